This design comes from an exercise in tuning for small area and a short achievable clock period on the open sky130 flow, not from production work.
The RTL was checked by simulation tests, not by an equivalence proof against the original design.
The runs stand in the order in which they began. Some may have run side by side, so a run need not build on the results above it, and the first need not be the original design.
Some runs may be left out. An edit can pass the tests and still lose a function that they never use.

--- flow/design.v ---
`timescale 1ns / 1ps
module cordic_single_stage #(parameter m = 6, parameter n = 10, parameter iter_length = 4)(clk, x_in, y_in, z_in, i, atan, x_out, y_out, z_out);
	input clk;
	input signed [m + n - 1:0] x_in, y_in, z_in;
	input signed [m + n - 1:0] atan;
	input [iter_length - 1:0] i;
	output reg [m + n - 1:0] x_out, y_out, z_out;
	reg signed [1:0] d;	
	always @(posedge clk) begin
		d = z_in[m + n - 1] == 1'b0 ? 1 : -1;
		x_out <= x_in - d * (y_in >>> i);
		y_out <= y_in + d * (x_in >>> i);
		z_out <= z_in - d * atan;
	end
endmodule
`timescale 1ns / 1ps
module cordic_pipeline(clk, x0, y0, z0, out_x, out_y, out_z);
	parameter M = 6;
	parameter N = 10;
	parameter ITER_BIT = 4;
	parameter ITER_COUNT = 11;
	input clk;
	input signed [M + N - 1:0] x0;
	input signed [M + N - 1:0] y0;
	input signed [M + N - 1:0] z0;
	output signed [M + N - 1:0] out_x;
	output signed [M + N - 1:0] out_y;
	output signed [M + N - 1:0] out_z;
	reg signed [M + N - 1:0] atan_lut [ITER_COUNT:0];
	initial begin
		atan_lut[0] = 16'b0000001100100100;
		atan_lut[1] = 16'b0000000111011010;
		atan_lut[2] = 16'b0000000011111010;
		atan_lut[3] = 16'b0000000001111111;
		atan_lut[4] = 16'b0000000000111111;
		atan_lut[5] = 16'b0000000000011111;
		atan_lut[6] = 16'b0000000000001111;
		atan_lut[7] = 16'b0000000000000111;
		atan_lut[8] = 16'b0000000000000011;
		atan_lut[9] = 16'b0000000000000001;
		atan_lut[10] = 16'b0000000000000000;
		atan_lut[11] = 16'b0000000000000000;
	end
	wire signed [M + N - 1:0] x_values [ITER_COUNT:0];
	wire signed [M + N - 1:0] y_values [ITER_COUNT:0];
	wire signed [M + N - 1:0] z_values [ITER_COUNT:0];
	assign x_values[0] = x0;
	assign y_values[0] = y0;
	assign z_values[0] = z0;
	genvar i;
	generate
		for (i = 0; i < ITER_COUNT; i = i + 1)
			begin
				cordic_single_stage #(.m(M), .n(N), .iter_length(ITER_BIT)) stage (
					 .clk(clk), 
					 .x_in(x_values[i]), 
					 .y_in(y_values[i]), 
					 .z_in(z_values[i]), 
					 .i(i), 
					 .atan(atan_lut[i]), 
					 .x_out(x_values[i + 1]), 
					 .y_out(y_values[i + 1]), 
					 .z_out(z_values[i + 1])
				);
			end
	endgenerate
	assign out_x = x_values[ITER_COUNT];
	assign out_y = y_values[ITER_COUNT];
	assign out_z = z_values[ITER_COUNT];
endmodule
module cordic_stream (
  input  wire        clk,
  input  wire        rst,
  input  wire        in_valid,
  input  wire [15:0] x0,
  input  wire [15:0] y0,
  input  wire [15:0] z0,
  output wire        out_valid,
  output wire [15:0] out_x,
  output wire [15:0] out_y,
  output wire [15:0] out_z
);
  reg [10:0] valid_sr;
  always @(posedge clk) begin
    if (rst)
      valid_sr <= 11'd0;
    else
      valid_sr <= {valid_sr[9:0], in_valid};
  end
  assign out_valid = valid_sr[10];
  cordic_pipeline core (
    .clk(clk), .x0(x0), .y0(y0), .z0(z0),
    .out_x(out_x), .out_y(out_y), .out_z(out_z)
  );
endmodule
--- flow/run.sh ---
#!/bin/bash
# synth_recipe.tcl (not shown) runs the flow's synth.tcl, then flattens the netlist and writes it again
# the make line also repeats each setting of config.mk as NAME=value (left out here)
make -C /OpenROAD-flow-scripts/flow DESIGN_CONFIG=/design/flow/config.mk WORK_HOME=/design/flow/orfs CLKGATE_MAP_FILE= SYNTH_SCRIPT=/design/flow/synth_recipe.tcl finish
--- flow/config.mk ---
export PLATFORM = sky130hd
export DESIGN_NAME = cordic_stream
export DESIGN_NICKNAME = cordic_stream
export VERILOG_FILES = /design/flow/design.v
export SDC_FILE = /design/flow/constraint.sdc
export NUM_CORES = 4
export LEC_CHECK = 0
export CAP_MARGIN = 20
export CORE_MARGIN = 2
export CORE_UTILIZATION = 40
export SLEW_MARGIN = 20
--- flow/constraint.sdc ---
create_clock -name core_clock -period 5.0 [get_ports {clk}]
set_input_delay 1.0000 -clock core_clock [delete_from_list [all_inputs] [get_ports {clk}]]
set_output_delay 1.0000 -clock core_clock [all_outputs]
set_load 0.01 [all_outputs]
==> impl_metrics.toml, run 1 <==
[critical_path]
rr_startpoint = "core.genblk1[7].stage.z_out[15]"
rrSetupSlack_ps = 1230
cp.arrival_ps = 4290
startpoint_type = "input pin"
end_kind = "flop"
startpoint = "z0[15]"
crit_required_ps = 5510
reg2reg_to = "core.genblk1[8].stage.x_out[14]"
r2r_cells = 13
crit_fanout = 29
crit_path_end = "core.genblk1[0].stage.x_out[15]"
crit_type = "in2reg"

[route]
vias = 34060
drc = 0
via_per_inst = 4.926
first_pass_iters = 5
ant_nets = 0
drt_wl_total_um = 91420
wl_per_cell_um = 13.22
dr.first_iter.drc_count = 1296

[cts]
clk_pin_slew_ps = 50
numCtsBuffers = 71
clk_latency_ps = 640
root_buffer = "clkbuf_16"
cts_tree = "built"
postCtsHoldBufs = 0
clock_path_buffers = 3
cts-htree-levels = 3
postCtsSetupRepairBufs = 0
cts_resized = 0
cts.sinks = 539

[floorplan]
initial_utilization_pct = 40.27
die_h_um = 343.1
die_w_um = 343.1
die_area_mm2 = 0.1177
fp.coreArea_mm2 = 0.1142
io_pins = 100
rows = 124

[global_route]
grt_pass1_vias = 33620
grt-ovfl-total = 0
grt_max_degree = 30
grt_pass1_wl_um = 158500
antenna_found_initial = 0
track_usage_pct = 15.93

[placement]
gp_congestion = 0.8676
place_area_mm2 = 0.04869
hpwl_um = 75450
place_inst = 6788
port_buffers = 99

[sta]
period_needed_ps = 3783
relSlewSlack_pct = 34.97
rsz0062_at_grt = "false"
setup_viol = 0
post-route-period-util_pct = 75.67
timing.setup.tns_ps = 0
worstMarginPinSlew_ps = 968.9
clock_skew_ps = 32.95
fmax_mhz = 264.3
slew_violations = 0
report.final.hold_viol_count = 0

[synthesis]
synth_top_area_cell = "dfxtp_1"
ys_seq_elements = 539
synth_nets = 6324
synth_ff_type = "dfxtp_1"
netlist.area_leader.share_pct = 23.47
synthCells = 5244
synth_area_leaders = "dfxtp_1 (23%), ha_1 (22%), fa_1 (10%)"
avgSynthCellArea_um2 = 8.768
async_reset_ff_share_pct = 0
seq_area_frac_synth_pct = 23.47
netlist_area_mm2 = 0.04598
yosys_warnings = 14
synth_edf_count = 0
synth_cell_types = 84

[final_layout]
nFillCells = 11280
area_delta_synth_final_pct = 11.09
final_cells = 6915
drive_gt1_share_pct = 3.905
n_antenna_cell = 0
final_cell_area_mm2 = 0.05108
post-route-util_pct = 44.73
multi_input_area_mm2 = 0.03173
seq_area_mm2 = 0.01079
fin_nets = 6429

[job]
cap_violations = 0

[hold_path]
hp-class = "reg2reg"

[outcome]
status = "finished clean"
[critical path, stage by stage]
cell             delay (ps)
clkdlybuf4s50_1         460
inv_1                   140
buf_4                   320
nor2_1                  100
ha_1                    280
inv_1                    80
fa_1                    420
ha_1                    340
o21ai_0                 100
a31oi_1                 220
o21ai_1                 170
o311ai_1                380
a21oi_1                 140
xnor2_1                 140
[how the worst min path moves through the flow]
stage,to,depth (start not counted),startpoint
global placement,core.genblk1[1].stage.z_out[0],0,core.genblk1[0].stage.z_out[0]
CTS,core.genblk1[1].stage.z_out[0],0,core.genblk1[0].stage.z_out[0]
detailed placement,core.genblk1[1].stage.z_out[0],0,core.genblk1[0].stage.z_out[0]
finish,core.genblk1[10].stage.z_out[1],0,core.genblk1[9].stage.z_out[1]
global route,core.genblk1[10].stage.z_out[1],0,core.genblk1[9].stage.z_out[1]
floorplan,core.genblk1[10].stage.z_out[0],0,core.genblk1[9].stage.z_out[0]
[kinds of logic (layout without fill, tap and decap cells)]
family	Yosys count	after routing	share of synthesized area, %
fa+ha+maj	1029	1029	31.85
xor+xnor	446	446	8.495
mux	33	33	0.7483
simple gates	1182	1182	12.46
compound gates	1092	1092	15.44
flops	539	539	23.47
buf+inv	923	1082	7.537
[sequential cells by signal, summed over array words and instances, names as in the netlist]
register and cells:
core.genblk1.stage.y_out 176, valid_sr 11, core.genblk1.stage.z_out 176, core.genblk1.stage.x_out 176
[synth_stat cells (63+ instances only)]
master,n
nand2b_1,82
nor3_1,79
xor2_1,110
clkbuf_1,82
ha_1,793
o21a_1,79
nor2b_1,96
inv_1,829
a21o_1,120
a21oi_1,330
o21ai_1,88
nor2_1,464
dfxtp_1,539
o21ai_0,118
fa_1,236
nand3_1,63
nand2_1,167
xnor2_1,336
[per-layer routing]
layer  track usage [%]  vias to the layer above  part of all wire (%)
li1                  -                    17900                     -
met1             19.80                    15660                    47
met2             28.75                      369                    48
met3             2.078                      135                   2.8
met4             4.276                        0                   2.3
met5                 0                        -                     0
[area by class of cell]
type                       instances  area share (%)
clock buffer                     102           4.086
multi-input combinational       3782           62.11
sequential                       539           21.12
clock inverter                    25          0.6001
tap                             1512           3.704
inverter                         836           6.143
timing repair buffer             119           2.234
[metrics by stage]
step / hold WS, ps / setup slack, ps
after floorplan: 309.6 / 948.1
after global placement: 313.7 / 671.1
after detailed placement: 319.3 / 621.3
after CTS: 332.4 / 1184
after global routing: 337.2 / 952.1
final: 328.1 / 1217
[cell usage in the layout, fill, tap and decap left out, types with 79 or more instances in the layout]
cell type / synthesis / layout
nand2_1: 167 / 167
nor2_1: 464 / 464
o21ai_0: 118 / 118
clkdlybuf4s50_1: 0 / 99
xor2_1: 110 / 110
nand2b_1: 82 / 82
nor2b_1: 96 / 96
o21a_1: 79 / 79
nor3_1: 79 / 79
dfxtp_1: 539 / 539
a21oi_1: 330 / 330
inv_1: 829 / 829
xnor2_1: 336 / 336
o21ai_1: 88 / 88
fa_1: 236 / 236
a21o_1: 120 / 120
ha_1: 793 / 793
Power of run 1 is not shown: default switching activity piles up to over one toggle a cycle in this logic, so the estimate is an artifact.
==> run 2: changes to the inputs <==
==> flow/design.v (replaced) <==
module cordic_single_stage #(parameter K = 0, parameter [15:0] ATAN = 16'd0) (
  input  wire [15:0] x_in,
  input  wire [15:0] y_in,
  input  wire [15:0] z_in,
  output wire [15:0] x_out,
  output wire [15:0] y_out,
  output wire [15:0] z_out
);
  wire [31:0] xe = {{16{x_in[15]}}, x_in};
  wire [31:0] ye = {{16{y_in[15]}}, y_in};
  wire [15:0] sx = xe[K +: 16];
  wire [15:0] sy = ye[K +: 16];
  wire n = ~z_in[15];
  wire m = z_in[15];
  cordic_add_xy ax (.a(x_in), .b(sy ^ {16{n}}), .cin(n), .s(x_out));
  cordic_add_xy ay (.a(y_in), .b(sx ^ {16{m}}), .cin(m), .s(y_out));
  cordic_add_z  az (.a(z_in), .b(ATAN ^ {16{n}}), .cin(n), .s(z_out));
endmodule
module cordic_add_xy (input wire [15:0] a, input wire [15:0] b, input wire cin, output wire [15:0] s);
  wire [15:0] p = a ^ b;
  wire [15:0] g0 = a & b;
  wire [15:0] gg0 = {g0[15:1], g0[0] | (p[0] & cin)};
  wire [15:0] pp0 = p;
  wire g1_1 = gg0[1] | (pp0[1] & gg0[0]);
  wire p1_1 = pp0[1] & pp0[0];
  wire g1_3 = gg0[3] | (pp0[3] & gg0[2]);
  wire p1_3 = pp0[3] & pp0[2];
  wire g1_5 = gg0[5] | (pp0[5] & gg0[4]);
  wire p1_5 = pp0[5] & pp0[4];
  wire g1_7 = gg0[7] | (pp0[7] & gg0[6]);
  wire p1_7 = pp0[7] & pp0[6];
  wire g1_9 = gg0[9] | (pp0[9] & gg0[8]);
  wire p1_9 = pp0[9] & pp0[8];
  wire g1_11 = gg0[11] | (pp0[11] & gg0[10]);
  wire p1_11 = pp0[11] & pp0[10];
  wire g1_13 = gg0[13] | (pp0[13] & gg0[12]);
  wire p1_13 = pp0[13] & pp0[12];
  wire g1_15 = gg0[15] | (pp0[15] & gg0[14]);
  wire p1_15 = pp0[15] & pp0[14];
  wire g2_2 = gg0[2] | (pp0[2] & g1_1);
  wire p2_2 = pp0[2] & p1_1;
  wire g2_3 = g1_3 | (p1_3 & g1_1);
  wire p2_3 = p1_3 & p1_1;
  wire g2_6 = gg0[6] | (pp0[6] & g1_5);
  wire p2_6 = pp0[6] & p1_5;
  wire g2_7 = g1_7 | (p1_7 & g1_5);
  wire p2_7 = p1_7 & p1_5;
  wire g2_10 = gg0[10] | (pp0[10] & g1_9);
  wire p2_10 = pp0[10] & p1_9;
  wire g2_11 = g1_11 | (p1_11 & g1_9);
  wire p2_11 = p1_11 & p1_9;
  wire g2_14 = gg0[14] | (pp0[14] & g1_13);
  wire p2_14 = pp0[14] & p1_13;
  wire g2_15 = g1_15 | (p1_15 & g1_13);
  wire p2_15 = p1_15 & p1_13;
  wire g3_4 = gg0[4] | (pp0[4] & g2_3);
  wire p3_4 = pp0[4] & p2_3;
  wire g3_5 = g1_5 | (p1_5 & g2_3);
  wire p3_5 = p1_5 & p2_3;
  wire g3_6 = g2_6 | (p2_6 & g2_3);
  wire p3_6 = p2_6 & p2_3;
  wire g3_7 = g2_7 | (p2_7 & g2_3);
  wire p3_7 = p2_7 & p2_3;
  wire g3_12 = gg0[12] | (pp0[12] & g2_11);
  wire p3_12 = pp0[12] & p2_11;
  wire g3_13 = g1_13 | (p1_13 & g2_11);
  wire p3_13 = p1_13 & p2_11;
  wire g3_14 = g2_14 | (p2_14 & g2_11);
  wire p3_14 = p2_14 & p2_11;
  wire g3_15 = g2_15 | (p2_15 & g2_11);
  wire p3_15 = p2_15 & p2_11;
  wire g4_8 = gg0[8] | (pp0[8] & g3_7);
  wire p4_8 = pp0[8] & p3_7;
  wire g4_9 = g1_9 | (p1_9 & g3_7);
  wire p4_9 = p1_9 & p3_7;
  wire g4_10 = g2_10 | (p2_10 & g3_7);
  wire p4_10 = p2_10 & p3_7;
  wire g4_11 = g2_11 | (p2_11 & g3_7);
  wire p4_11 = p2_11 & p3_7;
  wire g4_12 = g3_12 | (p3_12 & g3_7);
  wire p4_12 = p3_12 & p3_7;
  wire g4_13 = g3_13 | (p3_13 & g3_7);
  wire p4_13 = p3_13 & p3_7;
  wire g4_14 = g3_14 | (p3_14 & g3_7);
  wire p4_14 = p3_14 & p3_7;
  wire g4_15 = g3_15 | (p3_15 & g3_7);
  wire p4_15 = p3_15 & p3_7;
  wire [15:0] c = {g4_14, g4_13, g4_12, g4_11, g4_10, g4_9, g4_8, g3_7, g3_6, g3_5, g3_4, g2_3, g2_2, g1_1, gg0[0], cin};
  assign s = p ^ c;
endmodule
module cordic_add_z (input wire [15:0] a, input wire [15:0] b, input wire cin, output wire [15:0] s);
  wire [15:0] p = a ^ b;
  wire [15:0] g0 = a & b;
  wire [15:0] gg0 = {g0[15:1], g0[0] | (p[0] & cin)};
  wire [15:0] pp0 = p;
  wire g1_1 = gg0[1] | (pp0[1] & gg0[0]);
  wire p1_1 = pp0[1] & pp0[0];
  wire g2_2 = gg0[2] | (pp0[2] & g1_1);
  wire p2_2 = pp0[2] & p1_1;
  wire g3_3 = gg0[3] | (pp0[3] & g2_2);
  wire p3_3 = pp0[3] & p2_2;
  wire g4_4 = gg0[4] | (pp0[4] & g3_3);
  wire p4_4 = pp0[4] & p3_3;
  wire g5_5 = gg0[5] | (pp0[5] & g4_4);
  wire p5_5 = pp0[5] & p4_4;
  wire g6_6 = gg0[6] | (pp0[6] & g5_5);
  wire p6_6 = pp0[6] & p5_5;
  wire g7_7 = gg0[7] | (pp0[7] & g6_6);
  wire p7_7 = pp0[7] & p6_6;
  wire g8_8 = gg0[8] | (pp0[8] & g7_7);
  wire p8_8 = pp0[8] & p7_7;
  wire g9_9 = gg0[9] | (pp0[9] & g8_8);
  wire p9_9 = pp0[9] & p8_8;
  wire g10_10 = gg0[10] | (pp0[10] & g9_9);
  wire p10_10 = pp0[10] & p9_9;
  wire g11_11 = gg0[11] | (pp0[11] & g10_10);
  wire p11_11 = pp0[11] & p10_10;
  wire g12_12 = gg0[12] | (pp0[12] & g11_11);
  wire p12_12 = pp0[12] & p11_11;
  wire g13_13 = gg0[13] | (pp0[13] & g12_12);
  wire p13_13 = pp0[13] & p12_12;
  wire g14_14 = gg0[14] | (pp0[14] & g13_13);
  wire p14_14 = pp0[14] & p13_13;
  wire g15_15 = gg0[15] | (pp0[15] & g14_14);
  wire p15_15 = pp0[15] & p14_14;
  wire [15:0] c = {g14_14, g13_13, g12_12, g11_11, g10_10, g9_9, g8_8, g7_7, g6_6, g5_5, g4_4, g3_3, g2_2, g1_1, gg0[0], cin};
  assign s = p ^ c;
endmodule
module cordic_pipeline (
  input  wire        clk,
  input  wire [15:0] x0,
  input  wire [15:0] y0,
  input  wire [15:0] z0,
  output wire [15:0] out_x,
  output wire [15:0] out_y,
  output wire [15:0] out_z
);
  wire [15:0] xc0 = x0, yc0 = y0, zc0 = z0;
  wire [15:0] xn0, yn0, zn0;
  cordic_single_stage #(.K(0), .ATAN(16'd804)) it0 (
    .x_in(xc0), .y_in(yc0), .z_in(zc0), .x_out(xn0), .y_out(yn0), .z_out(zn0));
  reg [15:0] xr0, yr0, zr0;
  always @(posedge clk) begin
    xr0 <= xn0; yr0 <= yn0; zr0 <= zn0;
  end
  wire [15:0] xc1 = xr0, yc1 = yr0, zc1 = zr0;
  wire [15:0] xn1, yn1, zn1;
  cordic_single_stage #(.K(1), .ATAN(16'd474)) it1 (
    .x_in(xc1), .y_in(yc1), .z_in(zc1), .x_out(xn1), .y_out(yn1), .z_out(zn1));
  reg [15:0] xr1, yr1, zr1;
  always @(posedge clk) begin
    xr1 <= xn1; yr1 <= yn1; zr1 <= zn1;
  end
  wire [15:0] xc2 = xr1, yc2 = yr1, zc2 = zr1;
  wire [15:0] xn2, yn2, zn2;
  cordic_single_stage #(.K(2), .ATAN(16'd250)) it2 (
    .x_in(xc2), .y_in(yc2), .z_in(zc2), .x_out(xn2), .y_out(yn2), .z_out(zn2));
  reg [15:0] xr2, yr2, zr2;
  always @(posedge clk) begin
    xr2 <= xn2; yr2 <= yn2; zr2 <= zn2;
  end
  wire [15:0] xc3 = xr2, yc3 = yr2, zc3 = zr2;
  wire [15:0] xn3, yn3, zn3;
  cordic_single_stage #(.K(3), .ATAN(16'd127)) it3 (
    .x_in(xc3), .y_in(yc3), .z_in(zc3), .x_out(xn3), .y_out(yn3), .z_out(zn3));
  reg [15:0] xr3, yr3, zr3;
  always @(posedge clk) begin
    xr3 <= xn3; yr3 <= yn3; zr3 <= zn3;
  end
  wire [15:0] xc4 = xr3, yc4 = yr3, zc4 = zr3;
  wire [15:0] xn4, yn4, zn4;
  cordic_single_stage #(.K(4), .ATAN(16'd63)) it4 (
    .x_in(xc4), .y_in(yc4), .z_in(zc4), .x_out(xn4), .y_out(yn4), .z_out(zn4));
  reg [15:0] xr4, yr4, zr4;
  always @(posedge clk) begin
    xr4 <= xn4; yr4 <= yn4; zr4 <= zn4;
  end
  wire [15:0] xc5 = xr4, yc5 = yr4, zc5 = zr4;
  wire [15:0] xn5, yn5, zn5;
  cordic_single_stage #(.K(5), .ATAN(16'd31)) it5 (
    .x_in(xc5), .y_in(yc5), .z_in(zc5), .x_out(xn5), .y_out(yn5), .z_out(zn5));
  reg [15:0] xr5, yr5, zr5;
  always @(posedge clk) begin
    xr5 <= xn5; yr5 <= yn5; zr5 <= zn5;
  end
  wire [15:0] xc6 = xr5, yc6 = yr5, zc6 = zr5;
  wire [15:0] xn6, yn6, zn6;
  cordic_single_stage #(.K(6), .ATAN(16'd15)) it6 (
    .x_in(xc6), .y_in(yc6), .z_in(zc6), .x_out(xn6), .y_out(yn6), .z_out(zn6));
  reg [15:0] xr6, yr6, zr6;
  always @(posedge clk) begin
    xr6 <= xn6; yr6 <= yn6; zr6 <= zn6;
  end
  wire [15:0] xc7 = xr6, yc7 = yr6, zc7 = zr6;
  wire [15:0] xn7, yn7, zn7;
  cordic_single_stage #(.K(7), .ATAN(16'd7)) it7 (
    .x_in(xc7), .y_in(yc7), .z_in(zc7), .x_out(xn7), .y_out(yn7), .z_out(zn7));
  reg [15:0] xr7, yr7, zr7;
  always @(posedge clk) begin
    xr7 <= xn7; yr7 <= yn7; zr7 <= zn7;
  end
  wire [15:0] xc8 = xr7, yc8 = yr7, zc8 = zr7;
  wire [15:0] xn8, yn8, zn8;
  cordic_single_stage #(.K(8), .ATAN(16'd3)) it8 (
    .x_in(xc8), .y_in(yc8), .z_in(zc8), .x_out(xn8), .y_out(yn8), .z_out(zn8));
  reg [15:0] xr8, yr8, zr8;
  always @(posedge clk) begin
    xr8 <= xn8; yr8 <= yn8; zr8 <= zn8;
  end
  wire [15:0] xc9 = xr8, yc9 = yr8, zc9 = zr8;
  wire [15:0] xn9, yn9, zn9;
  cordic_single_stage #(.K(9), .ATAN(16'd1)) it9 (
    .x_in(xc9), .y_in(yc9), .z_in(zc9), .x_out(xn9), .y_out(yn9), .z_out(zn9));
  reg [15:0] xr9, yr9, zr9;
  always @(posedge clk) begin
    xr9 <= xn9; yr9 <= yn9; zr9 <= zn9;
  end
  wire [15:0] xc10 = xr9, yc10 = yr9, zc10 = zr9;
  wire [15:0] xn10, yn10, zn10;
  cordic_single_stage #(.K(10), .ATAN(16'd0)) it10 (
    .x_in(xc10), .y_in(yc10), .z_in(zc10), .x_out(xn10), .y_out(yn10), .z_out(zn10));
  reg [15:0] xr10, yr10, zr10;
  always @(posedge clk) begin
    xr10 <= xn10; yr10 <= yn10; zr10 <= zn10;
  end
  wire [15:0] xc11 = xr10, yc11 = yr10, zc11 = zr10;
  assign out_x = xc11;
  assign out_y = yc11;
  assign out_z = zc11;
endmodule
module cordic_stream (
  input  wire        clk,
  input  wire        rst,
  input  wire        in_valid,
  input  wire [15:0] x0,
  input  wire [15:0] y0,
  input  wire [15:0] z0,
  output wire        out_valid,
  output wire [15:0] out_x,
  output wire [15:0] out_y,
  output wire [15:0] out_z
);
  reg [10:0] valid_sr;
  always @(posedge clk) begin
    if (rst)
      valid_sr <= 11'd0;
    else
      valid_sr <= {valid_sr[9:0], in_valid};
  end
  assign out_valid = valid_sr[10];
  cordic_pipeline core (
    .clk(clk), .x0(x0), .y0(y0), .z0(z0),
    .out_x(out_x), .out_y(out_y), .out_z(out_z)
  );
endmodule
--- a/flow/config.mk
+++ b/flow/config.mk
@@ -9,3 +9,4 @@
 export CORE_MARGIN = 2
-export CORE_UTILIZATION = 40
+export CORE_UTILIZATION = 55
+export SETUP_SLACK_MARGIN = 2.5
 export SLEW_MARGIN = 20
==> run 2 against run 1 <==
The layout now fails its checks (negative setup slack). Count of clock-buffer cells in the layout decreased by 23. Wire length is 36% lower. Synthesized cell count down 45%. First-iteration DRC count shrank 62%. Register-to-register slack lost 1900 ps. Cell area down 26%. Maximum frequency is 33% lower. Global-route usage rose by 4.9 points. Utilization rose by 26 points. Non-clock buffer count is 139 higher. Critical endpoint is now core.zr10[14]. Largest cell class unchanged.
==> impl_metrics.toml, run 2 <==
[sta]
worstMarginPinSlew_ps = 647.2
fmax_mhz = 176.1
relSlewSlack_pct = 56.40
report.final.hold_viol_count = 0
rsz0062_at_grt = "true"
setup_viol = 17
setup_slack_ps = -677.7
period_needed_ps = 5678
slew_violations = 0
clock_skew_ps = 21.92
post-route-period-util_pct = 113.6

[synthesis]
synth_nets = 3461
yosysMostFrequentCell = "inv_1"
synth_cell_types = 45
synth_top_area_cell = "dfxtp_1"
synth_common_cells = "inv_1 (550), dfxtp_1 (539), ha_1 (295)"
async_reset_ff_share_pct = 0
seq_area_frac_synth_pct = 36.07
synth_adder_area_share_pct = 28.26
synth_mux_area_share_pct = 0.3680
synthCells = 2877
synth_xor_area_share_pct = 13.29
synth_top_family_by_area = "adder cells"
ys_seq_elements = 539
netlist_area_mm2 = 0.02992
synth_ff_type = "dfxtp_1"
synth_area_leaders = "dfxtp_1 (36%), fa_1 (16%), ha_1 (12%)"
synth_compound_area_share_pct = 8.478
yosys_warnings = 2
netlist.area_leader.share_pct = 36.07
yosys.area_share.simple_pct = 6.140
avgSynthCellArea_um2 = 10.40
synth_edf_count = 0

[cts]
clock_path_buffers = 3
clk_pin_slew_ps = 60
numCtsBuffers = 59
root_buffer = "clkbuf_16"
cts_tree = "built"
cts-htree-levels = 2
clk_latency_ps = 630
cts.sinks = 539

[final_layout]
n_antenna_cell = 0
area_delta_synth_final_pct = 26.80
drive_gt1_share_pct = 26.49
nFillCells = 3957
final_cell_mix = "dfxtp_1 (516), inv_1 (460), ha_1 (277)"
seq_area_mm2 = 0.01084
fin_nets = 3744
final_common_cell = "dfxtp_1"
multi_input_area_mm2 = 0.01942
post-route-util_pct = 70.49

[floorplan]
rows = 85
die_area_mm2 = 0.05628
fp.coreArea_mm2 = 0.05381
initial_utilization_pct = 55.59
die_w_um = 237.2
io_pins = 100
die_h_um = 237.2

[global_route]
grt_pass1_vias = 20140
grt_max_degree = 31
antenna_found_initial = 0
grt-ovfl-total = 0
grt_pass1_wl_um = 95300
track_usage_pct = 20.83

[hold_path]
hp-class = "reg2reg"
min_from = "core.zr1[0]"

[route]
ant_nets = 0
via_per_inst = 4.924
wl_per_cell_um = 15.01
first_pass_iters = 5
drc = 0
drt_wl_total_um = 58560
vias = 19210
dr.first_iter.drc_count = 493

[critical_path]
crit_fanout = 2
startpoint = "core.zr9[15]"
crit_type = "reg2reg"
crit_required_ps = 5530
end_kind = "flop"
startpoint_type = "flop"
cp.arrival_ps = 6210
rr_startpoint = "core.zr9[15]"

[placement]
port_buffers = 99
gp_congestion = 0.8123
hpwl_um = 42880

[job]
cap_violations = 0

[outcome]
status = "finished with violations"
violations = "negative setup slack"
run 2: cell types whose count changed after synthesis, moves of 81 or more:
cell,previous run,this run
ha_1,793,295
nand2_1,167,62
nor2_1,464,183
a21oi_1,330,130
a21o_1,120,39
inv_1,829,550
o21ai_0,118,32
run 2: kinds of logic (layout without fill, tap and decap cells):
| kind of cell | Yosys count | after routing |
|---|---|---|
| xor gates and xnor gates | 453 | 453 |
| DFF | 539 | 539 |
| buffers and inverters | 586 | 914 |
| muxes | 11 | 11 |
| AOI/OAI and AO/OA | 356 | 356 |
| and+or+nand+nor | 399 | 399 |
| adders and majority gates | 533 | 533 |
run 2: worst max-delay path, cell delays in order, from the launching register on:
cell	delay, ps
dfxtp_4	360
inv_8	60
ha_4	110
nor2_2	40
fa_2	340
fa_2	350
fa_2	350
fa_2	350
fa_2	350
fa_2	340
fa_2	350
fa_2	350
fa_2	350
fa_2	350
fa_2	340
fa_2	340
fa_2	350
fa_1	480
inv_1	40
run 2: area by class of cell:
class,count,share of cell area (%)
clock inverters,27,0.8708
multi-input cells,1752,51.21
well taps,696,2.296
repair buffers,258,7.214
inverters,550,5.522
flip-flops and latches,539,28.59
clock buffers,79,4.301
run 2: path summary, 6_finish.rpt:
check,to,slack (ps),cells past startpoint
max,core.zr10[14],-680,18
min,core.zr2[0],330,0
max reg2reg,core.zr10[14],-680,18
min reg2reg,core.zr2[0],330,0
run 2: metrics by stage:
step / worst slack, ps / area, µm² / cells / hold slack, ps / setup TNS (ps)
floorplan: -970.5 / 31330 / 2877 / 379.4 / -12980
global placement: -645.8 / 32850 / 3667 / 317.5 / -5106
detailed placement: -734.0 / 32850 / 3667 / 313.5 / -6510
CTS: -724.2 / 35990 / 3816 / 326.9 / -5160
global route: -823.4 / 37930 / 3901 / 329.2 / -7229
finish: -677.7 / 37930 / 3901 / 327.6 / -5104
run 2: repair_timing:
action                                  in CTS  in global routing
setup buffers                               36                 85
hold buffers                                 0                  0
pin swaps                                   92                117
cloned                                       7                  0
endpoints found under the setup margin     399                340
resized for setup                          187                261
run 2: layer usage:
layer	up-vias	global-route usage (%)	part of all wire [%]
met5	-	0	0
li1	9620	-	-
met3	93	3.077	2.7
met4	0	5.336	2.0
met2	187	39.35	54
met1	9307	24.59	41
Power of run 2 is left out for the same reason.
==> run 3: changes to the inputs <==
--- a/flow/config.mk
+++ b/flow/config.mk
@@ -9,4 +9,3 @@
 export CORE_MARGIN = 2
-export CORE_UTILIZATION = 55
-export SETUP_SLACK_MARGIN = 2.5
+export CORE_UTILIZATION = 40
 export SLEW_MARGIN = 20
==> run 3 against run 2 <==
The layout still fails its checks (negative setup slack). Utilization decreased by 24 points. Cell area shrank 8.2%. Via count down 4.1%. Sequential cell count stayed put. Critical path type unchanged. Critical endpoint unchanged. Highest routed layer unchanged.
==> impl_metrics.toml, run 3 <==
[critical_path]
path_common_cell = "fa_2"
startpoint_type = "flop"
crit_required_ps = 5500
r2r_cells = 18
crit_type = "reg2reg"
rrSetupSlack_ps = -730
cp_slowest_cell = "fa_1"
crit_cells = 18
end_kind = "flop"
path_cells = "inv_8, ha_4, nor2_2, fa_2, fa_2, fa_2, fa_2, fa_2, fa_2, fa_2, fa_2, fa_2, fa_2, fa_2, fa_2, fa_2, fa_1, inv_1"
crit_fanout = 2
cp.arrival_ps = 6230
critPathBufInv = 2
reg2reg_to = "core.zr10[14]"
crit_family = "adder cells"
rr_startpoint = "core.zr9[15]"
critPathMaxStageDelay_ps = 480

[placement]
dp_slack_ps = -737.3
port_buffers = 99
hpwl_um = 43240
place_area_mm2 = 0.03268
gp_congestion = 0.8776

[synthesis]
synth_common_cells = "inv_1 (550), dfxtp_1 (539), ha_1 (295)"
ys_seq_elements = 539
netlist.area_leader.share_pct = 36.07
synth_edf_count = 0
synth_nets = 3461
synth_area_leaders = "dfxtp_1 (36%), fa_1 (16%), ha_1 (12%)"
async_reset_ff_share_pct = 0
yosysMostFrequentCell = "inv_1"
avgSynthCellArea_um2 = 10.40
yosys_warnings = 2
netlist_area_mm2 = 0.02992
synthCells = 2877
seq_area_frac_synth_pct = 36.07
synth_top_area_cell = "dfxtp_1"
synth_cell_types = 45
synth_ff_type = "dfxtp_1"

[cts]
clock_path_buffers = 3
cts_tree = "built"
root_buffer = "clkbuf_16"
cts-htree-levels = 2
numCtsBuffers = 59
clk_latency_ps = 650
clk_pin_slew_ps = 60
postCtsHoldBufs = 0
cts.sinks = 539

[sta]
relSlewSlack_pct = 43.70
period_needed_ps = 5732
post-route-period-util_pct = 114.6
rsz0062_at_grt = "true"
fmax_mhz = 174.5
clock_skew_ps = 55.75
report.final.hold_viol_count = 0
setup_viol = 19
worstMarginPinSlew_ps = 838.5
slew_violations = 0
setup_slack_ps = -732.1

[floorplan]
io_pins = 100
die_h_um = 277.5
rows = 100
die_w_um = 277.5
die_area_mm2 = 0.07700
initial_utilization_pct = 40.32
fp.coreArea_mm2 = 0.07420

[final_layout]
nFillCells = 6830
drive_gt1_share_pct = 11.79
final_cell_area_mm2 = 0.03481
n_antenna_cell = 0
final_cell_mix = "dfxtp_1 (518), inv_1 (516), ha_1 (293)"
area_delta_synth_final_pct = 16.37
fin_nets = 3622
final_common_cell = "dfxtp_1"

[route]
via_per_inst = 4.539
drt_wl_total_um = 52420
dr.first_iter.drc_count = 592
drc = 0
vias = 18410
wl_per_cell_um = 12.92
first_pass_iters = 5
ant_nets = 0

[outcome]
violations = "negative setup slack"
status = "finished with violations"

[global_route]
grt_pass1_wl_um = 88310
grt_pass1_vias = 19160
grt-ovfl-total = 0
track_usage_pct = 13.71
grt_max_degree = 31
antenna_found_initial = 1

[hold_path]
hp-class = "reg2reg"
whs_endpoint = "core.zr2[0]"
hold_path_depth = 0
min_from = "core.zr1[0]"

[job]
cap_violations = 0
run 3: cell counts after synthesis:
Identical to the previous run, type by type.
run 3: per-stage QoR:
| stage | hold WS [ps] | std cells | TNS (ps) | utilization [%] |
|---|---|---|---|---|
| global placement | 326.8 | 3945 | -5736 | 44.05 |
| CTS | 333.9 | 4056 | -5846 | 46.91 |
| floorplan | 379.4 | 2877 | -12620 | - |
| finish | 329.7 | 4056 | -5726 | 46.92 |
| detailed placement | 319.7 | 3945 | -6887 | 44.05 |
| global route | 339.9 | 4056 | -8128 | 46.92 |
run 3: worst max-delay path by stage:
stage / end / slack (ps) / from
5_1_grt: core.zr10[14] / -870 / core.zr9[0]
4_1_cts: core.zr10[14] / -750 / core.zr9[0]
3_3_place_gp: core.zr10[14] / -710 / core.zr9[0]
6_report: core.zr10[14] / -730 / core.zr9[15]
2_1_floorplan: core.zr10[14] / -970 / core.zr9[15]
3_5_place_dp: core.zr10[14] / -740 / core.zr9[0]
run 3: cell families (layout without fill, tap and decap cells):
kind of cell	Yosys count	count (layout)	share of synthesized area (%)
AND/OR/NAND/NOR	399	399	6.140
multiplexers	11	11	0.3681
flip-flops	539	539	36.07
AO/OA/AOI/OAI	356	356	8.478
buffers and inverters	586	796	7.394
XOR/XNOR	453	453	13.29
adder cells (fa/ha/maj)	533	533	28.26
run 3: worst register-to-register path, cell delays in order, from the launching register on:
cell and delay [ps]:
dfxtp_4 360, inv_8 60, ha_4 110, nor2_2 40, fa_2 330, fa_2 350, fa_2 350, fa_2 350
fa_2 350, fa_2 340, fa_2 340, fa_2 350, fa_2 350, fa_2 340, fa_2 340, fa_2 350
fa_2 350, fa_1 480, inv_1 40
run 3: final cells by class:
cell class                      count  area (µm²)  area share [%]
Timing Repair Buffer              136        1266           3.637
Clock inverter                     28       424.2           1.218
Clock buffer                       82        1683           4.834
Sequential cell                   539       10840           31.14
Inverter                          550        2092           6.009
Tap cell                          969        1212           3.483
Multi-Input combinational cell   1752       17290           49.68
run 3: routing by layer:
metal / track usage [%] / routed length [µm] / part of all wire (%)
met1: 16.13 / 22590 / 43
met4: 4.181 / 1351 / 2.6
met3: 2.064 / 1687 / 3.2
met5: 0 / 0 / 0
met2: 25.51 / 26790 / 51
run 3: timing repair:
| item | in CTS | in global routing |
|---|---|---|
| setup buffers | 1 | 0 |
| gates resized for setup | 20 | 6 |
| endpoints found under the setup margin | 19 | 22 |
Power of run 3 is left out for the same reason.
==> run 4: changes to the inputs <==
==> flow/design.v (replaced) <==
module cordic_single_stage #(parameter K = 0) (
  input  wire [15:0] x_in,
  input  wire [15:0] y_in,
  input  wire        zneg,
  output wire [15:0] x_out,
  output wire [15:0] y_out
);
  wire [31:0] xe = {{16{x_in[15]}}, x_in};
  wire [31:0] ye = {{16{y_in[15]}}, y_in};
  wire [15:0] sx = xe[K +: 16];
  wire [15:0] sy = ye[K +: 16];
  wire n = ~zneg;
  cordic_add_xy ax (.a(x_in), .b(sy ^ {16{n}}), .cin(n), .s(x_out));
  cordic_add_xy ay (.a(y_in), .b(sx ^ {16{zneg}}), .cin(zneg), .s(y_out));
endmodule
module cordic_add_xy (input wire [15:0] a, input wire [15:0] b, input wire cin, output wire [15:0] s);
  wire t1 = (a[0] ^ b[0]);
  wire t2 = (a[1] ^ b[1]);
  wire t3 = (a[2] ^ b[2]);
  wire t4 = (a[3] ^ b[3]);
  wire t5 = (a[4] ^ b[4]);
  wire t6 = (a[5] ^ b[5]);
  wire t7 = (a[6] ^ b[6]);
  wire t8 = (a[7] ^ b[7]);
  wire t9 = (a[8] ^ b[8]);
  wire t10 = (a[9] ^ b[9]);
  wire t11 = (a[10] ^ b[10]);
  wire t12 = (a[11] ^ b[11]);
  wire t13 = (a[12] ^ b[12]);
  wire t14 = (a[13] ^ b[13]);
  wire t15 = (a[14] ^ b[14]);
  wire t16 = (a[15] ^ b[15]);
  wire t17 = (a[0] & b[0]);
  wire t18 = (a[1] & b[1]);
  wire t19 = (a[2] & b[2]);
  wire t20 = (a[3] & b[3]);
  wire t21 = (a[4] & b[4]);
  wire t22 = (a[5] & b[5]);
  wire t23 = (a[6] & b[6]);
  wire t24 = (a[7] & b[7]);
  wire t25 = (a[8] & b[8]);
  wire t26 = (a[9] & b[9]);
  wire t27 = (a[10] & b[10]);
  wire t28 = (a[11] & b[11]);
  wire t29 = (a[12] & b[12]);
  wire t30 = (a[13] & b[13]);
  wire t31 = (a[14] & b[14]);
  wire t32 = (a[15] & b[15]);
  wire t33 = (t17 | (t1 & cin));
  wire t34 = (t18 | (t2 & t33));
  wire t35 = (t2 & t1);
  wire t36 = (t20 | (t4 & t19));
  wire t37 = (t4 & t3);
  wire t38 = (t22 | (t6 & t21));
  wire t39 = (t6 & t5);
  wire t40 = (t24 | (t8 & t23));
  wire t41 = (t8 & t7);
  wire t42 = (t26 | (t10 & t25));
  wire t43 = (t10 & t9);
  wire t44 = (t28 | (t12 & t27));
  wire t45 = (t12 & t11);
  wire t46 = (t30 | (t14 & t29));
  wire t47 = (t14 & t13);
  wire t48 = (t32 | (t16 & t31));
  wire t49 = (t16 & t15);
  wire t50 = (t19 | (t3 & t34));
  wire t51 = (t3 & t35);
  wire t52 = (t36 | (t37 & t34));
  wire t53 = (t37 & t35);
  wire t54 = (t23 | (t7 & t38));
  wire t55 = (t7 & t39);
  wire t56 = (t40 | (t41 & t38));
  wire t57 = (t41 & t39);
  wire t58 = (t27 | (t11 & t42));
  wire t59 = (t11 & t43);
  wire t60 = (t44 | (t45 & t42));
  wire t61 = (t45 & t43);
  wire t62 = (t31 | (t15 & t46));
  wire t63 = (t15 & t47);
  wire t64 = (t48 | (t49 & t46));
  wire t65 = (t49 & t47);
  wire t66 = (t21 | (t5 & t52));
  wire t67 = (t5 & t53);
  wire t68 = (t38 | (t39 & t52));
  wire t69 = (t39 & t53);
  wire t70 = (t54 | (t55 & t52));
  wire t71 = (t55 & t53);
  wire t72 = (t56 | (t57 & t52));
  wire t73 = (t57 & t53);
  wire t74 = (t29 | (t13 & t60));
  wire t75 = (t13 & t61);
  wire t76 = (t46 | (t47 & t60));
  wire t77 = (t47 & t61);
  wire t78 = (t62 | (t63 & t60));
  wire t79 = (t63 & t61);
  wire t80 = (t64 | (t65 & t60));
  wire t81 = (t65 & t61);
  wire t82 = (t25 | (t9 & t72));
  wire t83 = (t9 & t73);
  wire t84 = (t42 | (t43 & t72));
  wire t85 = (t43 & t73);
  wire t86 = (t58 | (t59 & t72));
  wire t87 = (t59 & t73);
  wire t88 = (t60 | (t61 & t72));
  wire t89 = (t61 & t73);
  wire t90 = (t74 | (t75 & t72));
  wire t91 = (t75 & t73);
  wire t92 = (t76 | (t77 & t72));
  wire t93 = (t77 & t73);
  wire t94 = (t78 | (t79 & t72));
  wire t95 = (t79 & t73);
  wire t96 = (t80 | (t81 & t72));
  wire t97 = (t81 & t73);
  assign s = {(t16 ^ t94), (t15 ^ t92), (t14 ^ t90), (t13 ^ t88), (t12 ^ t86), (t11 ^ t84), (t10 ^ t82), (t9 ^ t72), (t8 ^ t70), (t7 ^ t68), (t6 ^ t66), (t5 ^ t52), (t4 ^ t50), (t3 ^ t34), (t2 ^ t33), (t1 ^ cin)};
endmodule
module cordic_pipeline (
  input  wire        clk,
  input  wire [15:0] x0,
  input  wire [15:0] y0,
  input  wire [15:0] z0,
  output wire [15:0] out_x,
  output wire [15:0] out_y,
  output wire [15:0] out_z
);
  wire [15:0] xc0 = x0, yc0 = y0, zc0 = z0;
  wire [15:0] xn0, yn0, zn0;
  cordic_single_stage #(.K(0)) it0 (
    .x_in(xc0), .y_in(yc0), .zneg(zc0[15]), .x_out(xn0), .y_out(yn0));
  cordic_z0 zs0 (.z(zc0), .zo(zn0));
  reg [15:0] xr0, yr0, zr0;
  always @(posedge clk) begin
    xr0 <= xn0; yr0 <= yn0; zr0 <= zn0;
  end
  wire [15:0] xc1 = xr0, yc1 = yr0, zc1 = zr0;
  wire [15:0] xn1, yn1, zn1;
  cordic_single_stage #(.K(1)) it1 (
    .x_in(xc1), .y_in(yc1), .zneg(zc1[15]), .x_out(xn1), .y_out(yn1));
  cordic_z1 zs1 (.z(zc1), .zo(zn1));
  reg [15:0] xr1, yr1, zr1;
  always @(posedge clk) begin
    xr1 <= xn1; yr1 <= yn1; zr1 <= zn1;
  end
  wire [15:0] xc2 = xr1, yc2 = yr1, zc2 = zr1;
  wire [15:0] xn2, yn2, zn2;
  cordic_single_stage #(.K(2)) it2 (
    .x_in(xc2), .y_in(yc2), .zneg(zc2[15]), .x_out(xn2), .y_out(yn2));
  cordic_z2 zs2 (.z(zc2), .zo(zn2));
  reg [15:0] xr2, yr2, zr2;
  always @(posedge clk) begin
    xr2 <= xn2; yr2 <= yn2; zr2 <= zn2;
  end
  wire [15:0] xc3 = xr2, yc3 = yr2, zc3 = zr2;
  wire [15:0] xn3, yn3, zn3;
  cordic_single_stage #(.K(3)) it3 (
    .x_in(xc3), .y_in(yc3), .zneg(zc3[15]), .x_out(xn3), .y_out(yn3));
  cordic_z3 zs3 (.z(zc3), .zo(zn3));
  reg [15:0] xr3, yr3, zr3;
  always @(posedge clk) begin
    xr3 <= xn3; yr3 <= yn3; zr3 <= zn3;
  end
  wire [15:0] xc4 = xr3, yc4 = yr3, zc4 = zr3;
  wire [15:0] xn4, yn4, zn4;
  cordic_single_stage #(.K(4)) it4 (
    .x_in(xc4), .y_in(yc4), .zneg(zc4[15]), .x_out(xn4), .y_out(yn4));
  cordic_z4 zs4 (.z(zc4), .zo(zn4));
  reg [15:0] xr4, yr4, zr4;
  always @(posedge clk) begin
    xr4 <= xn4; yr4 <= yn4; zr4 <= zn4;
  end
  wire [15:0] xc5 = xr4, yc5 = yr4, zc5 = zr4;
  wire [15:0] xn5, yn5, zn5;
  cordic_single_stage #(.K(5)) it5 (
    .x_in(xc5), .y_in(yc5), .zneg(zc5[15]), .x_out(xn5), .y_out(yn5));
  cordic_z5 zs5 (.z(zc5), .zo(zn5));
  reg [15:0] xr5, yr5, zr5;
  always @(posedge clk) begin
    xr5 <= xn5; yr5 <= yn5; zr5 <= zn5;
  end
  wire [15:0] xc6 = xr5, yc6 = yr5, zc6 = zr5;
  wire [15:0] xn6, yn6, zn6;
  cordic_single_stage #(.K(6)) it6 (
    .x_in(xc6), .y_in(yc6), .zneg(zc6[15]), .x_out(xn6), .y_out(yn6));
  cordic_z6 zs6 (.z(zc6), .zo(zn6));
  reg [15:0] xr6, yr6, zr6;
  always @(posedge clk) begin
    xr6 <= xn6; yr6 <= yn6; zr6 <= zn6;
  end
  wire [15:0] xc7 = xr6, yc7 = yr6, zc7 = zr6;
  wire [15:0] xn7, yn7, zn7;
  cordic_single_stage #(.K(7)) it7 (
    .x_in(xc7), .y_in(yc7), .zneg(zc7[15]), .x_out(xn7), .y_out(yn7));
  cordic_z7 zs7 (.z(zc7), .zo(zn7));
  reg [15:0] xr7, yr7, zr7;
  always @(posedge clk) begin
    xr7 <= xn7; yr7 <= yn7; zr7 <= zn7;
  end
  wire [15:0] xc8 = xr7, yc8 = yr7, zc8 = zr7;
  wire [15:0] xn8, yn8, zn8;
  cordic_single_stage #(.K(8)) it8 (
    .x_in(xc8), .y_in(yc8), .zneg(zc8[15]), .x_out(xn8), .y_out(yn8));
  cordic_z8 zs8 (.z(zc8), .zo(zn8));
  reg [15:0] xr8, yr8, zr8;
  always @(posedge clk) begin
    xr8 <= xn8; yr8 <= yn8; zr8 <= zn8;
  end
  wire [15:0] xc9 = xr8, yc9 = yr8, zc9 = zr8;
  wire [15:0] xn9, yn9, zn9;
  cordic_single_stage #(.K(9)) it9 (
    .x_in(xc9), .y_in(yc9), .zneg(zc9[15]), .x_out(xn9), .y_out(yn9));
  cordic_z9 zs9 (.z(zc9), .zo(zn9));
  reg [15:0] xr9, yr9, zr9;
  always @(posedge clk) begin
    xr9 <= xn9; yr9 <= yn9; zr9 <= zn9;
  end
  wire [15:0] xc10 = xr9, yc10 = yr9, zc10 = zr9;
  wire [15:0] xn10, yn10, zn10;
  cordic_single_stage #(.K(10)) it10 (
    .x_in(xc10), .y_in(yc10), .zneg(zc10[15]), .x_out(xn10), .y_out(yn10));
  cordic_z10 zs10 (.z(zc10), .zo(zn10));
  reg [15:0] xr10, yr10, zr10;
  always @(posedge clk) begin
    xr10 <= xn10; yr10 <= yn10; zr10 <= zn10;
  end
  wire [15:0] xc11 = xr10, yc11 = yr10, zc11 = zr10;
  assign out_x = xc11;
  assign out_y = yc11;
  assign out_z = zc11;
endmodule
module cordic_z0 (input wire [15:0] z, output wire [15:0] zo);
  wire t1 = ~z[2];
  wire t2 = ~z[5];
  wire t3 = ~z[8];
  wire t4 = ~z[9];
  wire t5 = (z[1] & z[0]);
  wire t6 = (z[3] & z[2]);
  wire t7 = (z[3] & t1);
  wire t8 = (t2 & z[4]);
  wire t9 = (z[7] & z[6]);
  wire t10 = (z[9] | (t4 & z[8]));
  wire t11 = (t4 & t3);
  wire t12 = (z[11] & z[10]);
  wire t13 = (z[13] & z[12]);
  wire t14 = (z[15] & z[14]);
  wire t15 = (t1 & t5);
  wire t16 = (t7 & t5);
  wire t17 = (z[6] & z[5]);
  wire t18 = (z[6] & t8);
  wire t19 = (t9 & z[5]);
  wire t20 = (t9 & t8);
  wire t21 = (z[10] & t10);
  wire t22 = (z[10] & t11);
  wire t23 = (t12 & t10);
  wire t24 = (t12 & t11);
  wire t25 = (z[14] & t13);
  wire t26 = (t14 & t13);
  wire t27 = (z[4] & t6);
  wire t28 = (z[4] & t16);
  wire t29 = (z[5] | (t8 & t6));
  wire t30 = (t8 & t16);
  wire t31 = (t17 | (t18 & t6));
  wire t32 = (t18 & t16);
  wire t33 = (t19 | (t20 & t6));
  wire t34 = (t20 & t16);
  wire t35 = (z[12] & t23);
  wire t36 = (z[12] & t24);
  wire t37 = (t13 & t23);
  wire t38 = (t13 & t24);
  wire t39 = (t25 & t23);
  wire t40 = (t25 & t24);
  wire t41 = (t26 & t23);
  wire t42 = (t26 & t24);
  wire t43 = (z[8] | (t3 & t33));
  wire t44 = (t3 & t34);
  wire t45 = (t10 | (t11 & t33));
  wire t46 = (t11 & t34);
  wire t47 = (t21 | (t22 & t33));
  wire t48 = (t22 & t34);
  wire t49 = (t23 | (t24 & t33));
  wire t50 = (t24 & t34);
  wire t51 = (t35 | (t36 & t33));
  wire t52 = (t36 & t34);
  wire t53 = (t37 | (t38 & t33));
  wire t54 = (t38 & t34);
  wire t55 = (t39 | (t40 & t33));
  wire t56 = (t40 & t34);
  wire t57 = (t41 | (t42 & t33));
  wire t58 = (t42 & t34);
  wire t59 = ~z[0];
  wire t60 = ~z[1];
  wire t61 = ~z[3];
  wire t62 = ~z[4];
  wire t63 = ~z[6];
  wire t64 = ~z[7];
  wire t65 = ~z[10];
  wire t66 = ~z[11];
  wire t67 = ~z[12];
  wire t68 = ~z[13];
  wire t69 = ~z[14];
  wire t70 = ~z[15];
  wire t71 = (z[0] | t59);
  wire t72 = (z[1] | (t60 & t71));
  wire t73 = (t60 & t59);
  wire t74 = (t61 & z[2]);
  wire t75 = (z[5] & z[4]);
  wire t76 = (z[5] & t62);
  wire t77 = (z[7] | (t64 & z[6]));
  wire t78 = (t64 & t63);
  wire t79 = (z[9] & z[8]);
  wire t80 = (z[11] | (t66 & z[10]));
  wire t81 = (t66 & t65);
  wire t82 = (z[13] | (t68 & z[12]));
  wire t83 = (t68 & t67);
  wire t84 = (z[15] | (t70 & z[14]));
  wire t85 = (t70 & t69);
  wire t86 = (z[2] & t72);
  wire t87 = (z[2] & t73);
  wire t88 = (z[3] | (t74 & t72));
  wire t89 = (t74 & t73);
  wire t90 = (z[6] | (t63 & t75));
  wire t91 = (t63 & t76);
  wire t92 = (t77 | (t78 & t75));
  wire t93 = (t78 & t76);
  wire t94 = (t65 & t79);
  wire t95 = (t81 & t79);
  wire t96 = (z[14] | (t69 & t82));
  wire t97 = (t69 & t83);
  wire t98 = (t84 | (t85 & t82));
  wire t99 = (t85 & t83);
  wire t100 = (z[4] | (t62 & t88));
  wire t101 = (t62 & t89);
  wire t102 = (t75 | (t76 & t88));
  wire t103 = (t76 & t89);
  wire t104 = (t90 | (t91 & t88));
  wire t105 = (t91 & t89);
  wire t106 = (t92 | (t93 & t88));
  wire t107 = (t93 & t89);
  wire t108 = (z[12] | (t67 & t80));
  wire t109 = (t67 & t95);
  wire t110 = (t82 | (t83 & t80));
  wire t111 = (t83 & t95);
  wire t112 = (t96 | (t97 & t80));
  wire t113 = (t97 & t95);
  wire t114 = (t98 | (t99 & t80));
  wire t115 = (t99 & t95);
  wire t116 = (z[8] & t106);
  wire t117 = (z[8] & t107);
  wire t118 = (t79 & t106);
  wire t119 = (t79 & t107);
  wire t120 = (z[10] | (t94 & t106));
  wire t121 = (t94 & t107);
  wire t122 = (t80 | (t95 & t106));
  wire t123 = (t95 & t107);
  wire t124 = (t108 | (t109 & t106));
  wire t125 = (t109 & t107);
  wire t126 = (t110 | (t111 & t106));
  wire t127 = (t111 & t107);
  wire t128 = (t112 | (t113 & t106));
  wire t129 = (t113 & t107);
  wire t130 = (t114 | (t115 & t106));
  wire t131 = (t115 & t107);
  wire [15:0] zp = {(z[15] ^ t55), (z[14] ^ t53), (z[13] ^ t51), (z[12] ^ t49), (z[11] ^ t47), (z[10] ^ t45), (t4 ^ t43), (t3 ^ t33), (z[7] ^ t31), (z[6] ^ t29), (t2 ^ t27), (z[4] ^ t6), (z[3] ^ z[2]), t1, z[1], z[0]};
  wire [15:0] zm = {(t70 ^ t128), (t69 ^ t126), (t68 ^ t124), (t67 ^ t122), (t66 ^ t120), (t65 ^ t118), (z[9] ^ t116), (z[8] ^ t106), (t64 ^ t104), (t63 ^ t102), (z[5] ^ t100), (t62 ^ t88), (t61 ^ t86), (z[2] ^ t72), (t60 ^ t71), ~t59};
  assign zo = z[15] ? zp : zm;
endmodule
module cordic_z1 (input wire [15:0] z, output wire [15:0] zo);
  wire t1 = ~z[1];
  wire t2 = ~z[3];
  wire t3 = ~z[4];
  wire t4 = ~z[6];
  wire t5 = ~z[7];
  wire t6 = ~z[8];
  wire t7 = (t1 & z[0]);
  wire t8 = (t2 & z[2]);
  wire t9 = (z[5] & z[4]);
  wire t10 = (z[5] & t3);
  wire t11 = (z[7] | (t5 & z[6]));
  wire t12 = (t5 & t4);
  wire t13 = (z[9] & z[8]);
  wire t14 = (z[9] & t6);
  wire t15 = (z[11] & z[10]);
  wire t16 = (z[13] & z[12]);
  wire t17 = (z[15] & z[14]);
  wire t18 = (z[2] & z[1]);
  wire t19 = (z[2] & t7);
  wire t20 = (z[3] | (t8 & z[1]));
  wire t21 = (t8 & t7);
  wire t22 = (z[6] | (t4 & t9));
  wire t23 = (t4 & t10);
  wire t24 = (t11 | (t12 & t9));
  wire t25 = (t12 & t10);
  wire t26 = (z[10] & t13);
  wire t27 = (z[10] & t14);
  wire t28 = (t15 & t13);
  wire t29 = (t15 & t14);
  wire t30 = (z[14] & t16);
  wire t31 = (t17 & t16);
  wire t32 = (z[4] | (t3 & t20));
  wire t33 = (t3 & t21);
  wire t34 = (t9 | (t10 & t20));
  wire t35 = (t10 & t21);
  wire t36 = (t22 | (t23 & t20));
  wire t37 = (t23 & t21);
  wire t38 = (t24 | (t25 & t20));
  wire t39 = (t25 & t21);
  wire t40 = (z[12] & t28);
  wire t41 = (z[12] & t29);
  wire t42 = (t16 & t28);
  wire t43 = (t16 & t29);
  wire t44 = (t30 & t28);
  wire t45 = (t30 & t29);
  wire t46 = (t31 & t28);
  wire t47 = (t31 & t29);
  wire t48 = (z[8] | (t6 & t38));
  wire t49 = (t6 & t39);
  wire t50 = (t13 | (t14 & t38));
  wire t51 = (t14 & t39);
  wire t52 = (t26 | (t27 & t38));
  wire t53 = (t27 & t39);
  wire t54 = (t28 | (t29 & t38));
  wire t55 = (t29 & t39);
  wire t56 = (t40 | (t41 & t38));
  wire t57 = (t41 & t39);
  wire t58 = (t42 | (t43 & t38));
  wire t59 = (t43 & t39);
  wire t60 = (t44 | (t45 & t38));
  wire t61 = (t45 & t39);
  wire t62 = (t46 | (t47 & t38));
  wire t63 = (t47 & t39);
  wire t64 = ~z[0];
  wire t65 = ~z[2];
  wire t66 = ~z[5];
  wire t67 = ~z[9];
  wire t68 = ~z[10];
  wire t69 = ~z[11];
  wire t70 = ~z[12];
  wire t71 = ~z[13];
  wire t72 = ~z[14];
  wire t73 = ~z[15];
  wire t74 = (z[0] | t64);
  wire t75 = (z[1] & t74);
  wire t76 = (z[1] & t64);
  wire t77 = (z[3] & z[2]);
  wire t78 = (z[3] & t65);
  wire t79 = (t66 & z[4]);
  wire t80 = (z[7] & z[6]);
  wire t81 = (t67 & z[8]);
  wire t82 = (z[11] | (t69 & z[10]));
  wire t83 = (t69 & t68);
  wire t84 = (z[13] | (t71 & z[12]));
  wire t85 = (t71 & t70);
  wire t86 = (z[15] | (t73 & z[14]));
  wire t87 = (t73 & t72);
  wire t88 = (z[2] | (t65 & t75));
  wire t89 = (t65 & t76);
  wire t90 = (t77 | (t78 & t75));
  wire t91 = (t78 & t76);
  wire t92 = (z[6] & z[5]);
  wire t93 = (z[6] & t79);
  wire t94 = (t80 & z[5]);
  wire t95 = (t80 & t79);
  wire t96 = (z[10] | (t68 & z[9]));
  wire t97 = (t68 & t81);
  wire t98 = (t82 | (t83 & z[9]));
  wire t99 = (t83 & t81);
  wire t100 = (z[14] | (t72 & t84));
  wire t101 = (t72 & t85);
  wire t102 = (t86 | (t87 & t84));
  wire t103 = (t87 & t85);
  wire t104 = (z[4] & t90);
  wire t105 = (z[4] & t91);
  wire t106 = (z[5] | (t79 & t90));
  wire t107 = (t79 & t91);
  wire t108 = (t92 | (t93 & t90));
  wire t109 = (t93 & t91);
  wire t110 = (t94 | (t95 & t90));
  wire t111 = (t95 & t91);
  wire t112 = (z[12] | (t70 & t98));
  wire t113 = (t70 & t99);
  wire t114 = (t84 | (t85 & t98));
  wire t115 = (t85 & t99);
  wire t116 = (t100 | (t101 & t98));
  wire t117 = (t101 & t99);
  wire t118 = (t102 | (t103 & t98));
  wire t119 = (t103 & t99);
  wire t120 = (z[8] & t110);
  wire t121 = (z[8] & t111);
  wire t122 = (z[9] | (t81 & t110));
  wire t123 = (t81 & t111);
  wire t124 = (t96 | (t97 & t110));
  wire t125 = (t97 & t111);
  wire t126 = (t98 | (t99 & t110));
  wire t127 = (t99 & t111);
  wire t128 = (t112 | (t113 & t110));
  wire t129 = (t113 & t111);
  wire t130 = (t114 | (t115 & t110));
  wire t131 = (t115 & t111);
  wire t132 = (t116 | (t117 & t110));
  wire t133 = (t117 & t111);
  wire t134 = (t118 | (t119 & t110));
  wire t135 = (t119 & t111);
  wire [15:0] zp = {(z[15] ^ t60), (z[14] ^ t58), (z[13] ^ t56), (z[12] ^ t54), (z[11] ^ t52), (z[10] ^ t50), (z[9] ^ t48), (t6 ^ t38), (t5 ^ t36), (t4 ^ t34), (z[5] ^ t32), (t3 ^ t20), (t2 ^ t18), (z[2] ^ z[1]), t1, z[0]};
  wire [15:0] zm = {(t73 ^ t132), (t72 ^ t130), (t71 ^ t128), (t70 ^ t126), (t69 ^ t124), (t68 ^ t122), (t67 ^ t120), (z[8] ^ t110), (z[7] ^ t108), (z[6] ^ t106), (t66 ^ t104), (z[4] ^ t90), (z[3] ^ t88), (t65 ^ t75), (z[1] ^ t74), ~t64};
  assign zo = z[15] ? zp : zm;
endmodule
module cordic_z2 (input wire [15:0] z, output wire [15:0] zo);
  wire t1 = ~z[1];
  wire t2 = ~z[3];
  wire t3 = ~z[4];
  wire t4 = ~z[5];
  wire t5 = ~z[6];
  wire t6 = ~z[7];
  wire t7 = (t1 & z[0]);
  wire t8 = (t2 & z[2]);
  wire t9 = (z[5] | (t4 & z[4]));
  wire t10 = (t4 & t3);
  wire t11 = (z[7] | (t6 & z[6]));
  wire t12 = (t6 & t5);
  wire t13 = (z[9] & z[8]);
  wire t14 = (z[11] & z[10]);
  wire t15 = (z[13] & z[12]);
  wire t16 = (z[15] & z[14]);
  wire t17 = (z[2] & z[1]);
  wire t18 = (z[2] & t7);
  wire t19 = (z[3] | (t8 & z[1]));
  wire t20 = (t8 & t7);
  wire t21 = (z[6] | (t5 & t9));
  wire t22 = (t5 & t10);
  wire t23 = (t11 | (t12 & t9));
  wire t24 = (t12 & t10);
  wire t25 = (z[10] & t13);
  wire t26 = (t14 & t13);
  wire t27 = (z[14] & t15);
  wire t28 = (t16 & t15);
  wire t29 = (z[4] | (t3 & t19));
  wire t30 = (t3 & t20);
  wire t31 = (t9 | (t10 & t19));
  wire t32 = (t10 & t20);
  wire t33 = (t21 | (t22 & t19));
  wire t34 = (t22 & t20);
  wire t35 = (t23 | (t24 & t19));
  wire t36 = (t24 & t20);
  wire t37 = (z[12] & t26);
  wire t38 = (t15 & t26);
  wire t39 = (t27 & t26);
  wire t40 = (t28 & t26);
  wire t41 = (z[8] & t35);
  wire t42 = (z[8] & t36);
  wire t43 = (t13 & t35);
  wire t44 = (t13 & t36);
  wire t45 = (t25 & t35);
  wire t46 = (t25 & t36);
  wire t47 = (t26 & t35);
  wire t48 = (t26 & t36);
  wire t49 = (t37 & t35);
  wire t50 = (t37 & t36);
  wire t51 = (t38 & t35);
  wire t52 = (t38 & t36);
  wire t53 = (t39 & t35);
  wire t54 = (t39 & t36);
  wire t55 = (t40 & t35);
  wire t56 = (t40 & t36);
  wire t57 = ~z[0];
  wire t58 = ~z[2];
  wire t59 = ~z[8];
  wire t60 = ~z[9];
  wire t61 = ~z[10];
  wire t62 = ~z[11];
  wire t63 = ~z[12];
  wire t64 = ~z[13];
  wire t65 = ~z[14];
  wire t66 = ~z[15];
  wire t67 = (z[0] | t57);
  wire t68 = (z[1] & t67);
  wire t69 = (z[1] & t57);
  wire t70 = (z[3] & z[2]);
  wire t71 = (z[3] & t58);
  wire t72 = (z[5] & z[4]);
  wire t73 = (z[7] & z[6]);
  wire t74 = (z[9] | (t60 & z[8]));
  wire t75 = (t60 & t59);
  wire t76 = (z[11] | (t62 & z[10]));
  wire t77 = (t62 & t61);
  wire t78 = (z[13] | (t64 & z[12]));
  wire t79 = (t64 & t63);
  wire t80 = (z[15] | (t66 & z[14]));
  wire t81 = (t66 & t65);
  wire t82 = (z[2] | (t58 & t68));
  wire t83 = (t58 & t69);
  wire t84 = (t70 | (t71 & t68));
  wire t85 = (t71 & t69);
  wire t86 = (z[6] & t72);
  wire t87 = (t73 & t72);
  wire t88 = (z[10] | (t61 & t74));
  wire t89 = (t61 & t75);
  wire t90 = (t76 | (t77 & t74));
  wire t91 = (t77 & t75);
  wire t92 = (z[14] | (t65 & t78));
  wire t93 = (t65 & t79);
  wire t94 = (t80 | (t81 & t78));
  wire t95 = (t81 & t79);
  wire t96 = (z[4] & t84);
  wire t97 = (z[4] & t85);
  wire t98 = (t72 & t84);
  wire t99 = (t72 & t85);
  wire t100 = (t86 & t84);
  wire t101 = (t86 & t85);
  wire t102 = (t87 & t84);
  wire t103 = (t87 & t85);
  wire t104 = (z[12] | (t63 & t90));
  wire t105 = (t63 & t91);
  wire t106 = (t78 | (t79 & t90));
  wire t107 = (t79 & t91);
  wire t108 = (t92 | (t93 & t90));
  wire t109 = (t93 & t91);
  wire t110 = (t94 | (t95 & t90));
  wire t111 = (t95 & t91);
  wire t112 = (z[8] | (t59 & t102));
  wire t113 = (t59 & t103);
  wire t114 = (t74 | (t75 & t102));
  wire t115 = (t75 & t103);
  wire t116 = (t88 | (t89 & t102));
  wire t117 = (t89 & t103);
  wire t118 = (t90 | (t91 & t102));
  wire t119 = (t91 & t103);
  wire t120 = (t104 | (t105 & t102));
  wire t121 = (t105 & t103);
  wire t122 = (t106 | (t107 & t102));
  wire t123 = (t107 & t103);
  wire t124 = (t108 | (t109 & t102));
  wire t125 = (t109 & t103);
  wire t126 = (t110 | (t111 & t102));
  wire t127 = (t111 & t103);
  wire [15:0] zp = {(z[15] ^ t53), (z[14] ^ t51), (z[13] ^ t49), (z[12] ^ t47), (z[11] ^ t45), (z[10] ^ t43), (z[9] ^ t41), (z[8] ^ t35), (t6 ^ t33), (t5 ^ t31), (t4 ^ t29), (t3 ^ t19), (t2 ^ t17), (z[2] ^ z[1]), t1, z[0]};
  wire [15:0] zm = {(t66 ^ t124), (t65 ^ t122), (t64 ^ t120), (t63 ^ t118), (t62 ^ t116), (t61 ^ t114), (t60 ^ t112), (t59 ^ t102), (z[7] ^ t100), (z[6] ^ t98), (z[5] ^ t96), (z[4] ^ t84), (z[3] ^ t82), (t58 ^ t68), (z[1] ^ t67), ~t57};
  assign zo = z[15] ? zp : zm;
endmodule
module cordic_z3 (input wire [15:0] z, output wire [15:0] zo);
  wire t1 = ~z[0];
  wire t2 = ~z[1];
  wire t3 = ~z[2];
  wire t4 = ~z[3];
  wire t5 = ~z[4];
  wire t6 = ~z[5];
  wire t7 = ~z[6];
  wire t8 = (z[1] | (t2 & z[0]));
  wire t9 = (t2 & t1);
  wire t10 = (z[3] | (t4 & z[2]));
  wire t11 = (t4 & t3);
  wire t12 = (z[5] | (t6 & z[4]));
  wire t13 = (t6 & t5);
  wire t14 = (z[7] & z[6]);
  wire t15 = (z[7] & t7);
  wire t16 = (z[9] & z[8]);
  wire t17 = (z[11] & z[10]);
  wire t18 = (z[13] & z[12]);
  wire t19 = (z[15] & z[14]);
  wire t20 = (z[2] | (t3 & t8));
  wire t21 = (t3 & t9);
  wire t22 = (t10 | (t11 & t8));
  wire t23 = (t11 & t9);
  wire t24 = (z[6] | (t7 & t12));
  wire t25 = (t7 & t13);
  wire t26 = (t14 | (t15 & t12));
  wire t27 = (t15 & t13);
  wire t28 = (z[10] & t16);
  wire t29 = (t17 & t16);
  wire t30 = (z[14] & t18);
  wire t31 = (t19 & t18);
  wire t32 = (z[4] | (t5 & t22));
  wire t33 = (t5 & t23);
  wire t34 = (t12 | (t13 & t22));
  wire t35 = (t13 & t23);
  wire t36 = (t24 | (t25 & t22));
  wire t37 = (t25 & t23);
  wire t38 = (t26 | (t27 & t22));
  wire t39 = (t27 & t23);
  wire t40 = (z[12] & t29);
  wire t41 = (t18 & t29);
  wire t42 = (t30 & t29);
  wire t43 = (t31 & t29);
  wire t44 = (z[8] & t38);
  wire t45 = (z[8] & t39);
  wire t46 = (t16 & t38);
  wire t47 = (t16 & t39);
  wire t48 = (t28 & t38);
  wire t49 = (t28 & t39);
  wire t50 = (t29 & t38);
  wire t51 = (t29 & t39);
  wire t52 = (t40 & t38);
  wire t53 = (t40 & t39);
  wire t54 = (t41 & t38);
  wire t55 = (t41 & t39);
  wire t56 = (t42 & t38);
  wire t57 = (t42 & t39);
  wire t58 = (t43 & t38);
  wire t59 = (t43 & t39);
  wire t60 = ~z[7];
  wire t61 = ~z[8];
  wire t62 = ~z[9];
  wire t63 = ~z[10];
  wire t64 = ~z[11];
  wire t65 = ~z[12];
  wire t66 = ~z[13];
  wire t67 = ~z[14];
  wire t68 = ~z[15];
  wire t69 = (z[1] & z[0]);
  wire t70 = (z[1] & z[0]);
  wire t71 = (z[3] & z[2]);
  wire t72 = (z[5] & z[4]);
  wire t73 = (t60 & z[6]);
  wire t74 = (z[9] | (t62 & z[8]));
  wire t75 = (t62 & t61);
  wire t76 = (z[11] | (t64 & z[10]));
  wire t77 = (t64 & t63);
  wire t78 = (z[13] | (t66 & z[12]));
  wire t79 = (t66 & t65);
  wire t80 = (z[15] | (t68 & z[14]));
  wire t81 = (t68 & t67);
  wire t82 = (z[2] & t69);
  wire t83 = (z[2] & t70);
  wire t84 = (t71 & t69);
  wire t85 = (t71 & t70);
  wire t86 = (z[6] & t72);
  wire t87 = (t73 & t72);
  wire t88 = (z[10] | (t63 & t74));
  wire t89 = (t63 & t75);
  wire t90 = (t76 | (t77 & t74));
  wire t91 = (t77 & t75);
  wire t92 = (z[14] | (t67 & t78));
  wire t93 = (t67 & t79);
  wire t94 = (t80 | (t81 & t78));
  wire t95 = (t81 & t79);
  wire t96 = (z[4] & t84);
  wire t97 = (z[4] & t85);
  wire t98 = (t72 & t84);
  wire t99 = (t72 & t85);
  wire t100 = (t86 & t84);
  wire t101 = (t86 & t85);
  wire t102 = (z[7] | (t87 & t84));
  wire t103 = (t87 & t85);
  wire t104 = (z[12] | (t65 & t90));
  wire t105 = (t65 & t91);
  wire t106 = (t78 | (t79 & t90));
  wire t107 = (t79 & t91);
  wire t108 = (t92 | (t93 & t90));
  wire t109 = (t93 & t91);
  wire t110 = (t94 | (t95 & t90));
  wire t111 = (t95 & t91);
  wire t112 = (z[8] | (t61 & t102));
  wire t113 = (t61 & t103);
  wire t114 = (t74 | (t75 & t102));
  wire t115 = (t75 & t103);
  wire t116 = (t88 | (t89 & t102));
  wire t117 = (t89 & t103);
  wire t118 = (t90 | (t91 & t102));
  wire t119 = (t91 & t103);
  wire t120 = (t104 | (t105 & t102));
  wire t121 = (t105 & t103);
  wire t122 = (t106 | (t107 & t102));
  wire t123 = (t107 & t103);
  wire t124 = (t108 | (t109 & t102));
  wire t125 = (t109 & t103);
  wire t126 = (t110 | (t111 & t102));
  wire t127 = (t111 & t103);
  wire [15:0] zp = {(z[15] ^ t56), (z[14] ^ t54), (z[13] ^ t52), (z[12] ^ t50), (z[11] ^ t48), (z[10] ^ t46), (z[9] ^ t44), (z[8] ^ t38), (z[7] ^ t36), (t7 ^ t34), (t6 ^ t32), (t5 ^ t22), (t4 ^ t20), (t3 ^ t8), (t2 ^ z[0]), t1};
  wire [15:0] zm = {(t68 ^ t124), (t67 ^ t122), (t66 ^ t120), (t65 ^ t118), (t64 ^ t116), (t63 ^ t114), (t62 ^ t112), (t61 ^ t102), (t60 ^ t100), (z[6] ^ t98), (z[5] ^ t96), (z[4] ^ t84), (z[3] ^ t82), (z[2] ^ t69), (z[1] ^ z[0]), ~z[0]};
  assign zo = z[15] ? zp : zm;
endmodule
module cordic_z4 (input wire [15:0] z, output wire [15:0] zo);
  wire t1 = ~z[0];
  wire t2 = ~z[1];
  wire t3 = ~z[2];
  wire t4 = ~z[3];
  wire t5 = ~z[4];
  wire t6 = ~z[5];
  wire t7 = (z[1] | (t2 & z[0]));
  wire t8 = (t2 & t1);
  wire t9 = (z[3] | (t4 & z[2]));
  wire t10 = (t4 & t3);
  wire t11 = (z[5] | (t6 & z[4]));
  wire t12 = (t6 & t5);
  wire t13 = (z[7] & z[6]);
  wire t14 = (z[9] & z[8]);
  wire t15 = (z[11] & z[10]);
  wire t16 = (z[13] & z[12]);
  wire t17 = (z[15] & z[14]);
  wire t18 = (z[2] | (t3 & t7));
  wire t19 = (t3 & t8);
  wire t20 = (t9 | (t10 & t7));
  wire t21 = (t10 & t8);
  wire t22 = (z[6] & t11);
  wire t23 = (z[6] & t12);
  wire t24 = (t13 & t11);
  wire t25 = (t13 & t12);
  wire t26 = (z[10] & t14);
  wire t27 = (t15 & t14);
  wire t28 = (z[14] & t16);
  wire t29 = (t17 & t16);
  wire t30 = (z[4] | (t5 & t20));
  wire t31 = (t5 & t21);
  wire t32 = (t11 | (t12 & t20));
  wire t33 = (t12 & t21);
  wire t34 = (t22 | (t23 & t20));
  wire t35 = (t23 & t21);
  wire t36 = (t24 | (t25 & t20));
  wire t37 = (t25 & t21);
  wire t38 = (z[12] & t27);
  wire t39 = (t16 & t27);
  wire t40 = (t28 & t27);
  wire t41 = (t29 & t27);
  wire t42 = (z[8] & t36);
  wire t43 = (z[8] & t37);
  wire t44 = (t14 & t36);
  wire t45 = (t14 & t37);
  wire t46 = (t26 & t36);
  wire t47 = (t26 & t37);
  wire t48 = (t27 & t36);
  wire t49 = (t27 & t37);
  wire t50 = (t38 & t36);
  wire t51 = (t38 & t37);
  wire t52 = (t39 & t36);
  wire t53 = (t39 & t37);
  wire t54 = (t40 & t36);
  wire t55 = (t40 & t37);
  wire t56 = (t41 & t36);
  wire t57 = (t41 & t37);
  wire t58 = ~z[6];
  wire t59 = ~z[7];
  wire t60 = ~z[8];
  wire t61 = ~z[9];
  wire t62 = ~z[10];
  wire t63 = ~z[11];
  wire t64 = ~z[12];
  wire t65 = ~z[13];
  wire t66 = ~z[14];
  wire t67 = ~z[15];
  wire t68 = (z[1] & z[0]);
  wire t69 = (z[1] & z[0]);
  wire t70 = (z[3] & z[2]);
  wire t71 = (z[5] & z[4]);
  wire t72 = (z[7] | (t59 & z[6]));
  wire t73 = (t59 & t58);
  wire t74 = (z[9] | (t61 & z[8]));
  wire t75 = (t61 & t60);
  wire t76 = (z[11] | (t63 & z[10]));
  wire t77 = (t63 & t62);
  wire t78 = (z[13] | (t65 & z[12]));
  wire t79 = (t65 & t64);
  wire t80 = (z[15] | (t67 & z[14]));
  wire t81 = (t67 & t66);
  wire t82 = (z[2] & t68);
  wire t83 = (z[2] & t69);
  wire t84 = (t70 & t68);
  wire t85 = (t70 & t69);
  wire t86 = (t58 & t71);
  wire t87 = (t73 & t71);
  wire t88 = (z[10] | (t62 & t74));
  wire t89 = (t62 & t75);
  wire t90 = (t76 | (t77 & t74));
  wire t91 = (t77 & t75);
  wire t92 = (z[14] | (t66 & t78));
  wire t93 = (t66 & t79);
  wire t94 = (t80 | (t81 & t78));
  wire t95 = (t81 & t79);
  wire t96 = (z[4] & t84);
  wire t97 = (z[4] & t85);
  wire t98 = (t71 & t84);
  wire t99 = (t71 & t85);
  wire t100 = (z[6] | (t86 & t84));
  wire t101 = (t86 & t85);
  wire t102 = (t72 | (t87 & t84));
  wire t103 = (t87 & t85);
  wire t104 = (z[12] | (t64 & t90));
  wire t105 = (t64 & t91);
  wire t106 = (t78 | (t79 & t90));
  wire t107 = (t79 & t91);
  wire t108 = (t92 | (t93 & t90));
  wire t109 = (t93 & t91);
  wire t110 = (t94 | (t95 & t90));
  wire t111 = (t95 & t91);
  wire t112 = (z[8] | (t60 & t102));
  wire t113 = (t60 & t103);
  wire t114 = (t74 | (t75 & t102));
  wire t115 = (t75 & t103);
  wire t116 = (t88 | (t89 & t102));
  wire t117 = (t89 & t103);
  wire t118 = (t90 | (t91 & t102));
  wire t119 = (t91 & t103);
  wire t120 = (t104 | (t105 & t102));
  wire t121 = (t105 & t103);
  wire t122 = (t106 | (t107 & t102));
  wire t123 = (t107 & t103);
  wire t124 = (t108 | (t109 & t102));
  wire t125 = (t109 & t103);
  wire t126 = (t110 | (t111 & t102));
  wire t127 = (t111 & t103);
  wire [15:0] zp = {(z[15] ^ t54), (z[14] ^ t52), (z[13] ^ t50), (z[12] ^ t48), (z[11] ^ t46), (z[10] ^ t44), (z[9] ^ t42), (z[8] ^ t36), (z[7] ^ t34), (z[6] ^ t32), (t6 ^ t30), (t5 ^ t20), (t4 ^ t18), (t3 ^ t7), (t2 ^ z[0]), t1};
  wire [15:0] zm = {(t67 ^ t124), (t66 ^ t122), (t65 ^ t120), (t64 ^ t118), (t63 ^ t116), (t62 ^ t114), (t61 ^ t112), (t60 ^ t102), (t59 ^ t100), (t58 ^ t98), (z[5] ^ t96), (z[4] ^ t84), (z[3] ^ t82), (z[2] ^ t68), (z[1] ^ z[0]), ~z[0]};
  assign zo = z[15] ? zp : zm;
endmodule
module cordic_z5 (input wire [15:0] z, output wire [15:0] zo);
  wire t1 = ~z[0];
  wire t2 = ~z[1];
  wire t3 = ~z[2];
  wire t4 = ~z[3];
  wire t5 = ~z[4];
  wire t6 = (z[1] | (t2 & z[0]));
  wire t7 = (t2 & t1);
  wire t8 = (z[3] | (t4 & z[2]));
  wire t9 = (t4 & t3);
  wire t10 = (z[5] & z[4]);
  wire t11 = (z[5] & t5);
  wire t12 = (z[7] & z[6]);
  wire t13 = (z[9] & z[8]);
  wire t14 = (z[11] & z[10]);
  wire t15 = (z[13] & z[12]);
  wire t16 = (z[15] & z[14]);
  wire t17 = (z[2] | (t3 & t6));
  wire t18 = (t3 & t7);
  wire t19 = (t8 | (t9 & t6));
  wire t20 = (t9 & t7);
  wire t21 = (z[6] & t10);
  wire t22 = (z[6] & t11);
  wire t23 = (t12 & t10);
  wire t24 = (t12 & t11);
  wire t25 = (z[10] & t13);
  wire t26 = (t14 & t13);
  wire t27 = (z[14] & t15);
  wire t28 = (t16 & t15);
  wire t29 = (z[4] | (t5 & t19));
  wire t30 = (t5 & t20);
  wire t31 = (t10 | (t11 & t19));
  wire t32 = (t11 & t20);
  wire t33 = (t21 | (t22 & t19));
  wire t34 = (t22 & t20);
  wire t35 = (t23 | (t24 & t19));
  wire t36 = (t24 & t20);
  wire t37 = (z[12] & t26);
  wire t38 = (t15 & t26);
  wire t39 = (t27 & t26);
  wire t40 = (t28 & t26);
  wire t41 = (z[8] & t35);
  wire t42 = (z[8] & t36);
  wire t43 = (t13 & t35);
  wire t44 = (t13 & t36);
  wire t45 = (t25 & t35);
  wire t46 = (t25 & t36);
  wire t47 = (t26 & t35);
  wire t48 = (t26 & t36);
  wire t49 = (t37 & t35);
  wire t50 = (t37 & t36);
  wire t51 = (t38 & t35);
  wire t52 = (t38 & t36);
  wire t53 = (t39 & t35);
  wire t54 = (t39 & t36);
  wire t55 = (t40 & t35);
  wire t56 = (t40 & t36);
  wire t57 = ~z[5];
  wire t58 = ~z[6];
  wire t59 = ~z[7];
  wire t60 = ~z[8];
  wire t61 = ~z[9];
  wire t62 = ~z[10];
  wire t63 = ~z[11];
  wire t64 = ~z[12];
  wire t65 = ~z[13];
  wire t66 = ~z[14];
  wire t67 = ~z[15];
  wire t68 = (z[1] & z[0]);
  wire t69 = (z[1] & z[0]);
  wire t70 = (z[3] & z[2]);
  wire t71 = (t57 & z[4]);
  wire t72 = (z[7] | (t59 & z[6]));
  wire t73 = (t59 & t58);
  wire t74 = (z[9] | (t61 & z[8]));
  wire t75 = (t61 & t60);
  wire t76 = (z[11] | (t63 & z[10]));
  wire t77 = (t63 & t62);
  wire t78 = (z[13] | (t65 & z[12]));
  wire t79 = (t65 & t64);
  wire t80 = (z[15] | (t67 & z[14]));
  wire t81 = (t67 & t66);
  wire t82 = (z[2] & t68);
  wire t83 = (z[2] & t69);
  wire t84 = (t70 & t68);
  wire t85 = (t70 & t69);
  wire t86 = (z[6] | (t58 & z[5]));
  wire t87 = (t58 & t71);
  wire t88 = (t72 | (t73 & z[5]));
  wire t89 = (t73 & t71);
  wire t90 = (z[10] | (t62 & t74));
  wire t91 = (t62 & t75);
  wire t92 = (t76 | (t77 & t74));
  wire t93 = (t77 & t75);
  wire t94 = (z[14] | (t66 & t78));
  wire t95 = (t66 & t79);
  wire t96 = (t80 | (t81 & t78));
  wire t97 = (t81 & t79);
  wire t98 = (z[4] & t84);
  wire t99 = (z[4] & t85);
  wire t100 = (z[5] | (t71 & t84));
  wire t101 = (t71 & t85);
  wire t102 = (t86 | (t87 & t84));
  wire t103 = (t87 & t85);
  wire t104 = (t88 | (t89 & t84));
  wire t105 = (t89 & t85);
  wire t106 = (z[12] | (t64 & t92));
  wire t107 = (t64 & t93);
  wire t108 = (t78 | (t79 & t92));
  wire t109 = (t79 & t93);
  wire t110 = (t94 | (t95 & t92));
  wire t111 = (t95 & t93);
  wire t112 = (t96 | (t97 & t92));
  wire t113 = (t97 & t93);
  wire t114 = (z[8] | (t60 & t104));
  wire t115 = (t60 & t105);
  wire t116 = (t74 | (t75 & t104));
  wire t117 = (t75 & t105);
  wire t118 = (t90 | (t91 & t104));
  wire t119 = (t91 & t105);
  wire t120 = (t92 | (t93 & t104));
  wire t121 = (t93 & t105);
  wire t122 = (t106 | (t107 & t104));
  wire t123 = (t107 & t105);
  wire t124 = (t108 | (t109 & t104));
  wire t125 = (t109 & t105);
  wire t126 = (t110 | (t111 & t104));
  wire t127 = (t111 & t105);
  wire t128 = (t112 | (t113 & t104));
  wire t129 = (t113 & t105);
  wire [15:0] zp = {(z[15] ^ t53), (z[14] ^ t51), (z[13] ^ t49), (z[12] ^ t47), (z[11] ^ t45), (z[10] ^ t43), (z[9] ^ t41), (z[8] ^ t35), (z[7] ^ t33), (z[6] ^ t31), (z[5] ^ t29), (t5 ^ t19), (t4 ^ t17), (t3 ^ t6), (t2 ^ z[0]), t1};
  wire [15:0] zm = {(t67 ^ t126), (t66 ^ t124), (t65 ^ t122), (t64 ^ t120), (t63 ^ t118), (t62 ^ t116), (t61 ^ t114), (t60 ^ t104), (t59 ^ t102), (t58 ^ t100), (t57 ^ t98), (z[4] ^ t84), (z[3] ^ t82), (z[2] ^ t68), (z[1] ^ z[0]), ~z[0]};
  assign zo = z[15] ? zp : zm;
endmodule
module cordic_z6 (input wire [15:0] z, output wire [15:0] zo);
  wire t1 = ~z[0];
  wire t2 = ~z[1];
  wire t3 = ~z[2];
  wire t4 = ~z[3];
  wire t5 = (z[1] | (t2 & z[0]));
  wire t6 = (t2 & t1);
  wire t7 = (z[3] | (t4 & z[2]));
  wire t8 = (t4 & t3);
  wire t9 = (z[5] & z[4]);
  wire t10 = (z[7] & z[6]);
  wire t11 = (z[9] & z[8]);
  wire t12 = (z[11] & z[10]);
  wire t13 = (z[13] & z[12]);
  wire t14 = (z[15] & z[14]);
  wire t15 = (z[2] | (t3 & t5));
  wire t16 = (t3 & t6);
  wire t17 = (t7 | (t8 & t5));
  wire t18 = (t8 & t6);
  wire t19 = (z[6] & t9);
  wire t20 = (t10 & t9);
  wire t21 = (z[10] & t11);
  wire t22 = (t12 & t11);
  wire t23 = (z[14] & t13);
  wire t24 = (t14 & t13);
  wire t25 = (z[4] & t17);
  wire t26 = (z[4] & t18);
  wire t27 = (t9 & t17);
  wire t28 = (t9 & t18);
  wire t29 = (t19 & t17);
  wire t30 = (t19 & t18);
  wire t31 = (t20 & t17);
  wire t32 = (t20 & t18);
  wire t33 = (z[12] & t22);
  wire t34 = (t13 & t22);
  wire t35 = (t23 & t22);
  wire t36 = (t24 & t22);
  wire t37 = (z[8] & t31);
  wire t38 = (z[8] & t32);
  wire t39 = (t11 & t31);
  wire t40 = (t11 & t32);
  wire t41 = (t21 & t31);
  wire t42 = (t21 & t32);
  wire t43 = (t22 & t31);
  wire t44 = (t22 & t32);
  wire t45 = (t33 & t31);
  wire t46 = (t33 & t32);
  wire t47 = (t34 & t31);
  wire t48 = (t34 & t32);
  wire t49 = (t35 & t31);
  wire t50 = (t35 & t32);
  wire t51 = (t36 & t31);
  wire t52 = (t36 & t32);
  wire t53 = ~z[4];
  wire t54 = ~z[5];
  wire t55 = ~z[6];
  wire t56 = ~z[7];
  wire t57 = ~z[8];
  wire t58 = ~z[9];
  wire t59 = ~z[10];
  wire t60 = ~z[11];
  wire t61 = ~z[12];
  wire t62 = ~z[13];
  wire t63 = ~z[14];
  wire t64 = ~z[15];
  wire t65 = (z[1] & z[0]);
  wire t66 = (z[1] & z[0]);
  wire t67 = (z[3] & z[2]);
  wire t68 = (z[5] | (t54 & z[4]));
  wire t69 = (t54 & t53);
  wire t70 = (z[7] | (t56 & z[6]));
  wire t71 = (t56 & t55);
  wire t72 = (z[9] | (t58 & z[8]));
  wire t73 = (t58 & t57);
  wire t74 = (z[11] | (t60 & z[10]));
  wire t75 = (t60 & t59);
  wire t76 = (z[13] | (t62 & z[12]));
  wire t77 = (t62 & t61);
  wire t78 = (z[15] | (t64 & z[14]));
  wire t79 = (t64 & t63);
  wire t80 = (z[2] & t65);
  wire t81 = (z[2] & t66);
  wire t82 = (t67 & t65);
  wire t83 = (t67 & t66);
  wire t84 = (z[6] | (t55 & t68));
  wire t85 = (t55 & t69);
  wire t86 = (t70 | (t71 & t68));
  wire t87 = (t71 & t69);
  wire t88 = (z[10] | (t59 & t72));
  wire t89 = (t59 & t73);
  wire t90 = (t74 | (t75 & t72));
  wire t91 = (t75 & t73);
  wire t92 = (z[14] | (t63 & t76));
  wire t93 = (t63 & t77);
  wire t94 = (t78 | (t79 & t76));
  wire t95 = (t79 & t77);
  wire t96 = (z[4] | (t53 & t82));
  wire t97 = (t53 & t83);
  wire t98 = (t68 | (t69 & t82));
  wire t99 = (t69 & t83);
  wire t100 = (t84 | (t85 & t82));
  wire t101 = (t85 & t83);
  wire t102 = (t86 | (t87 & t82));
  wire t103 = (t87 & t83);
  wire t104 = (z[12] | (t61 & t90));
  wire t105 = (t61 & t91);
  wire t106 = (t76 | (t77 & t90));
  wire t107 = (t77 & t91);
  wire t108 = (t92 | (t93 & t90));
  wire t109 = (t93 & t91);
  wire t110 = (t94 | (t95 & t90));
  wire t111 = (t95 & t91);
  wire t112 = (z[8] | (t57 & t102));
  wire t113 = (t57 & t103);
  wire t114 = (t72 | (t73 & t102));
  wire t115 = (t73 & t103);
  wire t116 = (t88 | (t89 & t102));
  wire t117 = (t89 & t103);
  wire t118 = (t90 | (t91 & t102));
  wire t119 = (t91 & t103);
  wire t120 = (t104 | (t105 & t102));
  wire t121 = (t105 & t103);
  wire t122 = (t106 | (t107 & t102));
  wire t123 = (t107 & t103);
  wire t124 = (t108 | (t109 & t102));
  wire t125 = (t109 & t103);
  wire t126 = (t110 | (t111 & t102));
  wire t127 = (t111 & t103);
  wire [15:0] zp = {(z[15] ^ t49), (z[14] ^ t47), (z[13] ^ t45), (z[12] ^ t43), (z[11] ^ t41), (z[10] ^ t39), (z[9] ^ t37), (z[8] ^ t31), (z[7] ^ t29), (z[6] ^ t27), (z[5] ^ t25), (z[4] ^ t17), (t4 ^ t15), (t3 ^ t5), (t2 ^ z[0]), t1};
  wire [15:0] zm = {(t64 ^ t124), (t63 ^ t122), (t62 ^ t120), (t61 ^ t118), (t60 ^ t116), (t59 ^ t114), (t58 ^ t112), (t57 ^ t102), (t56 ^ t100), (t55 ^ t98), (t54 ^ t96), (t53 ^ t82), (z[3] ^ t80), (z[2] ^ t65), (z[1] ^ z[0]), ~z[0]};
  assign zo = z[15] ? zp : zm;
endmodule
module cordic_z7 (input wire [15:0] z, output wire [15:0] zo);
  wire t1 = ~z[0];
  wire t2 = ~z[1];
  wire t3 = ~z[2];
  wire t4 = (z[1] | (t2 & z[0]));
  wire t5 = (t2 & t1);
  wire t6 = (z[3] & z[2]);
  wire t7 = (z[3] & t3);
  wire t8 = (z[5] & z[4]);
  wire t9 = (z[7] & z[6]);
  wire t10 = (z[9] & z[8]);
  wire t11 = (z[11] & z[10]);
  wire t12 = (z[13] & z[12]);
  wire t13 = (z[15] & z[14]);
  wire t14 = (z[2] | (t3 & t4));
  wire t15 = (t3 & t5);
  wire t16 = (t6 | (t7 & t4));
  wire t17 = (t7 & t5);
  wire t18 = (z[6] & t8);
  wire t19 = (t9 & t8);
  wire t20 = (z[10] & t10);
  wire t21 = (t11 & t10);
  wire t22 = (z[14] & t12);
  wire t23 = (t13 & t12);
  wire t24 = (z[4] & t16);
  wire t25 = (z[4] & t17);
  wire t26 = (t8 & t16);
  wire t27 = (t8 & t17);
  wire t28 = (t18 & t16);
  wire t29 = (t18 & t17);
  wire t30 = (t19 & t16);
  wire t31 = (t19 & t17);
  wire t32 = (z[12] & t21);
  wire t33 = (t12 & t21);
  wire t34 = (t22 & t21);
  wire t35 = (t23 & t21);
  wire t36 = (z[8] & t30);
  wire t37 = (z[8] & t31);
  wire t38 = (t10 & t30);
  wire t39 = (t10 & t31);
  wire t40 = (t20 & t30);
  wire t41 = (t20 & t31);
  wire t42 = (t21 & t30);
  wire t43 = (t21 & t31);
  wire t44 = (t32 & t30);
  wire t45 = (t32 & t31);
  wire t46 = (t33 & t30);
  wire t47 = (t33 & t31);
  wire t48 = (t34 & t30);
  wire t49 = (t34 & t31);
  wire t50 = (t35 & t30);
  wire t51 = (t35 & t31);
  wire t52 = ~z[3];
  wire t53 = ~z[4];
  wire t54 = ~z[5];
  wire t55 = ~z[6];
  wire t56 = ~z[7];
  wire t57 = ~z[8];
  wire t58 = ~z[9];
  wire t59 = ~z[10];
  wire t60 = ~z[11];
  wire t61 = ~z[12];
  wire t62 = ~z[13];
  wire t63 = ~z[14];
  wire t64 = ~z[15];
  wire t65 = (z[1] & z[0]);
  wire t66 = (z[1] & z[0]);
  wire t67 = (t52 & z[2]);
  wire t68 = (z[5] | (t54 & z[4]));
  wire t69 = (t54 & t53);
  wire t70 = (z[7] | (t56 & z[6]));
  wire t71 = (t56 & t55);
  wire t72 = (z[9] | (t58 & z[8]));
  wire t73 = (t58 & t57);
  wire t74 = (z[11] | (t60 & z[10]));
  wire t75 = (t60 & t59);
  wire t76 = (z[13] | (t62 & z[12]));
  wire t77 = (t62 & t61);
  wire t78 = (z[15] | (t64 & z[14]));
  wire t79 = (t64 & t63);
  wire t80 = (z[2] & t65);
  wire t81 = (z[2] & t66);
  wire t82 = (z[3] | (t67 & t65));
  wire t83 = (t67 & t66);
  wire t84 = (z[6] | (t55 & t68));
  wire t85 = (t55 & t69);
  wire t86 = (t70 | (t71 & t68));
  wire t87 = (t71 & t69);
  wire t88 = (z[10] | (t59 & t72));
  wire t89 = (t59 & t73);
  wire t90 = (t74 | (t75 & t72));
  wire t91 = (t75 & t73);
  wire t92 = (z[14] | (t63 & t76));
  wire t93 = (t63 & t77);
  wire t94 = (t78 | (t79 & t76));
  wire t95 = (t79 & t77);
  wire t96 = (z[4] | (t53 & t82));
  wire t97 = (t53 & t83);
  wire t98 = (t68 | (t69 & t82));
  wire t99 = (t69 & t83);
  wire t100 = (t84 | (t85 & t82));
  wire t101 = (t85 & t83);
  wire t102 = (t86 | (t87 & t82));
  wire t103 = (t87 & t83);
  wire t104 = (z[12] | (t61 & t90));
  wire t105 = (t61 & t91);
  wire t106 = (t76 | (t77 & t90));
  wire t107 = (t77 & t91);
  wire t108 = (t92 | (t93 & t90));
  wire t109 = (t93 & t91);
  wire t110 = (t94 | (t95 & t90));
  wire t111 = (t95 & t91);
  wire t112 = (z[8] | (t57 & t102));
  wire t113 = (t57 & t103);
  wire t114 = (t72 | (t73 & t102));
  wire t115 = (t73 & t103);
  wire t116 = (t88 | (t89 & t102));
  wire t117 = (t89 & t103);
  wire t118 = (t90 | (t91 & t102));
  wire t119 = (t91 & t103);
  wire t120 = (t104 | (t105 & t102));
  wire t121 = (t105 & t103);
  wire t122 = (t106 | (t107 & t102));
  wire t123 = (t107 & t103);
  wire t124 = (t108 | (t109 & t102));
  wire t125 = (t109 & t103);
  wire t126 = (t110 | (t111 & t102));
  wire t127 = (t111 & t103);
  wire [15:0] zp = {(z[15] ^ t48), (z[14] ^ t46), (z[13] ^ t44), (z[12] ^ t42), (z[11] ^ t40), (z[10] ^ t38), (z[9] ^ t36), (z[8] ^ t30), (z[7] ^ t28), (z[6] ^ t26), (z[5] ^ t24), (z[4] ^ t16), (z[3] ^ t14), (t3 ^ t4), (t2 ^ z[0]), t1};
  wire [15:0] zm = {(t64 ^ t124), (t63 ^ t122), (t62 ^ t120), (t61 ^ t118), (t60 ^ t116), (t59 ^ t114), (t58 ^ t112), (t57 ^ t102), (t56 ^ t100), (t55 ^ t98), (t54 ^ t96), (t53 ^ t82), (t52 ^ t80), (z[2] ^ t65), (z[1] ^ z[0]), ~z[0]};
  assign zo = z[15] ? zp : zm;
endmodule
module cordic_z8 (input wire [15:0] z, output wire [15:0] zo);
  wire t1 = ~z[0];
  wire t2 = ~z[1];
  wire t3 = (z[1] | (t2 & z[0]));
  wire t4 = (t2 & t1);
  wire t5 = (z[3] & z[2]);
  wire t6 = (z[5] & z[4]);
  wire t7 = (z[7] & z[6]);
  wire t8 = (z[9] & z[8]);
  wire t9 = (z[11] & z[10]);
  wire t10 = (z[13] & z[12]);
  wire t11 = (z[15] & z[14]);
  wire t12 = (z[2] & t3);
  wire t13 = (z[2] & t4);
  wire t14 = (t5 & t3);
  wire t15 = (t5 & t4);
  wire t16 = (z[6] & t6);
  wire t17 = (t7 & t6);
  wire t18 = (z[10] & t8);
  wire t19 = (t9 & t8);
  wire t20 = (z[14] & t10);
  wire t21 = (t11 & t10);
  wire t22 = (z[4] & t14);
  wire t23 = (z[4] & t15);
  wire t24 = (t6 & t14);
  wire t25 = (t6 & t15);
  wire t26 = (t16 & t14);
  wire t27 = (t16 & t15);
  wire t28 = (t17 & t14);
  wire t29 = (t17 & t15);
  wire t30 = (z[12] & t19);
  wire t31 = (t10 & t19);
  wire t32 = (t20 & t19);
  wire t33 = (t21 & t19);
  wire t34 = (z[8] & t28);
  wire t35 = (z[8] & t29);
  wire t36 = (t8 & t28);
  wire t37 = (t8 & t29);
  wire t38 = (t18 & t28);
  wire t39 = (t18 & t29);
  wire t40 = (t19 & t28);
  wire t41 = (t19 & t29);
  wire t42 = (t30 & t28);
  wire t43 = (t30 & t29);
  wire t44 = (t31 & t28);
  wire t45 = (t31 & t29);
  wire t46 = (t32 & t28);
  wire t47 = (t32 & t29);
  wire t48 = (t33 & t28);
  wire t49 = (t33 & t29);
  wire t50 = ~z[2];
  wire t51 = ~z[3];
  wire t52 = ~z[4];
  wire t53 = ~z[5];
  wire t54 = ~z[6];
  wire t55 = ~z[7];
  wire t56 = ~z[8];
  wire t57 = ~z[9];
  wire t58 = ~z[10];
  wire t59 = ~z[11];
  wire t60 = ~z[12];
  wire t61 = ~z[13];
  wire t62 = ~z[14];
  wire t63 = ~z[15];
  wire t64 = (z[1] & z[0]);
  wire t65 = (z[1] & z[0]);
  wire t66 = (z[3] | (t51 & z[2]));
  wire t67 = (t51 & t50);
  wire t68 = (z[5] | (t53 & z[4]));
  wire t69 = (t53 & t52);
  wire t70 = (z[7] | (t55 & z[6]));
  wire t71 = (t55 & t54);
  wire t72 = (z[9] | (t57 & z[8]));
  wire t73 = (t57 & t56);
  wire t74 = (z[11] | (t59 & z[10]));
  wire t75 = (t59 & t58);
  wire t76 = (z[13] | (t61 & z[12]));
  wire t77 = (t61 & t60);
  wire t78 = (z[15] | (t63 & z[14]));
  wire t79 = (t63 & t62);
  wire t80 = (z[2] | (t50 & t64));
  wire t81 = (t50 & t65);
  wire t82 = (t66 | (t67 & t64));
  wire t83 = (t67 & t65);
  wire t84 = (z[6] | (t54 & t68));
  wire t85 = (t54 & t69);
  wire t86 = (t70 | (t71 & t68));
  wire t87 = (t71 & t69);
  wire t88 = (z[10] | (t58 & t72));
  wire t89 = (t58 & t73);
  wire t90 = (t74 | (t75 & t72));
  wire t91 = (t75 & t73);
  wire t92 = (z[14] | (t62 & t76));
  wire t93 = (t62 & t77);
  wire t94 = (t78 | (t79 & t76));
  wire t95 = (t79 & t77);
  wire t96 = (z[4] | (t52 & t82));
  wire t97 = (t52 & t83);
  wire t98 = (t68 | (t69 & t82));
  wire t99 = (t69 & t83);
  wire t100 = (t84 | (t85 & t82));
  wire t101 = (t85 & t83);
  wire t102 = (t86 | (t87 & t82));
  wire t103 = (t87 & t83);
  wire t104 = (z[12] | (t60 & t90));
  wire t105 = (t60 & t91);
  wire t106 = (t76 | (t77 & t90));
  wire t107 = (t77 & t91);
  wire t108 = (t92 | (t93 & t90));
  wire t109 = (t93 & t91);
  wire t110 = (t94 | (t95 & t90));
  wire t111 = (t95 & t91);
  wire t112 = (z[8] | (t56 & t102));
  wire t113 = (t56 & t103);
  wire t114 = (t72 | (t73 & t102));
  wire t115 = (t73 & t103);
  wire t116 = (t88 | (t89 & t102));
  wire t117 = (t89 & t103);
  wire t118 = (t90 | (t91 & t102));
  wire t119 = (t91 & t103);
  wire t120 = (t104 | (t105 & t102));
  wire t121 = (t105 & t103);
  wire t122 = (t106 | (t107 & t102));
  wire t123 = (t107 & t103);
  wire t124 = (t108 | (t109 & t102));
  wire t125 = (t109 & t103);
  wire t126 = (t110 | (t111 & t102));
  wire t127 = (t111 & t103);
  wire [15:0] zp = {(z[15] ^ t46), (z[14] ^ t44), (z[13] ^ t42), (z[12] ^ t40), (z[11] ^ t38), (z[10] ^ t36), (z[9] ^ t34), (z[8] ^ t28), (z[7] ^ t26), (z[6] ^ t24), (z[5] ^ t22), (z[4] ^ t14), (z[3] ^ t12), (z[2] ^ t3), (t2 ^ z[0]), t1};
  wire [15:0] zm = {(t63 ^ t124), (t62 ^ t122), (t61 ^ t120), (t60 ^ t118), (t59 ^ t116), (t58 ^ t114), (t57 ^ t112), (t56 ^ t102), (t55 ^ t100), (t54 ^ t98), (t53 ^ t96), (t52 ^ t82), (t51 ^ t80), (t50 ^ t64), (z[1] ^ z[0]), ~z[0]};
  assign zo = z[15] ? zp : zm;
endmodule
module cordic_z9 (input wire [15:0] z, output wire [15:0] zo);
  wire t1 = ~z[0];
  wire t2 = (z[1] & z[0]);
  wire t3 = (z[1] & t1);
  wire t4 = (z[3] & z[2]);
  wire t5 = (z[5] & z[4]);
  wire t6 = (z[7] & z[6]);
  wire t7 = (z[9] & z[8]);
  wire t8 = (z[11] & z[10]);
  wire t9 = (z[13] & z[12]);
  wire t10 = (z[15] & z[14]);
  wire t11 = (z[2] & t2);
  wire t12 = (z[2] & t3);
  wire t13 = (t4 & t2);
  wire t14 = (t4 & t3);
  wire t15 = (z[6] & t5);
  wire t16 = (t6 & t5);
  wire t17 = (z[10] & t7);
  wire t18 = (t8 & t7);
  wire t19 = (z[14] & t9);
  wire t20 = (t10 & t9);
  wire t21 = (z[4] & t13);
  wire t22 = (z[4] & t14);
  wire t23 = (t5 & t13);
  wire t24 = (t5 & t14);
  wire t25 = (t15 & t13);
  wire t26 = (t15 & t14);
  wire t27 = (t16 & t13);
  wire t28 = (t16 & t14);
  wire t29 = (z[12] & t18);
  wire t30 = (t9 & t18);
  wire t31 = (t19 & t18);
  wire t32 = (t20 & t18);
  wire t33 = (z[8] & t27);
  wire t34 = (z[8] & t28);
  wire t35 = (t7 & t27);
  wire t36 = (t7 & t28);
  wire t37 = (t17 & t27);
  wire t38 = (t17 & t28);
  wire t39 = (t18 & t27);
  wire t40 = (t18 & t28);
  wire t41 = (t29 & t27);
  wire t42 = (t29 & t28);
  wire t43 = (t30 & t27);
  wire t44 = (t30 & t28);
  wire t45 = (t31 & t27);
  wire t46 = (t31 & t28);
  wire t47 = (t32 & t27);
  wire t48 = (t32 & t28);
  wire t49 = ~z[1];
  wire t50 = ~z[2];
  wire t51 = ~z[3];
  wire t52 = ~z[4];
  wire t53 = ~z[5];
  wire t54 = ~z[6];
  wire t55 = ~z[7];
  wire t56 = ~z[8];
  wire t57 = ~z[9];
  wire t58 = ~z[10];
  wire t59 = ~z[11];
  wire t60 = ~z[12];
  wire t61 = ~z[13];
  wire t62 = ~z[14];
  wire t63 = ~z[15];
  wire t64 = (z[1] | (t49 & z[0]));
  wire t65 = (t49 & z[0]);
  wire t66 = (z[3] | (t51 & z[2]));
  wire t67 = (t51 & t50);
  wire t68 = (z[5] | (t53 & z[4]));
  wire t69 = (t53 & t52);
  wire t70 = (z[7] | (t55 & z[6]));
  wire t71 = (t55 & t54);
  wire t72 = (z[9] | (t57 & z[8]));
  wire t73 = (t57 & t56);
  wire t74 = (z[11] | (t59 & z[10]));
  wire t75 = (t59 & t58);
  wire t76 = (z[13] | (t61 & z[12]));
  wire t77 = (t61 & t60);
  wire t78 = (z[15] | (t63 & z[14]));
  wire t79 = (t63 & t62);
  wire t80 = (z[2] | (t50 & t64));
  wire t81 = (t50 & t65);
  wire t82 = (t66 | (t67 & t64));
  wire t83 = (t67 & t65);
  wire t84 = (z[6] | (t54 & t68));
  wire t85 = (t54 & t69);
  wire t86 = (t70 | (t71 & t68));
  wire t87 = (t71 & t69);
  wire t88 = (z[10] | (t58 & t72));
  wire t89 = (t58 & t73);
  wire t90 = (t74 | (t75 & t72));
  wire t91 = (t75 & t73);
  wire t92 = (z[14] | (t62 & t76));
  wire t93 = (t62 & t77);
  wire t94 = (t78 | (t79 & t76));
  wire t95 = (t79 & t77);
  wire t96 = (z[4] | (t52 & t82));
  wire t97 = (t52 & t83);
  wire t98 = (t68 | (t69 & t82));
  wire t99 = (t69 & t83);
  wire t100 = (t84 | (t85 & t82));
  wire t101 = (t85 & t83);
  wire t102 = (t86 | (t87 & t82));
  wire t103 = (t87 & t83);
  wire t104 = (z[12] | (t60 & t90));
  wire t105 = (t60 & t91);
  wire t106 = (t76 | (t77 & t90));
  wire t107 = (t77 & t91);
  wire t108 = (t92 | (t93 & t90));
  wire t109 = (t93 & t91);
  wire t110 = (t94 | (t95 & t90));
  wire t111 = (t95 & t91);
  wire t112 = (z[8] | (t56 & t102));
  wire t113 = (t56 & t103);
  wire t114 = (t72 | (t73 & t102));
  wire t115 = (t73 & t103);
  wire t116 = (t88 | (t89 & t102));
  wire t117 = (t89 & t103);
  wire t118 = (t90 | (t91 & t102));
  wire t119 = (t91 & t103);
  wire t120 = (t104 | (t105 & t102));
  wire t121 = (t105 & t103);
  wire t122 = (t106 | (t107 & t102));
  wire t123 = (t107 & t103);
  wire t124 = (t108 | (t109 & t102));
  wire t125 = (t109 & t103);
  wire t126 = (t110 | (t111 & t102));
  wire t127 = (t111 & t103);
  wire [15:0] zp = {(z[15] ^ t45), (z[14] ^ t43), (z[13] ^ t41), (z[12] ^ t39), (z[11] ^ t37), (z[10] ^ t35), (z[9] ^ t33), (z[8] ^ t27), (z[7] ^ t25), (z[6] ^ t23), (z[5] ^ t21), (z[4] ^ t13), (z[3] ^ t11), (z[2] ^ t2), (z[1] ^ z[0]), t1};
  wire [15:0] zm = {(t63 ^ t124), (t62 ^ t122), (t61 ^ t120), (t60 ^ t118), (t59 ^ t116), (t58 ^ t114), (t57 ^ t112), (t56 ^ t102), (t55 ^ t100), (t54 ^ t98), (t53 ^ t96), (t52 ^ t82), (t51 ^ t80), (t50 ^ t64), (t49 ^ z[0]), ~z[0]};
  assign zo = z[15] ? zp : zm;
endmodule
module cordic_z10 (input wire [15:0] z, output wire [15:0] zo);
  wire t1 = (z[1] & z[0]);
  wire t2 = (z[3] & z[2]);
  wire t3 = (z[5] & z[4]);
  wire t4 = (z[7] & z[6]);
  wire t5 = (z[9] & z[8]);
  wire t6 = (z[11] & z[10]);
  wire t7 = (z[13] & z[12]);
  wire t8 = (z[15] & z[14]);
  wire t9 = (z[2] & t1);
  wire t10 = (t2 & t1);
  wire t11 = (z[6] & t3);
  wire t12 = (t4 & t3);
  wire t13 = (z[10] & t5);
  wire t14 = (t6 & t5);
  wire t15 = (z[14] & t7);
  wire t16 = (t8 & t7);
  wire t17 = (z[4] & t10);
  wire t18 = (t3 & t10);
  wire t19 = (t11 & t10);
  wire t20 = (t12 & t10);
  wire t21 = (z[12] & t14);
  wire t22 = (t7 & t14);
  wire t23 = (t15 & t14);
  wire t24 = (t16 & t14);
  wire t25 = (z[8] & t20);
  wire t26 = (t5 & t20);
  wire t27 = (t13 & t20);
  wire t28 = (t14 & t20);
  wire t29 = (t21 & t20);
  wire t30 = (t22 & t20);
  wire t31 = (t23 & t20);
  wire t32 = (t24 & t20);
  wire t33 = ~z[0];
  wire t34 = ~z[1];
  wire t35 = ~z[2];
  wire t36 = ~z[3];
  wire t37 = ~z[4];
  wire t38 = ~z[5];
  wire t39 = ~z[6];
  wire t40 = ~z[7];
  wire t41 = ~z[8];
  wire t42 = ~z[9];
  wire t43 = ~z[10];
  wire t44 = ~z[11];
  wire t45 = ~z[12];
  wire t46 = ~z[13];
  wire t47 = ~z[14];
  wire t48 = ~z[15];
  wire t49 = (z[0] | t33);
  wire t50 = (z[1] | (t34 & t49));
  wire t51 = (t34 & t33);
  wire t52 = (z[3] | (t36 & z[2]));
  wire t53 = (t36 & t35);
  wire t54 = (z[5] | (t38 & z[4]));
  wire t55 = (t38 & t37);
  wire t56 = (z[7] | (t40 & z[6]));
  wire t57 = (t40 & t39);
  wire t58 = (z[9] | (t42 & z[8]));
  wire t59 = (t42 & t41);
  wire t60 = (z[11] | (t44 & z[10]));
  wire t61 = (t44 & t43);
  wire t62 = (z[13] | (t46 & z[12]));
  wire t63 = (t46 & t45);
  wire t64 = (z[15] | (t48 & z[14]));
  wire t65 = (t48 & t47);
  wire t66 = (z[2] | (t35 & t50));
  wire t67 = (t35 & t51);
  wire t68 = (t52 | (t53 & t50));
  wire t69 = (t53 & t51);
  wire t70 = (z[6] | (t39 & t54));
  wire t71 = (t39 & t55);
  wire t72 = (t56 | (t57 & t54));
  wire t73 = (t57 & t55);
  wire t74 = (z[10] | (t43 & t58));
  wire t75 = (t43 & t59);
  wire t76 = (t60 | (t61 & t58));
  wire t77 = (t61 & t59);
  wire t78 = (z[14] | (t47 & t62));
  wire t79 = (t47 & t63);
  wire t80 = (t64 | (t65 & t62));
  wire t81 = (t65 & t63);
  wire t82 = (z[4] | (t37 & t68));
  wire t83 = (t37 & t69);
  wire t84 = (t54 | (t55 & t68));
  wire t85 = (t55 & t69);
  wire t86 = (t70 | (t71 & t68));
  wire t87 = (t71 & t69);
  wire t88 = (t72 | (t73 & t68));
  wire t89 = (t73 & t69);
  wire t90 = (z[12] | (t45 & t76));
  wire t91 = (t45 & t77);
  wire t92 = (t62 | (t63 & t76));
  wire t93 = (t63 & t77);
  wire t94 = (t78 | (t79 & t76));
  wire t95 = (t79 & t77);
  wire t96 = (t80 | (t81 & t76));
  wire t97 = (t81 & t77);
  wire t98 = (z[8] | (t41 & t88));
  wire t99 = (t41 & t89);
  wire t100 = (t58 | (t59 & t88));
  wire t101 = (t59 & t89);
  wire t102 = (t74 | (t75 & t88));
  wire t103 = (t75 & t89);
  wire t104 = (t76 | (t77 & t88));
  wire t105 = (t77 & t89);
  wire t106 = (t90 | (t91 & t88));
  wire t107 = (t91 & t89);
  wire t108 = (t92 | (t93 & t88));
  wire t109 = (t93 & t89);
  wire t110 = (t94 | (t95 & t88));
  wire t111 = (t95 & t89);
  wire t112 = (t96 | (t97 & t88));
  wire t113 = (t97 & t89);
  wire [15:0] zp = {z[15], z[14], z[13], z[12], z[11], z[10], z[9], z[8], z[7], z[6], z[5], z[4], z[3], z[2], z[1], z[0]};
  wire [15:0] zm = {(t48 ^ t110), (t47 ^ t108), (t46 ^ t106), (t45 ^ t104), (t44 ^ t102), (t43 ^ t100), (t42 ^ t98), (t41 ^ t88), (t40 ^ t86), (t39 ^ t84), (t38 ^ t82), (t37 ^ t68), (t36 ^ t66), (t35 ^ t50), (t34 ^ t49), ~t33};
  assign zo = z[15] ? zp : zm;
endmodule
module cordic_stream (
  input  wire        clk,
  input  wire        rst,
  input  wire        in_valid,
  input  wire [15:0] x0,
  input  wire [15:0] y0,
  input  wire [15:0] z0,
  output wire        out_valid,
  output wire [15:0] out_x,
  output wire [15:0] out_y,
  output wire [15:0] out_z
);
  reg [10:0] valid_sr;
  always @(posedge clk) begin
    if (rst)
      valid_sr <= 11'd0;
    else
      valid_sr <= {valid_sr[9:0], in_valid};
  end
  assign out_valid = valid_sr[10];
  cordic_pipeline core (
    .clk(clk), .x0(x0), .y0(y0), .z0(z0),
    .out_x(out_x), .out_y(out_y), .out_z(out_z)
  );
endmodule
--- a/flow/config.mk
+++ b/flow/config.mk
@@ -9,3 +9,4 @@
 export CORE_MARGIN = 2
-export CORE_UTILIZATION = 40
+export CORE_UTILIZATION = 55
+export SETUP_SLACK_MARGIN = 2.4
 export SLEW_MARGIN = 20
==> run 4 against run 3 <==
Now clean on timing, DRC and antenna. Cell area is 7.5% higher. Cell count decreased by 4.6%. Global-route usage grew 9.1 points. Worst hold slack lost 5.5 ps. Setup slack gained 2900 ps. Synthesized cell count decreased by 1.4%.
==> impl_metrics.toml, run 4 <==
[route]
via_per_inst = 5.358
drt_wl_total_um = 65900
vias = 20730
first_pass_iters = 5
drc = 0
wl_per_cell_um = 17.03
dr.first_iter.drc_count = 744
ant_nets = 0

[sta]
post-route-period-util_pct = 55.66
fmax_mhz = 359.3
period_needed_ps = 2783
timing.setup.tns_ps = 0
report.final.hold_viol_count = 0
setup_viol = 0
rsz0062_at_grt = "true"
relSlewSlack_pct = 50.48
clock_skew_ps = 22.82
worstMarginPinSlew_ps = 732.8
slew_violations = 0

[cts]
clk_latency_ps = 620
cts_tree = "built"
cts.sinks = 539
numCtsBuffers = 59
clk_pin_slew_ps = 60
clock_path_buffers = 3
postCtsHoldBufs = 0
root_buffer = "clkbuf_16"
cts-htree-levels = 2

[critical_path]
startpoint_type = "flop"
path_cells = "buf_6, mux2_4, fa_2, a211oi_2, o21bai_2, a21oi_2, nor2b_1, o21ai_1, nand2_1, fa_2, xor2_2"
path_common_cell = "fa_2"
crit_family = "adder cells"
critPathMaxStageDelay_ps = 400
cp.arrival_ps = 3270
crit_required_ps = 5490
critPathBufInv = 1
end_kind = "flop"
cp_slowest_cell = "fa_2"
crit_fanout = 6
crit_type = "reg2reg"

[synthesis]
synth_ff_type = "dfxtp_1"
yosysMostFrequentCell = "dfxtp_1"
yosys_warnings = 2
synth_adder_area_share_pct = 20.57
netlist.area_leader.share_pct = 36.82
synth_common_cells = "dfxtp_1 (539), ha_1 (341), xnor2_1 (309)"
synthCells = 2838
synth_cell_types = 67
seq_area_frac_synth_pct = 36.82
synth_area_leaders = "dfxtp_1 (37%), ha_1 (15%), xnor2_1 (9.2%)"
synth_top_family_by_area = "adder cells"
avgSynthCellArea_um2 = 10.33
synth_top_area_cell = "dfxtp_1"
synth_compound_area_share_pct = 11.48
synth_mux_area_share_pct = 2.130
synth_nets = 3318
synth_edf_count = 0
ys_seq_elements = 539
async_reset_ff_share_pct = 0
yosys.area_share.simple_pct = 8.598
netlist_area_mm2 = 0.02931
synth_xor_area_share_pct = 18.16

[outcome]
status = "finished clean"

[placement]
port_buffers = 99
gp_congestion = 0.8635
hpwl_um = 47060
place_inst = 3569

[floorplan]
initial_utilization_pct = 55.66
die_h_um = 234.8
io_pins = 100
die_w_um = 234.8
die_area_mm2 = 0.05515
rows = 84
fp.coreArea_mm2 = 0.05266

[job]
cap_violations = 0

[final_layout]
drive_gt1_share_pct = 21.18
final_cell_mix = "dfxtp_1 (521), ha_1 (317), xnor2_1 (276)"
fin_nets = 3617
final_common_cell = "dfxtp_1"
n_antenna_cell = 0
final_cells = 3870
area_delta_synth_final_pct = 27.72

[global_route]
grt_pass1_vias = 20600
antenna_found_initial = 0
grt_pass1_wl_um = 103200
track_usage_pct = 22.78
grt-ovfl-total = 0
grt_max_degree = 25

[hold_path]
hp-class = "reg2reg"
-- run 4: cell types whose count changed in the layout (fill, tap and decap cells not counted), moves of 39 or more --
cell,previous run,this run
o21a_1,58,6
mux2i_1,11,50
a21oi_2,2,48
fa_1,97,42
fa_2,141,46
nand2_1,62,134
nor2_1,182,88
xor2_1,177,268
buf_4,37,158
inv_1,516,106
-- run 4: kinds of logic after synthesis --
kind of cell,after synthesis
XOR/XNOR,607
flip-flops,539
AO/OA/AOI/OAI,527
AND/OR/NAND/NOR,500
adder cells (fa/ha/maj),429
buffers and inverters,174
multiplexers,61
other,1
-- run 4: final cells by class --
class,instances,area (µm²)
clock buffer,76,1650
clock inverter,30,420.4
fill,3853,15220
inverter,107,402.9
multi-input combinational,2125,20200
sequential,539,10850
tap,688,860.8
timing repair buffer,305,3052
-- run 4: timing repair --
item / 4_1_cts / 5_1_grt
endpoints found under the setup margin: 207 / 118
gates cloned: 3 / 2
pin swaps: 100 / 194
setup buffers: 126 / 64
resized for setup: 210 / 212
-- run 4: worst paths after layout --
| kind | cells after the start | endpoint | slack [ps] | start |
|---|---|---|---|---|
| setup reg to reg | 11 | core.yr1[9] | 2220 | core.zr0[15] |
| hold / removal | 0 | core.zr10[13] | 320 | core.zr9[13] |
| setup / recovery | 11 | core.yr1[9] | 2220 | core.zr0[15] |
| hold reg to reg | 0 | core.zr10[13] | 320 | core.zr9[13] |
-- run 4: stage by stage --
step	hold WS, ps	instance area (µm²)	setup slack [ps]	utilization [%]
floorplan	309.6	30400	1731	-
detailed placement	312.1	31510	1183	59.85
global placement	310.7	31510	1240	59.85
CTS	325.9	35690	2281	67.78
global route	331.7	37430	2162	71.09
finish	324.2	37430	2217	71.09
-- run 4: worst reg2reg max path, stage by stage, from the launching register on --
cell      delay (ps)
dfxtp_4          390
buf_6            150
mux2_4           280
fa_2             400
a211oi_2         250
o21bai_2         130
a21oi_2          200
nor2b_1          100
o21ai_1          160
nand2_1           80
fa_2             360
xor2_2           170
-- run 4: per-layer routing --
layer	up-vias	global-route usage (%)	share of wire (%)
met5	-	0	0
met4	0	7.979	3.7
met3	129	2.655	2.5
met2	255	42.85	53
met1	9821	26.49	41
li1	10530	-	-
Power of run 4 is left out for the same reason.
==> run 5: changes to the inputs <==
--- a/flow/config.mk
+++ b/flow/config.mk
@@ -9,3 +9,3 @@
 export CORE_MARGIN = 2
-export CORE_UTILIZATION = 55
+export CORE_UTILIZATION = 40
 export SETUP_SLACK_MARGIN = 2.4
==> run 5 against run 4 <==
Sequential share of layout area grew 0.54 points. Via count decreased by 1.7%. Worst hold slack lost 6.3 ps. Non-clock buffer count down 54. Count of clock-buffer cells in the layout grew 10. Die area increased by 37%. Sequential cell count stayed put. Wire length decreased by 6.7%. Synthesized cell count stayed put. Setup slack improved by 100 ps. Critical endpoint is now core.yr5[15]. Highest routed layer unchanged.
==> impl_metrics.toml, run 5 <==
[outcome]
status = "finished clean"

[route]
first_pass_iters = 7
via_per_inst = 4.983
ant_nets = 0
dr_wl_met2_um = 33570
dr.first_iter.drc_count = 699
wl_per_cell_um = 15.02
top_layer_used = "met4"
drt-met1-wl_um = 23720
wl_met3_um = 1758
drc = 0
vias = 20380
drt_wl_total_um = 61460

[global_route]
track_usage_pct = 15.83
grt_pass1_wl_um = 98710
grt_pass1_vias = 21070
grt-ovfl-total = 0
grt_max_degree = 23
antenna_found_initial = 0

[floorplan]
fp.coreArea_mm2 = 0.07271
die_w_um = 274.7
die_area_mm2 = 0.07545
io_pins = 100
rows = 99
die_h_um = 274.7
initial_utilization_pct = 40.31

[cts]
cts-htree-levels = 2
clock_path_buffers = 3
postCtsHoldBufs = 0
root_buffer = "clkbuf_16"
numCtsBuffers = 59
clk_pin_slew_ps = 60
cts_tree = "built"
cts.sinks = 539
clk_latency_ps = 650

[final_layout]
post-route-util_pct = 50.56
n_antenna_cell = 0
final_common_cell = "dfxtp_1"
final_cell_mix = "dfxtp_1 (518), ha_1 (322), xnor2_1 (276)"
area_delta_synth_final_pct = 25.42
drive_gt1_share_pct = 18.45
fin_nets = 3563

[sta]
rsz0062_at_grt = "true"
post-route-period-util_pct = 53.67
report.final.hold_viol_count = 0
setup_viol = 0
clock_skew_ps = 29.39
fmax_mhz = 372.6
timing.setup.tns_ps = 0
slew_violations = 0
period_needed_ps = 2684
relSlewSlack_pct = 57.53
worstMarginPinSlew_ps = 632.5

[synthesis]
seq_area_frac_synth_pct = 36.82
synth_common_cells = "dfxtp_1 (539), ha_1 (341), xnor2_1 (309)"
async_reset_ff_share_pct = 0
yosysMostFrequentCell = "dfxtp_1"
netlist_area_mm2 = 0.02931
avgSynthCellArea_um2 = 10.33
synth_top_area_cell = "dfxtp_1"
synthCells = 2838
synth_ff_type = "dfxtp_1"
ys_seq_elements = 539
yosys_warnings = 2
synth_area_leaders = "dfxtp_1 (37%), ha_1 (15%), xnor2_1 (9.2%)"
synth_edf_count = 0
synth_cell_types = 67
netlist.area_leader.share_pct = 36.82
synth_nets = 3318

[hold_path]
hold_path_depth = 0
min_from = "core.zr9[5]"
hp-class = "reg2reg"
whs_endpoint = "core.zr10[5]"

[critical_path]
startpoint_type = "flop"
crit_fanout = 8
crit_type = "reg2reg"
cp.arrival_ps = 3240
reg2reg_to = "core.yr5[15]"
r2r_cells = 10
rrSetupSlack_ps = 2320
crit_required_ps = 5560
end_kind = "flop"
rr_startpoint = "core.zr4[15]"

[placement]
hpwl_um = 44990
gp_congestion = 0.8506
port_buffers = 99

[job]
cap_violations = 0
==> run 5: cell counts after synthesis <==
No cell type changed its count.
==> run 5: cell families after synthesis <==
group,Yosys count,share of synthesized area (%)
multiplexers,61,2.130
AO/OA/AOI/OAI,527,11.48
adder cells (fa/ha/maj),429,20.57
AND/OR/NAND/NOR,500,8.598
other,1,0.01279
XOR/XNOR,607,18.16
buffers and inverters,174,2.228
flip-flops,539,36.82
==> run 5: repair_timing <==
| action | CTS | global route |
|---|---|---|
| cloned | 4 | 3 |
| buffers inserted | 70 | 62 |
| resized for setup | 179 | 153 |
| setup endpoints to repair | 202 | 98 |
| pin swaps | 57 | 111 |
==> run 5: cell type report <==
type | instances | area [µm²]
clock buffer | 86 | 1698
inverter | 107 | 406.6
tap | 959 | 1200
fill | 6343 | 35950
multi-input combinational | 2125 | 19830
sequential | 539 | 10850
timing repair buffer | 251 | 2434
clock inverter | 24 | 347.8
==> run 5: critical path, stage by stage (launching register included) <==
cell and delay, ps:
dfxtp_4 380, buf_12 150, mux2_2 270, fa_2 350, a211oi_2 250, o21bai_2 100, buf_4 150, o41ai_4 430
o2111ai_2 220, a21oi_2 170, xor2_1 150
==> run 5: worst max-delay path by stage <==
stage               slack (ps)          from           end  cells after the start
floorplan                 1730        z0[15]   core.xr0[9]                     13
global placement          1220         x0[1]   core.yr0[9]                     11
detailed placement        1210         x0[1]   core.yr0[9]                     11
CTS                       2260  core.zr9[15]  core.xr10[9]                     11
global route              2210  core.zr4[15]  core.yr5[15]                     10
finish                    2320  core.zr4[15]  core.yr5[15]                     10
==> run 5: layer usage <==
layer  vias up  global-route usage (%)
met3       139                   2.426
met1      9528                   16.31
met4         0                   6.679
met2       302                   31.35
li1      10420                       -
met5         -                       0
==> run 5: metrics by stage <==
stage | instance area (µm²) | hold slack, ps | setup slack [ps] | std cells
2_1_floorplan | 30400 | 309.6 | 1731 | 2838
3_3_place_gp | 31870 | 309.7 | 1219 | 3842
3_5_place_dp | 31870 | 312.1 | 1207 | 3842
4_1_cts | 35370 | 324.4 | 2265 | 4026
5_1_grt | 36760 | 329.8 | 2215 | 4091
6_report | 36760 | 317.9 | 2316 | 4091
Power of run 5 is left out for the same reason.
==> run 6: changes to the inputs <==
--- a/flow/config.mk
+++ b/flow/config.mk
@@ -10,2 +10,4 @@
 export CORE_UTILIZATION = 40
+export CTS_CLUSTER_DIAMETER = 60
+export CTS_CLUSTER_SIZE = 20
 export SETUP_SLACK_MARGIN = 2.4
==> run 6 against run 5 <==
Global-route usage shrank 0.28 points. Wire length is 0.81% lower. Setup slack worse by 14 ps. Critical path type unchanged. Highest routed layer unchanged.
==> impl_metrics.toml, run 6 <==
[sta]
fmax_mhz = 370.6
period_needed_ps = 2698
rsz0062_at_grt = "true"
worstMarginPinSlew_ps = 669.1
report.final.hold_viol_count = 0
clock_skew_ps = 38.25
post-route-period-util_pct = 53.96
relSlewSlack_pct = 55.07
slew_violations = 0
timing.setup.tns_ps = 0
setup_viol = 0

[route]
vias = 20290
ant_nets = 0
dr.first_iter.drc_count = 612
drc = 0
drt_wl_total_um = 60970
wl_per_cell_um = 14.94
first_pass_iters = 4
via_per_inst = 4.973

[global_route]
antenna_found_initial = 0
grt_pass1_wl_um = 97260
track_usage_pct = 15.55
grt-ovfl-total = 0
grt_max_degree = 23
grt_pass1_vias = 20750

[floorplan]
rows = 99
die_h_um = 274.7
fp.coreArea_mm2 = 0.07271
die_w_um = 274.7
initial_utilization_pct = 40.31
io_pins = 100
die_area_mm2 = 0.07545

[hold_path]
hp-class = "reg2reg"

[synthesis]
synth_top_area_cell = "dfxtp_1"
synth_common_cells = "dfxtp_1 (539), ha_1 (341), xnor2_1 (309)"
netlist_area_mm2 = 0.02931
seq_area_frac_synth_pct = 36.82
synth_cell_types = 67
synth_nets = 3318
yosys_warnings = 2
synth_edf_count = 0
synth_ff_type = "dfxtp_1"
synth_area_leaders = "dfxtp_1 (37%), ha_1 (15%), xnor2_1 (9.2%)"
yosysMostFrequentCell = "dfxtp_1"
avgSynthCellArea_um2 = 10.33
netlist.area_leader.share_pct = 36.82
synthCells = 2838
async_reset_ff_share_pct = 0
ys_seq_elements = 539

[critical_path]
cp.arrival_ps = 3220
rrSetupSlack_ps = 2300
crit_family = "compound AO/OA/AOI/OAI gates"
cp_slowest_cell = "o41ai_4"
rr_startpoint = "core.zr4[15]"
crit_path_end = "core.yr5[15]"
crit_fanout = 6
end_kind = "flop"
r2r_cells = 10
startpoint = "core.zr4[15]"
path_cells = "buf_12, mux2_2, fa_2, a211oi_2, o21bai_2, buf_4, o41ai_4, o2111ai_2, a21oi_2, xor2_1"
reg2reg_to = "core.yr5[15]"
crit_required_ps = 5520
startpoint_type = "flop"
critPathMaxStageDelay_ps = 430
critPathBufInv = 2
crit_type = "reg2reg"
crit_cells = 10

[cts]
root_buffer = "clkbuf_16"
cts-htree-levels = 2
cts_tree = "built"
cts.sinks = 539
clk_pin_slew_ps = 80
clock_path_buffers = 3
clk_latency_ps = 620
numCtsBuffers = 47

[outcome]
status = "finished clean"

[final_layout]
drive_gt1_share_pct = 19.48
fin_nets = 3564
final_cell_mix = "dfxtp_1 (518), ha_1 (316), xnor2_1 (271)"
n_antenna_cell = 0
area_delta_synth_final_pct = 25.35
final_common_cell = "dfxtp_1"

[placement]
port_buffers = 99
hpwl_um = 44990
gp_congestion = 0.8506

[job]
cap_violations = 0
-- run 6: kinds of logic (layout without fill, tap and decap cells) --
logic type,count (synthesis),in the layout,synth area share (%)
buffers and inverters,174,457,2.228
other,1,1,0.01279
DFF,539,539,36.82
AOI/OAI and AO/OA,527,527,11.48
and+or+nand+nor,500,500,8.598
adders and majority gates,429,429,20.57
muxes,61,61,2.130
xor gates and xnor gates,607,607,18.16
-- run 6: worst reg2reg max path: stages (launching register included) --
cell       delay (ps)
dfxtp_4           390
buf_12            140
mux2_2            270
fa_2              360
a211oi_2          250
o21bai_2          100
buf_4             150
o41ai_4           430
o2111ai_2         220
a21oi_2           170
xor2_1            150
-- run 6: worst min-delay path by stage --
stage | startpoint | to | slack, ps | depth (start not counted)
final | core.zr9[11] | core.zr10[11] | 330 | 0
after global routing | core.zr1[0] | core.zr2[0] | 330 | 0
after CTS | core.zr9[11] | core.zr10[11] | 330 | 0
after detailed placement | core.zr9[10] | core.zr10[10] | 310 | 0
after global placement | core.zr9[10] | core.zr10[10] | 310 | 0
after floorplan | core.zr9[0] | core.zr10[0] | 310 | 0
-- run 6: final cells by class --
type	instances	area, µm²
repair buffers	264	2582
clock buffers	50	1209
fillers	6352	35970
well taps	959	1200
multi-input cells	2125	20060
inverters	107	406.6
clock inverters	36	424.2
flip-flops and latches	539	10850
-- run 6: stage by stage --
stage,setup WS (ps),utilization (%),hold slack (ps),cells,area [µm²]
6_report,2302,50.53,330.3,4080,36740
5_1_grt,2200,50.53,333.1,4080,36740
2_1_floorplan,1731,-,309.6,2838,30400
3_5_place_dp,1207,43.83,312.1,3842,31870
4_1_cts,2298,48.09,331.1,3996,34970
3_3_place_gp,1219,43.83,309.7,3842,31870
-- run 6: repair_timing --
| item | in CTS | in global routing |
|---|---|---|
| hold buffers | 0 | 0 |
| setup buffers | 64 | 81 |
| setup endpoints to repair | 204 | 100 |
| resized for setup | 182 | 190 |
| gates cloned | 4 | 3 |
| pin swaps | 60 | 115 |
-- run 6: metal layers --
layer,vias to the layer above,global-route usage (%),part of all wire [%]
met5,-,0,0
met4,0,6.093,4.2
met3,137,2.313,2.5
met2,246,31.08,54
met1,9497,16.02,39
li1,10410,-,-
Power of run 6 is left out for the same reason.
==> run 7: changes to the inputs <==
--- a/flow/config.mk
+++ b/flow/config.mk
@@ -10,4 +10,4 @@
 export CORE_UTILIZATION = 40
-export CTS_CLUSTER_DIAMETER = 60
-export CTS_CLUSTER_SIZE = 20
+export CTS_CLUSTER_DIAMETER = 80
+export CTS_CLUSTER_SIZE = 30
 export SETUP_SLACK_MARGIN = 2.4
==> run 7 against run 6 <==
Sequential share of layout area grew 0.41 points. Still clean. Sequential cell count unchanged. Synthesized area did not move. First-iteration DRC count shrank 0.65%.
==> impl_metrics.toml, run 7 <==
[final_layout]
n_antenna_cell = 0
drive_gt1_share_pct = 18.66
final_common_cell = "dfxtp_1"
fin_nets = 3553
area_delta_synth_final_pct = 23.63
post-route-util_pct = 49.83
final_cell_mix = "dfxtp_1 (519), ha_1 (319), xnor2_1 (273)"

[sta]
clock_skew_ps = 28.42
relSlewSlack_pct = 57.09
timing.setup.tns_ps = 0
report.final.hold_viol_count = 0
period_needed_ps = 2736
setup_viol = 0
post-route-period-util_pct = 54.73
worstMarginPinSlew_ps = 639.1
slew_violations = 0
fmax_mhz = 365.5
rsz0062_at_grt = "true"

[global_route]
track_usage_pct = 15.16
grt_max_degree = 29
antenna_found_initial = 0
grt-ovfl-total = 0
grt_pass1_wl_um = 95680
grt_pass1_vias = 20350

[critical_path]
startpoint_type = "flop"
critPathMaxStageDelay_ps = 430
critPathBufInv = 2
crit_type = "reg2reg"
crit_fanout = 4
crit_family = "compound AO/OA/AOI/OAI gates"
cp.arrival_ps = 3300
cp_slowest_cell = "o41ai_4"
rrSetupSlack_ps = 2260
path_cells = "buf_8, mux2_4, fa_2, a211oi_2, o21bai_2, buf_4, o41ai_4, o2111ai_2, a21oi_2, xor2_1"
end_kind = "flop"
crit_required_ps = 5570

[cts]
root_buffer = "clkbuf_16"
postCtsHoldBufs = 0
cts_tree = "built"
cts-htree-levels = 1
clock_path_buffers = 3
numCtsBuffers = 31
clk_pin_slew_ps = 100
clk_latency_ps = 630
cts.sinks = 539

[synthesis]
yosysMostFrequentCell = "dfxtp_1"
netlist_area_mm2 = 0.02931
avgSynthCellArea_um2 = 10.33
synth_area_leaders = "dfxtp_1 (37%), ha_1 (15%), xnor2_1 (9.2%)"
yosys_warnings = 2
async_reset_ff_share_pct = 0
netlist.area_leader.share_pct = 36.82
synth_ff_type = "dfxtp_1"
synth_cell_types = 67
synth_edf_count = 0
synth_top_area_cell = "dfxtp_1"
ys_seq_elements = 539
synth_nets = 3318
synthCells = 2838
seq_area_frac_synth_pct = 36.82
synth_common_cells = "dfxtp_1 (539), ha_1 (341), xnor2_1 (309)"

[placement]
gp_congestion = 0.8506
hpwl_um = 44990
port_buffers = 99

[floorplan]
die_h_um = 274.7
die_area_mm2 = 0.07545
die_w_um = 274.7
io_pins = 100
fp.coreArea_mm2 = 0.07271
initial_utilization_pct = 40.31
rows = 99

[route]
first_pass_iters = 6
dr.first_iter.drc_count = 608
drt_wl_total_um = 60610
wl_per_cell_um = 14.94
via_per_inst = 4.979
drc = 0
vias = 20190
ant_nets = 0

[hold_path]
hp-class = "reg2reg"

[outcome]
status = "finished clean"

[job]
cap_violations = 0
-- run 7: cell counts after synthesis --
Identical to the previous run, type by type.
-- run 7: what timing repair did --
| item | in CTS | in global routing |
|---|---|---|
| cloned | 2 | 5 |
| gates resized for setup | 178 | 190 |
| setup buffers | 62 | 88 |
| endpoints found under the hold margin | 0 | 0 |
| setup endpoints to repair | 206 | 98 |
| pin swaps | 45 | 135 |
-- run 7: cell type report --
cell class | instances | area (µm²)
inverter | 107 | 406.6
clock buffer | 34 | 817.0
multi-input combinational | 2125 | 20010
fill | 6392 | 36480
sequential | 539 | 10850
tap | 959 | 1200
timing repair buffer | 269 | 2614
clock inverter | 23 | 335.3
-- run 7: path summary, 6_finish.rpt --
kind	startpoint	end	cells after the start
max	core.zr9[15]	core.yr10[15]	10
min	core.zr9[4]	core.zr10[4]	0
max reg2reg	core.zr9[15]	core.yr10[15]	10
min reg2reg	core.zr9[4]	core.zr10[4]	0
-- run 7: kinds of logic (layout without fill, tap and decap cells) --
group | Yosys count | count (layout) | synth area share, %
AOI/OAI and AO/OA | 527 | 527 | 11.48
other | 1 | 1 | 0.01279
adders and majority gates | 429 | 429 | 20.57
buffers and inverters | 174 | 433 | 2.228
muxes | 61 | 61 | 2.130
xor gates and xnor gates | 607 | 607 | 18.16
DFF | 539 | 539 | 36.82
and+or+nand+nor | 500 | 500 | 8.598
-- run 7: worst reg2reg max path: cells and delay by family, from the launching register on --
| kind | cells | cell delay [ps] |
|---|---|---|
| muxes | 1 | 280 |
| adders and majority gates | 1 | 390 |
| buffers and inverters | 2 | 290 |
| AOI/OAI and AO/OA | 5 | 1210 |
| DFF | 1 | 370 |
| xor gates and xnor gates | 1 | 140 |
-- run 7: through the flow --
stage | cell area (µm²) | hold WS (ps) | worst slack [ps] | std cells
floorplan | 30400 | 309.6 | 1731 | 2838
global placement | 31870 | 309.7 | 1219 | 3842
detailed placement | 31870 | 312.1 | 1207 | 3842
CTS | 34410 | 335.9 | 2303 | 3963
global route | 36230 | 340.7 | 2185 | 4056
finish | 36230 | 332.9 | 2264 | 4056
-- run 7: metal layers --
layer | vias to the layer above | routed length (µm) | part of all wire [%] | global-route usage, %
met4 | 0 | 2125 | 3.5 | 4.863
met5 | - | 0 | 0 | 0
met2 | 237 | 33440 | 55 | 30.88
li1 | 10350 | - | - | -
met3 | 106 | 1391 | 2.3 | 1.545
met1 | 9497 | 23650 | 39 | 15.97
Power of run 7 is left out for the same reason.
==> run 8: changes to the inputs <==
--- a/flow/config.mk
+++ b/flow/config.mk
@@ -7,2 +7,3 @@
 export LEC_CHECK = 0
+export ABC_AREA = 1
 export CAP_MARGIN = 20
@@ -10,5 +11,3 @@
 export CORE_UTILIZATION = 40
-export CTS_CLUSTER_DIAMETER = 80
-export CTS_CLUSTER_SIZE = 30
-export SETUP_SLACK_MARGIN = 2.4
+export SETUP_SLACK_MARGIN = 2.7
 export SLEW_MARGIN = 20
==> run 8 against run 7 <==
Setup slack gained 460 ps. Still clean on timing, DRC and antenna. Clock skew fell by 3.2 ps. Wire length grew 16%. Cell area increased by 11%. Via count grew 28%.
==> impl_metrics.toml, run 8 <==
[critical_path]
crit_fanout = 9
crit_type = "reg2reg"
end_kind = "flop"
cp.arrival_ps = 2730
startpoint_type = "flop"
crit_required_ps = 5460

[route]
dr.first_iter.drc_count = 777
drt_wl_total_um = 70450
wl_per_cell_um = 12.55
ant_nets = 0
drc = 0
vias = 25830
first_pass_iters = 5
via_per_inst = 4.600

[floorplan]
fp.coreArea_mm2 = 0.08198
rows = 105
die_w_um = 291.6
initial_utilization_pct = 40.34
io_pins = 100
die_h_um = 291.6
die_area_mm2 = 0.08500

[sta]
clock_skew_ps = 25.25
timing.setup.tns_ps = 0
fmax_mhz = 439.1
period_needed_ps = 2278
worstMarginPinSlew_ps = 510.4
post-route-period-util_pct = 45.55
setup_slack_ps = 2722
relSlewSlack_pct = 65.85
report.final.hold_viol_count = 0
rsz0062_at_grt = "true"
slew_violations = 0
setup_viol = 0

[cts]
root_buffer = "clkbuf_16"
clk_latency_ps = 600
clk_pin_slew_ps = 50
cts-htree-levels = 3
cts.sinks = 539
numCtsBuffers = 66
cts_tree = "built"
clock_path_buffers = 3
postCtsHoldBufs = 0

[synthesis]
ys_seq_elements = 539
synthCells = 4243
synth_nets = 4723
synth_edf_count = 0
synth_common_cells = "nand2_1 (1278), dfxtp_1 (539), inv_1 (406)"
synth_area_leaders = "dfxtp_1 (33%), nand2_1 (15%), ha_1 (13%)"
async_reset_ff_share_pct = 0
synth_cell_types = 46
avgSynthCellArea_um2 = 7.795
netlist_area_mm2 = 0.03307
synth_top_area_cell = "dfxtp_1"
netlist.area_leader.share_pct = 32.62
seq_area_frac_synth_pct = 32.62
yosys_warnings = 2
yosysMostFrequentCell = "nand2_1"
synth_ff_type = "dfxtp_1"

[placement]
hpwl_um = 53480
gp_congestion = 0.8392
port_buffers = 99
dp_slack_ps = 1572

[final_layout]
nFillCells = 7868
drive_gt1_share_pct = 13.78
final_cell_mix = "nand2_1 (1228), dfxtp_1 (524), inv_1 (394)"
n_antenna_cell = 0
area_delta_synth_final_pct = 21.18
final_common_cell = "nand2_1"
fin_nets = 4974
post-route-util_pct = 48.89

[global_route]
grt-ovfl-total = 0
grt_use_met1_pct = 17.95
grt_max_degree = 36
track_usage_pct = 16.30
grt_pass1_wl_um = 115900
antenna_found_initial = 0
met2_usage_pct = 30.89
grt_use_met3_pct = 2.405
top_usage_layer = "met2"
grt_pass1_vias = 24810

[hold_path]
hp-class = "reg2reg"

[outcome]
status = "finished clean"

[job]
cap_violations = 0
[run 8: cell types whose count changed after synthesis, moves of 38 or more]
| cell | before | now |
|---|---|---|
| nand2_1 | 142 | 1278 |
| inv_1 | 106 | 406 |
| xnor2_1 | 309 | 117 |
| nor2_1 | 90 | 279 |
| nand3_1 | 41 | 184 |
| a21oi_1 | 165 | 254 |
| a21o_1 | 54 | 0 |
| o21ai_0 | 112 | 67 |
| buf_2 | 0 | 42 |
| mux2i_1 | 50 | 10 |
| o21ai_1 | 0 | 38 |
[run 8: cell families (layout without fill, tap and decap cells)]
kind of cell | count (synthesis) | count (layout) | synth area share [%]
AOI/OAI and AO/OA | 413 | 413 | 6.700
xor gates and xnor gates | 418 | 418 | 11.23
adders and majority gates | 429 | 429 | 18.23
buffers and inverters | 493 | 794 | 5.871
DFF | 539 | 539 | 32.62
muxes | 20 | 20 | 0.6431
other | 1 | 1 | 0.01134
and+or+nand+nor | 1930 | 1930 | 24.70
[run 8: worst paths after layout]
kind | from | to | slack (ps) | cells after the start
setup / recovery | core.zr3[15] | core.yr4[9] | 2720 | 9
hold / removal | core.zr9[4] | core.zr10[4] | 320 | 0
setup reg to reg | core.zr3[15] | core.yr4[9] | 2720 | 9
hold reg to reg | core.zr9[4] | core.zr10[4] | 320 | 0
[run 8: layout make-up]
| class | instances | area, µm² | share of cell area, % |
|---|---|---|---|
| Clock buffer | 88 | 1907 | 4.757 |
| Clock inverter | 30 | 354.1 | 0.8834 |
| Inverter | 426 | 1660 | 4.142 |
| Sequential cell | 539 | 10830 | 27.02 |
| Tap cell | 1070 | 1339 | 3.340 |
| Timing Repair Buffer | 249 | 2509 | 6.259 |
| Multi-Input combinational cell | 3211 | 21480 | 53.58 |
| Timing Repair inverter | 1 | 5.005 | 0.01249 |
[run 8: timing repair]
item,4_1_cts,5_1_grt
resized for setup,213,136
setup endpoints to repair,278,89
pin swaps,27,85
endpoints found under the hold margin,0,0
setup buffers,57,71
cloned,5,5
[run 8: routing by layer]
metal	wire length, µm	vias to the layer above
met3	2021	141
li1	-	13980
met2	36080	319
met4	2885	0
met1	29460	11380
met5	0	-
[run 8: per-stage QoR]
stage | cells | hold slack [ps] | cell area [µm²]
floorplan | 4243 | 309.6 | 33430
detailed placement | 5358 | 312.1 | 35380
global route | 5614 | 329.4 | 40080
global placement | 5358 | 312.3 | 35380
finish | 5614 | 324.7 | 40080
CTS | 5538 | 325.6 | 38860
[run 8: critical path, cell delays in order (launching register included)]
cell and delay [ps]:
dfxtp_4 390, buf_12 150, mux2_4 280, fa_2 390, nand3_2 100, nand2_4 60
nand2_2 90, nand3_4 90, fa_2 420, xor2_2 180
Power of run 8 is left out for the same reason.
==> run 9: changes to the inputs <==
--- a/flow/config.mk
+++ b/flow/config.mk
@@ -7,7 +7,9 @@
 export LEC_CHECK = 0
-export ABC_AREA = 1
 export CAP_MARGIN = 20
 export CORE_MARGIN = 2
-export CORE_UTILIZATION = 40
-export SETUP_SLACK_MARGIN = 2.7
+export CORE_UTILIZATION = 60
+export CTS_CLUSTER_DIAMETER = 60
+export CTS_CLUSTER_SIZE = 20
+export PLACE_DENSITY = 0.75
+export SETUP_SLACK_MARGIN = 2.4
 export SLEW_MARGIN = 20
==> run 9 against run 8 <==
Register-to-register slack got worse by 410 ps. Sequential cell count unchanged. Non-clock buffer count increased by 32. First-iteration DRC count increased by 12%. Utilization increased by 27 points. Global-route usage increased by 7.7 points. Setup slack got worse by 440 ps. Maximum frequency decreased by 16%. Wire length decreased by 8.5%. Count of clock-buffer cells in the layout decreased by 35. Sequential share of layout area increased by 2.8 points. Critical path depth increased by 3. Critical endpoint is now core.xr0[9].
==> impl_metrics.toml, run 9 <==
[floorplan]
die_h_um = 225.0
fp.coreArea_mm2 = 0.04795
io_pins = 100
rows = 80
die_area_mm2 = 0.05063
initial_utilization_pct = 61.13
die_w_um = 225.0

[critical_path]
reg2reg_to = "core.xr9[9]"
crit_type = "in2reg"
startpoint = "z0[15]"
rr_startpoint = "core.zr8[15]"
crit_fanout = 8
cp.arrival_ps = 3190
critPathMaxStageDelay_ps = 390
startpoint_type = "input pin"
path_cells = "buf_16, buf_8, o21ai_4, fa_2, a211oi_4, o21bai_4, a21oi_2, nor2b_1, o21ai_1, nand2_1, fa_2, xor2_1"
path_common_cell = "fa_2"
cp_slowest_cell = "fa_2"
rrSetupSlack_ps = 2310
r2r_cells = 9
crit_required_ps = 5470
end_kind = "flop"

[synthesis]
avgSynthCellArea_um2 = 10.33
ys_seq_elements = 539
netlist_area_mm2 = 0.02931
synth_ff_type = "dfxtp_1"
synth_area_leaders = "dfxtp_1 (37%), ha_1 (15%), xnor2_1 (9.2%)"
synth_cell_types = 67
netlist.area_leader.share_pct = 36.82
synth_common_cells = "dfxtp_1 (539), ha_1 (341), xnor2_1 (309)"
synth_top_area_cell = "dfxtp_1"
seq_area_frac_synth_pct = 36.82
synth_nets = 3318
yosys_warnings = 2
synthCells = 2838
synth_edf_count = 0
yosysMostFrequentCell = "dfxtp_1"
async_reset_ff_share_pct = 0

[cts]
root_buffer = "clkbuf_16"
cts_tree = "built"
clock_path_buffers = 3
cts.sinks = 539
numCtsBuffers = 43
clk_latency_ps = 590
clk_pin_slew_ps = 80
cts-htree-levels = 2

[route]
drt_wl_total_um = 64430
dr.first_iter.drc_count = 869
ant_nets = 0
drc = 0
first_pass_iters = 5
vias = 21060
via_per_inst = 5.626
wl_per_cell_um = 17.21

[sta]
setup_viol = 0
relSlewSlack_pct = 47.51
post-route-period-util_pct = 54.33
timing.setup.tns_ps = 0
report.final.hold_viol_count = 0
worstMarginPinSlew_ps = 776.7
clock_skew_ps = 24.92
slew_violations = 0
rsz0062_at_grt = "true"
fmax_mhz = 368.1
whs_ps = 322.8
period_needed_ps = 2716

[outcome]
status = "finished clean"

[final_layout]
n_antenna_cell = 0
nFillCells = 3033
final_cell_mix = "dfxtp_1 (519), ha_1 (314), xnor2_1 (277)"
drive_gt1_share_pct = 19.94
fin_nets = 3577
area_delta_synth_final_pct = 24.19
final_common_cell = "dfxtp_1"

[global_route]
grt_pass1_wl_um = 98590
grt-ovfl-total = 0
track_usage_pct = 23.97
grt_max_degree = 25
antenna_found_initial = 0
grt_pass1_vias = 20940

[hold_path]
whs_endpoint = "core.zr1[0]"
min_from = "core.zr0[0]"
hold_path_depth = 0
hp-class = "reg2reg"

[placement]
port_buffers = 99
hpwl_um = 45130
gp_congestion = 0.8640

[job]
cap_violations = 0
==> run 9: what timing repair did <==
item / CTS / global route
buffers inserted: 95 / 73
resized for setup: 215 / 195
endpoints found under the setup margin: 208 / 109
gates cloned: 2 / 1
pin swaps: 83 / 142
hold buffers: 0 / 0
==> run 9: cells by family after synthesis <==
| family | count (synthesis) | share of synthesized area [%] |
|---|---|---|
| buffers and inverters | 174 | 2.228 |
| AO/OA/AOI/OAI | 527 | 11.48 |
| flip-flops | 539 | 36.82 |
| XOR/XNOR | 607 | 18.16 |
| other | 1 | 0.01279 |
| multiplexers | 61 | 2.130 |
| AND/OR/NAND/NOR | 500 | 8.598 |
| adder cells (fa/ha/maj) | 429 | 20.57 |
==> run 9: worst max-delay path, delay by kind of cell <==
kind / cells / cell delay (ps)
AO/OA/AOI/OAI: 5 / 810
XOR/XNOR: 1 / 160
adder cells (fa/ha/maj): 2 / 740
buffers and inverters: 2 / 290
AND/OR/NAND/NOR: 2 / 170
==> run 9: metal layers <==
layer	global-route usage [%]	vias to the layer above	wire (µm)
met2	47.37	390	35260
met1	24.58	10060	23810
met3	2.868	161	1911
met4	12.03	0	3453
li1	-	10450	-
met5	0	-	0
==> run 9: final cells by class <==
| class | instances | area [µm²] | share of cell area [%] |
|---|---|---|---|
| Clock buffer | 53 | 1176 | 3.231 |
| Clock inverter | 24 | 330.3 | 0.9075 |
| Inverter | 107 | 414.1 | 1.138 |
| Multi-Input combinational cell | 2125 | 20130 | 55.30 |
| Sequential cell | 539 | 10850 | 29.80 |
| Tap cell | 615 | 769.5 | 2.114 |
| Timing Repair Buffer | 281 | 2733 | 7.507 |
==> run 9: through the flow <==
step	instances	utilization (%)	setup WS [ps]	instance area, µm²
3_5_place_dp	3496	65.54	991.6	31420
3_3_place_gp	3496	65.54	1100	31420
4_1_cts	3670	72.45	2348	34740
5_1_grt	3744	75.92	2222	36400
2_1_floorplan	2838	-	1731	30400
6_report	3744	75.92	2284	36400
==> run 9: worst max-delay path by stage <==
stage | end | slack, ps | cells past startpoint
after floorplan | core.xr0[9] | 1730 | 13
after global placement | core.yr0[8] | 1100 | 11
after detailed placement | core.yr0[8] | 990 | 11
after CTS | core.xr4[9] | 2350 | 11
after global routing | core.yr5[13] | 2220 | 12
final | core.xr0[9] | 2280 | 12
Power of run 9 is left out for the same reason.
==> run 10: changes to the inputs <==
==> flow/config.mk (replaced) <==
export PLATFORM = sky130hd
export DESIGN_NAME = cordic_stream
export DESIGN_NICKNAME = cordic_stream
export VERILOG_FILES = /design/flow/design.v
export SDC_FILE = /design/flow/constraint.sdc
export NUM_CORES = 4
export LEC_CHECK = 0
export ABC_AREA = 1
export CAP_MARGIN = 20
export CORE_MARGIN = 2
export CORE_UTILIZATION = 40
export SETUP_SLACK_MARGIN = 2.9
export SLEW_MARGIN = 20
==> run 10 against run 9 <==
Still clean on timing, DRC and antenna. First-iteration DRC count down 6.1%. Cell count up 53%. Synthesized cell count up 50%. Maximum frequency up 17%. Die area up 68%. Critical path type is now reg2reg.
==> impl_metrics.toml, run 10 <==
[outcome]
status = "finished clean"

[synthesis]
synth_top_area_cell = "dfxtp_1"
ys_seq_elements = 539
netlist.area_leader.share_pct = 32.62
synth_xor_area_share_pct = 11.23
avgSynthCellArea_um2 = 7.795
yosys.area_share.simple_pct = 24.70
synthCells = 4243
async_reset_ff_share_pct = 0
synth_cell_types = 46
seq_area_frac_synth_pct = 32.62
synth_nets = 4723
synth_mux_area_share_pct = 0.6431
synth_compound_area_share_pct = 6.700
synth_top_family_by_area = "simple AND/OR/NAND/NOR gates"
yosys_warnings = 2
yosysMostFrequentCell = "nand2_1"
synth_ff_type = "dfxtp_1"
synth_edf_count = 0
netlist_area_mm2 = 0.03307
synth_common_cells = "nand2_1 (1278), dfxtp_1 (539), inv_1 (406)"
synth_area_leaders = "dfxtp_1 (33%), nand2_1 (15%), ha_1 (13%)"
synth_adder_area_share_pct = 18.23

[route]
first_pass_iters = 6
via_per_inst = 4.672
ant_nets = 0
vias = 26750
drc = 0
wl_per_cell_um = 13.14
dr.first_iter.drc_count = 816
drt_wl_total_um = 75210

[final_layout]
final_cell_mix = "nand2_1 (1116), dfxtp_1 (521), inv_1 (382)"
n_antenna_cell = 0
drive_gt1_share_pct = 27.68
area_delta_synth_final_pct = 34.85
final_common_cell = "nand2_1"
fin_nets = 5086
final_cells = 5726

[placement]
hpwl_um = 51180
gp_congestion = 0.8671
port_buffers = 99
place_inst = 5353

[sta]
slew_violations = 0
worstMarginPinSlew_ps = 869.4
relSlewSlack_pct = 41.43
post-route-period-util_pct = 46.47
rsz0062_at_grt = "true"
whs_ps = 324.8
report.final.hold_viol_count = 0
clock_skew_ps = 22.79
timing.setup.tns_ps = 0
setup_viol = 0
period_needed_ps = 2324
fmax_mhz = 430.4

[critical_path]
startpoint_type = "flop"
rr_startpoint = "core.zr4[15]"
crit_type = "reg2reg"
cp_slowest_cell = "dfxtp_4"
end_kind = "flop"
crit_required_ps = 5490
startpoint = "core.zr4[15]"
path_cells = "clkbuf_16, buf_12, xor2_4, ha_4, a21oi_1, nand3_4, fa_2, xor2_2"
cp.arrival_ps = 2810
critPathMaxStageDelay_ps = 420
rrSetupSlack_ps = 2680
crit_fanout = 5

[cts]
clk_pin_slew_ps = 60
clock_path_buffers = 3
clk_latency_ps = 600
cts.sinks = 539
cts_tree = "built"
numCtsBuffers = 66
root_buffer = "clkbuf_16"
cts-htree-levels = 3

[job]
cap_violations = 0

[global_route]
grt-ovfl-total = 0
antenna_found_initial = 1
grt_max_degree = 23
track_usage_pct = 16.35
grt_pass1_vias = 25290
grt_pass1_wl_um = 116700

[hold_path]
hp-class = "reg2reg"
min_from = "core.zr9[14]"

[floorplan]
rows = 105
die_area_mm2 = 0.08500
initial_utilization_pct = 40.34
io_pins = 100
die_w_um = 291.6
die_h_um = 291.6
fp.coreArea_mm2 = 0.08198
[run 10: cell count changes in the layout (fill, tap and decap cells not counted), sizes merged, moves of 124 or more]
cell | previous run | this run
buf | 185 | 309
inv | 119 | 423
nand2 | 142 | 1295
nand3 | 41 | 213
nor2 | 90 | 302
xnor2 | 310 | 124
[run 10: cells by family (layout without fill, tap and decap cells)]
family,Yosys count,in the layout
simple gates,1930,1930
flops,539,539
buf+inv,493,906
fa+ha+maj,429,429
xor+xnor,418,418
compound gates,413,413
mux,20,20
other cells,1,1
[run 10: routing by layer]
| metal | wire, µm | track usage [%] | part of all wire, % | vias to the layer above |
|---|---|---|---|---|
| met5 | 11 | 0 | 0.015 | - |
| met4 | 3589 | 7.040 | 4.8 | 2 |
| met2 | 41230 | 33.00 | 55 | 356 |
| met1 | 28520 | 16.52 | 38 | 12010 |
| li1 | - | - | - | 14210 |
| met3 | 1861 | 2.108 | 2.5 | 172 |
[run 10: area by class of cell]
cell class / instances / area, µm²
clock buffer: 91 / 1948
clock inverter: 27 / 390.4
fill: 7219 / 37380
inverter: 426 / 1669
multi-input combinational: 3211 / 24740
sequential: 539 / 10840
tap: 1070 / 1339
timing repair buffer: 361 / 3659
timing repair inverter: 1 / 8.758
[run 10: worst max-delay path: cells and delay by family (launching register included)]
kind | cells | cell delay [ps]
fa+ha+maj | 2 | 630
buf+inv | 2 | 330
flops | 1 | 420
simple gates | 1 | 120
xor+xnor | 2 | 490
compound gates | 1 | 230
[run 10: worst paths after layout]
path | endpoint | cells past startpoint
max | core.yr5[9] | 8
min | core.zr10[14] | 0
max reg2reg | core.yr5[9] | 8
min reg2reg | core.zr10[14] | 0
[run 10: what timing repair did]
action                     4_1_cts  5_1_grt
cloned                          10        6
setup buffers                  126      113
resized for setup              516      667
hold buffers                     0        0
pin swaps                      118      268
setup endpoints to repair      343      203
[run 10: through the flow]
step	utilization, %	setup WS [ps]	area (µm²)
after floorplan	-	2066	33850
after global placement	43.47	1503	35630
after detailed placement	43.47	1427	35630
after CTS	49.23	2717	40360
after global routing	54.40	2649	44600
final	54.40	2676	44600
Power of run 10 is left out for the same reason.
==> run 11: changes to the inputs <==
==> flow/design.v (replaced) <==
module cordic_single_stage #(parameter K = 0, parameter [15:0] ATAN = 16'd0) (
  input  wire [15:0] x_in,
  input  wire [15:0] yi_in,
  input  wire [14:0] w_in,
  input  wire        d_in,
  output wire [15:0] x_out,
  output wire [15:0] yi_out,
  output wire [14:0] w_out,
  output wire        d_out
);
  wire [31:0] xe = {{16{x_in[15]}}, x_in};
  wire [31:0] ye = {{16{yi_in[15]}}, yi_in};
  wire [15:0] sx = xe[K +: 16];
  wire [15:0] sy = ye[K +: 16];
  wire [15:0] y_t;
  cordic_add_xy ax (.a(x_in), .b(sy), .cin(d_in), .s(x_out));
  cordic_add_xy ay (.a(yi_in), .b(~sx), .cin(1'b1), .s(y_t));
  wire [15:0] u = {1'b1, w_in} + ATAN;
  wire flip = ~u[15];
  assign d_out = ~(d_in ^ u[15]);
  assign yi_out = y_t ^ {16{flip}};
  assign w_out = u[14:0] ^ {15{flip}};
endmodule
module cordic_add_xy (input wire [15:0] a, input wire [15:0] b, input wire cin, output wire [15:0] s);
  wire [15:0] p = a ^ b;
  wire [15:0] g = a & b;
  wire g0c = g[0] | (p[0] & cin);
  wire g1_1 = g[1] | (p[1] & g0c);
  wire p1_1 = p[1] & p[0];
  wire g1_3 = g[3] | (p[3] & g[2]);
  wire p1_3 = p[3] & p[2];
  wire g1_5 = g[5] | (p[5] & g[4]);
  wire p1_5 = p[5] & p[4];
  wire g1_7 = g[7] | (p[7] & g[6]);
  wire p1_7 = p[7] & p[6];
  wire g1_9 = g[9] | (p[9] & g[8]);
  wire p1_9 = p[9] & p[8];
  wire g1_11 = g[11] | (p[11] & g[10]);
  wire p1_11 = p[11] & p[10];
  wire g1_13 = g[13] | (p[13] & g[12]);
  wire p1_13 = p[13] & p[12];
  wire g1_15 = g[15] | (p[15] & g[14]);
  wire p1_15 = p[15] & p[14];
  wire g2_3 = g1_3 | (p1_3 & g1_1);
  wire p2_3 = p1_3 & p1_1;
  wire g2_7 = g1_7 | (p1_7 & g1_5);
  wire p2_7 = p1_7 & p1_5;
  wire g2_11 = g1_11 | (p1_11 & g1_9);
  wire p2_11 = p1_11 & p1_9;
  wire g2_15 = g1_15 | (p1_15 & g1_13);
  wire p2_15 = p1_15 & p1_13;
  wire g3_7 = g2_7 | (p2_7 & g2_3);
  wire p3_7 = p2_7 & p2_3;
  wire g3_15 = g2_15 | (p2_15 & g2_11);
  wire p3_15 = p2_15 & p2_11;
  wire g4_15 = g3_15 | (p3_15 & g3_7);
  wire p4_15 = p3_15 & p3_7;
  wire g6_11 = g2_11 | (p2_11 & g3_7);
  wire p6_11 = p2_11 & p3_7;
  wire g7_5 = g1_5 | (p1_5 & g2_3);
  wire p7_5 = p1_5 & p2_3;
  wire g7_9 = g1_9 | (p1_9 & g3_7);
  wire p7_9 = p1_9 & p3_7;
  wire g7_13 = g1_13 | (p1_13 & g6_11);
  wire p7_13 = p1_13 & p6_11;
  wire g8_2 = g[2] | (p[2] & g1_1);
  wire p8_2 = p[2] & p1_1;
  wire g8_4 = g[4] | (p[4] & g2_3);
  wire p8_4 = p[4] & p2_3;
  wire g8_6 = g[6] | (p[6] & g7_5);
  wire p8_6 = p[6] & p7_5;
  wire g8_8 = g[8] | (p[8] & g3_7);
  wire p8_8 = p[8] & p3_7;
  wire g8_10 = g[10] | (p[10] & g7_9);
  wire p8_10 = p[10] & p7_9;
  wire g8_12 = g[12] | (p[12] & g6_11);
  wire p8_12 = p[12] & p6_11;
  wire g8_14 = g[14] | (p[14] & g7_13);
  wire p8_14 = p[14] & p7_13;
  wire [15:0] c = {g8_14, g7_13, g8_12, g6_11, g8_10, g7_9, g8_8, g3_7, g8_6, g7_5, g8_4, g2_3, g8_2, g1_1, g0c, cin};
  assign s = p ^ c;
endmodule
module cordic_pipeline (
  input  wire        clk,
  input  wire [15:0] x0,
  input  wire [15:0] y0,
  input  wire [15:0] z0,
  output wire [15:0] out_x,
  output wire [15:0] out_y,
  output wire [15:0] out_z
);
  wire [15:0] xa = x0, ya = y0, za = z0;
  wire        dc0 = ~za[15];
  wire [15:0] xc0 = xa;
  wire [15:0] yc0 = ya ^ {16{dc0}};
  wire [14:0] wc0 = za[14:0] ^ {15{dc0}};
  wire [15:0] xn0, yn0;
  wire [14:0] wn0;
  wire        dn0;
  cordic_single_stage #(.K(0), .ATAN(16'd804)) it0 (
    .x_in(xc0), .yi_in(yc0), .w_in(wc0), .d_in(dc0),
    .x_out(xn0), .yi_out(yn0), .w_out(wn0), .d_out(dn0));
  reg [15:0] xr0, yr0;
  reg [14:0] wr0;
  reg        dr0;
  always @(posedge clk) begin
    xr0 <= xn0; yr0 <= yn0; wr0 <= wn0; dr0 <= dn0;
  end
  wire [15:0] xc1 = xr0, yc1 = yr0;
  wire [14:0] wc1 = wr0;
  wire        dc1 = dr0;
  wire [15:0] xn1, yn1;
  wire [14:0] wn1;
  wire        dn1;
  cordic_single_stage #(.K(1), .ATAN(16'd474)) it1 (
    .x_in(xc1), .yi_in(yc1), .w_in(wc1), .d_in(dc1),
    .x_out(xn1), .yi_out(yn1), .w_out(wn1), .d_out(dn1));
  reg [15:0] xr1, yr1;
  reg [14:0] wr1;
  reg        dr1;
  always @(posedge clk) begin
    xr1 <= xn1; yr1 <= yn1; wr1 <= wn1; dr1 <= dn1;
  end
  wire [15:0] xc2 = xr1, yc2 = yr1;
  wire [14:0] wc2 = wr1;
  wire        dc2 = dr1;
  wire [15:0] xn2, yn2;
  wire [14:0] wn2;
  wire        dn2;
  cordic_single_stage #(.K(2), .ATAN(16'd250)) it2 (
    .x_in(xc2), .yi_in(yc2), .w_in(wc2), .d_in(dc2),
    .x_out(xn2), .yi_out(yn2), .w_out(wn2), .d_out(dn2));
  reg [15:0] xr2, yr2;
  reg [14:0] wr2;
  reg        dr2;
  always @(posedge clk) begin
    xr2 <= xn2; yr2 <= yn2; wr2 <= wn2; dr2 <= dn2;
  end
  wire [15:0] xc3 = xr2, yc3 = yr2;
  wire [14:0] wc3 = wr2;
  wire        dc3 = dr2;
  wire [15:0] xn3, yn3;
  wire [14:0] wn3;
  wire        dn3;
  cordic_single_stage #(.K(3), .ATAN(16'd127)) it3 (
    .x_in(xc3), .yi_in(yc3), .w_in(wc3), .d_in(dc3),
    .x_out(xn3), .yi_out(yn3), .w_out(wn3), .d_out(dn3));
  reg [15:0] xr3, yr3;
  reg [14:0] wr3;
  reg        dr3;
  always @(posedge clk) begin
    xr3 <= xn3; yr3 <= yn3; wr3 <= wn3; dr3 <= dn3;
  end
  wire [15:0] xc4 = xr3, yc4 = yr3;
  wire [14:0] wc4 = wr3;
  wire        dc4 = dr3;
  wire [15:0] xn4, yn4;
  wire [14:0] wn4;
  wire        dn4;
  cordic_single_stage #(.K(4), .ATAN(16'd63)) it4 (
    .x_in(xc4), .yi_in(yc4), .w_in(wc4), .d_in(dc4),
    .x_out(xn4), .yi_out(yn4), .w_out(wn4), .d_out(dn4));
  reg [15:0] xr4, yr4;
  reg [14:0] wr4;
  reg        dr4;
  always @(posedge clk) begin
    xr4 <= xn4; yr4 <= yn4; wr4 <= wn4; dr4 <= dn4;
  end
  wire [15:0] xc5 = xr4, yc5 = yr4;
  wire [14:0] wc5 = wr4;
  wire        dc5 = dr4;
  wire [15:0] xn5, yn5;
  wire [14:0] wn5;
  wire        dn5;
  cordic_single_stage #(.K(5), .ATAN(16'd31)) it5 (
    .x_in(xc5), .yi_in(yc5), .w_in(wc5), .d_in(dc5),
    .x_out(xn5), .yi_out(yn5), .w_out(wn5), .d_out(dn5));
  reg [15:0] xr5, yr5;
  reg [14:0] wr5;
  reg        dr5;
  always @(posedge clk) begin
    xr5 <= xn5; yr5 <= yn5; wr5 <= wn5; dr5 <= dn5;
  end
  wire [15:0] xc6 = xr5, yc6 = yr5;
  wire [14:0] wc6 = wr5;
  wire        dc6 = dr5;
  wire [15:0] xn6, yn6;
  wire [14:0] wn6;
  wire        dn6;
  cordic_single_stage #(.K(6), .ATAN(16'd15)) it6 (
    .x_in(xc6), .yi_in(yc6), .w_in(wc6), .d_in(dc6),
    .x_out(xn6), .yi_out(yn6), .w_out(wn6), .d_out(dn6));
  reg [15:0] xr6, yr6;
  reg [14:0] wr6;
  reg        dr6;
  always @(posedge clk) begin
    xr6 <= xn6; yr6 <= yn6; wr6 <= wn6; dr6 <= dn6;
  end
  wire [15:0] xc7 = xr6, yc7 = yr6;
  wire [14:0] wc7 = wr6;
  wire        dc7 = dr6;
  wire [15:0] xn7, yn7;
  wire [14:0] wn7;
  wire        dn7;
  cordic_single_stage #(.K(7), .ATAN(16'd7)) it7 (
    .x_in(xc7), .yi_in(yc7), .w_in(wc7), .d_in(dc7),
    .x_out(xn7), .yi_out(yn7), .w_out(wn7), .d_out(dn7));
  reg [15:0] xr7, yr7;
  reg [14:0] wr7;
  reg        dr7;
  always @(posedge clk) begin
    xr7 <= xn7; yr7 <= yn7; wr7 <= wn7; dr7 <= dn7;
  end
  wire [15:0] xc8 = xr7, yc8 = yr7;
  wire [14:0] wc8 = wr7;
  wire        dc8 = dr7;
  wire [15:0] xn8, yn8;
  wire [14:0] wn8;
  wire        dn8;
  cordic_single_stage #(.K(8), .ATAN(16'd3)) it8 (
    .x_in(xc8), .yi_in(yc8), .w_in(wc8), .d_in(dc8),
    .x_out(xn8), .yi_out(yn8), .w_out(wn8), .d_out(dn8));
  reg [15:0] xr8, yr8;
  reg [14:0] wr8;
  reg        dr8;
  always @(posedge clk) begin
    xr8 <= xn8; yr8 <= yn8; wr8 <= wn8; dr8 <= dn8;
  end
  wire [15:0] xc9 = xr8, yc9 = yr8;
  wire [14:0] wc9 = wr8;
  wire        dc9 = dr8;
  wire [15:0] xn9, yn9;
  wire [14:0] wn9;
  wire        dn9;
  cordic_single_stage #(.K(9), .ATAN(16'd1)) it9 (
    .x_in(xc9), .yi_in(yc9), .w_in(wc9), .d_in(dc9),
    .x_out(xn9), .yi_out(yn9), .w_out(wn9), .d_out(dn9));
  reg [15:0] xr9, yr9;
  reg [14:0] wr9;
  reg        dr9;
  always @(posedge clk) begin
    xr9 <= xn9; yr9 <= yn9; wr9 <= wn9; dr9 <= dn9;
  end
  wire [15:0] xc10 = xr9, yc10 = yr9;
  wire [14:0] wc10 = wr9;
  wire        dc10 = dr9;
  wire [31:0] xe10 = {{16{xc10[15]}}, xc10};
  wire [31:0] ye10 = {{16{yc10[15]}}, yc10};
  wire [15:0] xn10, yt10;
  cordic_add_xy ax10 (.a(xc10), .b(ye10[10 +: 16]), .cin(dc10), .s(xn10));
  cordic_add_xy ay10 (.a(yc10), .b(~xe10[10 +: 16]), .cin(1'b1), .s(yt10));
  wire [15:0] yn10 = yt10 ^ {16{dc10}};
  wire [15:0] zn10 = {1'b1, wc10} ^ {16{dc10}};
  reg [15:0] xr10, yr10, zr10;
  always @(posedge clk) begin
    xr10 <= xn10; yr10 <= yn10; zr10 <= zn10;
  end
  assign out_x = xr10;
  assign out_y = yr10;
  assign out_z = zr10;
endmodule
module cordic_stream (
  input  wire        clk,
  input  wire        rst,
  input  wire        in_valid,
  input  wire [15:0] x0,
  input  wire [15:0] y0,
  input  wire [15:0] z0,
  output wire        out_valid,
  output wire [15:0] out_x,
  output wire [15:0] out_y,
  output wire [15:0] out_z
);
  reg [10:0] valid_sr;
  always @(posedge clk) begin
    if (rst)
      valid_sr <= 11'd0;
    else
      valid_sr <= {valid_sr[9:0], in_valid};
  end
  assign out_valid = valid_sr[10];
  cordic_pipeline core (
    .clk(clk), .x0(x0), .y0(y0), .z0(z0),
    .out_x(out_x), .out_y(out_y), .out_z(out_z)
  );
endmodule
--- a/flow/config.mk
+++ b/flow/config.mk
@@ -11,3 +11,3 @@
 export CORE_UTILIZATION = 40
-export SETUP_SLACK_MARGIN = 2.9
+export SETUP_SLACK_MARGIN = 2.7
 export SLEW_MARGIN = 20
==> run 11 against run 10 <==
Highest routed layer is now met4. First-iteration DRC count decreased by 35%. Cell area decreased by 16%. Still clean on timing, DRC and antenna. Setup slack got worse by 310 ps. Cell count decreased by 22%. Wire length decreased by 29%. Worst hold slack improved by 77 ps. Global-route usage decreased by 2.7 points. Sequential cell count unchanged.
==> impl_metrics.toml, run 11 <==
[sta]
timing.setup.tns_ps = 0
rsz0062_at_grt = "true"
period_needed_ps = 2634
post-route-period-util_pct = 52.68
clock_skew_ps = 29.67
relSlewSlack_pct = 55.34
slew_violations = 0
setup_viol = 0
report.final.hold_viol_count = 0
fmax_mhz = 379.6
worstMarginPinSlew_ps = 668.4

[hold_path]
hp-class = "reg2reg"

[cts]
root_buffer = "clkbuf_16"
cts-htree-levels = 2
cts.sinks = 539
clk_pin_slew_ps = 60
numCtsBuffers = 59
postCtsHoldBufs = 0
clk_latency_ps = 630
cts_tree = "built"
clock_path_buffers = 3

[final_layout]
fin_nets = 3975
n_antenna_cell = 0
final_common_cell = "dfxtp_1"
area_delta_synth_final_pct = 25.22
drive_gt1_share_pct = 24.60
final_cell_mix = "dfxtp_1 (462), nand2_1 (448), inv_1 (420)"

[synthesis]
synth_area_leaders = "dfxtp_1 (36%), fa_1 (13%), ha_1 (12%)"
synthCells = 3169
yosysMostFrequentCell = "nand2_1"
seq_area_frac_synth_pct = 36.27
avgSynthCellArea_um2 = 9.389
netlist_area_mm2 = 0.02975
yosys_warnings = 2
synth_common_cells = "nand2_1 (584), dfxtp_1 (539), inv_1 (482)"
async_reset_ff_share_pct = 0
synth_cell_types = 47
ys_seq_elements = 539
synth_edf_count = 0
netlist.area_leader.share_pct = 36.27
synth_nets = 3690
synth_ff_type = "dfxtp_1"
synth_top_area_cell = "dfxtp_1"

[critical_path]
cp.arrival_ps = 3160
crit_required_ps = 5530
end_kind = "flop"
crit_family = "adder cells"
rr_startpoint = "core.xr3[4]"
startpoint_type = "input pin"
crit_type = "in2reg"
critPathMaxStageDelay_ps = 340
startpoint = "z0[15]"
path_cells = "buf_16, buf_16, xnor2_2, ha_4, a21oi_1, nand3_4, nand2_2, nand2_2, buf_4, fa_2, xnor2_2, inv_1, nand2_1, nand2_1"
crit_fanout = 7
r2r_cells = 13
critPathBufInv = 4
crit_cells = 14
crit_path_end = "core.yr0[13]"
cp_slowest_cell = "fa_2"
rrSetupSlack_ps = 2600
reg2reg_to = "core.yr4[14]"

[floorplan]
rows = 100
die_w_um = 276.7
die_area_mm2 = 0.07658
fp.coreArea_mm2 = 0.07407
io_pins = 100
die_h_um = 276.7
initial_utilization_pct = 40.17

[global_route]
antenna_found_initial = 1
track_usage_pct = 13.66
grt_pass1_wl_um = 87630
grt-ovfl-total = 0
grt_max_degree = 32
grt_pass1_vias = 19480

[route]
via_per_inst = 4.392
drt_wl_total_um = 53180
vias = 19650
wl_per_cell_um = 11.89
drc = 0
dr.first_iter.drc_count = 531
first_pass_iters = 6
ant_nets = 0

[placement]
gp_congestion = 0.8137
port_buffers = 99
hpwl_um = 39090

[outcome]
status = "finished clean"

[job]
cap_violations = 0
run 11: worst min path at each step:
| stage | startpoint | end | slack (ps) | cells past startpoint |
|---|---|---|---|---|
| after global placement | valid_sr[3] | valid_sr[4] | 390 | 2 |
| final | valid_sr[9] | valid_sr[10] | 400 | 2 |
| after global routing | valid_sr[0] | valid_sr[1] | 420 | 2 |
| after CTS | valid_sr[9] | valid_sr[10] | 400 | 2 |
| after detailed placement | valid_sr[9] | valid_sr[10] | 400 | 2 |
| after floorplan | valid_sr[9] | valid_sr[10] | 390 | 2 |
run 11: routing by layer:
layer	up-vias	routed length [µm]	global-route usage (%)
met1	8887	20170	13.45
li1	10450	-	-
met3	101	1513	2.345
met5	-	0	0
met2	211	29460	27.82
met4	0	2042	5.351
run 11: logic make-up (layout without fill, tap and decap cells):
| family | count (synthesis) | count (layout) | synth area share (%) |
|---|---|---|---|
| buffers and inverters | 525 | 859 | 7.023 |
| AOI/OAI and AO/OA | 228 | 229 | 4.802 |
| DFF | 539 | 539 | 36.27 |
| and+or+nand+nor | 910 | 910 | 12.82 |
| adders and majority gates | 470 | 470 | 24.46 |
| muxes | 1 | 1 | 0.03364 |
| xor gates and xnor gates | 496 | 496 | 14.60 |
run 11: tightest hold or removal path, stage by stage, from the launching register on:
cell	delay [ps]
dfxtp_1	290
inv_1	40
nor2_1	30
run 11: cell type report:
type	count	area, µm²
Fill cell	6707	36810
Clock buffer	78	1678
Multi-Input combinational cell	2106	18870
Sequential cell	539	10930
Tap cell	969	1212
Clock inverter	33	352.8
Inverter	485	1859
Timing Repair Buffer	263	2352
run 11: repair_timing:
action	4_1_cts	5_1_grt
gates cloned	2	0
pin swaps	124	150
endpoints found under the setup margin	230	169
setup buffers	107	47
gates resized for setup	364	293
run 11: metrics by stage:
stage | setup WS, ps | instances | area [µm²] | util (%) | hold slack, ps
final | 2366 | 4473 | 37260 | 50.30 | 401.8
after global routing | 2261 | 4473 | 37260 | 50.30 | 420.2
after CTS | 2371 | 4426 | 35940 | 48.53 | 403.1
after detailed placement | 1072 | 4206 | 32030 | 43.24 | 395.2
after global placement | 1139 | 4206 | 32030 | 43.24 | 388.6
after floorplan | 1585 | 3169 | 30060 | - | 388.3
Power of run 11 is not shown: the default activity estimate is doubtful for this run.
==> run 12: changes to the inputs <==
==> flow/design.v: back to that of run 4 <==
==> flow/flow/run.sh (new file) <==
#!/bin/bash
# Layout flow: the standard flow (standard.sh) with two synthesis changes:
# Yosys's full-adder extraction is skipped (ADDER_MAP_FILE empty) and the
# final ABC mapping is area-oriented (flow/synth.tcl, flow/abc_map_area.script).
# Placement, CTS, timing repair and routing are the standard ones.
set -uo pipefail
here=$(pwd)
bash standard.sh SYNTH_SCRIPT="$here/flow/synth.tcl" ADDER_MAP_FILE= finish > "$here/flow_make.log" 2>&1
status=$?
exit $status
==> flow/flow/abc_map_area.script (new file) <==
strash
dch
map -a
topo
stime -c
buffer -c
upsize -c
dnsize -c
==> flow/flow/synth.tcl (new file) <==
set my_abc_script [file join [file dirname [file normalize [info script]]] abc_map_area.script]
proc abc {args} {
  set i [lsearch -exact $args -script]
  if {$i >= 0} { lset args [expr {$i + 1}] $::my_abc_script }
  puts "abc (area map): $args"
  yosys abc {*}$args
}
source [file join [file dirname [file dirname [file normalize [info script]]]] synth_recipe.tcl]
==> flow/standard.sh (new file) <==
#!/bin/bash
# synth_recipe.tcl (not shown) runs the flow's synth.tcl, then flattens the netlist and writes it again
# the make line also repeats each setting of config.mk as NAME=value (left out here)
make -C /OpenROAD-flow-scripts/flow DESIGN_CONFIG=/design/flow/config.mk WORK_HOME=/design/flow/orfs CLKGATE_MAP_FILE= SYNTH_SCRIPT=/design/flow/synth_recipe.tcl "${@:-finish}"
--- a/flow/config.mk
+++ b/flow/config.mk
@@ -7,3 +7,2 @@
 export LEC_CHECK = 0
-export ABC_AREA = 1
 export CAP_MARGIN = 20
@@ -11,3 +10,3 @@
 export CORE_UTILIZATION = 40
-export SETUP_SLACK_MARGIN = 2.7
+export SETUP_SLACK_MARGIN = 2.8
 export SLEW_MARGIN = 20
removed: flow/run.sh
==> run 12 against run 11 <==
Setup slack improved by 240 ps. Clock skew up 0.64 ps. Global-route usage rose by 3.1 points. Synthesized cell count is 38% higher. Critical path type is now reg2reg.
==> impl_metrics.toml, run 12 <==
[floorplan]
fp.coreArea_mm2 = 0.07708
die_w_um = 282.4
io_pins = 100
die_area_mm2 = 0.07976
die_h_um = 282.4
rows = 102
initial_utilization_pct = 40.23

[route]
drc = 0
ant_nets = 0
wl_per_cell_um = 12.56
first_pass_iters = 5
drt_wl_total_um = 74850
via_per_inst = 4.621
dr.first_iter.drc_count = 1096
vias = 27540

[global_route]
grt_pass1_wl_um = 111100
grt-ovfl-total = 0
track_usage_pct = 16.75
antenna_found_initial = 0
grt_max_degree = 24
grt_pass1_vias = 24660

[synthesis]
synth_edf_count = 0
synth_ff_type = "dfxtp_1"
seq_area_frac_synth_pct = 34.80
ys_seq_elements = 539
synth_common_cells = "nor2_1 (874), inv_1 (733), nand2_1 (621)"
yosys_warnings = 2
netlist.area_leader.share_pct = 34.80
synth_top_area_cell = "dfxtp_1"
synth_cell_types = 65
yosysMostFrequentCell = "nor2_1"
netlist_area_mm2 = 0.03101
synth_area_leaders = "dfxtp_1 (35%), xor2_1 (13%), nor2_1 (11%)"
avgSynthCellArea_um2 = 7.091
synth_nets = 4424
synthCells = 4373
async_reset_ff_share_pct = 0

[sta]
timing.setup.tns_ps = 0
setup_viol = 0
slew_violations = 0
worstMarginPinSlew_ps = 562.3
period_needed_ps = 2396
whs_ps = 324.9
clock_skew_ps = 30.31
report.final.hold_viol_count = 0
rsz0062_at_grt = "true"
fmax_mhz = 417.3
post-route-period-util_pct = 47.92
relSlewSlack_pct = 62.22

[cts]
numCtsBuffers = 66
cts_tree = "built"
clk_pin_slew_ps = 60
cts.sinks = 539
clk_latency_ps = 610
root_buffer = "clkbuf_16"
clock_path_buffers = 3
cts-htree-levels = 3

[final_layout]
final_common_cell = "nor2_1"
final_cell_mix = "nor2_1 (664), inv_1 (653), dfxtp_1 (522)"
drive_gt1_share_pct = 30.23
post-route-util_pct = 57.02
area_delta_synth_final_pct = 41.74
n_antenna_cell = 0
fin_nets = 4918
final_cell_area_mm2 = 0.04395

[placement]
place_area_mm2 = 0.03294
port_buffers = 99
gp_congestion = 0.8415
hpwl_um = 46150

[hold_path]
hp-class = "reg2reg"

[job]
cap_violations = 0

[critical_path]
cp.arrival_ps = 2880
crit_type = "reg2reg"
crit_fanout = 7
end_kind = "flop"
crit_required_ps = 5480
startpoint_type = "flop"

[outcome]
status = "finished clean"
==> run 12: cell types whose count changed in the layout (fill, tap and decap cells not counted), moves of 59 or more <==
cell,change
buf_4,+145
dfxtp_1,+60
fa_1,-97
fa_2,-89
ha_1,-234
inv_1,+233
nor2_1,+545
nor2_2,+146
nor2_4,+59
o21ai_0,+115
xor2_1,+95
xor2_2,+60
==> run 12: path summary, 6_finish.rpt <==
| kind | slack [ps] | start | cells after the start | endpoint |
|---|---|---|---|---|
| setup / recovery | 2600 | core.zr1[15] | 15 | core.yr2[15] |
| hold / removal | 320 | core.zr9[11] | 0 | core.zr10[11] |
| setup reg to reg | 2600 | core.zr1[15] | 15 | core.yr2[15] |
| hold reg to reg | 320 | core.zr9[11] | 0 | core.zr10[11] |
==> run 12: cell type report <==
class                      count  area [µm²]
inverter                     754        2935
timing repair buffer         493        4950
multi-input combinational   3013       21720
sequential                   539       10840
clock inverter                26       310.3
clock buffer                  94        1889
fill                        6566       33130
tap                         1040        1301
==> run 12: routing by layer <==
layer | routed length, µm | up-vias | global-route usage [%] | share of wire, %
met5 | 0 | - | 0 | 0
met4 | 2300 | 0 | 5.644 | 3.1
met3 | 2528 | 152 | 2.676 | 3.4
met2 | 39310 | 391 | 30.98 | 53
met1 | 30710 | 12500 | 19.49 | 41
li1 | - | 14490 | - | -
==> run 12: logic make-up after synthesis <==
family                   Yosys count  synth area share, %
XOR/XNOR                         697                20.11
buffers and inverters            825                10.71
AND/OR/NAND/NOR                 1734                22.52
adder cells (fa/ha/maj)            1              0.03631
AO/OA/AOI/OAI                    577                11.83
flip-flops                       539                34.80
==> run 12: worst max-delay path, cell delays in order (launching register included) <==
cell,delay [ps]
dfxtp_4,420
buf_6,160
buf_12,120
buf_16,130
xnor2_4,120
nor2_1,110
inv_1,100
nand2_2,100
inv_2,40
nand2_2,100
o221ai_4,140
a221oi_2,270
nor2_1,80
nor2_1,120
o21ai_1,80
xor2_1,160
==> run 12: timing repair <==
item,4_1_cts,5_1_grt
buffers inserted,169,192
cloned,12,14
hold buffers,0,0
resized for setup,520,906
setup endpoints to repair,297,265
pin swaps,152,332
==> run 12: metrics by stage <==
| step | instances | setup slack [ps] |
|---|---|---|
| global route | 5959 | 2490 |
| detailed placement | 5452 | 1512 |
| global placement | 5452 | 1541 |
| CTS | 5753 | 2686 |
| floorplan | 4373 | 2320 |
| finish | 5959 | 2604 |
Power of run 12 is not shown: default switching activity piles up to over one toggle a cycle in this logic, so the estimate is an artifact.
==> run 13: changes to the inputs <==
--- a/flow/config.mk
+++ b/flow/config.mk
@@ -10,3 +10,3 @@
 export CORE_UTILIZATION = 40
-export SETUP_SLACK_MARGIN = 2.8
+export SETUP_SLACK_MARGIN = 2.6
 export SLEW_MARGIN = 20
==> run 13 against run 12 <==
Still clean on timing, DRC and antenna. Cell count shrank 4.5%. First-iteration DRC count shrank 11%. Die area is the same. Cell area shrank 15%. Count of clock-buffer cells in the layout shrank 9. Non-clock buffer count shrank 260. Maximum frequency shrank 0.16%. Worst hold slack lost 0.63 ps. Synthesized area is the same. Wire length shrank 17%. Utilization shrank 8.5 points.
==> impl_metrics.toml, run 13 <==
[final_layout]
drive_gt1_share_pct = 12.84
final_cell_mix = "nor2_1 (828), inv_1 (707), nand2_1 (586)"
fin_nets = 4649
n_antenna_cell = 0
final_common_cell = "nor2_1"
area_delta_synth_final_pct = 20.62
nFillCells = 7621

[critical_path]
rr_startpoint = "core.zr3[15]"
cp.arrival_ps = 2930
crit_family = "simple AND/OR/NAND/NOR gates"
end_kind = "flop"
startpoint_type = "flop"
crit_type = "reg2reg"
r2r_cells = 11
cp_slowest_cell = "o41ai_4"
path_cells = "buf_12, xnor2_4, xor2_2, nor2_1, a21oi_2, o41ai_4, nand4_1, nand2_4, nand4_1, nand3_1, xor2_1"
path_common_cell = "nand4_1"
crit_required_ps = 5530
crit_fanout = 6
reg2reg_to = "core.yr4[15]"
critPathBufInv = 1
rrSetupSlack_ps = 2600
critPathMaxStageDelay_ps = 480

[floorplan]
die_area_mm2 = 0.07976
die_w_um = 282.4
die_h_um = 282.4
initial_utilization_pct = 40.23
io_pins = 100
rows = 102
fp.coreArea_mm2 = 0.07708

[global_route]
antenna_found_initial = 0
grt-ovfl-total = 0
grt_pass1_vias = 23290
grt_max_degree = 39
grt_pass1_wl_um = 103600
track_usage_pct = 15.33

[cts]
cts_tree = "built"
numCtsBuffers = 61
cts.sinks = 539
clk_pin_slew_ps = 60
clock_path_buffers = 3
cts-htree-levels = 2
postCtsHoldBufs = 0
root_buffer = "clkbuf_16"
clk_latency_ps = 630

[synthesis]
synth_edf_count = 0
synthCells = 4373
synth_cell_types = 65
netlist_area_mm2 = 0.03101
synth_top_area_cell = "dfxtp_1"
synth_area_leaders = "dfxtp_1 (35%), xor2_1 (13%), nor2_1 (11%)"
ys_seq_elements = 539
synth_nets = 4424
synth_common_cells = "nor2_1 (874), inv_1 (733), nand2_1 (621)"
yosys_warnings = 2
synth_ff_type = "dfxtp_1"
seq_area_frac_synth_pct = 34.80
avgSynthCellArea_um2 = 7.091
async_reset_ff_share_pct = 0
netlist.area_leader.share_pct = 34.80
yosysMostFrequentCell = "nor2_1"

[route]
vias = 25420
via_per_inst = 4.467
drc = 0
dr.first_iter.drc_count = 980
first_pass_iters = 5
ant_nets = 0
drt_wl_total_um = 62370
wl_per_cell_um = 10.96

[placement]
gp_congestion = 0.8590
port_buffers = 99
hpwl_um = 46080
dp_slack_ps = 1451

[hold_path]
whs_endpoint = "core.zr10[7]"
hp-class = "reg2reg"
hold_path_depth = 0
min_from = "core.zr9[7]"

[sta]
fmax_mhz = 416.7
relSlewSlack_pct = 60.68
timing.setup.tns_ps = 0
worstMarginPinSlew_ps = 585.3
setup_viol = 0
whs_ps = 324.2
clock_skew_ps = 36.24
period_needed_ps = 2400
setup_slack_ps = 2600
post-route-period-util_pct = 48.00
slew_violations = 0
rsz0062_at_grt = "true"
report.final.hold_viol_count = 0

[outcome]
status = "finished clean"

[job]
cap_violations = 0
[run 13: changes by cell type in the layout (fill, tap and decap cells not counted), moves of 39 or more]
cell,change
a21oi_1,+45
nor2_4,-54
nor2_1,+164
nor2_2,-110
inv_1,+54
xor2_1,+65
nand3_2,-39
dlygate4sd2_1,+45
nand2_1,+97
buf_4,-172
nand3_1,+40
nand2_2,-82
[run 13: worst max-delay path by stage]
stage          slack, ps  cells after the start          from           end
2_1_floorplan       2320                     14        z0[15]  core.xr0[15]
3_3_place_gp        1520                     14        z0[15]  core.xr0[15]
3_5_place_dp        1450                     14        z0[15]  core.xr0[15]
4_1_cts             2590                     17         x0[1]  core.xr0[15]
5_1_grt             2430                     11  core.zr3[15]  core.yr4[15]
6_report            2600                     11  core.zr3[15]  core.yr4[15]
[run 13: layer usage]
| metal | track usage, % | wire [µm] | vias to the layer above | share of wire [%] |
|---|---|---|---|---|
| met1 | 18.34 | 28260 | 11100 | 45 |
| met3 | 2.081 | 1921 | 86 | 3.1 |
| li1 | - | - | 13940 | - |
| met4 | 4.138 | 1449 | 0 | 2.3 |
| met2 | 28.48 | 30740 | 284 | 49 |
| met5 | 0 | 0 | - | 0 |
[run 13: final cells by class]
| cell class | instances | area [µm²] | share of cell area (%) |
|---|---|---|---|
| timing repair buffer | 233 | 2257 | 6.035 |
| multi-input combinational | 3009 | 18090 | 48.37 |
| tap | 1040 | 1301 | 3.479 |
| sequential | 539 | 10830 | 28.94 |
| inverter | 754 | 2875 | 7.687 |
| clock buffer | 85 | 1779 | 4.757 |
| clock inverter | 30 | 271.5 | 0.7259 |
[run 13: kinds of logic (layout without fill, tap and decap cells)]
family,Yosys count,in the layout,share of synthesized area (%)
xor gates and xnor gates,697,697,20.11
adders and majority gates,1,1,0.03631
AOI/OAI and AO/OA,577,577,11.83
buffers and inverters,825,1102,10.71
DFF,539,539,34.80
and+or+nand+nor,1734,1734,22.52
[run 13: per-stage QoR]
stage / cells / utilization [%] / instance area, µm²
global route: 5690 / 48.52 / 37400
floorplan: 4373 / - / 31050
global placement: 5452 / 42.71 / 32920
detailed placement: 5452 / 42.71 / 32920
CTS: 5615 / 46.40 / 35770
finish: 5690 / 48.52 / 37400
[run 13: what timing repair did]
item,4_1_cts,5_1_grt
buffers inserted,45,71
gates cloned,3,4
pin swaps,37,87
endpoints found under the setup margin,243,153
gates resized for setup,168,247
Power of run 13 is left out for the same reason.
==> run 14: changes to the inputs <==
==> flow/design.v (replaced) <==
module cordic_single_stage #(parameter K = 0, parameter [15:0] ATAN = 16'd0) (
  input  wire [15:0] x_in,
  input  wire [15:0] yi_in,
  input  wire [14:0] w_in,
  input  wire        d_in,
  output wire [15:0] x_out,
  output wire [15:0] yi_out,
  output wire [14:0] w_out,
  output wire        d_out
);
  wire [31:0] xe = {{16{x_in[15]}}, x_in};
  wire [31:0] ye = {{16{yi_in[15]}}, yi_in};
  wire [15:0] sx = xe[K +: 16];
  wire [15:0] sy = ye[K +: 16];
  wire [15:0] y_t;
  cordic_add_xy ax (.a(x_in), .b(sy), .cin(d_in), .s(x_out));
  cordic_add_xy ay (.a(yi_in), .b(~sx), .cin(1'b1), .s(y_t));
  wire [15:0] u = {1'b1, w_in} + ATAN;
  wire flip = ~u[15];
  assign d_out = ~(d_in ^ u[15]);
  assign yi_out = y_t ^ {16{flip}};
  assign w_out = u[14:0] ^ {15{flip}};
endmodule
module cordic_add_xy (input wire [15:0] a, input wire [15:0] b, input wire cin, output wire [15:0] s);
  wire [15:0] p = a ^ b;
  wire [15:0] g = a & b;
  wire g0c = g[0] | (p[0] & cin);
  wire g1_1 = g[1] | (p[1] & g0c);
  wire p1_1 = p[1] & p[0];
  wire g1_3 = g[3] | (p[3] & g[2]);
  wire p1_3 = p[3] & p[2];
  wire g1_5 = g[5] | (p[5] & g[4]);
  wire p1_5 = p[5] & p[4];
  wire g1_7 = g[7] | (p[7] & g[6]);
  wire p1_7 = p[7] & p[6];
  wire g1_9 = g[9] | (p[9] & g[8]);
  wire p1_9 = p[9] & p[8];
  wire g1_11 = g[11] | (p[11] & g[10]);
  wire p1_11 = p[11] & p[10];
  wire g1_13 = g[13] | (p[13] & g[12]);
  wire p1_13 = p[13] & p[12];
  wire g1_15 = g[15] | (p[15] & g[14]);
  wire p1_15 = p[15] & p[14];
  wire g2_2 = g[2] | (p[2] & g1_1);
  wire p2_2 = p[2] & p1_1;
  wire g2_3 = g1_3 | (p1_3 & g1_1);
  wire p2_3 = p1_3 & p1_1;
  wire g2_6 = g[6] | (p[6] & g1_5);
  wire p2_6 = p[6] & p1_5;
  wire g2_7 = g1_7 | (p1_7 & g1_5);
  wire p2_7 = p1_7 & p1_5;
  wire g2_10 = g[10] | (p[10] & g1_9);
  wire p2_10 = p[10] & p1_9;
  wire g2_11 = g1_11 | (p1_11 & g1_9);
  wire p2_11 = p1_11 & p1_9;
  wire g2_14 = g[14] | (p[14] & g1_13);
  wire p2_14 = p[14] & p1_13;
  wire g2_15 = g1_15 | (p1_15 & g1_13);
  wire p2_15 = p1_15 & p1_13;
  wire g3_4 = g[4] | (p[4] & g2_3);
  wire p3_4 = p[4] & p2_3;
  wire g3_5 = g1_5 | (p1_5 & g2_3);
  wire p3_5 = p1_5 & p2_3;
  wire g3_6 = g2_6 | (p2_6 & g2_3);
  wire p3_6 = p2_6 & p2_3;
  wire g3_7 = g2_7 | (p2_7 & g2_3);
  wire p3_7 = p2_7 & p2_3;
  wire g3_12 = g[12] | (p[12] & g2_11);
  wire p3_12 = p[12] & p2_11;
  wire g3_13 = g1_13 | (p1_13 & g2_11);
  wire p3_13 = p1_13 & p2_11;
  wire g3_14 = g2_14 | (p2_14 & g2_11);
  wire p3_14 = p2_14 & p2_11;
  wire g3_15 = g2_15 | (p2_15 & g2_11);
  wire p3_15 = p2_15 & p2_11;
  wire g4_8 = g[8] | (p[8] & g3_7);
  wire p4_8 = p[8] & p3_7;
  wire g4_9 = g1_9 | (p1_9 & g3_7);
  wire p4_9 = p1_9 & p3_7;
  wire g4_10 = g2_10 | (p2_10 & g3_7);
  wire p4_10 = p2_10 & p3_7;
  wire g4_11 = g2_11 | (p2_11 & g3_7);
  wire p4_11 = p2_11 & p3_7;
  wire g4_12 = g3_12 | (p3_12 & g3_7);
  wire p4_12 = p3_12 & p3_7;
  wire g4_13 = g3_13 | (p3_13 & g3_7);
  wire p4_13 = p3_13 & p3_7;
  wire g4_14 = g3_14 | (p3_14 & g3_7);
  wire p4_14 = p3_14 & p3_7;
  wire g4_15 = g3_15 | (p3_15 & g3_7);
  wire p4_15 = p3_15 & p3_7;
  wire [15:0] c = {g4_14, g4_13, g4_12, g4_11, g4_10, g4_9, g4_8, g3_7, g3_6, g3_5, g3_4, g2_3, g2_2, g1_1, g0c, cin};
  assign s = p ^ c;
endmodule
module cordic_pipeline (
  input  wire        clk,
  input  wire [15:0] x0,
  input  wire [15:0] y0,
  input  wire [15:0] z0,
  output wire [15:0] out_x,
  output wire [15:0] out_y,
  output wire [15:0] out_z
);
  wire        dh = ~z0[15];
  reg  [15:0] xi, yi;
  reg  [14:0] wi;
  reg         di;
  always @(posedge clk) begin
    xi <= x0; yi <= y0 ^ {16{dh}}; wi <= z0[14:0] ^ {15{dh}}; di <= dh;
  end
  wire        dc0 = di;
  wire [15:0] xc0 = xi;
  wire [15:0] yc0 = yi;
  wire [14:0] wc0 = wi;
  wire [15:0] xn0, yn0;
  wire [14:0] wn0;
  wire        dn0;
  cordic_single_stage #(.K(0), .ATAN(16'd804)) it0 (
    .x_in(xc0), .yi_in(yc0), .w_in(wc0), .d_in(dc0),
    .x_out(xn0), .yi_out(yn0), .w_out(wn0), .d_out(dn0));
  reg [15:0] xr0, yr0;
  reg [14:0] wr0;
  reg        dr0;
  always @(posedge clk) begin
    xr0 <= xn0; yr0 <= yn0; wr0 <= wn0; dr0 <= dn0;
  end
  wire [15:0] xc1 = xr0, yc1 = yr0;
  wire [14:0] wc1 = wr0;
  wire        dc1 = dr0;
  wire [15:0] xn1, yn1;
  wire [14:0] wn1;
  wire        dn1;
  cordic_single_stage #(.K(1), .ATAN(16'd474)) it1 (
    .x_in(xc1), .yi_in(yc1), .w_in(wc1), .d_in(dc1),
    .x_out(xn1), .yi_out(yn1), .w_out(wn1), .d_out(dn1));
  reg [15:0] xr1, yr1;
  reg [14:0] wr1;
  reg        dr1;
  always @(posedge clk) begin
    xr1 <= xn1; yr1 <= yn1; wr1 <= wn1; dr1 <= dn1;
  end
  wire [15:0] xc2 = xr1, yc2 = yr1;
  wire [14:0] wc2 = wr1;
  wire        dc2 = dr1;
  wire [15:0] xn2, yn2;
  wire [14:0] wn2;
  wire        dn2;
  cordic_single_stage #(.K(2), .ATAN(16'd250)) it2 (
    .x_in(xc2), .yi_in(yc2), .w_in(wc2), .d_in(dc2),
    .x_out(xn2), .yi_out(yn2), .w_out(wn2), .d_out(dn2));
  reg [15:0] xr2, yr2;
  reg [14:0] wr2;
  reg        dr2;
  always @(posedge clk) begin
    xr2 <= xn2; yr2 <= yn2; wr2 <= wn2; dr2 <= dn2;
  end
  wire [15:0] xc3 = xr2, yc3 = yr2;
  wire [14:0] wc3 = wr2;
  wire        dc3 = dr2;
  wire [15:0] xn3, yn3;
  wire [14:0] wn3;
  wire        dn3;
  cordic_single_stage #(.K(3), .ATAN(16'd127)) it3 (
    .x_in(xc3), .yi_in(yc3), .w_in(wc3), .d_in(dc3),
    .x_out(xn3), .yi_out(yn3), .w_out(wn3), .d_out(dn3));
  reg [15:0] xr3, yr3;
  reg [14:0] wr3;
  reg        dr3;
  always @(posedge clk) begin
    xr3 <= xn3; yr3 <= yn3; wr3 <= wn3; dr3 <= dn3;
  end
  wire [15:0] xc4 = xr3, yc4 = yr3;
  wire [14:0] wc4 = wr3;
  wire        dc4 = dr3;
  wire [15:0] xn4, yn4;
  wire [14:0] wn4;
  wire        dn4;
  cordic_single_stage #(.K(4), .ATAN(16'd63)) it4 (
    .x_in(xc4), .yi_in(yc4), .w_in(wc4), .d_in(dc4),
    .x_out(xn4), .yi_out(yn4), .w_out(wn4), .d_out(dn4));
  reg [15:0] xr4, yr4;
  reg [14:0] wr4;
  reg        dr4;
  always @(posedge clk) begin
    xr4 <= xn4; yr4 <= yn4; wr4 <= wn4; dr4 <= dn4;
  end
  wire [15:0] xc5 = xr4, yc5 = yr4;
  wire [14:0] wc5 = wr4;
  wire        dc5 = dr4;
  wire [15:0] xn5, yn5;
  wire [14:0] wn5;
  wire        dn5;
  cordic_single_stage #(.K(5), .ATAN(16'd31)) it5 (
    .x_in(xc5), .yi_in(yc5), .w_in(wc5), .d_in(dc5),
    .x_out(xn5), .yi_out(yn5), .w_out(wn5), .d_out(dn5));
  reg [15:0] xr5, yr5;
  reg [14:0] wr5;
  reg        dr5;
  always @(posedge clk) begin
    xr5 <= xn5; yr5 <= yn5; wr5 <= wn5; dr5 <= dn5;
  end
  wire [15:0] xc6 = xr5, yc6 = yr5;
  wire [14:0] wc6 = wr5;
  wire        dc6 = dr5;
  wire [15:0] xn6, yn6;
  wire [14:0] wn6;
  wire        dn6;
  cordic_single_stage #(.K(6), .ATAN(16'd15)) it6 (
    .x_in(xc6), .yi_in(yc6), .w_in(wc6), .d_in(dc6),
    .x_out(xn6), .yi_out(yn6), .w_out(wn6), .d_out(dn6));
  reg [15:0] xr6, yr6;
  reg [14:0] wr6;
  reg        dr6;
  always @(posedge clk) begin
    xr6 <= xn6; yr6 <= yn6; wr6 <= wn6; dr6 <= dn6;
  end
  wire [15:0] xc7 = xr6, yc7 = yr6;
  wire [14:0] wc7 = wr6;
  wire        dc7 = dr6;
  wire [15:0] xn7, yn7;
  wire [14:0] wn7;
  wire        dn7;
  cordic_single_stage #(.K(7), .ATAN(16'd7)) it7 (
    .x_in(xc7), .yi_in(yc7), .w_in(wc7), .d_in(dc7),
    .x_out(xn7), .yi_out(yn7), .w_out(wn7), .d_out(dn7));
  reg [15:0] xr7, yr7;
  reg [14:0] wr7;
  reg        dr7;
  always @(posedge clk) begin
    xr7 <= xn7; yr7 <= yn7; wr7 <= wn7; dr7 <= dn7;
  end
  wire [15:0] xc8 = xr7, yc8 = yr7;
  wire [14:0] wc8 = wr7;
  wire        dc8 = dr7;
  wire [15:0] xn8, yn8;
  wire [14:0] wn8;
  wire        dn8;
  cordic_single_stage #(.K(8), .ATAN(16'd3)) it8 (
    .x_in(xc8), .yi_in(yc8), .w_in(wc8), .d_in(dc8),
    .x_out(xn8), .yi_out(yn8), .w_out(wn8), .d_out(dn8));
  reg [15:0] xr8, yr8;
  reg [14:0] wr8;
  reg        dr8;
  always @(posedge clk) begin
    xr8 <= xn8; yr8 <= yn8; wr8 <= wn8; dr8 <= dn8;
  end
  wire [15:0] xc9 = xr8, yc9 = yr8;
  wire [14:0] wc9 = wr8;
  wire        dc9 = dr8;
  wire [15:0] xn9, yn9;
  wire [14:0] wn9;
  wire        dn9;
  cordic_single_stage #(.K(9), .ATAN(16'd1)) it9 (
    .x_in(xc9), .yi_in(yc9), .w_in(wc9), .d_in(dc9),
    .x_out(xn9), .yi_out(yn9), .w_out(wn9), .d_out(dn9));
  reg [15:0] xr9, yr9;
  reg [14:0] wr9;
  reg        dr9;
  always @(posedge clk) begin
    xr9 <= xn9; yr9 <= yn9; wr9 <= wn9; dr9 <= dn9;
  end
  wire [15:0] xc10 = xr9, yc10 = yr9;
  wire [14:0] wc10 = wr9;
  wire        dc10 = dr9;
  wire [31:0] xe10 = {{16{xc10[15]}}, xc10};
  wire [31:0] ye10 = {{16{yc10[15]}}, yc10};
  wire [15:0] xn10, yt10;
  cordic_add_xy ax10 (.a(xc10), .b(ye10[10 +: 16]), .cin(dc10), .s(xn10));
  cordic_add_xy ay10 (.a(yc10), .b(~xe10[10 +: 16]), .cin(1'b1), .s(yt10));
  wire [15:0] yn10 = yt10 ^ {16{dc10}};
  wire [15:0] zn10 = {1'b1, wc10} ^ {16{dc10}};
  reg [15:0] xr10, yr10, zr10;
  always @(posedge clk) begin
    xr10 <= xn10; yr10 <= yn10; zr10 <= zn10;
  end
  assign out_x = xr10;
  assign out_y = yr10;
  assign out_z = zr10;
endmodule
module cordic_stream (
  input  wire        clk,
  input  wire        rst,
  input  wire        in_valid,
  input  wire [15:0] x0,
  input  wire [15:0] y0,
  input  wire [15:0] z0,
  output wire        out_valid,
  output wire [15:0] out_x,
  output wire [15:0] out_y,
  output wire [15:0] out_z
);
  reg [11:0] valid_sr;
  always @(posedge clk) begin
    if (rst)
      valid_sr <= 12'd0;
    else
      valid_sr <= {valid_sr[10:0], in_valid};
  end
  assign out_valid = valid_sr[11];
  cordic_pipeline core (
    .clk(clk), .x0(x0), .y0(y0), .z0(z0),
    .out_x(out_x), .out_y(out_y), .out_z(out_z)
  );
endmodule
--- a/flow/config.mk
+++ b/flow/config.mk
@@ -10,3 +10,3 @@
 export CORE_UTILIZATION = 40
-export SETUP_SLACK_MARGIN = 2.6
+export SETUP_SLACK_MARGIN = 3.0
 export SLEW_MARGIN = 20
==> run 14 against run 13 <==
Count of clock-buffer cells in the layout rose by 9. Cell area rose by 6.0%. Register-to-register slack improved by 220 ps. Worst hold slack improved by 73 ps. Die area fell by 4.2%. Sequential cell count rose by 49. First-iteration DRC count fell by 11%.
==> impl_metrics.toml, run 14 <==
[global_route]
grt_pass1_vias = 22830
grt_max_degree = 33
grt_pass1_wl_um = 104700
grt-ovfl-total = 0
antenna_found_initial = 0
track_usage_pct = 16.28

[floorplan]
rows = 99
die_area_mm2 = 0.07644
initial_utilization_pct = 40.57
fp.coreArea_mm2 = 0.07321
die_w_um = 276.5
die_h_um = 276.5
io_pins = 100

[critical_path]
crit_fanout = 8
r2r_cells = 14
cp.arrival_ps = 2710
end_kind = "flop"
crit_type = "reg2reg"
reg2reg_to = "core.yr1[10]"
crit_required_ps = 5520
crit_path_end = "core.yr1[10]"
startpoint_type = "flop"
startpoint = "core.yr0[1]"
rrSetupSlack_ps = 2820
rr_startpoint = "core.yr0[1]"

[sta]
timing.setup.tns_ps = 0
post-route-period-util_pct = 43.66
clock_skew_ps = 34.64
worstMarginPinSlew_ps = 850.0
slew_violations = 0
fmax_mhz = 458.1
whs_ps = 396.9
rsz0062_at_grt = "true"
setup_viol = 0
report.final.hold_viol_count = 0
relSlewSlack_pct = 43.33
period_needed_ps = 2183

[final_layout]
area_delta_synth_final_pct = 33.52
final_common_cell = "nor2_1"
fin_nets = 4462
drive_gt1_share_pct = 27.36
final_cells = 5421
final_cell_mix = "nor2_1 (770), inv_1 (534), xor2_1 (474)"
final_cell_area_mm2 = 0.03965
n_antenna_cell = 0

[synthesis]
yosysMostFrequentCell = "nor2_1"
seq_area_frac_synth_pct = 39.64
synth_cell_types = 64
synthCells = 3971
synth_area_leaders = "dfxtp_1 (40%), xor2_1 (14%), nor2_1 (12%)"
synth_nets = 4022
netlist_area_mm2 = 0.02970
netlist.area_leader.share_pct = 39.64
synth_ff_type = "dfxtp_1"
ys_seq_elements = 588
synth_top_area_cell = "dfxtp_1"
avgSynthCellArea_um2 = 7.479
yosys_warnings = 2
synth_common_cells = "nor2_1 (929), inv_1 (643), dfxtp_1 (588)"
async_reset_ff_share_pct = 0
synth_edf_count = 0

[route]
drc = 0
wl_per_cell_um = 12.44
vias = 24850
drt_wl_total_um = 67430
first_pass_iters = 5
ant_nets = 0
via_per_inst = 4.584
dr.first_iter.drc_count = 871

[cts]
numCtsBuffers = 68
root_buffer = "clkbuf_16"
clock_path_buffers = 3
clk_pin_slew_ps = 50
clk_latency_ps = 610
cts_tree = "built"
cts.sinks = 588
cts-htree-levels = 3

[outcome]
status = "finished clean"

[placement]
place_area_mm2 = 0.03175
port_buffers = 99
place_inst = 4990
gp_congestion = 0.8672
hpwl_um = 44530

[hold_path]
hp-class = "reg2reg"
hold_path_depth = 2

[job]
cap_violations = 0
-- run 14: changes by cell type in the layout (fill, tap and decap cells not counted), sizes merged, moves of 22 or more --
cell           before  now
nand2             639  372
inv               749  656
o21ai             221  186
dfxtp             539  588
a21oi             187  139
clkdlybuf4s50      26   49
nor2              880  946
nand3              99   63
or2                29    7
buf               128  359
dlygate4sd2        62    0
o211ai             27    4
-- run 14: repair_timing --
| item | in CTS | in global routing |
|---|---|---|
| gates cloned | 6 | 3 |
| setup endpoints to repair | 380 | 384 |
| gates resized for setup | 594 | 621 |
| pin swaps | 120 | 250 |
| hold buffers | 0 | 0 |
| setup buffers | 168 | 133 |
-- run 14: worst min path at each step --
stage                  from           end  slack, ps
2_1_floorplan   core.wr8[0]   core.wr9[0]        370
3_3_place_gp    core.wr8[0]   core.wr9[0]        390
3_5_place_dp    core.wr8[0]   core.wr9[0]        380
4_1_cts         core.wr8[0]   core.wr9[0]        400
5_1_grt         core.wr8[0]   core.wr9[0]        420
6_report       valid_sr[10]  valid_sr[11]        400
-- run 14: worst max-delay path: stages, from the launching register on --
cell and delay, ps:
dfxtp_4 360, xnor2_2 160, nand2_1 80, a21boi_4 140
nor2_1 100, nor2_1 60, nor2_1 140, nor2_2 60
inv_2 80, a31oi_4 90, buf_12 170, buf_4 130
o31ai_2 190, xor2_1 190, xor2_1 150
-- run 14: metrics by stage --
stage          worst slack, ps  util (%)
2_1_floorplan             2891         -
3_3_place_gp              2244     43.35
3_5_place_dp              2462     43.36
4_1_cts                   2870     49.90
5_1_grt                   2679     54.17
6_report                  2817     54.17
-- run 14: final cells by class --
class / count / area (µm²)
Fill cell: 6607 / 33550
Multi-Input combinational cell: 2679 / 17980
Sequential cell: 588 / 12000
Timing Repair Buffer: 412 / 3656
Inverter: 662 / 2570
Clock buffer: 94 / 1952
Tap cell: 959 / 1200
Clock inverter: 27 / 294.0
-- run 14: logic make-up after synthesis --
kind of cell,count (synthesis),share of synthesized area (%)
buf+inv,708,9.247
fa+ha+maj,3,0.1011
xor+xnor,708,21.16
compound gates,480,9.757
simple gates,1484,20.10
flops,588,39.64
-- run 14: per-layer routing --
| metal | global-route usage, % | up-vias | part of all wire, % |
|---|---|---|---|
| met3 | 2.290 | 144 | 3.2 |
| met5 | 0 | - | 0 |
| li1 | - | 13130 | - |
| met2 | 31.05 | 392 | 52 |
| met4 | 5.815 | 0 | 3.5 |
| met1 | 18.26 | 11180 | 41 |
Power of run 14 is not shown: the default activity estimate is doubtful for this run.
==> run 15: changes to the inputs <==
--- a/flow/config.mk
+++ b/flow/config.mk
@@ -10,3 +10,3 @@
 export CORE_UTILIZATION = 40
-export SETUP_SLACK_MARGIN = 3.0
+export SETUP_SLACK_MARGIN = 2.8
 export SLEW_MARGIN = 20
==> run 15 against run 14 <==
Still clean. Worst hold slack better by 4.4 ps. Clock skew is 12 ps lower. Global-route usage is 0.79 points lower. Count of clock-buffer cells in the layout is 1 higher. Critical path depth is 11 higher. Die area stayed put. Highest routed layer unchanged. Synthesized cell count stayed put. Via count is 5.6% lower.
==> impl_metrics.toml, run 15 <==
[synthesis]
synthCells = 3971
synth_ff_type = "dfxtp_1"
netlist.area_leader.share_pct = 39.64
yosys_warnings = 2
netlist_area_mm2 = 0.02970
synth_cell_types = 64
yosysMostFrequentCell = "nor2_1"
synth_edf_count = 0
async_reset_ff_share_pct = 0
synth_area_leaders = "dfxtp_1 (40%), xor2_1 (14%), nor2_1 (12%)"
avgSynthCellArea_um2 = 7.479
seq_area_frac_synth_pct = 39.64
synth_nets = 4022
synth_common_cells = "nor2_1 (929), inv_1 (643), dfxtp_1 (588)"
synth_top_area_cell = "dfxtp_1"
ys_seq_elements = 588

[final_layout]
final_cell_mix = "nor2_1 (849), inv_1 (605), dfxtp_1 (528)"
final_common_cell = "nor2_1"
nFillCells = 7060
area_delta_synth_final_pct = 24.02
drive_gt1_share_pct = 15.35
fin_nets = 4279
n_antenna_cell = 0

[sta]
fmax_mhz = 453.1
clock_skew_ps = 22.26
report.final.hold_viol_count = 0
period_needed_ps = 2207
worstMarginPinSlew_ps = 846.8
timing.setup.tns_ps = 0
relSlewSlack_pct = 43.55
post-route-period-util_pct = 44.14
rsz0062_at_grt = "true"
slew_violations = 0
setup_viol = 0

[floorplan]
io_pins = 100
die_h_um = 276.5
rows = 99
initial_utilization_pct = 40.57
die_w_um = 276.5
fp.coreArea_mm2 = 0.07321
die_area_mm2 = 0.07644

[global_route]
met2_usage_pct = 28.52
grt_pass1_vias = 21720
grt-ovfl-total = 0
grt_max_degree = 33
top_usage_layer = "met2"
grt_pass1_wl_um = 99500
grt_use_met3_pct = 2.375
track_usage_pct = 15.49
grt_use_met1_pct = 17.81
antenna_found_initial = 0

[critical_path]
r2r_cells = 25
cp.arrival_ps = 2730
crit_required_ps = 5530
end_kind = "flop"
startpoint_type = "flop"
crit_type = "reg2reg"
crit_fanout = 5

[cts]
clock_path_buffers = 3
root_buffer = "clkbuf_16"
clk_pin_slew_ps = 60
cts_tree = "built"
postCtsHoldBufs = 0
clk_latency_ps = 610
numCtsBuffers = 67
cts-htree-levels = 3
cts.sinks = 588

[placement]
hpwl_um = 44640
port_buffers = 99
gp_congestion = 0.8854

[hold_path]
hp-class = "reg2reg"
hold_path_depth = 2

[job]
cap_violations = 0

[route]
drt_wl_total_um = 61600
wl_per_cell_um = 11.76
first_pass_iters = 5
ant_nets = 0
drc = 0
vias = 23460
via_per_inst = 4.478
dr.first_iter.drc_count = 811

[outcome]
status = "finished clean"
## run 15: cell types whose count changed in the layout (fill, tap and decap cells not counted), moves of 24 or more
cell / delta
a21oi_1: +26
buf_4: -153
buf_6: -50
clkdlybuf4s15_1: +35
dfxtp_1: +62
dfxtp_2: -47
inv_1: +71
inv_2: -56
nor2_1: +79
nor2_2: -30
nor2_4: -49
o21ai_0: +39
o21ai_2: -24
## run 15: metal layers
metal  share of wire (%)  vias up  wire length (µm)
li1                    -    12760                 -
met1                  43    10280             26630
met2                  50      307             30950
met3                 3.1      115              1925
met4                 3.4        0              2094
met5                   0        -                 0
## run 15: layout make-up
type,instances,area [µm²],share of cell area (%)
tap,959,1200,3.258
sequential,588,11880,32.26
multi-input combinational,2679,16620,45.14
clock buffer,95,1903,5.167
inverter,662,2521,6.845
timing repair buffer,230,2192,5.951
clock inverter,26,508.0,1.379
## run 15: timing repair
item                                    CTS  global route
endpoints found under the setup margin  263           305
gates cloned                              5             3
pin swaps                                23           122
buffers inserted                         31            89
gates resized for setup                 217           378
## run 15: worst paths after layout
check         startpoint     endpoint  slack [ps]
max          core.wr1[2]  core.yr2[8]        2790
min          valid_sr[8]  valid_sr[9]         400
max reg2reg  core.wr1[2]  core.yr2[8]        2790
min reg2reg  valid_sr[8]  valid_sr[9]         400
## run 15: worst max-delay path: stages (launching register included)
cell	delay, ps
dfxtp_2	320
nand2_1	50
inv_1	50
nor2_1	80
inv_1	50
nor2_1	90
inv_1	60
nor2_1	90
inv_1	70
nor2_2	90
inv_2	50
nor2_2	90
inv_2	60
nand2_4	70
nor2_4	40
nand2_1	60
inv_2	50
nand2_2	50
inv_2	40
nand2_2	50
inv_2	40
nand2_2	70
clkinv_4	80
nand2_8	130
buf_12	150
xor2_1	150
## run 15: stage by stage
| step | util (%) | std cells | setup slack, ps | hold WS, ps | area (µm²) |
|---|---|---|---|---|---|
| after floorplan | - | 3971 | 2875 | 374.7 | 29700 |
| after CTS | 47.72 | 5147 | 2667 | 404.1 | 34940 |
| after global routing | 50.31 | 5239 | 2583 | 416.3 | 36830 |
| final | 50.31 | 5239 | 2793 | 401.3 | 36830 |
| after global placement | 43.28 | 4990 | 2507 | 388.7 | 31680 |
| after detailed placement | 43.28 | 4990 | 2453 | 393.9 | 31680 |
## run 15: logic make-up (layout without fill, tap and decap cells)
group / after synthesis / in the layout / synth area share [%]
and+or+nand+nor: 1484 / 1488 / 20.10
buffers and inverters: 708 / 1013 / 9.247
adders and majority gates: 3 / 3 / 0.1011
xor gates and xnor gates: 708 / 708 / 21.16
AOI/OAI and AO/OA: 480 / 480 / 9.757
DFF: 588 / 588 / 39.64
Power of run 15 is not shown: the default activity estimate is doubtful for this run.
==> run 16: changes to the inputs <==
==> flow/flow/abc_map_area.script (replaced) <==
strash
dch
map -B 0.9
topo
stime -c
buffer -c
upsize -c
dnsize -c
==> run 16 against run 15 <==
Largest cell class unchanged. Cell count is 17% higher. Non-clock buffer count is 118 lower. Global-route usage is 0.28 points higher. Clock skew is 2.0 ps higher. Critical path type is now reg2out. Cell area is 0.20% lower. Register-to-register slack better by 240 ps. First-iteration DRC count is 15% higher. Count of clock-buffer cells in the layout is 8 higher. Synthesized area is 8.8% higher. Still clean. Maximum frequency is 2.6% higher. Utilization is 4.5 points lower.
==> impl_metrics.toml, run 16 <==
[placement]
place_area_mm2 = 0.03436
gp_congestion = 0.8576
hpwl_um = 51510
place_inst = 6006
port_buffers = 99

[critical_path]
crit_required_ps = 4000
cp_slowest_cell = "dfxtp_1"
critPathBufInv = 1
startpoint = "valid_sr[11]"
crit_path_end = "out_valid"
rr_startpoint = "core.wi[2]"
end_kind = "output pin"
critPathMaxStageDelay_ps = 290
rrSetupSlack_ps = 3030
crit_cells = 1
r2r_cells = 11
crit_family = "flip-flops"
crit_fanout = 1
cp.arrival_ps = 1150
reg2reg_to = "core.yr0[7]"
startpoint_type = "flop"
path_cells = "dlygate4sd2_1"
crit_type = "reg2out"

[final_layout]
final_common_cell = "nand2_1"
fin_nets = 5076
final_cell_area_mm2 = 0.03676
final_cell_mix = "nand2_1 (1465), inv_1 (772), nor2_1 (637)"
n_antenna_cell = 0
area_delta_synth_final_pct = 13.76
final_cells = 6138
drive_gt1_share_pct = 5.337

[synthesis]
synth_edf_count = 0
synth_cell_types = 52
synthCells = 4891
seq_area_frac_synth_pct = 36.43
yosys_warnings = 2
yosysMostFrequentCell = "nand2_1"
netlist.area_leader.share_pct = 36.43
async_reset_ff_share_pct = 0
synth_area_leaders = "dfxtp_1 (36%), nand2_1 (17%), xor2_1 (9.2%)"
avgSynthCellArea_um2 = 6.607
netlist_area_mm2 = 0.03231
synth_ff_type = "dfxtp_1"
ys_seq_elements = 588
synth_nets = 4942
synth_top_area_cell = "dfxtp_1"
synth_common_cells = "nand2_1 (1465), inv_1 (773), nor2_1 (638)"

[floorplan]
die_area_mm2 = 0.08307
die_w_um = 288.2
fp.coreArea_mm2 = 0.08029
die_h_um = 288.2
initial_utilization_pct = 40.25
rows = 104
io_pins = 100

[sta]
post-route-period-util_pct = 43.03
rsz0062_at_grt = "false"
fmax_mhz = 464.7
relSlewSlack_pct = 38.81
slew_violations = 0
period_needed_ps = 2152
worstMarginPinSlew_ps = 917.9
timing.setup.tns_ps = 0
clock_skew_ps = 24.29
setup_viol = 0
report.final.hold_viol_count = 0

[route]
vias = 27010
drt_wl_total_um = 64220
wl_per_cell_um = 10.46
dr.first_iter.drc_count = 935
drt-met1-wl_um = 27180
drc = 0
first_pass_iters = 5
via_per_inst = 4.400
dr_wl_met2_um = 32700
ant_nets = 0
top_layer_used = "met4"
wl_met3_um = 1958

[cts]
cts.sinks = 588
root_buffer = "clkbuf_16"
numCtsBuffers = 71
clk_latency_ps = 620
cts-htree-levels = 3
clk_pin_slew_ps = 50
clock_path_buffers = 3
cts_tree = "built"

[hold_path]
min_from = "valid_sr[9]"
hp-class = "reg2reg"

[global_route]
track_usage_pct = 15.77
grt_max_degree = 33
antenna_found_initial = 0
grt_pass1_wl_um = 110400
grt-ovfl-total = 0
grt_pass1_vias = 25120

[job]
cap_violations = 0

[outcome]
status = "finished clean"
[run 16: changes by cell type in the layout (fill, tap and decap cells not counted), moves of 51 or more]
cell / delta
dfxtp_1: +51
nand3_1: +184
nor2_1: -212
inv_1: +167
nor2_2: -59
nand2_1: +1139
buf_4: -93
xor2_1: -140
[run 16: kinds of logic (layout without fill, tap and decap cells)]
logic type	Yosys count	in the layout	synth area share, %
AOI/OAI and AO/OA	377	377	6.377
xor gates and xnor gates	537	537	14.64
adders and majority gates	1	1	0.03098
buffers and inverters	831	1018	10.05
DFF	588	588	36.43
and+or+nand+nor	2557	2557	32.47
[run 16: per-stage QoR]
| step | setup WS [ps] | hold WS [ps] | utilization (%) |
|---|---|---|---|
| final | 2848 | 399.1 | 45.78 |
| after global routing | 2800 | 406.5 | 45.78 |
| after CTS | 2729 | 399.1 | 45.83 |
| after detailed placement | 2658 | 391.6 | 42.80 |
| after global placement | 2713 | 388.7 | 42.80 |
| after floorplan | 3106 | 388.3 | - |
[run 16: layout make-up]
| cell class | count | area (µm²) |
|---|---|---|
| fillers | 8129 | 43530 |
| clock inverters | 23 | 342.8 |
| flip-flops and latches | 588 | 11780 |
| clock buffers | 103 | 2088 |
| repair buffers | 112 | 959.7 |
| well taps | 1060 | 1326 |
| inverters | 780 | 2932 |
| multi-input cells | 3472 | 17330 |
[run 16: repair_timing]
| item | 4_1_cts | 5_1_grt |
|---|---|---|
| endpoints found under the hold margin | 0 | 0 |
| endpoints found under the setup margin | 57 | 75 |
| buffers inserted | 1 | 5 |
| resized for setup | 111 | 46 |
| pin swaps | 0 | 2 |
| hold buffers | 0 | 0 |
| cloned | 0 | 0 |
[run 16: worst min path at each step]
stage	to	slack, ps	depth (start not counted)
after floorplan	valid_sr[10]	390	2
after global placement	valid_sr[10]	390	2
after detailed placement	valid_sr[10]	390	2
after CTS	valid_sr[10]	400	2
after global routing	valid_sr[9]	410	2
final	valid_sr[10]	400	2
[run 16: metal layers]
layer  track usage (%)  vias up
met5                 0        -
met3             2.694      147
li1                  -    15130
met4             6.503        0
met2             30.58      269
met1             16.67    11460
Power of run 16 is not shown: the default activity estimate is doubtful for this run.
==> run 17: changes to the inputs <==
==> flow/flow/run.sh (replaced) <==
#!/bin/bash
# Layout flow: the standard flow (standard.sh) with two synthesis changes:
# Yosys's full-adder extraction is skipped (ADDER_MAP_FILE empty), and the
# final ABC mapping uses flow/abc_map.script (see flow/synth.tcl).
# Placement, CTS, timing repair and routing are the standard ones.
# The make output (all tools) goes to flow_make.log; ORFS keeps each
# step's log under orfs/logs/.
set -uo pipefail
here=$(pwd)
bash standard.sh SYNTH_SCRIPT="$here/flow/synth.tcl" ADDER_MAP_FILE= finish > "$here/flow_make.log" 2>&1
exit $?
==> flow/flow/abc_map.script (new file) <==
strash
dch
map -D 1500
topo
stime -c
buffer -c
upsize -c
dnsize -c
==> flow/flow/synth.tcl (replaced) <==
set my_abc_script [file join [file dirname [file normalize [info script]]] abc_map.script]
proc abc {args} {
  set i [lsearch -exact $args -script]
  if {$i >= 0} { lset args [expr {$i + 1}] $::my_abc_script }
  puts "abc (own script): $args"
  yosys abc {*}$args
}
source [file join [file dirname [file dirname [file normalize [info script]]]] synth_recipe.tcl]
removed: flow/flow/abc_map_area.script
==> run 17 against run 16 <==
Setup slack got worse by 1.1 ps. Critical path depth did not move. Global-route usage fell by 0.94 points. Sequential share of layout area rose by 1.2 points. Synthesized area fell by 9.0%. Highest routed layer unchanged. Non-clock buffer count rose by 83. Count of clock-buffer cells in the layout fell by 6. Cell area fell by 3.2%. Synthesized cell count fell by 22%. Wire length fell by 11%.
==> impl_metrics.toml, run 17 <==
[outcome]
status = "finished clean"

[synthesis]
synth_cell_types = 67
synth_nets = 3871
netlist_area_mm2 = 0.02940
seq_area_frac_synth_pct = 40.04
synth_top_area_cell = "dfxtp_1"
async_reset_ff_share_pct = 0
ys_seq_elements = 588
synth_ff_type = "dfxtp_1"
yosys_warnings = 2
synthCells = 3820
netlist.area_leader.share_pct = 40.04
yosysMostFrequentCell = "nor2_1"
synth_edf_count = 0
synth_common_cells = "nor2_1 (796), dfxtp_1 (588), inv_1 (513)"
synth_area_leaders = "dfxtp_1 (40%), xor2_1 (15%), nor2_1 (10%)"
avgSynthCellArea_um2 = 7.697

[route]
ant_nets = 0
dr.first_iter.drc_count = 854
via_per_inst = 4.528
drc = 0
first_pass_iters = 5
vias = 22860
wl_per_cell_um = 11.28
drt_wl_total_um = 56960

[floorplan]
die_area_mm2 = 0.07569
rows = 99
initial_utilization_pct = 40.37
io_pins = 100
die_h_um = 275.1
die_w_um = 275.1
fp.coreArea_mm2 = 0.07283

[final_layout]
nFillCells = 7030
drive_gt1_share_pct = 11.81
final_cell_area_mm2 = 0.03559
fin_nets = 4094
area_delta_synth_final_pct = 21.04
final_cell_mix = "nor2_1 (759), dfxtp_1 (558), inv_1 (506)"
n_antenna_cell = 0
final_common_cell = "nor2_1"
post-route-util_pct = 48.86

[sta]
worstMarginPinSlew_ps = 890.2
setup_viol = 0
post-route-period-util_pct = 43.06
slew_violations = 0
rsz0062_at_grt = "true"
clock_skew_ps = 19.97
setup_slack_ps = 2847
relSlewSlack_pct = 40.65
period_needed_ps = 2153
report.final.hold_viol_count = 0
fmax_mhz = 464.5
timing.setup.tns_ps = 0

[placement]
place_area_mm2 = 0.03135
gp_congestion = 0.8430
dp_slack_ps = 2291
hpwl_um = 41710
port_buffers = 99

[cts]
clk_pin_slew_ps = 60
root_buffer = "clkbuf_16"
cts-htree-levels = 3
postCtsHoldBufs = 0
numCtsBuffers = 68
cts_tree = "built"
clk_latency_ps = 590
cts.sinks = 588
clock_path_buffers = 3

[global_route]
grt-ovfl-total = 0
antenna_found_initial = 0
grt_pass1_wl_um = 94530
grt_max_degree = 33
grt_pass1_vias = 21430
track_usage_pct = 14.82

[critical_path]
cp.arrival_ps = 1150
crit_fanout = 1
crit_type = "reg2out"
cp_slowest_cell = "dfxtp_1"
startpoint_type = "flop"
critPathMaxStageDelay_ps = 290
crit_required_ps = 4000
end_kind = "output pin"
crit_family = "flip-flops"
critPathBufInv = 1
path_cells = "dlygate4sd2_1"

[hold_path]
hp-class = "reg2reg"

[job]
cap_violations = 0
-- run 17: cell families (layout without fill, tap and decap cells) --
logic type / after synthesis / after routing / synth area share (%)
flops: 588 / 588 / 40.04
xor+xnor: 750 / 750 / 22.34
compound gates: 469 / 469 / 10.12
fa+ha+maj: 5 / 5 / 0.1702
buf+inv: 574 / 840 / 7.660
simple gates: 1434 / 1439 / 19.67
-- run 17: layer usage --
layer / wire, µm / track usage [%] / share of wire [%] / up-vias
li1: - / - / - / 12340
met1: 24560 / 16.44 / 43 / 10200
met2: 29340 / 28.42 / 52 / 235
met3: 1598 / 2.243 / 2.8 / 86
met4: 1463 / 5.192 / 2.6 / 0
met5: 0 / 0 / 0 / -
-- run 17: worst min-delay path, cell delays in order (launching register included) --
cell     delay, ps
dfxtp_1        290
inv_1           40
nor2_1          30
-- run 17: timing repair --
action                                  4_1_cts  5_1_grt
resized for setup                           118      267
cloned                                        4        3
endpoints found under the setup margin      282      299
hold endpoints to repair                      0        0
setup buffers                                23       67
pin swaps                                    18       85
-- run 17: final timing paths --
| path | startpoint | end | slack (ps) | cells after the start |
|---|---|---|---|---|
| min | valid_sr[3] | valid_sr[4] | 400 | 2 |
| min reg2reg | valid_sr[3] | valid_sr[4] | 400 | 2 |
| max reg2reg | core.yr5[6] | core.xr6[11] | 2860 | 11 |
| max | core.yr10[14] | out_y[14] | 2850 | 1 |
-- run 17: area by class of cell --
| class | count | area, µm² | share of cell area [%] |
|---|---|---|---|
| multi-input cells | 2663 | 16460 | 46.25 |
| flip-flops and latches | 588 | 11840 | 33.26 |
| clock buffers | 97 | 2004 | 5.632 |
| inverters | 527 | 1994 | 5.604 |
| repair buffers | 195 | 1848 | 5.193 |
| well taps | 959 | 1200 | 3.372 |
| clock inverters | 21 | 246.5 | 0.6926 |
-- run 17: through the flow --
stage          hold slack (ps)  std cells
6_report                 396.5       5050
3_3_place_gp             387.5       4835
2_1_floorplan            379.4       3820
5_1_grt                  414.1       5050
4_1_cts                  400.1       4980
3_5_place_dp             392.0       4835
Power of run 17 is not shown: the default activity estimate is doubtful for this run.
==> run 18: changes to the inputs <==
==> flow/flow/abc_map.script (replaced) <==
strash
dch
map -B 0.9
topo
stime -c
buffer -c
upsize -c
dnsize -c
--- a/flow/config.mk
+++ b/flow/config.mk
@@ -10,2 +10,4 @@
 export CORE_UTILIZATION = 40
+export CTS_CLUSTER_DIAMETER = 60
+export CTS_CLUSTER_SIZE = 20
 export SETUP_SLACK_MARGIN = 2.8
==> run 18 against run 17 <==
Global-route usage increased by 0.77 points. Worst hold slack improved by 2.8 ps. Wire length grew 12%. Via count is 18% higher. Die area grew 9.8%.
==> impl_metrics.toml, run 18 <==
[placement]
port_buffers = 99
gp_congestion = 0.8576
place_area_mm2 = 0.03436
dp_slack_ps = 2658
hpwl_um = 51510

[synthesis]
async_reset_ff_share_pct = 0
netlist_area_mm2 = 0.03231
synth_ff_type = "dfxtp_1"
netlist.area_leader.share_pct = 36.43
ys_seq_elements = 588
avgSynthCellArea_um2 = 6.607
synth_common_cells = "nand2_1 (1465), inv_1 (773), nor2_1 (638)"
synthCells = 4891
seq_area_frac_synth_pct = 36.43
yosys_warnings = 2
synth_edf_count = 0
synth_nets = 4942
synth_cell_types = 52
yosysMostFrequentCell = "nand2_1"
synth_top_area_cell = "dfxtp_1"
synth_area_leaders = "dfxtp_1 (36%), nand2_1 (17%), xor2_1 (9.2%)"

[route]
ant_nets = 0
drc = 0
first_pass_iters = 5
dr.first_iter.drc_count = 1023
vias = 26960
via_per_inst = 4.407
wl_per_cell_um = 10.46
drt_wl_total_um = 63970

[sta]
setup_slack_ps = 2856
timing.setup.tns_ps = 0
post-route-period-util_pct = 42.87
report.final.hold_viol_count = 0
fmax_mhz = 466.5
relSlewSlack_pct = 38.11
period_needed_ps = 2144
worstMarginPinSlew_ps = 928.3
rsz0062_at_grt = "false"
slew_violations = 0
setup_viol = 0
clock_skew_ps = 30.40
whs_ps = 399.3

[critical_path]
rrSetupSlack_ps = 3020
startpoint_type = "flop"
crit_required_ps = 4000
crit_type = "reg2out"
cp_slowest_cell = "dfxtp_1"
end_kind = "output pin"
critPathMaxStageDelay_ps = 310
cp.arrival_ps = 1140
critPathBufInv = 1
reg2reg_to = "core.yr0[7]"
r2r_cells = 11
crit_fanout = 1
rr_startpoint = "core.wi[2]"
path_cells = "clkdlybuf4s15_2"
crit_family = "flip-flops"

[cts]
numCtsBuffers = 57
cts_tree = "built"
clk_pin_slew_ps = 70
cts.sinks = 588
root_buffer = "clkbuf_16"
clk_latency_ps = 640
cts-htree-levels = 2
clock_path_buffers = 3

[final_layout]
final_cell_area_mm2 = 0.03626
n_antenna_cell = 0
final_common_cell = "nand2_1"
drive_gt1_share_pct = 5.575
fin_nets = 5062
area_delta_synth_final_pct = 12.20
final_cell_mix = "nand2_1 (1465), inv_1 (772), nor2_1 (637)"

[hold_path]
whs_endpoint = "valid_sr[10]"
hp-class = "reg2reg"
min_from = "valid_sr[9]"
hold_path_depth = 2

[global_route]
antenna_found_initial = 0
grt_max_degree = 33
grt-ovfl-total = 0
grt_pass1_wl_um = 109700
track_usage_pct = 15.59
grt_pass1_vias = 24820

[floorplan]
initial_utilization_pct = 40.25
io_pins = 100
die_w_um = 288.2
die_h_um = 288.2
fp.coreArea_mm2 = 0.08029
die_area_mm2 = 0.08307
rows = 104

[job]
cap_violations = 0

[outcome]
status = "finished clean"
[run 18: repair_timing]
item / in CTS / in global routing
endpoints found under the setup margin: 57 / 86
pin swaps: 0 / 2
resized for setup: 140 / 54
hold buffers: 0 / 0
gates cloned: 0 / 0
setup buffers: 1 / 5
[run 18: layer usage]
layer | global-route usage (%) | up-vias | routed length (µm)
li1 | - | 15110 | -
met1 | 16.77 | 11470 | 27220
met2 | 30.53 | 258 | 32800
met3 | 2.188 | 124 | 1788
met4 | 5.790 | 0 | 2159
met5 | 0 | - | 0
[run 18: kinds of logic after synthesis]
kind of cell             after synthesis  share of synthesized area [%]
XOR/XNOR                             537                          14.64
buffers and inverters                831                          10.05
AO/OA/AOI/OAI                        377                          6.377
flip-flops                           588                          36.43
AND/OR/NAND/NOR                     2557                          32.47
adder cells (fa/ha/maj)                1                        0.03098
[run 18: how the worst max path moves through the flow]
stage / slack [ps] / cells past startpoint / to / start
2_1_floorplan: 3110 / 3 / core.wi[10] / z0[15]
3_3_place_gp: 2710 / 12 / core.xr10[15] / core.dr9
3_5_place_dp: 2660 / 12 / core.xr10[11] / core.dr9
4_1_cts: 2700 / 1 / out_x[14] / core.xr10[14]
5_1_grt: 2800 / 1 / out_valid / valid_sr[11]
6_report: 2860 / 1 / out_z[10] / core.zr10[10]
[run 18: per-stage QoR]
| step | instances | util, % |
|---|---|---|
| floorplan | 4891 | - |
| global placement | 6006 | 42.80 |
| detailed placement | 6006 | 42.80 |
| CTS | 6113 | 45.29 |
| global route | 6118 | 45.16 |
| finish | 6118 | 45.16 |
[run 18: cell type report]
class                   instances  area, µm²
well taps                    1060       1326
fillers                      8195      44030
multi-input cells            3472      17330
clock buffers                  59       1444
repair buffers                112      888.4
flip-flops and latches        588      11780
clock inverters                47      554.3
inverters                     780       2932
Power of run 18 is not shown: the default activity estimate is doubtful for this run.
==> run 19: changes to the inputs <==
==> flow/flow/abc_map.script (replaced) <==
strash
dch
map -D 1500
topo
stime -c
buffer -c
upsize -c
dnsize -c
==> run 19 against run 18 <==
Still clean. Sequential share of layout area is 1.2 points higher. Via count is 16% lower. Cell area is 3.1% lower. Maximum frequency is 3.2% lower. Critical path type is now reg2reg. Highest routed layer unchanged.
==> impl_metrics.toml, run 19 <==
[outcome]
status = "finished clean"

[hold_path]
hp-class = "reg2reg"
min_from = "valid_sr[0]"
whs_endpoint = "valid_sr[1]"
hold_path_depth = 2

[synthesis]
synth_nets = 3871
synth_ff_type = "dfxtp_1"
synthCells = 3820
synth_top_area_cell = "dfxtp_1"
synth_edf_count = 0
yosys_warnings = 2
synth_area_leaders = "dfxtp_1 (40%), xor2_1 (15%), nor2_1 (10%)"
synth_cell_types = 67
netlist.area_leader.share_pct = 40.04
yosysMostFrequentCell = "nor2_1"
synth_common_cells = "nor2_1 (796), dfxtp_1 (588), inv_1 (513)"
avgSynthCellArea_um2 = 7.697
seq_area_frac_synth_pct = 40.04
netlist_area_mm2 = 0.02940
ys_seq_elements = 588
async_reset_ff_share_pct = 0

[global_route]
grt_max_degree = 33
top_usage_layer = "met2"
grt_use_met3_pct = 1.911
grt_pass1_wl_um = 94120
antenna_found_initial = 0
grt-ovfl-total = 0
grt_use_met1_pct = 16.41
track_usage_pct = 14.67
met2_usage_pct = 28.42
grt_pass1_vias = 21250

[final_layout]
area_delta_synth_final_pct = 19.46
fin_nets = 4081
drive_gt1_share_pct = 12.95
final_common_cell = "nor2_1"
final_cell_mix = "nor2_1 (759), dfxtp_1 (555), inv_1 (506)"
n_antenna_cell = 0

[route]
drt_wl_total_um = 56990
drc = 0
dr.first_iter.drc_count = 783
first_pass_iters = 5
wl_per_cell_um = 11.33
via_per_inst = 4.516
vias = 22720
ant_nets = 0

[cts]
clk_latency_ps = 610
cts-htree-levels = 2
cts_tree = "built"
clk_pin_slew_ps = 80
numCtsBuffers = 51
root_buffer = "clkbuf_16"
cts.sinks = 588
clock_path_buffers = 3

[sta]
clock_skew_ps = 32.10
relSlewSlack_pct = 40.78
rsz0062_at_grt = "true"
report.final.hold_viol_count = 0
worstMarginPinSlew_ps = 888.3
fmax_mhz = 451.7
setup_viol = 0
period_needed_ps = 2214
timing.setup.tns_ps = 0
slew_violations = 0
post-route-period-util_pct = 44.28

[floorplan]
die_area_mm2 = 0.07569
initial_utilization_pct = 40.37
rows = 99
fp.coreArea_mm2 = 0.07283
io_pins = 100
die_h_um = 275.1
die_w_um = 275.1

[job]
cap_violations = 0

[critical_path]
r2r_cells = 13
reg2reg_to = "core.xr2[9]"
cp.arrival_ps = 2720
startpoint_type = "flop"
end_kind = "flop"
rr_startpoint = "core.yr1[2]"
crit_type = "reg2reg"
rrSetupSlack_ps = 2790
crit_fanout = 8
crit_required_ps = 5510

[placement]
hpwl_um = 41710
port_buffers = 99
gp_congestion = 0.8430
## run 19: per-stage QoR
stage	instances	cell area (µm²)	util, %	setup slack, ps	hold WS (ps)
after floorplan	3820	29400	-	2983	379.4
after global placement	4835	31350	43.04	2310	387.5
after detailed placement	4835	31350	43.04	2291	392.0
after CTS	4955	33630	46.18	2795	402.5
after global routing	5030	35120	48.22	2670	416.1
final	5030	35120	48.22	2786	400.7
## run 19: layout make-up
type | instances | area (µm²)
clock inverter | 39 | 485.5
sequential | 588 | 11840
tap | 959 | 1200
inverter | 527 | 1997
timing repair buffer | 198 | 1745
fill | 7144 | 37710
clock buffer | 55 | 1323
multi-input combinational | 2664 | 16540
## run 19: cell families after synthesis
| family | synth area share, % |
|---|---|
| buf+inv | 7.660 |
| flops | 40.04 |
| xor+xnor | 22.34 |
| compound gates | 10.12 |
| fa+ha+maj | 0.1702 |
| simple gates | 19.67 |
## run 19: critical path, cell delays in order (launching register included)
cell and delay (ps):
dfxtp_4 360, nand2_2 50, inv_2 50, or2_4 260
nor2_4 130, nor2_4 60, o21ai_4 180, nand3_2 110
nand2_4 120, a41oi_4 220, buf_6 200, nor3_2 90
nor2_1 70, xnor2_1 200
## run 19: repair_timing
item,CTS,global route
hold endpoints to repair,0,0
buffers inserted,22,71
pin swaps,15,102
hold buffers,0,0
cloned,4,4
setup endpoints to repair,285,276
resized for setup,184,277
## run 19: worst max-delay path by stage
stage                            from            to  slack, ps  cells after the start
after floorplan           core.wr3[0]   core.yr4[8]       2980                     11
after global placement    core.wr0[1]  core.yr1[13]       2310                     14
after detailed placement  core.wr0[1]  core.yr1[11]       2290                     14
after CTS                  core.yi[3]  core.yr0[15]       2800                     13
after global routing      core.yr1[2]  core.xr2[13]       2670                     11
final                     core.yr1[2]   core.xr2[9]       2790                     13
## run 19: routing by layer
metal  vias to the layer above  wire (µm)
met5                         -          0
met2                       202      29090
met1                     10110      24790
met3                        87       1566
li1                      12320          -
met4                         0       1539
Power of run 19 is not shown: the default activity estimate is doubtful for this run.
==> run 20: changes to the inputs <==
--- a/flow/config.mk
+++ b/flow/config.mk
@@ -10,4 +10,4 @@
 export CORE_UTILIZATION = 40
-export CTS_CLUSTER_DIAMETER = 60
-export CTS_CLUSTER_SIZE = 20
+export CTS_CLUSTER_DIAMETER = 80
+export CTS_CLUSTER_SIZE = 30
 export SETUP_SLACK_MARGIN = 2.8
==> run 20 against run 19 <==
Still clean. Utilization down 0.65 points. Count of clock-buffer cells in the layout down 20. Wire length down 1.4%. Synthesized cell count unchanged. Register-to-register slack better by 50 ps. Worst hold slack better by 2.7 ps. Cell area down 1.4%. Sequential cell count unchanged. Setup slack better by 48 ps. Critical endpoint is now core.xr6[11]. Highest routed layer unchanged.
==> impl_metrics.toml, run 20 <==
[final_layout]
final_common_cell = "nor2_1"
n_antenna_cell = 0
area_delta_synth_final_pct = 17.84
final_cell_mix = "nor2_1 (761), dfxtp_1 (545), inv_1 (505)"
nFillCells = 7178
fin_nets = 4069
drive_gt1_share_pct = 11.73
final_cells = 5001

[synthesis]
synth_common_cells = "nor2_1 (796), dfxtp_1 (588), inv_1 (513)"
ys_seq_elements = 588
avgSynthCellArea_um2 = 7.697
synthCells = 3820
yosysMostFrequentCell = "nor2_1"
synth_nets = 3871
synth_top_area_cell = "dfxtp_1"
synth_ff_type = "dfxtp_1"
synth_cell_types = 67
netlist.area_leader.share_pct = 40.04
yosys_warnings = 2
seq_area_frac_synth_pct = 40.04
async_reset_ff_share_pct = 0
netlist_area_mm2 = 0.02940
synth_area_leaders = "dfxtp_1 (40%), xor2_1 (15%), nor2_1 (10%)"
synth_edf_count = 0

[sta]
fmax_mhz = 461.8
setup_slack_ps = 2834
post-route-period-util_pct = 43.31
report.final.hold_viol_count = 0
setup_viol = 0
period_needed_ps = 2166
rsz0062_at_grt = "true"
relSlewSlack_pct = 40.95
clock_skew_ps = 48.80
worstMarginPinSlew_ps = 885.8
whs_ps = 403.5
slew_violations = 0
timing.setup.tns_ps = 0

[critical_path]
r2r_cells = 11
crit_type = "reg2reg"
rr_startpoint = "core.yr5[6]"
cp.arrival_ps = 2620
crit_required_ps = 5460
startpoint_type = "flop"
crit_fanout = 5
critPathMaxStageDelay_ps = 380
reg2reg_to = "core.xr6[11]"
path_cells = "xnor2_2, nor2_1, a21oi_2, o21a_2, o41ai_4, nand4_1, nand2_4, inv_2, nor2_2, nor3_1, xor2_1"
rrSetupSlack_ps = 2830
cp_slowest_cell = "dfxtp_4"
end_kind = "flop"

[global_route]
track_usage_pct = 14.51
grt-ovfl-total = 0
grt_pass1_vias = 21040
grt_pass1_wl_um = 93080
grt_max_degree = 33
antenna_found_initial = 0

[job]
cap_violations = 0

[route]
drc = 0
via_per_inst = 4.527
drt_wl_total_um = 56220
vias = 22640
wl_per_cell_um = 11.24
ant_nets = 0
first_pass_iters = 5
dr.first_iter.drc_count = 814

[cts]
cts_tree = "built"
numCtsBuffers = 35
clock_path_buffers = 3
postCtsHoldBufs = 0
cts.sinks = 588
clk_pin_slew_ps = 90
root_buffer = "clkbuf_16"
cts-htree-levels = 2
clk_latency_ps = 580

[floorplan]
io_pins = 100
die_w_um = 275.1
fp.coreArea_mm2 = 0.07283
die_area_mm2 = 0.07569
rows = 99
die_h_um = 275.1
initial_utilization_pct = 40.37

[hold_path]
hp-class = "reg2reg"
whs_endpoint = "valid_sr[1]"
hold_path_depth = 2
min_from = "valid_sr[0]"

[placement]
gp_congestion = 0.8430
hpwl_um = 41710
place_inst = 4835
dp_slack_ps = 2291
port_buffers = 99

[outcome]
status = "finished clean"
==> run 20: routing by layer <==
layer	vias to the layer above	routed length [µm]	track usage [%]	share of wire, %
met5	-	0	0	0
met4	0	1399	4.154	2.5
met3	80	1296	1.719	2.3
met2	204	28980	28.44	52
met1	10090	24540	16.21	44
li1	12270	-	-	-
==> run 20: timing repair <==
item	in CTS	in global routing
gates resized for setup	121	286
cloned	3	4
endpoints found under the setup margin	281	278
buffers inserted	24	74
pin swaps	13	85
==> run 20: worst max-delay path, delay by kind of cell, from the launching register on <==
kind / cells / cell delay (ps)
simple gates: 5 / 660
compound gates: 3 / 650
flops: 1 / 380
xor+xnor: 2 / 300
buf+inv: 1 / 60
==> run 20: worst max path at each step <==
stage	slack, ps	cells past startpoint	to	start
global route	2670	11	core.xr5[11]	core.xr4[0]
global placement	2310	14	core.yr1[13]	core.wr0[1]
detailed placement	2290	14	core.yr1[11]	core.wr0[1]
CTS	2780	15	core.wr1[2]	core.wr0[1]
finish	2830	11	core.xr6[11]	core.yr5[6]
floorplan	2980	11	core.yr4[8]	core.wr3[0]
==> run 20: cells by family (layout without fill, tap and decap cells) <==
| logic type | count (synthesis) | after routing | share of synthesized area [%] |
|---|---|---|---|
| AND/OR/NAND/NOR | 1434 | 1439 | 19.67 |
| AO/OA/AOI/OAI | 469 | 469 | 10.12 |
| buffers and inverters | 574 | 791 | 7.660 |
| flip-flops | 588 | 588 | 40.04 |
| XOR/XNOR | 750 | 750 | 22.34 |
| adder cells (fa/ha/maj) | 5 | 5 | 0.1702 |
==> run 20: area by class of cell <==
| type | instances | area (µm²) | area share [%] |
|---|---|---|---|
| multi-input cells | 2663 | 16490 | 47.60 |
| flip-flops and latches | 588 | 11850 | 34.20 |
| inverters | 527 | 1991 | 5.746 |
| repair buffers | 203 | 1896 | 5.471 |
| well taps | 959 | 1200 | 3.463 |
| clock buffers | 35 | 875.8 | 2.528 |
| clock inverters | 26 | 344.1 | 0.9931 |
==> run 20: through the flow <==
| stage | util, % | area (µm²) |
|---|---|---|
| after floorplan | - | 29400 |
| after global placement | 43.04 | 31350 |
| after detailed placement | 43.04 | 31350 |
| after CTS | 45.34 | 33020 |
| after global routing | 47.57 | 34650 |
| final | 47.57 | 34650 |
Power of run 20 is not shown: the default activity estimate is doubtful for this run.
==> run 21: changes to the inputs <==
==> flow/flow/run.sh (replaced) <==
#!/bin/bash
# Layout flow: the standard flow (standard.sh) with these changes:
#  - synthesis skips Yosys's full-adder extraction (ADDER_MAP_FILE empty)
#    and maps with flow/abc_map.script (see flow/synth.tcl);
#  - every input and output port still gets its own buffer, but a plain
#    buf_4 (BUFFER_PORTS_ARGS) rather than the delay cell ORFS picks.
# Placement, CTS, timing repair and routing are the standard ones.
# The make output (all tools) goes to flow_make.log; ORFS keeps each
# step's log under orfs/logs/.
set -uo pipefail
here=$(pwd)
bash standard.sh SYNTH_SCRIPT="$here/flow/synth.tcl" ADDER_MAP_FILE= \
  "BUFFER_PORTS_ARGS=-buffer_cell sky130_fd_sc_hd__buf_4" finish > "$here/flow_make.log" 2>&1
exit $?
--- a/flow/config.mk
+++ b/flow/config.mk
@@ -12,3 +12,3 @@
 export CTS_CLUSTER_SIZE = 30
-export SETUP_SLACK_MARGIN = 2.8
+export SETUP_SLACK_MARGIN = 2.9
 export SLEW_MARGIN = 20
==> run 21 against run 20 <==
Cell area up 3.4%. Sequential share of layout area down 1.1 points. Wire length up 6.2%. Die area unchanged. Highest routed layer unchanged. Sequential cell count unchanged. Worst hold slack worse by 4.0 ps. Clock skew down 9.2 ps. Synthesized cell count unchanged.
==> impl_metrics.toml, run 21 <==
[outcome]
status = "finished clean"

[cts]
cts-htree-levels = 2
cts.sinks = 588
clock_path_buffers = 3
numCtsBuffers = 34
cts_tree = "built"
clk_latency_ps = 590
clk_pin_slew_ps = 100
root_buffer = "clkbuf_16"

[placement]
port_buffers = 99
place_inst = 4835
place_area_mm2 = 0.03110
hpwl_um = 42240
gp_congestion = 0.8427

[sta]
worstMarginPinSlew_ps = 648.3
rsz0062_at_grt = "true"
post-route-period-util_pct = 43.43
setup_viol = 0
clock_skew_ps = 39.58
report.final.hold_viol_count = 0
slew_violations = 0
relSlewSlack_pct = 56.65
timing.setup.tns_ps = 0
fmax_mhz = 460.5
period_needed_ps = 2171

[global_route]
met2_usage_pct = 29.44
grt_pass1_vias = 22040
antenna_found_initial = 0
grt-ovfl-total = 0
grt_pass1_wl_um = 96170
grt_use_met1_pct = 16.30
top_usage_layer = "met2"
grt_use_met3_pct = 1.842
grt_max_degree = 33
track_usage_pct = 14.99

[route]
drc = 0
via_per_inst = 4.584
vias = 23290
wl_per_cell_um = 11.76
drt_wl_total_um = 59720
ant_nets = 0
dr.first_iter.drc_count = 911
first_pass_iters = 5

[hold_path]
hp-class = "reg2reg"
whs_endpoint = "valid_sr[8]"
min_from = "valid_sr[7]"
hold_path_depth = 2

[final_layout]
final_common_cell = "nor2_1"
area_delta_synth_final_pct = 21.86
post-route-util_pct = 49.19
final_cells = 5080
final_cell_area_mm2 = 0.03583
drive_gt1_share_pct = 18.25
n_antenna_cell = 0
final_cell_mix = "nor2_1 (742), dfxtp_1 (532), inv_1 (491)"
fin_nets = 4150
nFillCells = 7018

[synthesis]
synth_common_cells = "nor2_1 (796), dfxtp_1 (588), inv_1 (513)"
synth_xor_area_share_pct = 22.34
synth_edf_count = 0
async_reset_ff_share_pct = 0
synth_top_family_by_area = "XOR/XNOR gates"
avgSynthCellArea_um2 = 7.697
yosys.area_share.simple_pct = 19.67
yosysMostFrequentCell = "nor2_1"
synth_cell_types = 67
synth_adder_area_share_pct = 0.1702
synthCells = 3820
synth_nets = 3871
netlist.area_leader.share_pct = 40.04
yosys_warnings = 2
synth_area_leaders = "dfxtp_1 (40%), xor2_1 (15%), nor2_1 (10%)"
synth_compound_area_share_pct = 10.12
synth_mux_area_share_pct = 0
netlist_area_mm2 = 0.02940
synth_ff_type = "dfxtp_1"
ys_seq_elements = 588
synth_top_area_cell = "dfxtp_1"
seq_area_frac_synth_pct = 40.04

[critical_path]
crit_fanout = 4
crit_required_ps = 5440
cp_slowest_cell = "dfxtp_4"
critPathBufInv = 1
crit_type = "reg2reg"
rr_startpoint = "core.yr3[13]"
rrSetupSlack_ps = 2830
crit_family = "simple AND/OR/NAND/NOR gates"
end_kind = "flop"
critPathMaxStageDelay_ps = 380
path_cells = "inv_1, nor2_4, nor2_4, a21oi_2, nor3_2, nor2_1, nor2_1, nor2_2, nor3_2, a2111oi_4, o41ai_4, xor2_1"
r2r_cells = 12
reg2reg_to = "core.xr4[15]"
startpoint_type = "flop"
cp.arrival_ps = 2620

[floorplan]
io_pins = 100
die_area_mm2 = 0.07569
initial_utilization_pct = 40.37
rows = 99
die_w_um = 275.1
die_h_um = 275.1
fp.coreArea_mm2 = 0.07283

[job]
cap_violations = 0
## run 21: layout make-up
class	count	area [µm²]	area share [%]
clock inverter	23	346.6	0.9673
sequential	588	11870	33.13
inverter	527	1999	5.581
clock buffer	35	854.6	2.385
multi-input combinational	2665	17130	47.81
timing repair buffer	283	2430	6.782
tap	959	1200	3.349
## run 21: timing repair
action,4_1_cts,5_1_grt
hold buffers,0,0
pin swaps,71,137
gates cloned,5,6
endpoints found under the setup margin,298,266
endpoints found under the hold margin,0,0
resized for setup,177,314
setup buffers,82,94
## run 21: how the worst max path moves through the flow
stage                      start  cells past startpoint           end
global route        core.yr3[13]                     11  core.xr4[15]
detailed placement   core.wr0[1]                     14   core.yr1[9]
finish              core.yr3[13]                     12  core.xr4[15]
CTS                  core.wr1[2]                     14  core.yr2[13]
floorplan            core.wr3[0]                     11   core.yr4[8]
global placement     core.wr0[1]                     14  core.yr1[13]
## run 21: cells by family (layout without fill, tap and decap cells)
logic type,count (synthesis),in the layout
fa+ha+maj,5,5
buf+inv,574,868
simple gates,1434,1441
compound gates,469,469
flops,588,588
xor+xnor,750,750
## run 21: worst reg2reg max path, stage by stage, from the launching register on
cell and delay [ps]:
dfxtp_4 380, inv_1 60, nor2_4 150, nor2_4 60, a21oi_2 190, nor3_2 60, nor2_1 150, nor2_1 80
nor2_2 170, nor3_2 90, a2111oi_4 360, o41ai_4 140, xor2_1 170
## run 21: layer usage
metal / wire, µm / up-vias
li1: - / 12420
met1: 25330 / 10530
met2: 31080 / 234
met3: 1547 / 103
met4: 1765 / 0
met5: 0 / -
## run 21: through the flow
step                hold slack [ps]  setup slack [ps]
finish                        399.5              2829
global route                  416.1              2667
CTS                           404.7              2808
detailed placement            388.4              2321
global placement              387.3              2344
floorplan                     379.4              2983
Power of run 21 is not shown: the default activity estimate is doubtful for this run.
==> run 22: changes to the inputs <==
--- a/flow/config.mk
+++ b/flow/config.mk
@@ -12,3 +12,3 @@
 export CTS_CLUSTER_SIZE = 30
-export SETUP_SLACK_MARGIN = 2.9
+export SETUP_SLACK_MARGIN = 2.8
 export SLEW_MARGIN = 20
==> run 22 against run 21 <==
Still clean on timing, DRC and antenna. Cell area decreased by 3.6%. Non-clock buffer count decreased by 72. Via count decreased by 1.7%. First-iteration DRC count down 3.3%. Die area unchanged. Highest routed layer unchanged. Utilization shrank 1.8 points. Synthesized cell count unchanged.
==> impl_metrics.toml, run 22 <==
[sta]
fmax_mhz = 455.3
relSlewSlack_pct = 56.84
clock_skew_ps = 39.84
rsz0062_at_grt = "true"
setup_viol = 0
period_needed_ps = 2197
timing.setup.tns_ps = 0
post-route-period-util_pct = 43.93
setup_slack_ps = 2803
slew_violations = 0
report.final.hold_viol_count = 0
worstMarginPinSlew_ps = 645.4

[critical_path]
reg2reg_to = "core.xr5[11]"
rrSetupSlack_ps = 2800
end_kind = "flop"
crit_required_ps = 5470
startpoint = "core.yr4[5]"
crit_type = "reg2reg"
startpoint_type = "flop"
cp.arrival_ps = 2660
crit_fanout = 6
crit_path_end = "core.xr5[11]"
rr_startpoint = "core.yr4[5]"
r2r_cells = 11

[floorplan]
initial_utilization_pct = 40.37
die_h_um = 275.1
io_pins = 100
rows = 99
fp.coreArea_mm2 = 0.07283
die_area_mm2 = 0.07569
die_w_um = 275.1

[route]
wl_per_cell_um = 11.40
via_per_inst = 4.570
drt_wl_total_um = 57090
dr.first_iter.drc_count = 881
ant_nets = 0
vias = 22880
first_pass_iters = 5
drc = 0

[cts]
numCtsBuffers = 34
postCtsHoldBufs = 0
root_buffer = "clkbuf_16"
clock_path_buffers = 3
cts.sinks = 588
cts_tree = "built"
clk_pin_slew_ps = 110
cts-htree-levels = 2
clk_latency_ps = 590

[synthesis]
synth_common_cells = "nor2_1 (796), dfxtp_1 (588), inv_1 (513)"
synth_area_leaders = "dfxtp_1 (40%), xor2_1 (15%), nor2_1 (10%)"
synth_ff_type = "dfxtp_1"
yosys_warnings = 2
yosysMostFrequentCell = "nor2_1"
synth_edf_count = 0
ys_seq_elements = 588
synth_top_area_cell = "dfxtp_1"
synth_nets = 3871
avgSynthCellArea_um2 = 7.697
seq_area_frac_synth_pct = 40.04
netlist.area_leader.share_pct = 40.04
synthCells = 3820
synth_cell_types = 67
async_reset_ff_share_pct = 0
netlist_area_mm2 = 0.02940

[hold_path]
hp-class = "reg2reg"

[global_route]
grt_pass1_vias = 21640
grt_max_degree = 33
antenna_found_initial = 0
grt-ovfl-total = 0
track_usage_pct = 14.68
grt_pass1_wl_um = 94300

[final_layout]
final_common_cell = "nor2_1"
final_cell_area_mm2 = 0.03453
n_antenna_cell = 0
drive_gt1_share_pct = 14.01
area_delta_synth_final_pct = 17.44
nFillCells = 7166
final_cells = 5006
fin_nets = 4076
final_cell_mix = "nor2_1 (758), dfxtp_1 (552), inv_1 (503)"

[placement]
place_inst = 4835
place_area_mm2 = 0.03110
port_buffers = 99
gp_congestion = 0.8427
hpwl_um = 42240
dp_slack_ps = 2321

[job]
cap_violations = 0

[outcome]
status = "finished clean"
run 22: cell count changes in the layout (fill, tap and decap cells not counted), sizes merged:
cell / before / now
clkbuf: 39 / 37
nand2: 452 / 450
buf: 279 / 209
clkinvlp: 4 / 3
inv: 533 / 534
run 22: worst min-delay path by stage:
| stage | from | end | slack (ps) | cells past startpoint |
|---|---|---|---|---|
| after floorplan | core.wr8[0] | core.wr9[0] | 380 | 1 |
| after global placement | core.wr8[0] | core.wr9[0] | 390 | 1 |
| after detailed placement | core.wr8[0] | core.wr9[0] | 390 | 1 |
| after CTS | valid_sr[7] | valid_sr[8] | 400 | 2 |
| after global routing | valid_sr[4] | valid_sr[5] | 420 | 2 |
| final | valid_sr[7] | valid_sr[8] | 400 | 2 |
run 22: worst max-delay path, stage by stage, from the launching register on:
cell,delay (ps)
dfxtp_4,370
xnor2_2,140
nor2_1,140
a21oi_2,60
o21a_2,250
o41ai_4,410
nand4_1,160
nand2_2,180
inv_2,80
nor2_4,90
nor3_1,60
xor2_1,150
run 22: metal layers:
layer / share of wire [%] / global-route usage (%) / vias to the layer above
met2: 52 / 28.82 / 234
met3: 2.8 / 1.824 / 84
met1: 43 / 16.02 / 10280
met5: 0 / 0 / -
li1: - / - / 12280
met4: 2.7 / 5.021 / 0
run 22: repair_timing:
item / in CTS / in global routing
buffers inserted: 37 / 69
cloned: 4 / 3
resized for setup: 80 / 241
pin swaps: 32 / 88
setup endpoints to repair: 235 / 239
run 22: kinds of logic after synthesis:
| family | count (synthesis) | synth area share (%) |
|---|---|---|
| buf+inv | 574 | 7.660 |
| xor+xnor | 750 | 22.34 |
| flops | 588 | 40.04 |
| compound gates | 469 | 10.12 |
| fa+ha+maj | 5 | 0.1702 |
| simple gates | 1434 | 19.67 |
run 22: through the flow:
step | util (%) | hold WS, ps
CTS | 45.28 | 404.7
finish | 47.40 | 399.2
detailed placement | 42.70 | 388.4
global route | 47.40 | 416.1
global placement | 42.70 | 387.3
floorplan | - | 379.4
run 22: area by class of cell:
type,instances,area [µm²],share of cell area (%)
clock buffer,35,854.6,2.475
multi-input combinational,2663,16540,47.90
inverter,527,1996,5.780
timing repair buffer,211,1745,5.055
clock inverter,23,346.6,1.004
tap,959,1200,3.475
sequential,588,11850,34.31
Power of run 22 is not shown: the default activity estimate is doubtful for this run.
==> run 23: changes to the inputs <==
==> flow/flow/run.sh (replaced) <==
#!/bin/bash
# Layout flow: the standard flow (standard.sh) with two synthesis changes:
# Yosys's full-adder extraction is skipped (ADDER_MAP_FILE empty), and the
# final ABC mapping uses flow/abc_map.script (see flow/synth.tcl).
# Placement, CTS, timing repair and routing are the standard ones.
# The make output (all tools) goes to flow_make.log; ORFS keeps each
# step's log under orfs/logs/.
set -uo pipefail
here=$(pwd)
bash standard.sh SYNTH_SCRIPT="$here/flow/synth.tcl" ADDER_MAP_FILE= finish > "$here/flow_make.log" 2>&1
exit $?
==> flow/flow/abc_map.script (replaced) <==
strash
dch -f
map -D 1500
topo
stime -c
buffer -c
upsize -c
dnsize -c
==> run 23 against run 22 <==
Still clean on timing, DRC and antenna. Global-route usage is 0.18 points lower. Count of clock-buffer cells in the layout is 2 lower. Register-to-register slack worse by 20 ps. Clock skew is 5.5 ps lower. Maximum frequency is 0.93% lower. Synthesized area is 0.48% higher. Cell area is 0.45% higher. Die area is 0.48% higher. Synthesized cell count is 0.86% higher.
==> impl_metrics.toml, run 23 <==
[synthesis]
synth_nets = 3904
yosysMostFrequentCell = "nor2_1"
synthCells = 3853
synth_common_cells = "nor2_1 (839), dfxtp_1 (588), inv_1 (539)"
ys_seq_elements = 588
synth_top_area_cell = "dfxtp_1"
seq_area_frac_synth_pct = 39.85
synth_area_leaders = "dfxtp_1 (40%), xor2_1 (15%), nor2_1 (11%)"
async_reset_ff_share_pct = 0
synth_edf_count = 0
netlist_area_mm2 = 0.02954
avgSynthCellArea_um2 = 7.667
yosys_warnings = 2
synth_ff_type = "dfxtp_1"
netlist.area_leader.share_pct = 39.85
synth_cell_types = 69

[critical_path]
critPathBufInv = 0
crit_cells = 9
crit_type = "reg2reg"
path_cells = "xnor2_4, nor2_2, a21oi_2, o21a_2, o41ai_4, nand4_1, nand2_2, a311oi_2, xor2_1"
crit_required_ps = 5490
end_kind = "flop"
crit_fanout = 7
crit_family = "compound AO/OA/AOI/OAI gates"
cp.arrival_ps = 2710
cp_slowest_cell = "o41ai_4"
r2r_cells = 9
startpoint_type = "flop"
critPathMaxStageDelay_ps = 400

[sta]
slew_violations = 0
period_needed_ps = 2217
clock_skew_ps = 34.32
rsz0062_at_grt = "true"
worstMarginPinSlew_ps = 875.9
timing.setup.tns_ps = 0
setup_viol = 0
post-route-period-util_pct = 44.34
fmax_mhz = 451.0
report.final.hold_viol_count = 0
relSlewSlack_pct = 41.61

[final_layout]
final_cell_area_mm2 = 0.03468
final_common_cell = "nor2_1"
drive_gt1_share_pct = 13.05
nFillCells = 7263
final_cell_mix = "nor2_1 (801), dfxtp_1 (535), inv_1 (529)"
final_cells = 5035
area_delta_synth_final_pct = 17.40
fin_nets = 4105
n_antenna_cell = 0

[floorplan]
die_w_um = 275.8
initial_utilization_pct = 40.42
io_pins = 100
die_h_um = 275.8
fp.coreArea_mm2 = 0.07308
die_area_mm2 = 0.07605
rows = 99

[route]
top_layer_used = "met4"
ant_nets = 0
drc = 0
dr_wl_met2_um = 29530
drt_wl_total_um = 56500
wl_per_cell_um = 11.22
dr.first_iter.drc_count = 716
first_pass_iters = 16
drt-met1-wl_um = 24320
via_per_inst = 4.538
wl_met3_um = 1362
vias = 22850

[placement]
port_buffers = 99
place_inst = 4871
place_area_mm2 = 0.03151
gp_congestion = 0.8581
hpwl_um = 42130

[cts]
clk_pin_slew_ps = 110
cts-htree-levels = 1
clock_path_buffers = 3
cts.sinks = 588
numCtsBuffers = 30
root_buffer = "clkbuf_16"
clk_latency_ps = 630
cts_tree = "built"

[hold_path]
hold_path_depth = 2
hp-class = "reg2reg"

[outcome]
status = "finished clean"

[global_route]
grt_max_degree = 33
grt_pass1_vias = 21570
grt_pass1_wl_um = 94230
grt-ovfl-total = 0
antenna_found_initial = 0
track_usage_pct = 14.50

[job]
cap_violations = 0
-- run 23: area by class of cell --
class / instances / area, µm² / share of cell area (%)
multi-input cells: 2676 / 16600 / 47.85
repair buffers: 215 / 1938 / 5.588
inverters: 543 / 2049 / 5.909
clock inverters: 21 / 232.7 / 0.6710
clock buffers: 33 / 793.3 / 2.287
well taps: 959 / 1200 / 3.460
flip-flops and latches: 588 / 11870 / 34.23
-- run 23: kinds of logic after synthesis --
family                     share of synthesized area, %
AOI/OAI and AO/OA                                 9.640
DFF                                               39.85
buffers and inverters                             7.848
xor gates and xnor gates                          22.53
adders and majority gates                        0.1355
and+or+nand+nor                                   20.00
-- run 23: what timing repair did --
| action | in CTS | in global routing |
|---|---|---|
| gates resized for setup | 301 | 260 |
| gates cloned | 4 | 5 |
| pin swaps | 22 | 96 |
| setup endpoints to repair | 334 | 288 |
| hold buffers | 0 | 0 |
| buffers inserted | 27 | 74 |
-- run 23: through the flow --
step,hold WS [ps],worst slack [ps],util [%]
floorplan,379.4,2958,-
global placement,390.0,2140,43.11
detailed placement,393.4,2158,43.11
CTS,372.4,2796,45.20
global route,409.1,2661,47.46
finish,378.2,2783,47.46
-- run 23: worst register-to-register path, stage by stage (launching register included) --
cell and delay (ps):
dfxtp_4 390, xnor2_4 130, nor2_2 120, a21oi_2 40
o21a_2 240, o41ai_4 400, nand4_1 260, nand2_2 230
a311oi_2 130, xor2_1 160
-- run 23: path summary, 6_finish.rpt --
| path | from | to | slack [ps] |
|---|---|---|---|
| worst max-delay path | core.yr4[5] | core.xr5[13] | 2780 |
| worst min-delay path | valid_sr[2] | valid_sr[3] | 380 |
| worst max register to register | core.yr4[5] | core.xr5[13] | 2780 |
| worst min register to register | valid_sr[2] | valid_sr[3] | 380 |
-- run 23: per-layer routing --
layer  track usage [%]  up-vias
met1             16.19    10250
met5                 0        -
met2             28.76      200
met3             1.557       67
met4             3.806        0
li1                  -    12330
Power of run 23 is not shown: the default activity estimate is doubtful for this run.

-- separate check: timing with driven ports --
In the flow no input, the clock included, has a driving cell. The finished layouts below were timed again as built, in two steps.
Step 1 assumes that a clkbuf_16 drives the clock port and a buf_2 every other input.
Step 2 moves the port delays by t, midway between the first and last clock arrival at a register: inputs arrive t later, outputs are due t later. That takes back most of the time a late clock gives input paths.
a / b / c = ideal ports / drivers / drivers and shift; a / b = the first two.
run	t, ns	setup WS [ns]	worst hold slack (ns)	worst setup path after step 2	cell pins on the clock port's net
run 1	0.693	1.217 / 1.229 / 0.571	0.328 / 0.328 / 0.328	input to register	1
run 2	0.678	-0.678 / -0.678 / -0.678	0.328 / 0.328 / 0.328	register to register	1
run 3	0.682	-0.732 / -0.732 / -0.732	0.330 / 0.330 / 0.330	register to register	1
run 4	0.671	2.217 / 2.217 / 1.560	0.324 / 0.324 / 0.324	input to register	1
run 5	0.693	2.316 / 2.316 / 1.718	0.318 / 0.318 / 0.318	input to register	1
run 6	0.659	2.302 / 2.302 / 1.829	0.330 / 0.330 / 0.330	input to register	1
run 7	0.676	2.264 / 2.264 / 1.747	0.333 / 0.333 / 0.333	input to register	1
run 8	0.656	2.722 / 2.722 / 2.112	0.325 / 0.325 / 0.325	input to register	1
run 9	0.639	2.284 / 2.239 / 1.599	0.323 / 0.323 / 0.323	input to register	1
run 10	0.648	2.676 / 2.676 / 2.166	0.325 / 0.325 / 0.325	input to register	1
run 11	0.676	2.366 / 2.260 / 1.584	0.402 / 0.402 / 0.402	input to register	1
run 12	0.673	2.604 / 2.604 / 1.969	0.325 / 0.325 / 0.325	input to register	1
run 13	0.682	2.600 / 2.600 / 1.969	0.324 / 0.324 / 0.324	input to register	1
run 14	0.649	2.817 / 2.817 / 2.817	0.397 / 0.397 / 0.397	register to register	1
run 15	0.662	2.793 / 2.793 / 2.793	0.401 / 0.401 / 0.401	register to register	1
run 16	0.671	2.848 / 2.784 / 2.970	0.399 / 0.399 / 0.399	input to register	1
run 17	0.640	2.847 / 2.787 / 2.864	0.397 / 0.397 / 0.397	register to register	1
run 18	0.689	2.856 / 2.793 / 2.966	0.399 / 0.399 / 0.399	input to register	1
run 19	0.661	2.786 / 2.786 / 2.786	0.401 / 0.401 / 0.401	register to register	1
run 20	0.623	2.834 / 2.787 / 2.834	0.403 / 0.403 / 0.403	register to register	1
run 21	0.635	2.829 / 2.829 / 2.829	0.399 / 0.399 / 0.399	register to register	1
run 22	0.632	2.803 / 2.803 / 2.803	0.399 / 0.399 / 0.399	register to register	1
run 23	0.676	2.783 / 2.783 / 2.783	0.378 / 0.378 / 0.378	register to register	1
For run 11, which loses most, drivers alone change the setup slack by -0.106 ns; drivers and shift together by -0.782 ns.
